This design comes from an exercise in tuning for small area and a short achievable clock period on the open sky130 flow, not from production work.
RTL that was checked went through simulation tests only; none was proved equivalent to the original.
Runs are listed by start time; runs that overlapped did not see each other's results, and the first one shown may already differ from the original design.
Some runs may be left out. An edit can pass the tests and still lose a function that they never use.
Function not checked in runs 10 to 12: the RTL went through the layout flow alone.
The clock cells of runs 9 to 12 come from the design's own scripts or RTL, not from TritonCTS.
The clock port is modelled as an ideal driver, which makes a skipped or thinned clock tree look cheaper than it is; a real chip needs a root buffer or a tree.
Power is estimated from default activity; no workload was simulated.

File: flow/config.mk
export PLATFORM = sky130hd
export DESIGN_NAME = alu_top
export DESIGN_NICKNAME = alu_top
export VERILOG_FILES = /design/flow/design.v
export SDC_FILE = /design/flow/constraint.sdc
export NUM_CORES = 4
export LEC_CHECK = 0
export CAP_MARGIN = 20
export CORE_MARGIN = 2
export CORE_UTILIZATION = 40
export SLEW_MARGIN = 20
File: flow/constraint.sdc
create_clock -name core_clock -period 26.0 [get_ports {clk_i}]
set_input_delay 5.2000 -clock core_clock [delete_from_list [all_inputs] [get_ports {clk_i}]]
set_output_delay 5.2000 -clock core_clock [all_outputs]
set_load 0.01 [all_outputs]
File: flow/design.v
`timescale 1ns/10ps
module alu_top (
    input  logic        clk_i,
    input  logic [2:0]  ALUControl_i,
    input  logic [63:0] A_i,
    input  logic [63:0] B_i,
    output logic [63:0] result_o,
    output logic        zero_o,
    output logic        overflow_o,
    output logic        carryout_o,
    output logic        negative_o
);
    logic [2:0]  ctrl_q;
    logic [63:0] a_q;
    logic [63:0] b_q;
    logic [63:0] result_d;
    logic        zero_d, overflow_d, carryout_d, negative_d;
    always_ff @(posedge clk_i) begin
        ctrl_q <= ALUControl_i;
        a_q    <= A_i;
        b_q    <= B_i;
    end
    ALU u_alu (
        .result_o     (result_d),
        .zero_o       (zero_d),
        .overflow_o   (overflow_d),
        .carryout_o   (carryout_d),
        .negative_o   (negative_d),
        .ALUControl_i (ctrl_q),
        .A_i          (a_q),
        .B_i          (b_q)
    );
    always_ff @(posedge clk_i) begin
        result_o   <= result_d;
        zero_o     <= zero_d;
        overflow_o <= overflow_d;
        carryout_o <= carryout_d;
        negative_o <= negative_d;
    end
endmodule

`timescale 1ns/10ps
module MUX_2x1 (out_o, in_zero_i, in_one_i, select_i);
    output  logic   out_o;
    input   logic   in_zero_i;
    input   logic   in_one_i;
    input   logic   select_i;
    logic           not_select;
    logic           and_zero;
    logic           and_one;
    not     NOT_SELECT  (not_select, select_i);
    and     AND_ZERO    (and_zero, in_zero_i, not_select);
    and     AND_ONE     (and_one, in_one_i, select_i);
    or      OR_OUT      (out_o, and_zero, and_one);
endmodule
`timescale 1ns/10ps
module MUX_Nx2x1(outputs_o, inputs_i, select_i);
    parameter   INPUT_LENGTH    = 64;
    parameter   INPUT_WIDTH     = 2;
    output  logic [INPUT_LENGTH - 1 : 0]                        outputs_o;
    input   logic [INPUT_WIDTH - 1 : 0] [INPUT_LENGTH - 1 : 0]  inputs_i;
    input   logic                                               select_i;
    genvar i;
    generate
        for (i = 0; i < INPUT_LENGTH; i++)
            MUX_2x1  mux_i   (.out_o(outputs_o[i]), .in_zero_i(inputs_i[0][i]), .in_one_i(inputs_i[1][i]), .select_i(select_i));
    endgenerate
endmodule
`timescale 1ns/10ps
module MUX_Nx4x1(outputs_o, inputs_i, selects_i);
    parameter   INPUT_LENGTH    = 64;
    parameter   INPUT_WIDTH     = 4;
    parameter   SELECT_WIDTH    = $clog2(INPUT_WIDTH);
    output  logic [INPUT_LENGTH - 1 : 0]                        outputs_o;
    input   logic [INPUT_WIDTH - 1 : 0] [INPUT_LENGTH - 1 : 0]  inputs_i;
    input   logic [SELECT_WIDTH - 1 : 0]                        selects_i;
    logic [SELECT_WIDTH - 1 : 0] [INPUT_LENGTH - 1 : 0]         temp;
    MUX_Nx2x1   m1  (.outputs_o(temp[0]), .inputs_i(inputs_i[1:0]), .select_i(selects_i[0]));
    MUX_Nx2x1   m2  (.outputs_o(temp[1]), .inputs_i(inputs_i[3:2]), .select_i(selects_i[0]));
    MUX_Nx2x1   m3  (.outputs_o(outputs_o), .inputs_i(temp), .select_i(selects_i[1]));
endmodule
`timescale 1ns/10ps
module MUX_Nx8x1(outputs_o, inputs_i, selects_i);
    parameter   INPUT_LENGTH    = 64;
    parameter   INPUT_WIDTH     = 8;
    parameter   SELECT_WIDTH    = $clog2(INPUT_WIDTH);
    output  logic [INPUT_LENGTH - 1 : 0]                        outputs_o;
    input   logic [INPUT_WIDTH - 1 : 0] [INPUT_LENGTH - 1 : 0]  inputs_i;
    input   logic [SELECT_WIDTH - 1 : 0]                        selects_i;
    logic [1 : 0] [INPUT_LENGTH - 1 : 0]         temp;
    MUX_Nx4x1   m1  (.outputs_o(temp[0]), .inputs_i(inputs_i[3:0]), .selects_i(selects_i[1:0]));
    MUX_Nx4x1   m2  (.outputs_o(temp[1]), .inputs_i(inputs_i[7:4]), .selects_i(selects_i[1:0]));
    MUX_Nx2x1   m3  (.outputs_o(outputs_o), .inputs_i(temp), .select_i(selects_i[2]));
endmodule
`timescale 1ns/10ps
module Full_Adder(S_o, C_out_o, A_i, B_i, C_in_i);
    output  logic   S_o;
    output  logic   C_out_o;
    input   logic   A_i;
    input   logic   B_i;
    input   logic   C_in_i;
    logic           AB;
    logic           BC_in;
    logic           AC_in;
    and     and_ab      (AB, A_i, B_i);
    and     and_bc      (BC_in, B_i, C_in_i);
    and     and_ac      (AC_in, A_i, C_in_i);
    or      or_c_out    (C_out_o, AB, BC_in, AC_in);
    xor     xor_s       (S_o, A_i, B_i, C_in_i);
endmodule
`timescale 1ns/10ps
module Full_Adder_N(S_o, C_out_o, A_i, B_i, C_in_i);
    parameter   REGISTER_WIDTH              = 64;
    output  logic [REGISTER_WIDTH - 1 : 0]  S_o;
    output  logic [REGISTER_WIDTH - 1 : 0]  C_out_o;
    input   logic [REGISTER_WIDTH - 1 : 0]  A_i;
    input   logic [REGISTER_WIDTH - 1 : 0]  B_i;
    input   logic                           C_in_i;
    Full_Adder  fa_i    (.S_o(S_o[0]), .C_out_o(C_out_o[0]), .A_i(A_i[0]), .B_i(B_i[0]), .C_in_i(C_in_i));
    genvar i;
    generate
        for(i = 1; i < REGISTER_WIDTH; i++) begin
            Full_Adder  fa_i    (.S_o(S_o[i]), .C_out_o(C_out_o[i]), .A_i(A_i[i]), .B_i(B_i[i]), .C_in_i(C_out_o[i-1]));
        end
    endgenerate
endmodule
`timescale 1ns/10ps
module AND_N (out_o, A_i, B_i);
    parameter   REGISTER_LENGTH                 = 64;
    output  logic [REGISTER_LENGTH - 1 : 0]     out_o; 
    input   logic [REGISTER_LENGTH - 1 : 0]     A_i;
    input   logic [REGISTER_LENGTH - 1 : 0]     B_i;
    genvar i;
    generate
        for (i = 0; i < REGISTER_LENGTH; i++) begin
            and     and_i   (out_o[i], A_i[i], B_i[i]);
        end
    endgenerate
endmodule
`timescale 1ns/10ps
module OR_N (out_o, A_i, B_i);
    parameter   REGISTER_LENGTH                 = 64;
    output  logic [REGISTER_LENGTH - 1 : 0]     out_o; 
    input   logic [REGISTER_LENGTH - 1 : 0]     A_i;
    input   logic [REGISTER_LENGTH - 1 : 0]     B_i;
    genvar i;
    generate
        for (i = 0; i < REGISTER_LENGTH; i++) begin
            or  or_i    (out_o[i], A_i[i], B_i[i]);
        end
    endgenerate
endmodule
`timescale 1ns/10ps
module XOR_N (out_o, A_i, B_i);
    parameter   REGISTER_LENGTH                 = 64;
    output  logic [REGISTER_LENGTH - 1 : 0]     out_o; 
    input   logic [REGISTER_LENGTH - 1 : 0]     A_i;
    input   logic [REGISTER_LENGTH - 1 : 0]     B_i;
    genvar i;
    generate
        for (i = 0; i < REGISTER_LENGTH; i++) begin
            xor     xor_i   (out_o[i], A_i[i], B_i[i]);
        end
    endgenerate
endmodule
`timescale 1ns/10ps
module zero_checker (flag_o, in_i);
    parameter   REGISTER_LENGTH     = 64;
    output  logic                               flag_o; 
    input   logic [REGISTER_LENGTH - 1 : 0]     in_i;
    logic [REGISTER_LENGTH : 0]             temp;
    assign temp[0] = 1'b0;
    not     not_one     (flag_o, temp[REGISTER_LENGTH]);
    genvar i;
    generate
        for (i = 0; i < REGISTER_LENGTH; i++) begin
            or  or_i    (temp[i+1], in_i[i], temp[i]);
        end
    endgenerate
endmodule
`timescale 1ns/10ps
module ALU (result_o, zero_o, overflow_o, carryout_o, negative_o, ALUControl_i, A_i, B_i);
    parameter   REGISTER_LENGTH                 = 64;
    parameter   ALU_CONTROL_LENGTH              = 3;
    output  logic [REGISTER_LENGTH - 1 : 0]     result_o;
    output  logic                               zero_o;
    output  logic                               overflow_o;
    output  logic                               carryout_o;
    output  logic                               negative_o;
    input   logic [ALU_CONTROL_LENGTH - 1 : 0]  ALUControl_i;
    input   logic [REGISTER_LENGTH - 1 : 0]     A_i;
    input   logic [REGISTER_LENGTH - 1 : 0]     B_i;
    logic [REGISTER_LENGTH - 1 : 0]             B_not;
    logic [REGISTER_LENGTH - 1 : 0]             cout_add;
    logic [REGISTER_LENGTH - 1 : 0]             cout_sub;
    /*verilator lint_off UNUSEDSIGNAL*/
    logic [REGISTER_LENGTH - 1 : 0]             cout;
    /*verilator lint_on UNUSEDSIGNAL*/
    logic [7 : 0] [REGISTER_LENGTH - 1 : 0]     op_matrix;
    genvar i;
    generate
        for (i = 0; i < REGISTER_LENGTH; i++)
            not     not_b_i     (B_not[i], B_i[i]);
    endgenerate
    Full_Adder_N    add_res     (.S_o(op_matrix[2]), .C_out_o(cout_add), .A_i(A_i), .B_i(B_i), .C_in_i(1'b0));
    Full_Adder_N    sub_res     (.S_o(op_matrix[3]), .C_out_o(cout_sub), .A_i(A_i), .B_i(B_not), .C_in_i(1'b1));
    AND_N           and_res     (.out_o(op_matrix[4]), .A_i(A_i), .B_i(B_i));
    OR_N            or_res      (.out_o(op_matrix[5]), .A_i(A_i), .B_i(B_i));
    XOR_N           xor_res     (.out_o(op_matrix[6]), .A_i(A_i), .B_i(B_i));
    assign op_matrix[0] = B_i;
    assign op_matrix[1] = '0;
    assign op_matrix[7] = '0;
    MUX_Nx8x1       res_mux     (.outputs_o(result_o), .inputs_i(op_matrix), .selects_i(ALUControl_i));
    MUX_Nx2x1       cout_mux    (.outputs_o(cout), .inputs_i({cout_sub, cout_add}), .select_i(ALUControl_i[0]));
    zero_checker    zflag       (.flag_o(zero_o), .in_i(result_o));
    xor             xor_of      (overflow_o, cout[63], cout[62]);
    assign carryout_o = cout[63];
    assign negative_o = result_o[63];
endmodule
File: flow/run.sh
#!/bin/bash
# synth_recipe.tcl (not shown) runs the flow's synth.tcl, then flattens the netlist and writes it again
# the make line also repeats each setting of config.mk as NAME=value (left out here)
make -C /OpenROAD-flow-scripts/flow DESIGN_CONFIG=/design/flow/config.mk WORK_HOME=/design/flow/orfs CLKGATE_MAP_FILE= SYNTH_SCRIPT=/design/flow/synth_recipe.tcl finish
==> out/results.txt, run 1 <==
status - finished clean
Crit path max-delay family - adder cells
area of placed instances - 0.0142 mm^2
vias in the first global route - 8743
ys async rst share - 0%
#FFs+latches synth - 198
worst reg2reg endpoint - zero_o
Core Box Area - 0.0296 mm^2
Routed WL - 31.2 mm
Final period util - 97.3%
Max Slew Vio Count - 0
First DRT Iteration DRCs - 518
die width - 177 um
Reg2Reg Setup Slack - 0.70 ns
clk buf depth - 2
Die Y - 177 um
Placer Congestion - 0.844
# DRC - 0
Req. time, crit path - 26.35 ns
initial antenna violation count - 0
slowest stage delay, CP - 0.46 ns
Setup violations, final - 0
main flop type after synthesis - dfxtp_1
first-pass GRT wire length - 48.5 mm
most used cell, CP - fa_2
Final Hold Viols - 0
unrepaired setup endpoints after global routing - no
dpl hpwl - 23.1 mm
worst setup margin - 0.696 ns
Slowest-stage cell, CP - fa_2
Placement Setup Slack - -1.37 ns
DP Cell Count - 1676
Clk Latency, worst-skew pair - 0.44 ns
count leader, synth - dfxtp_1
port buffer count - 199
crit start category - flop
Mapped Nets - 1527
number of synthesized flops with an enable pin - 0
layout cells sized above 1 - 11.5%
wire per inst - 18.3 um
Synth top area share - 33.0%
Final #Nets - 1692
TritonCTS clock tree - yes
non-filler cells, final - 1708
Hold Crit Class - reg -> reg
Worst EP arrival - 25.66 ns
initial core utilization - 40.6%
synth-to-layout area growth - 25.1%
Clock Skew - 0.0128 ns
final instance area - 0.0150 mm^2
post-CTS setup repair buffer count - 0
clock sink total - 198
MaxCap Viol Count - 0
worst hold start - b_q[55]
via count - 8773
Setup CP Type - reg -> reg
Area contributors post-synth - dfxtp_1, fa_1, ha_1
total gr overflow - 0
Post-Route Setup TNS - 0 ns
area of the die - 0.0314 mm^2
Total Power - 0.823 mW
WP depth - 70
DRT Pass-1 Iters - 5
Core Rows - 63
total CTS buffers - 17
Max VDD drop - 0.0464 mV
Mean Syn Cell Area - 10.5 um^2
FF-to-FF Start - b_q[0]
Antenna Nets Post-Route - 0
largest area contributor in the netlist - dfxtp_1
post-synthesis cell area - 0.0120 mm^2
worst setup path end - zero_o
Fmax achieved - 0.0395 GHz
Cell variety after synth - 30
H-tree level count - 4
GRT Util Overall - 20.4%
Least-Margin Pin Slew - 0.864 ns
pin count of the biggest net entering global routing - 207
YS warnings - 1
min cycle time layout - 25.30 ns
cells on worst reg2reg path - 70
CTS root buf - clkbuf_16
Clk pin slew, worst setup/hold paths - 0.07 ns
worst setup path startpoint - b_q[0]
Synth Instances - 1140
sequential area share after synthesis - 33.0%
maximum fanout along the worst path - 2
CP endpoint kind - flop
Pleak - 6.33 nW
number of diodes - 0
Ports - 200
pwr/cell area - 54.8 mW/mm^2
synth cell count leaders - dfxtp_1, ha_1, inv_1
Buf/Inv on CP - 0
vias per std cell - 5.14
max_slew headroom - 42.4%
==> worst reg2reg max path: cells and delay by family (launching register included) <==
| family | cells | cell delay (ns) |
|---|---|---|
| adders and majority gates | 64 | 23.80 |
| and+or+nand+nor | 4 | 0.85 |
| DFF | 1 | 0.32 |
| AOI/OAI and AO/OA | 2 | 0.26 |
==> power breakdown <==
group	leakage [nW]	switching (mW)	internal [mW]
clock	0.292	0.124	0.152
sequential	1.67	0.0270	0.328
combinational	4.36	0.0932	0.0991
==> metrics by stage <==
| step | hold WS [ns] | utilization [%] |
|---|---|---|
| global route | 0.725 | 50.8 |
| floorplan | 0.586 | - |
| CTS | 0.681 | 50.5 |
| finish | 0.679 | 50.8 |
| global placement | 0.652 | 48.1 |
| detailed placement | 0.667 | 48.1 |
==> registers in the layout (all words and copies together), names as in the netlist <==
signal,count
b_q,64
carryout_o,1
overflow_o,1
result_o,64
a_q,64
zero_o,1
ctrl_q,3
==> cell type report <==
class / count / area, um^2
fill: 2671 / 14500
clock inverter: 12 / 141
sequential: 198 / 3980
tap: 390 / 488
multi-input combinational: 742 / 7310
timing repair buffer: 217 / 2140
clock buffer: 20 / 468
inverter: 129 / 484
==> metal layers <==
| layer | track usage [%] | wire length, um | vias up | share of wire (%) |
|---|---|---|---|---|
| li1 | - | - | 4183 | - |
| met4 | 5.79 | 634 | 0 | 2.0 |
| met1 | 25.9 | 13400 | 4299 | 43 |
| met5 | 0 | 0 | - | 0 |
| met3 | 3.89 | 1570 | 34 | 5.0 |
| met2 | 35.3 | 15600 | 257 | 50 |
==> how the worst min path moves through the flow <==
stage | endpoint | cells past startpoint
after floorplan | result_o[0] | 2
after global placement | result_o[63] | 2
after detailed placement | result_o[24] | 2
after CTS | result_o[55] | 2
after global routing | result_o[44] | 2
final | result_o[55] | 2
==> placed cells by master (no fill, tap or decap), drive strengths merged <==
master	n
clkinvlp	3
a22oi	1
mux2i	1
dfxtp	198
clkinv	3
nor4	17
nand2	121
nor2	62
xnor2	1
nand4	4
clkbuf	20
bufinv	2
ha	129
a21oi	65
nor2b	17
o21ai	8
nand2b	8
a21o	4
fa	126
buf	18
a211o	59
o211ai	56
clkdlybuf4s50	199
a32oi	63
inv	133
==> what timing repair did <==
action                     in CTS  in global routing
setup endpoints to repair       6                  5
hold buffers                    0                  0
resized for setup              39                 34
pin swaps                      11                 16
==> kinds of logic after synthesis <==
group / share of synthesized area [%]
multiplexers: 0.0834
buffers and inverters: 7.91
flip-flops: 33.0
AO/OA/AOI/OAI: 16.1
adder cells (fa/ha/maj): 34.5
AND/OR/NAND/NOR: 8.31
XOR/XNOR: 0.0730
==> inputs of run 2 (changes only) <==
==> flow/design.v (replaced) <==
`timescale 1ns/10ps
module alu_top (
    input  logic        clk_i,
    input  logic [2:0]  ALUControl_i,
    input  logic [63:0] A_i,
    input  logic [63:0] B_i,
    output logic [63:0] result_o,
    output logic        zero_o,
    output logic        overflow_o,
    output logic        carryout_o,
    output logic        negative_o
);
    logic [2:0]  ctrl_q;
    logic [63:0] a_q;
    logic [63:0] b_q;
    logic [63:0] result_d;
    logic        zero_d, overflow_d, carryout_d, negative_d;
    always_ff @(posedge clk_i) begin
        ctrl_q <= ALUControl_i;
        a_q    <= A_i;
        b_q    <= B_i;
    end
    ALU u_alu (
        .result_o     (result_d),
        .zero_o       (zero_d),
        .overflow_o   (overflow_d),
        .carryout_o   (carryout_d),
        .negative_o   (negative_d),
        .ALUControl_i (ctrl_q),
        .A_i          (a_q),
        .B_i          (b_q)
    );
    always_ff @(posedge clk_i) begin
        result_o   <= result_d;
        zero_o     <= zero_d;
        overflow_o <= overflow_d;
        carryout_o <= carryout_d;
        negative_o <= negative_d;
    end
endmodule

`timescale 1ns/10ps
module ALU (result_o, zero_o, overflow_o, carryout_o, negative_o, ALUControl_i, A_i, B_i);
    output  logic [63:0]    result_o;
    output  logic           zero_o;
    output  logic           overflow_o;
    output  logic           carryout_o;
    output  logic           negative_o;
    input   logic [2:0]     ALUControl_i;
    input   logic [63:0]    A_i;
    input   logic [63:0]    B_i;
    logic        sub;
    logic [63:0] p;      
    logic [63:0] pp;     
    logic [64:0] c;      
    logic [63:0] s;      
    assign sub = ALUControl_i[0];
    assign p   = A_i ^ B_i;
    assign pp  = p ^ {64{sub}};
    assign c[0] = sub;
    assign c[1] = pp[0] ? c[0] : A_i[0];
    assign c[2] = pp[1] ? c[1] : A_i[1];
    assign c[3] = pp[2] ? c[2] : A_i[2];
    assign c[4] = pp[3] ? c[3] : A_i[3];
    assign c[5] = pp[4] ? c[4] : A_i[4];
    assign c[6] = pp[5] ? c[5] : A_i[5];
    logic [12:6] gl1, gh1;
    assign gl1[6] = 1'b0;
    assign gh1[6] = 1'b1;
    assign gl1[7] = pp[6] ? gl1[6] : A_i[6];
    assign gh1[7] = pp[6] ? gh1[6] : A_i[6];
    assign gl1[8] = pp[7] ? gl1[7] : A_i[7];
    assign gh1[8] = pp[7] ? gh1[7] : A_i[7];
    assign gl1[9] = pp[8] ? gl1[8] : A_i[8];
    assign gh1[9] = pp[8] ? gh1[8] : A_i[8];
    assign gl1[10] = pp[9] ? gl1[9] : A_i[9];
    assign gh1[10] = pp[9] ? gh1[9] : A_i[9];
    assign gl1[11] = pp[10] ? gl1[10] : A_i[10];
    assign gh1[11] = pp[10] ? gh1[10] : A_i[10];
    assign gl1[12] = pp[11] ? gl1[11] : A_i[11];
    assign gh1[12] = pp[11] ? gh1[11] : A_i[11];
    assign c[7] = c[6] ? gh1[7] : gl1[7];
    assign c[8] = c[6] ? gh1[8] : gl1[8];
    assign c[9] = c[6] ? gh1[9] : gl1[9];
    assign c[10] = c[6] ? gh1[10] : gl1[10];
    assign c[11] = c[6] ? gh1[11] : gl1[11];
    assign c[12] = c[6] ? gh1[12] : gl1[12];
    logic [19:12] gl2, gh2;
    assign gl2[12] = 1'b0;
    assign gh2[12] = 1'b1;
    assign gl2[13] = pp[12] ? gl2[12] : A_i[12];
    assign gh2[13] = pp[12] ? gh2[12] : A_i[12];
    assign gl2[14] = pp[13] ? gl2[13] : A_i[13];
    assign gh2[14] = pp[13] ? gh2[13] : A_i[13];
    assign gl2[15] = pp[14] ? gl2[14] : A_i[14];
    assign gh2[15] = pp[14] ? gh2[14] : A_i[14];
    assign gl2[16] = pp[15] ? gl2[15] : A_i[15];
    assign gh2[16] = pp[15] ? gh2[15] : A_i[15];
    assign gl2[17] = pp[16] ? gl2[16] : A_i[16];
    assign gh2[17] = pp[16] ? gh2[16] : A_i[16];
    assign gl2[18] = pp[17] ? gl2[17] : A_i[17];
    assign gh2[18] = pp[17] ? gh2[17] : A_i[17];
    assign gl2[19] = pp[18] ? gl2[18] : A_i[18];
    assign gh2[19] = pp[18] ? gh2[18] : A_i[18];
    assign c[13] = c[12] ? gh2[13] : gl2[13];
    assign c[14] = c[12] ? gh2[14] : gl2[14];
    assign c[15] = c[12] ? gh2[15] : gl2[15];
    assign c[16] = c[12] ? gh2[16] : gl2[16];
    assign c[17] = c[12] ? gh2[17] : gl2[17];
    assign c[18] = c[12] ? gh2[18] : gl2[18];
    assign c[19] = c[12] ? gh2[19] : gl2[19];
    logic [27:19] gl3, gh3;
    assign gl3[19] = 1'b0;
    assign gh3[19] = 1'b1;
    assign gl3[20] = pp[19] ? gl3[19] : A_i[19];
    assign gh3[20] = pp[19] ? gh3[19] : A_i[19];
    assign gl3[21] = pp[20] ? gl3[20] : A_i[20];
    assign gh3[21] = pp[20] ? gh3[20] : A_i[20];
    assign gl3[22] = pp[21] ? gl3[21] : A_i[21];
    assign gh3[22] = pp[21] ? gh3[21] : A_i[21];
    assign gl3[23] = pp[22] ? gl3[22] : A_i[22];
    assign gh3[23] = pp[22] ? gh3[22] : A_i[22];
    assign gl3[24] = pp[23] ? gl3[23] : A_i[23];
    assign gh3[24] = pp[23] ? gh3[23] : A_i[23];
    assign gl3[25] = pp[24] ? gl3[24] : A_i[24];
    assign gh3[25] = pp[24] ? gh3[24] : A_i[24];
    assign gl3[26] = pp[25] ? gl3[25] : A_i[25];
    assign gh3[26] = pp[25] ? gh3[25] : A_i[25];
    assign gl3[27] = pp[26] ? gl3[26] : A_i[26];
    assign gh3[27] = pp[26] ? gh3[26] : A_i[26];
    assign c[20] = c[19] ? gh3[20] : gl3[20];
    assign c[21] = c[19] ? gh3[21] : gl3[21];
    assign c[22] = c[19] ? gh3[22] : gl3[22];
    assign c[23] = c[19] ? gh3[23] : gl3[23];
    assign c[24] = c[19] ? gh3[24] : gl3[24];
    assign c[25] = c[19] ? gh3[25] : gl3[25];
    assign c[26] = c[19] ? gh3[26] : gl3[26];
    assign c[27] = c[19] ? gh3[27] : gl3[27];
    logic [36:27] gl4, gh4;
    assign gl4[27] = 1'b0;
    assign gh4[27] = 1'b1;
    assign gl4[28] = pp[27] ? gl4[27] : A_i[27];
    assign gh4[28] = pp[27] ? gh4[27] : A_i[27];
    assign gl4[29] = pp[28] ? gl4[28] : A_i[28];
    assign gh4[29] = pp[28] ? gh4[28] : A_i[28];
    assign gl4[30] = pp[29] ? gl4[29] : A_i[29];
    assign gh4[30] = pp[29] ? gh4[29] : A_i[29];
    assign gl4[31] = pp[30] ? gl4[30] : A_i[30];
    assign gh4[31] = pp[30] ? gh4[30] : A_i[30];
    assign gl4[32] = pp[31] ? gl4[31] : A_i[31];
    assign gh4[32] = pp[31] ? gh4[31] : A_i[31];
    assign gl4[33] = pp[32] ? gl4[32] : A_i[32];
    assign gh4[33] = pp[32] ? gh4[32] : A_i[32];
    assign gl4[34] = pp[33] ? gl4[33] : A_i[33];
    assign gh4[34] = pp[33] ? gh4[33] : A_i[33];
    assign gl4[35] = pp[34] ? gl4[34] : A_i[34];
    assign gh4[35] = pp[34] ? gh4[34] : A_i[34];
    assign gl4[36] = pp[35] ? gl4[35] : A_i[35];
    assign gh4[36] = pp[35] ? gh4[35] : A_i[35];
    assign c[28] = c[27] ? gh4[28] : gl4[28];
    assign c[29] = c[27] ? gh4[29] : gl4[29];
    assign c[30] = c[27] ? gh4[30] : gl4[30];
    assign c[31] = c[27] ? gh4[31] : gl4[31];
    assign c[32] = c[27] ? gh4[32] : gl4[32];
    assign c[33] = c[27] ? gh4[33] : gl4[33];
    assign c[34] = c[27] ? gh4[34] : gl4[34];
    assign c[35] = c[27] ? gh4[35] : gl4[35];
    assign c[36] = c[27] ? gh4[36] : gl4[36];
    logic [46:36] gl5, gh5;
    assign gl5[36] = 1'b0;
    assign gh5[36] = 1'b1;
    assign gl5[37] = pp[36] ? gl5[36] : A_i[36];
    assign gh5[37] = pp[36] ? gh5[36] : A_i[36];
    assign gl5[38] = pp[37] ? gl5[37] : A_i[37];
    assign gh5[38] = pp[37] ? gh5[37] : A_i[37];
    assign gl5[39] = pp[38] ? gl5[38] : A_i[38];
    assign gh5[39] = pp[38] ? gh5[38] : A_i[38];
    assign gl5[40] = pp[39] ? gl5[39] : A_i[39];
    assign gh5[40] = pp[39] ? gh5[39] : A_i[39];
    assign gl5[41] = pp[40] ? gl5[40] : A_i[40];
    assign gh5[41] = pp[40] ? gh5[40] : A_i[40];
    assign gl5[42] = pp[41] ? gl5[41] : A_i[41];
    assign gh5[42] = pp[41] ? gh5[41] : A_i[41];
    assign gl5[43] = pp[42] ? gl5[42] : A_i[42];
    assign gh5[43] = pp[42] ? gh5[42] : A_i[42];
    assign gl5[44] = pp[43] ? gl5[43] : A_i[43];
    assign gh5[44] = pp[43] ? gh5[43] : A_i[43];
    assign gl5[45] = pp[44] ? gl5[44] : A_i[44];
    assign gh5[45] = pp[44] ? gh5[44] : A_i[44];
    assign gl5[46] = pp[45] ? gl5[45] : A_i[45];
    assign gh5[46] = pp[45] ? gh5[45] : A_i[45];
    assign c[37] = c[36] ? gh5[37] : gl5[37];
    assign c[38] = c[36] ? gh5[38] : gl5[38];
    assign c[39] = c[36] ? gh5[39] : gl5[39];
    assign c[40] = c[36] ? gh5[40] : gl5[40];
    assign c[41] = c[36] ? gh5[41] : gl5[41];
    assign c[42] = c[36] ? gh5[42] : gl5[42];
    assign c[43] = c[36] ? gh5[43] : gl5[43];
    assign c[44] = c[36] ? gh5[44] : gl5[44];
    assign c[45] = c[36] ? gh5[45] : gl5[45];
    assign c[46] = c[36] ? gh5[46] : gl5[46];
    logic [57:46] gl6, gh6;
    assign gl6[46] = 1'b0;
    assign gh6[46] = 1'b1;
    assign gl6[47] = pp[46] ? gl6[46] : A_i[46];
    assign gh6[47] = pp[46] ? gh6[46] : A_i[46];
    assign gl6[48] = pp[47] ? gl6[47] : A_i[47];
    assign gh6[48] = pp[47] ? gh6[47] : A_i[47];
    assign gl6[49] = pp[48] ? gl6[48] : A_i[48];
    assign gh6[49] = pp[48] ? gh6[48] : A_i[48];
    assign gl6[50] = pp[49] ? gl6[49] : A_i[49];
    assign gh6[50] = pp[49] ? gh6[49] : A_i[49];
    assign gl6[51] = pp[50] ? gl6[50] : A_i[50];
    assign gh6[51] = pp[50] ? gh6[50] : A_i[50];
    assign gl6[52] = pp[51] ? gl6[51] : A_i[51];
    assign gh6[52] = pp[51] ? gh6[51] : A_i[51];
    assign gl6[53] = pp[52] ? gl6[52] : A_i[52];
    assign gh6[53] = pp[52] ? gh6[52] : A_i[52];
    assign gl6[54] = pp[53] ? gl6[53] : A_i[53];
    assign gh6[54] = pp[53] ? gh6[53] : A_i[53];
    assign gl6[55] = pp[54] ? gl6[54] : A_i[54];
    assign gh6[55] = pp[54] ? gh6[54] : A_i[54];
    assign gl6[56] = pp[55] ? gl6[55] : A_i[55];
    assign gh6[56] = pp[55] ? gh6[55] : A_i[55];
    assign gl6[57] = pp[56] ? gl6[56] : A_i[56];
    assign gh6[57] = pp[56] ? gh6[56] : A_i[56];
    assign c[47] = c[46] ? gh6[47] : gl6[47];
    assign c[48] = c[46] ? gh6[48] : gl6[48];
    assign c[49] = c[46] ? gh6[49] : gl6[49];
    assign c[50] = c[46] ? gh6[50] : gl6[50];
    assign c[51] = c[46] ? gh6[51] : gl6[51];
    assign c[52] = c[46] ? gh6[52] : gl6[52];
    assign c[53] = c[46] ? gh6[53] : gl6[53];
    assign c[54] = c[46] ? gh6[54] : gl6[54];
    assign c[55] = c[46] ? gh6[55] : gl6[55];
    assign c[56] = c[46] ? gh6[56] : gl6[56];
    assign c[57] = c[46] ? gh6[57] : gl6[57];
    logic [64:57] gl7, gh7;
    assign gl7[57] = 1'b0;
    assign gh7[57] = 1'b1;
    assign gl7[58] = pp[57] ? gl7[57] : A_i[57];
    assign gh7[58] = pp[57] ? gh7[57] : A_i[57];
    assign gl7[59] = pp[58] ? gl7[58] : A_i[58];
    assign gh7[59] = pp[58] ? gh7[58] : A_i[58];
    assign gl7[60] = pp[59] ? gl7[59] : A_i[59];
    assign gh7[60] = pp[59] ? gh7[59] : A_i[59];
    assign gl7[61] = pp[60] ? gl7[60] : A_i[60];
    assign gh7[61] = pp[60] ? gh7[60] : A_i[60];
    assign gl7[62] = pp[61] ? gl7[61] : A_i[61];
    assign gh7[62] = pp[61] ? gh7[61] : A_i[61];
    assign gl7[63] = pp[62] ? gl7[62] : A_i[62];
    assign gh7[63] = pp[62] ? gh7[62] : A_i[62];
    assign gl7[64] = pp[63] ? gl7[63] : A_i[63];
    assign gh7[64] = pp[63] ? gh7[63] : A_i[63];
    assign c[58] = c[57] ? gh7[58] : gl7[58];
    assign c[59] = c[57] ? gh7[59] : gl7[59];
    assign c[60] = c[57] ? gh7[60] : gl7[60];
    assign c[61] = c[57] ? gh7[61] : gl7[61];
    assign c[62] = c[57] ? gh7[62] : gl7[62];
    assign c[63] = c[57] ? gh7[63] : gl7[63];
    assign c[64] = c[57] ? gh7[64] : gl7[64];
    assign s = pp ^ c[63:0];
    always_comb begin
        case (ALUControl_i)
            3'b000:  result_o = B_i;
            3'b010,
            3'b011:  result_o = s;
            3'b100:  result_o = A_i & B_i;
            3'b101:  result_o = A_i | B_i;
            3'b110:  result_o = p;
            default: result_o = '0;
        endcase
    end
    assign zero_o     = ~|result_o;
    assign negative_o = result_o[63];
    assign carryout_o = c[64];
    assign overflow_o = c[64] ^ c[63];
endmodule
--- a/flow/config.mk
+++ b/flow/config.mk
@@ -5,6 +5,7 @@
 export SDC_FILE = /design/flow/constraint.sdc
 export NUM_CORES = 4
 export LEC_CHECK = 0
+export ABC_AREA = 1
 export CAP_MARGIN = 20
 export CORE_MARGIN = 2
 export CORE_UTILIZATION = 40
==> out/results.txt, run 2 <==
status - finished clean (unchanged)
Final Hold Viols - 0 (unchanged)
main flop type after synthesis - dfxtp_1 (unchanged)
clock sink total - 198 (unchanged)
biggest regs - a_q x64, b_q x64, result_o x64 (unchanged)
Cell variety after synth - 41 (was 30)
most frequent cells in the layout - nand2_1, inv_1, clkdlybuf4s50_1 (was clkdlybuf4s50_1, dfxtp_1, inv_1, ha_1, nand2_1)
layout cells sized above 1 - 4.15% (was 11.5%)
CTS root buf - clkbuf_16 (unchanged)
commonest non-fill, non-tap cell in the layout - nand2_1 (was clkdlybuf4s50_1)
wire per inst - 13.8 um (was 18.3 um)
Mean Syn Cell Area - 7.10 um^2 (was 10.5 um^2)
Crit path max-delay family - buffers and inverters (was adder cells)
crit start category - flop (unchanged)
Slowest-stage cell, CP - clkdlybuf4s50_1 (was fa_2)
Setup violations, final - 0 (unchanged)
Internal Power - 0.601 mW (was 0.579 mW)
Buf/Inv on CP - 1 (was 0)
port buffer count - 199 (unchanged)
via count - 10800 (was 8773)
Max Slew Vio Count - 0 (unchanged)
unrepaired setup endpoints after global routing - no (unchanged)
Hold Crit Class - reg -> reg (unchanged)
Req. time, crit path - 20.80 ns (was 26.35 ns)
total CTS buffers - 17 (unchanged)
Core Rows - 62 (was 63)
number of synthesized flops with an enable pin - 0 (unchanged)
largest area contributor in the netlist - dfxtp_1 (unchanged)
Setup CP Type - reg -> out (was reg -> reg)
area of the die - 0.0309 mm^2 (was 0.0314 mm^2)
initial antenna violation count - 1 (was 0)
final instance area - 0.0146 mm^2 (was 0.0150 mm^2)
YS warnings - 2 (was 1)
count leader, synth - nand2_1 (was dfxtp_1)
vias per std cell - 4.81 (was 5.14)
max_slew headroom - 37.2% (was 42.4%)
ys async rst share - 0% (unchanged)
Final #Nets - 2103 (was 1692)
TritonCTS clock tree - yes (unchanged)
clock share of power - 27.3% (was 33.6%)
Pleak - 7.48 nW (was 6.33 nW)
First DRT Iteration DRCs - 472 (was 518)
Comb pwr share - 35.7% (was 23.4%)
first-pass GRT wire length - 50.4 mm (was 48.5 mm)
maximum fanout along the worst path - 1 (was 2)
die width - 176 um (was 177 um)
total gr overflow - 0 (unchanged)
Fmax achieved - 0.153 GHz (was 0.0395 GHz)
cts hold-fix bufs - 0 (unchanged)
MaxCap Viol Count - 0 (unchanged)
sequential share of power - 37.0% (was 43.1%)
post-CTS setup repair buffer count - 0 (unchanged)
Mapped Nets - 1922 (was 1527)
clk buf depth - 2 (unchanged)
Clk Latency, worst-skew pair - 0.45 ns (was 0.44 ns)
pin count of the biggest net entering global routing - 58 (was 207)
post-synthesis cell area - 0.0118 mm^2 (was 0.0120 mm^2)
Fin Hold WS - 0.548 ns (was 0.679 ns)
Sw Pwr - 0.341 mW (was 0.244 mW)
dpl hpwl - 21.8 mm (was 23.1 mm)
synth-to-layout area growth - 24.1% (was 25.1%)
min cycle time layout - 6.52 ns (was 25.30 ns)
Clk pin slew, worst setup/hold paths - 0.08 ns (was 0.07 ns)
synth cell count leaders - nand2_1, inv_1, dfxtp_1 (was dfxtp_1, ha_1, inv_1)
DP Cell Count - 2208 (was 1676)
Max VDD drop - 0.0617 mV (was 0.0464 mV)
area of placed instances - 0.0141 mm^2 (was 0.0142 mm^2)
Post-Route Setup TNS - 0 ns (unchanged)
slowest stage delay, CP - 0.53 ns (was 0.46 ns)
Synth top area share - 33.6% (was 33.0%)
Least-Margin Pin Slew - 0.939 ns (was 0.864 ns)
Clock Skew - 0.0172 ns (was 0.0128 ns)
CP endpoint kind - primary output (was flop)
Switching Fraction - 36.2% (was 29.7%)
Final period util - 25.1% (was 97.3%)
Ports - 200 (unchanged)
initial core utilization - 40.9% (was 40.6%)
Die Y - 176 um (was 177 um)
H-tree level count - 4 (unchanged)
Antenna Nets Post-Route - 0 (unchanged)
vias in the first global route - 10300 (was 8743)
DRT Pass-1 Iters - 7 (was 5)
Synth Instances - 1662 (was 1140)
Area contributors post-synth - dfxtp_1, nand2_1, ha_1 (was dfxtp_1, fa_1, ha_1)
PostCTS Resize Cnt - 0 (was 39)
Worst EP arrival - 1.32 ns (was 25.66 ns)
GRT Util Overall - 20.5% (was 20.4%)
Placer Congestion - 0.821 (was 0.844)
non-filler cells, final - 2240 (was 1708)
sequential area share after synthesis - 33.6% (was 33.0%)
Routed WL - 31.0 mm (was 31.2 mm)
number of diodes - 0 (unchanged)
# DRC - 0 (unchanged)
pwr/cell area - 64.3 mW/mm^2 (was 54.8 mW/mm^2)
#FFs+latches synth - 198 (unchanged)
worst path cell trace - clkdlybuf4s50_1
Core Box Area - 0.0289 mm^2 (was 0.0296 mm^2)
==> run 2: cell count changes after synthesis, moves of 55 or more <==
cell and delta:
nand3_1 +120, a32oi_1 -63, nand2_1 +414, inv_1 +144, fa_1 -126, a221oi_1 +55, a211o_1 -59
==> run 2: metrics by stage <==
stage | util, % | power, mW | worst slack, ns
after global routing | 50.7 | 1.02 | 19.42
after floorplan | - | 0.583 | 20.31
after CTS | 50.7 | 0.953 | 19.44
final | 50.7 | 0.942 | 19.48
after global placement | 48.8 | 0.684 | 19.97
after detailed placement | 48.8 | 0.691 | 19.94
==> run 2: power groups by stage <==
stage | Clock [mW] | Sequential (mW) | Combinational (mW)
floorplan | 0 | 0.362 | 0.221
global placement | 0 | 0.355 | 0.329
detailed placement | 0 | 0.356 | 0.336
CTS | 0.266 | 0.349 | 0.338
global route | 0.280 | 0.352 | 0.384
finish | 0.257 | 0.349 | 0.336
==> run 2: final timing paths <==
path | slack, ns | start | depth (start not counted) | end
min reg2reg | 0.55 | b_q[58] | 2 | result_o[58]
max reg2reg | 20.27 | ctrl_q[0] | 24 | zero_o
min | 0.55 | b_q[58] | 2 | result_o[58]
max | 19.48 | result_o[54] | 1 | result_o[54]
==> run 2: logic make-up (layout without fill, tap and decap cells) <==
logic type	count (synthesis)	after routing	share of synthesized area (%)
and+or+nand+nor	788	788	27.7
buffers and inverters	320	514	11.0
DFF	198	198	33.6
AOI/OAI and AO/OA	175	175	9.94
adders and majority gates	128	128	13.6
xor gates and xnor gates	53	53	4.16
==> run 2: final cells by class <==
cell class | count | area (um^2)
Inverter | 277 | 1040
Sequential cell | 198 | 3970
Tap cell | 384 | 480
Timing Repair Buffer | 205 | 2040
Multi-Input combinational cell | 1144 | 6560
Clock buffer | 19 | 443
Clock inverter | 13 | 116
Fill cell | 2825 | 14200
==> run 2: routing by layer <==
layer	wire length [um]	share of wire [%]	global-route usage [%]
met5	16	0.052	0
met3	1550	5.0	4.31
met1	14400	47	26.0
met2	14400	46	34.8
met4	557	1.8	6.27
==> inputs of run 3 (changes only) <==
==> flow/design.v (replaced) <==
`timescale 1ns/10ps
module alu_top (
    input  logic        clk_i,
    input  logic [2:0]  ALUControl_i,
    input  logic [63:0] A_i,
    input  logic [63:0] B_i,
    output logic [63:0] result_o,
    output logic        zero_o,
    output logic        overflow_o,
    output logic        carryout_o,
    output logic        negative_o
);
    logic [2:0]  ctrl_q;
    logic [63:0] a_q;
    logic [63:0] b_q;
    logic [63:0] result_d;
    logic        zero_d, overflow_d, carryout_d, negative_d;
    always_ff @(posedge clk_i) begin
        ctrl_q <= ALUControl_i;
        a_q    <= A_i;
        b_q    <= B_i;
    end
    ALU u_alu (
        .result_o     (result_d),
        .zero_o       (zero_d),
        .overflow_o   (overflow_d),
        .carryout_o   (carryout_d),
        .negative_o   (negative_d),
        .ALUControl_i (ctrl_q),
        .A_i          (a_q),
        .B_i          (b_q)
    );
    always_ff @(posedge clk_i) begin
        result_o   <= result_d;
        zero_o     <= zero_d;
        overflow_o <= overflow_d;
        carryout_o <= carryout_d;
        negative_o <= negative_d;
    end
endmodule

`timescale 1ns/10ps
module alu_group #(parameter N = 8, parameter FIRST = 0) (
    input  logic [N-1:0] a_i,
    input  logic [N-1:0] b_i,
    input  logic         sub_i,      
    input  logic         ci_i,       
    input  logic         ts_i,       
    input  logic         tn_i,       
    input  logic         tx_i,       
    input  logic         tb_i,       
    output logic [N-1:0] r_o,
    output logic         g_o,        
    output logic         p_o,        
    output logic         c_last_o    
);
    logic [N-1:0] x, n, pp, s;
    logic [N:0]   gl, pl, c;
    assign x  = a_i ^ b_i;
    assign n  = a_i & b_i;
    assign pp = x ^ {N{sub_i}};
    assign gl[0] = FIRST ? ci_i : 1'b0;
    assign pl[0] = 1'b1;
    genvar i;
    generate
        for (i = 0; i < N; i++) begin : g_bit
            assign gl[i+1] = pp[i] ? gl[i] : a_i[i];
            assign pl[i+1] = pl[i] & pp[i];
            if (FIRST) begin : g_first
                assign c[i] = gl[i];
            end else begin : g_next
                assign c[i] = gl[i] | (pl[i] & ci_i);
            end
        end
    endgenerate
    assign c[N] = 1'b0;
    assign s   = pp ^ c[N-1:0];
    assign r_o = (s & {N{ts_i}}) | (n & {N{tn_i}}) | (x & {N{tx_i}}) | (b_i & {N{tb_i}});
    assign g_o = gl[N];
    assign p_o = pl[N];
    assign c_last_o = c[N-1];
endmodule
module ALU (result_o, zero_o, overflow_o, carryout_o, negative_o, ALUControl_i, A_i, B_i);
    output  logic [63:0]    result_o;
    output  logic           zero_o;
    output  logic           overflow_o;
    output  logic           carryout_o;
    output  logic           negative_o;
    input   logic [2:0]     ALUControl_i;
    input   logic [63:0]    A_i;
    input   logic [63:0]    B_i;
    logic [8:0] gc;        
    logic [7:0] gg, gp, gcl;
    logic ts, tn, tx, tb;
    assign ts = ~ALUControl_i[2] &  ALUControl_i[1];
    assign tb = ~ALUControl_i[2] & ~ALUControl_i[1] & ~ALUControl_i[0];
    assign tn =  ALUControl_i[2] & ~ALUControl_i[1];
    assign tx =  ALUControl_i[2] & (ALUControl_i[1] ^ ALUControl_i[0]);
    assign gc[0] = ALUControl_i[0];
    alu_group #(.N(6), .FIRST(1)) u_g0 (.a_i(A_i[5:0]), .b_i(B_i[5:0]), .sub_i(ALUControl_i[0]), .ci_i(gc[0]),
        .ts_i(ts), .tn_i(tn), .tx_i(tx), .tb_i(tb), .r_o(result_o[5:0]), .g_o(gg[0]), .p_o(gp[0]), .c_last_o(gcl[0]));
    assign gc[1] = gg[0];
    alu_group #(.N(6), .FIRST(0)) u_g1 (.a_i(A_i[11:6]), .b_i(B_i[11:6]), .sub_i(ALUControl_i[0]), .ci_i(gc[1]),
        .ts_i(ts), .tn_i(tn), .tx_i(tx), .tb_i(tb), .r_o(result_o[11:6]), .g_o(gg[1]), .p_o(gp[1]), .c_last_o(gcl[1]));
    assign gc[2] = gg[1] | (gp[1] & gc[1]);
    alu_group #(.N(7), .FIRST(0)) u_g2 (.a_i(A_i[18:12]), .b_i(B_i[18:12]), .sub_i(ALUControl_i[0]), .ci_i(gc[2]),
        .ts_i(ts), .tn_i(tn), .tx_i(tx), .tb_i(tb), .r_o(result_o[18:12]), .g_o(gg[2]), .p_o(gp[2]), .c_last_o(gcl[2]));
    assign gc[3] = gg[2] | (gp[2] & gc[2]);
    alu_group #(.N(8), .FIRST(0)) u_g3 (.a_i(A_i[26:19]), .b_i(B_i[26:19]), .sub_i(ALUControl_i[0]), .ci_i(gc[3]),
        .ts_i(ts), .tn_i(tn), .tx_i(tx), .tb_i(tb), .r_o(result_o[26:19]), .g_o(gg[3]), .p_o(gp[3]), .c_last_o(gcl[3]));
    assign gc[4] = gg[3] | (gp[3] & gc[3]);
    alu_group #(.N(9), .FIRST(0)) u_g4 (.a_i(A_i[35:27]), .b_i(B_i[35:27]), .sub_i(ALUControl_i[0]), .ci_i(gc[4]),
        .ts_i(ts), .tn_i(tn), .tx_i(tx), .tb_i(tb), .r_o(result_o[35:27]), .g_o(gg[4]), .p_o(gp[4]), .c_last_o(gcl[4]));
    assign gc[5] = gg[4] | (gp[4] & gc[4]);
    alu_group #(.N(10), .FIRST(0)) u_g5 (.a_i(A_i[45:36]), .b_i(B_i[45:36]), .sub_i(ALUControl_i[0]), .ci_i(gc[5]),
        .ts_i(ts), .tn_i(tn), .tx_i(tx), .tb_i(tb), .r_o(result_o[45:36]), .g_o(gg[5]), .p_o(gp[5]), .c_last_o(gcl[5]));
    assign gc[6] = gg[5] | (gp[5] & gc[5]);
    alu_group #(.N(11), .FIRST(0)) u_g6 (.a_i(A_i[56:46]), .b_i(B_i[56:46]), .sub_i(ALUControl_i[0]), .ci_i(gc[6]),
        .ts_i(ts), .tn_i(tn), .tx_i(tx), .tb_i(tb), .r_o(result_o[56:46]), .g_o(gg[6]), .p_o(gp[6]), .c_last_o(gcl[6]));
    assign gc[7] = gg[6] | (gp[6] & gc[6]);
    alu_group #(.N(7), .FIRST(0)) u_g7 (.a_i(A_i[63:57]), .b_i(B_i[63:57]), .sub_i(ALUControl_i[0]), .ci_i(gc[7]),
        .ts_i(ts), .tn_i(tn), .tx_i(tx), .tb_i(tb), .r_o(result_o[63:57]), .g_o(gg[7]), .p_o(gp[7]), .c_last_o(gcl[7]));
    assign gc[8] = gg[7] | (gp[7] & gc[7]);
    assign zero_o     = ~|result_o;
    assign negative_o = result_o[63];
    assign carryout_o = gc[8];
    assign overflow_o = gc[8] ^ gcl[7];
endmodule
==> out/results.txt, run 3 <==
Fmax achieved - 0.154 GHz (was 0.153 GHz)
count leader, synth - nand2_1 (unchanged)
number of synthesized flops with an enable pin - 0 (unchanged)
Post-Route Setup TNS - 0 ns (unchanged)
wire per inst - 13.9 um (was 13.8 um)
min cycle time layout - 6.49 ns (was 6.52 ns)
Total Power - 0.856 mW (was 0.942 mW)
Reg2Reg Setup Slack - 20.86 ns (was 20.27 ns)
die width - 161 um (was 176 um)
Clk Latency, worst-skew pair - 0.43 ns (was 0.45 ns)
CP endpoint kind - primary output (unchanged)
layout cells sized above 1 - 8.08% (was 4.15%)
Die Y - 161 um (was 176 um)
Core Rows - 57 (was 62)
sequential share of power - 40.1% (was 37.0%)
pin count of the biggest net entering global routing - 60 (was 58)
Hold Path Stages - 2 (unchanged)
max_slew headroom - 48.9% (was 37.2%)
Core Box Area - 0.0242 mm^2 (was 0.0289 mm^2)
vias in the first global route - 7933 (was 10300)
dpl hpwl - 18.0 mm (was 21.8 mm)
post-synthesis cell area - 0.00983 mm^2 (was 0.0118 mm^2)
Hold Crit Class - reg -> reg (unchanged)
post-CTS setup repair buffer count - 0 (unchanged)
clock sink total - 198 (unchanged)
unrepaired setup endpoints after global routing - no (unchanged)
Placer Congestion - 0.805 (was 0.821)
number of diodes - 0 (unchanged)
total gr overflow - 0 (unchanged)
commonest non-fill, non-tap cell in the layout - nand2_1 (unchanged)
Cell variety after synth - 44 (was 41)
synth-to-layout area growth - 29.0% (was 24.1%)
cts hold-fix bufs - 0 (unchanged)
most frequent cells in the layout - nand2_1, clkdlybuf4s50_1, dfxtp_1 (was nand2_1, inv_1, clkdlybuf4s50_1)
worst reg2reg endpoint - zero_o (unchanged)
Mean Syn Cell Area - 7.73 um^2 (was 7.10 um^2)
Ports - 200 (unchanged)
worst hold start - a_q[63] (was b_q[58])
sequential area share after synthesis - 40.3% (was 33.6%)
Internal Power - 0.598 mW (was 0.601 mW)
Final period util - 25.0% (was 25.1%)
Setup CP Type - reg -> out (unchanged)
GRT Util Overall - 19.5% (was 20.5%)
Mapped Nets - 1467 (was 1922)
FF-to-FF Start - ctrl_q[0] (unchanged)
Pleak - 5.87 nW (was 7.48 nW)
Max VDD drop - 0.0408 mV (was 0.0617 mV)
H-tree level count - 4 (unchanged)
Least-Margin Pin Slew - 0.766 ns (was 0.939 ns)
TritonCTS clock tree - yes (unchanged)
largest area contributor in the netlist - dfxtp_1 (unchanged)
YS warnings - 1 (was 2)
Clock Skew - 0.0114 ns (was 0.0172 ns)
crit start category - flop (unchanged)
worst path cell trace - clkdlybuf4s50_1 (unchanged)
first-pass GRT wire length - 40.0 mm (was 50.4 mm)
Final #Nets - 1655 (was 2103)
port buffer count - 199 (unchanged)
Final Hold Viols - 0 (unchanged)
#FFs+latches synth - 198 (unchanged)
hold worst-path end - carryout_o (was result_o[58])
Worst EP arrival - 1.29 ns (was 1.32 ns)
vias per std cell - 4.73 (was 4.81)
Max Slew Vio Count - 0 (unchanged)
clk buf depth - 2 (unchanged)
MaxCap Viol Count - 0 (unchanged)
biggest regs - a_q x64, b_q x64, result_o x64 (unchanged)
initial core utilization - 40.5% (was 40.9%)
pwr/cell area - 67.6 mW/mm^2 (was 64.3 mW/mm^2)
Crit path max-delay family - buffers and inverters (unchanged)
CTS root buf - clkbuf_16 (unchanged)
Area contributors post-synth - dfxtp_1, nand2_1, ha_1 (unchanged)
DRT Pass-1 Iters - 5 (was 7)
Slowest-stage cell, CP - clkdlybuf4s50_1 (unchanged)
Synth top area share - 40.3% (was 33.6%)
# DRC - 0 (unchanged)
status - finished clean (unchanged)
cells on worst reg2reg path - 31 (was 24)
synth cell count leaders - nand2_1, dfxtp_1, inv_1 (was nand2_1, inv_1, dfxtp_1)
First DRT Iteration DRCs - 430 (was 472)
Comb pwr share - 27.4% (was 35.7%)
Routed WL - 25.0 mm (was 31.0 mm)
PostCTS Resize Cnt - 0 (unchanged)
ys async rst share - 0% (unchanged)
Switching Fraction - 30.1% (was 36.2%)
main flop type after synthesis - dfxtp_1 (unchanged)
slowest stage delay, CP - 0.54 ns (was 0.53 ns)
via count - 8491 (was 10800)
Clk pin slew, worst setup/hold paths - 0.07 ns (was 0.08 ns)
Req. time, crit path - 20.80 ns (about the same)
Antenna Nets Post-Route - 0 (unchanged)
Buf/Inv on CP - 1 (unchanged)
Sw Pwr - 0.258 mW (was 0.341 mW)
Setup violations, final - 0 (unchanged)
area of the die - 0.0258 mm^2 (was 0.0309 mm^2)
maximum fanout along the worst path - 1 (unchanged)
Synth Instances - 1271 (was 1662)
initial antenna violation count - 1 (unchanged)
clock share of power - 32.5% (was 27.3%)
total CTS buffers - 17 (unchanged)
run 3: cell count changes in the layout (fill, tap and decap cells not counted), sizes merged, moves of 9 or more:
cell,delta
nand2,-184
inv,-159
a21oi,+76
ha,-64
a221oi,-55
o22ai,-33
a22o,+31
o21ai,-24
or2,+17
nor2,-9
run 3: area by class of cell:
| class | count | area [um^2] |
|---|---|---|
| clock buffer | 23 | 478 |
| inverter | 124 | 465 |
| clock inverter | 9 | 138 |
| multi-input combinational | 914 | 5190 |
| fill | 2316 | 11600 |
| sequential | 198 | 3970 |
| tap | 324 | 405 |
| timing repair buffer | 204 | 2030 |
run 3: worst max-delay path by stage:
stage,from,cells after the start,to,slack [ns]
6_report,result_o[29],1,result_o[29],19.51
5_1_grt,result_o[18],1,result_o[18],19.45
4_1_cts,result_o[18],1,result_o[18],19.47
3_5_place_dp,result_o[18],1,result_o[18],19.95
3_3_place_gp,result_o[63],1,negative_o,19.97
2_1_floorplan,result_o[63],1,result_o[63],20.31
run 3: power by group through the flow:
stage	clock network (mW)	registers [mW]	logic, mW
after floorplan	0	0.357	0.144
after global placement	0	0.349	0.232
after detailed placement	0	0.350	0.234
after CTS	0.286	0.344	0.236
after global routing	0.300	0.346	0.262
final	0.278	0.343	0.235
run 3: routing by layer:
layer / wire length, um / part of all wire (%) / GRT usage (%) / vias up
met5: 11 / 0.044 / 0 / -
met4: 312 / 1.2 / 5.64 / 2
met3: 1210 / 4.8 / 3.54 / 27
met2: 11400 / 45 / 31.8 / 192
met1: 12100 / 48 / 26.4 / 3779
li1: - / - / - / 4491
run 3: cell families after synthesis:
| family | after synthesis | synth area share, % |
|---|---|---|
| AO/OA/AOI/OAI | 163 | 10.0 |
| AND/OR/NAND/NOR | 623 | 27.9 |
| XOR/XNOR | 64 | 6.54 |
| flip-flops | 198 | 40.3 |
| adder cells (fa/ha/maj) | 64 | 8.15 |
| buffers and inverters | 159 | 7.02 |
run 3: per-stage QoR:
| stage | instance area (um^2) | hold slack, ns | utilization, % | setup slack, ns | std cells |
|---|---|---|---|---|---|
| 5_1_grt | 12700 | 0.537 | 52.3 | 19.45 | 1796 |
| 6_report | 12700 | 0.514 | 52.3 | 19.51 | 1796 |
| 4_1_cts | 12700 | 0.512 | 52.3 | 19.47 | 1796 |
| 3_3_place_gp | 12100 | 0.499 | 49.7 | 19.97 | 1764 |
| 2_1_floorplan | 9830 | 0.467 | - | 20.31 | 1271 |
| 3_5_place_dp | 12100 | 0.495 | 49.7 | 19.95 | 1764 |
==> inputs of run 4 (changes only) <==
==> flow/flow/run.sh (new file) <==
#!/bin/bash
export BUFFER_PORTS_ARGS="-buffer_cell sky130_fd_sc_hd__buf_1"
bash standard.sh > standard.log 2>&1
==> flow/standard.sh (new file) <==
#!/bin/bash
# synth_recipe.tcl (not shown) runs the flow's synth.tcl, then flattens the netlist and writes it again
# the make line also repeats each setting of config.mk as NAME=value (left out here)
make -C /OpenROAD-flow-scripts/flow DESIGN_CONFIG=/design/flow/config.mk WORK_HOME=/design/flow/orfs CLKGATE_MAP_FILE= SYNTH_SCRIPT=/design/flow/synth_recipe.tcl "${@:-finish}"
removed: flow/run.sh
==> out/results.txt, run 4 <==
#FFs+latches synth - 198 (unchanged)
area of placed instances - 0.0108 mm^2 (was 0.0121 mm^2)
post-CTS setup repair buffer count - 0 (unchanged)
post-synthesis cell area - 0.00983 mm^2 (unchanged)
Least-Margin Pin Slew - 0.791 ns (was 0.766 ns)
Hold Path Stages - 2 (unchanged)
via count - 8482 (was 8491)
Area contributors post-synth - dfxtp_1, nand2_1, ha_1 (unchanged)
CP endpoint kind - primary output (unchanged)
Sw Pwr - 0.255 mW (was 0.258 mW)
pin count of the biggest net entering global routing - 60 (unchanged)
initial core utilization - 40.5% (unchanged)
MaxCap Viol Count - 0 (unchanged)
Synth Instances - 1271 (unchanged)
# DRC - 0 (unchanged)
Fmax achieved - 0.164 GHz (was 0.154 GHz)
Pleak - 5.29 nW (was 5.87 nW)
Placer Congestion - 0.848 (was 0.805)
Slowest-stage cell, CP - dfxtp_1 (was clkdlybuf4s50_1)
most frequent cells in the layout - nand2_1, buf_1, dfxtp_1 (was nand2_1, clkdlybuf4s50_1, dfxtp_1)
Max VDD drop - 0.0290 mV (was 0.0408 mV)
WP depth - 1 (unchanged)
sequential area share after synthesis - 40.3% (unchanged)
crit start category - flop (unchanged)
ys async rst share - 0% (unchanged)
Final period util - 23.5% (was 25.0%)
clock sink total - 198 (unchanged)
area of the die - 0.0258 mm^2 (unchanged)
PostCTS Resize Cnt - 0 (unchanged)
sequential share of power - 43.7% (was 40.1%)
largest area contributor in the netlist - dfxtp_1 (unchanged)
min cycle time layout - 6.12 ns (was 6.49 ns)
total CTS buffers - 17 (unchanged)
Comb pwr share - 25.6% (was 27.4%)
final instance area - 0.0113 mm^2 (was 0.0127 mm^2)
CTS root buf - clkbuf_16 (unchanged)
maximum fanout along the worst path - 1 (unchanged)
wire per inst - 13.5 um (was 13.9 um)
cts hold-fix bufs - 0 (unchanged)
Total Power - 0.786 mW (was 0.856 mW)
vias per std cell - 4.73 (about the same)
dpl hpwl - 17.6 mm (was 18.0 mm)
Routed WL - 24.2 mm (was 25.0 mm)
clock share of power - 30.7% (was 32.5%)
Crit path max-delay family - flip-flops (was buffers and inverters)
Die Y - 161 um (unchanged)
commonest non-fill, non-tap cell in the layout - nand2_1 (unchanged)
synth-to-layout area growth - 15.3% (was 29.0%)
Setup CP Type - reg -> out (unchanged)
die width - 161 um (unchanged)
layout cells sized above 1 - 7.89% (was 8.08%)
worst hold start - a_q[63] (unchanged)
clk buf depth - 2 (unchanged)
FF-to-FF Start - ctrl_q[0] (unchanged)
Worst EP arrival - 0.92 ns (was 1.29 ns)
pwr/cell area - 69.4 mW/mm^2 (was 67.6 mW/mm^2)
Ports - 200 (unchanged)
Final #Nets - 1655 (unchanged)
H-tree level count - 4 (unchanged)
worst path cell trace - buf_1 (was clkdlybuf4s50_1)
DRT Pass-1 Iters - 5 (unchanged)
First DRT Iteration DRCs - 370 (was 430)
worst setup path startpoint - result_o[32] (was result_o[29])
Setup violations, final - 0 (unchanged)
total gr overflow - 0 (unchanged)
synth cell count leaders - nand2_1, dfxtp_1, inv_1 (unchanged)
unrepaired setup endpoints after global routing - no (unchanged)
Cell variety after synth - 44 (unchanged)
first-pass GRT wire length - 39.1 mm (was 40.0 mm)
Core Rows - 57 (unchanged)
vias in the first global route - 7807 (was 7933)
Max Slew Vio Count - 0 (unchanged)
Hold Crit Class - reg -> reg (unchanged)
max_slew headroom - 47.3% (was 48.9%)
slowest stage delay, CP - 0.33 ns (was 0.54 ns)
Reg2Reg Setup Slack - 20.92 ns (was 20.86 ns)
Clk Latency, worst-skew pair - 0.43 ns (about the same)
number of synthesized flops with an enable pin - 0 (unchanged)
Buf/Inv on CP - 1 (unchanged)
Post-Route Setup TNS - 0 ns (unchanged)
Switching Fraction - 32.4% (was 30.1%)
Antenna Nets Post-Route - 0 (unchanged)
status - finished clean (unchanged)
TritonCTS clock tree - yes (unchanged)
Clock Skew - 0.0140 ns (was 0.0114 ns)
Mapped Nets - 1467 (unchanged)
Mean Syn Cell Area - 7.73 um^2 (unchanged)
port buffer count - 199 (unchanged)
biggest regs - a_q x64, b_q x64, result_o x64 (unchanged)
Internal Power - 0.531 mW (was 0.598 mW)
number of diodes - 0 (unchanged)
count leader, synth - nand2_1 (unchanged)
GRT Util Overall - 18.9% (was 19.5%)
Req. time, crit path - 20.80 ns (about the same)
Core Box Area - 0.0242 mm^2 (unchanged)
Final Hold Viols - 0 (unchanged)
YS warnings - 1 (unchanged)
cells on worst reg2reg path - 31 (unchanged)
main flop type after synthesis - dfxtp_1 (unchanged)
Clk pin slew, worst setup/hold paths - 0.07 ns (about the same)
initial antenna violation count - 1 (unchanged)
Synth top area share - 40.3% (unchanged)
-- run 4: cell counts after synthesis --
Identical to the previous run, type by type.
-- run 4: kinds of logic after synthesis --
kind of cell             Yosys count  share of synthesized area (%)
AO/OA/AOI/OAI                    163                           10.0
XOR/XNOR                          64                           6.54
adder cells (fa/ha/maj)           64                           8.15
buffers and inverters            159                           7.02
flip-flops                       198                           40.3
AND/OR/NAND/NOR                  623                           27.9
-- run 4: power groups by stage --
stage / Combinational, mW / Sequential, mW / Clock, mW
final: 0.201 / 0.343 / 0.241
after global routing: 0.228 / 0.346 / 0.262
after CTS: 0.202 / 0.344 / 0.248
after detailed placement: 0.201 / 0.350 / 0
after global placement: 0.199 / 0.349 / 0
after floorplan: 0.144 / 0.357 / 0
-- run 4: through the flow --
stage / hold WS, ns / setup WS (ns) / cells / util (%)
after floorplan: 0.467 / 20.31 / 1271 / -
final: 0.510 / 19.88 / 1794 / 46.7
after global placement: 0.514 / 20.35 / 1764 / 44.6
after global routing: 0.525 / 19.83 / 1794 / 46.7
after detailed placement: 0.493 / 20.35 / 1764 / 44.6
after CTS: 0.509 / 19.86 / 1794 / 46.7
-- run 4: tightest hold or removal path: cells and delay by family, from the launching register on --
family,cells,cell delay (ns)
flops,1,0.32
simple gates,2,0.13
-- run 4: routing by layer --
layer / global-route usage, % / routed length, um
met5: 0 / 13
met3: 3.18 / 905
met2: 30.5 / 11000
met4: 4.46 / 279
met1: 26.6 / 12000
-- run 4: final cells by class --
class / count / area, um^2
clock buffers: 23 / 468
clock inverters: 7 / 50.0
multi-input cells: 914 / 5190
inverters: 124 / 465
flip-flops and latches: 198 / 3970
well taps: 324 / 405
repair buffers: 204 / 785
fillers: 2525 / 12900
-- run 4: path summary, 6_finish.rpt --
kind	endpoint
worst max register to register	zero_o
worst max-delay path	result_o[32]
worst min register to register	carryout_o
worst min-delay path	carryout_o
==> inputs of run 5 (changes only) <==
==> flow/flow/run.sh (replaced) <==
#!/bin/bash
# The standard layout with two changes:
#  - synthesis maps with flow/abc_map.script (see flow/abc_override.tcl);
#    everything else in synth_recipe.tcl is kept as is;
#  - the port buffers are the smallest buffer, sky130_fd_sc_hd__buf_1.
set -euo pipefail
here=$(pwd)
export FLOW_FLOW_DIR=$here/flow
{ head -n 1 synth_recipe.tcl; cat flow/abc_override.tcl; tail -n +2 synth_recipe.tcl; } > my_synth.tcl
sed "s#SYNTH_SCRIPT=[^ ]*#SYNTH_SCRIPT=$here/my_synth.tcl#" standard.sh > my_standard.sh
grep -q "SYNTH_SCRIPT=$here/my_synth.tcl" my_standard.sh
export BUFFER_PORTS_ARGS="-buffer_cell sky130_fd_sc_hd__buf_1"
bash my_standard.sh > standard.log 2>&1
==> flow/flow/abc_map.script (new file) <==
&get -n
&st
&dch
&nf -R 1000
&put
topo
stime -c
buffer -c
upsize -c
dnsize -c
==> flow/flow/abc_override.tcl (new file) <==
# Run Yosys's abc with flow/abc_map.script, an area-recovering mapping
# (&nf -R 1000), in place of ORFS's speed script and its 26 ps delay target.
proc abc {args} {
  set new {}
  set skip 0
  foreach a $args {
    if { $skip } { set skip 0; continue }
    if { $a eq "-script" } { lappend new -script $::env(FLOW_FLOW_DIR)/abc_map.script; set skip 1; continue }
    if { $a eq "-D" } { set skip 1; continue }
    lappend new $a
  }
  lappend new -D 4000
  yosys abc {*}$new
}
--- a/flow/config.mk
+++ b/flow/config.mk
@@ -5,7 +5,6 @@
 export SDC_FILE = /design/flow/constraint.sdc
 export NUM_CORES = 4
 export LEC_CHECK = 0
-export ABC_AREA = 1
 export CAP_MARGIN = 20
 export CORE_MARGIN = 2
 export CORE_UTILIZATION = 40
==> out/results.txt, run 5 <==
status - finished clean (unchanged)
Placement Setup Slack - 20.23 ns (was 20.35 ns)
post-synthesis cell area - 0.00849 mm^2 (was 0.00983 mm^2)
initial antenna violation count - 1 (unchanged)
Ports - 200 (unchanged)
Synth top area share - 46.7% (was 40.3%)
PostCTS Resize Cnt - 0 (unchanged)
area of placed instances - 0.00950 mm^2 (was 0.0108 mm^2)
FF-to-FF Start - a_q[1] (was ctrl_q[0])
non-filler cells, final - 1317 (was 1794)
Clock Skew - 0.0101 ns (was 0.0140 ns)
worst path cell trace - buf_1 (unchanged)
synth-to-layout area growth - 18.6% (was 15.3%)
clk buf depth - 2 (unchanged)
Pleak - 4.03 nW (was 5.29 nW)
worst setup path end - zero_o (was result_o[32])
DP Cell Count - 1284 (was 1764)
total CTS buffers - 17 (unchanged)
Mapped Nets - 1035 (was 1467)
worst setup margin - 19.84 ns (was 19.88 ns)
cts hold-fix bufs - 0 (unchanged)
biggest regs - a_q x64, b_q x64, result_o x64 (unchanged)
M1 WL - 9.89 mm (was 12.0 mm)
Final #Nets - 1224 (was 1655)
Buf/Inv on CP - 1 (unchanged)
Clk pin slew, worst setup/hold paths - 0.07 ns (about the same)
Slowest-stage cell, CP - dfxtp_1 (unchanged)
total gr overflow - 0 (unchanged)
Mean Syn Cell Area - 10.1 um^2 (was 7.73 um^2)
vias per std cell - 5.18 (was 4.73)
#FFs+latches synth - 198 (unchanged)
first-pass GRT wire length - 33.4 mm (was 39.1 mm)
most frequent cells in the layout - buf_1, dfxtp_1, nand2_1 (was nand2_1, buf_1, dfxtp_1)
slowest stage delay, CP - 0.32 ns (was 0.33 ns)
Routed WL - 21.5 mm (was 24.2 mm)
Setup violations, final - 0 (unchanged)
clock sink total - 198 (unchanged)
worst reg2reg endpoint - zero_o (unchanged)
CTS root buf - clkbuf_16 (unchanged)
final instance area - 0.0101 mm^2 (was 0.0113 mm^2)
Core Box Area - 0.0209 mm^2 (was 0.0242 mm^2)
TritonCTS clock tree - yes (unchanged)
Max Slew Vio Count - 0 (unchanged)
initial core utilization - 40.6% (was 40.5%)
ys async rst share - 0% (unchanged)
dpl hpwl - 15.3 mm (was 17.6 mm)
layout cells sized above 1 - 5.38% (was 7.89%)
min cycle time layout - 6.16 ns (was 6.12 ns)
# DRC - 0 (unchanged)
Clk Latency, worst-skew pair - 0.44 ns (was 0.43 ns)
Cell variety after synth - 51 (was 44)
number of synthesized flops with an enable pin - 0 (unchanged)
Crit path max-delay family - flip-flops (unchanged)
pin count of the biggest net entering global routing - 46 (was 60)
cells on worst reg2reg path - 24 (was 31)
Fmax achieved - 0.162 GHz (was 0.164 GHz)
synth cell count leaders - dfxtp_1, nand2_1, xnor2_1 (was nand2_1, dfxtp_1, inv_1)
DRT Pass-1 Iters - 6 (was 5)
CP endpoint kind - primary output (unchanged)
Least-Margin Pin Slew - 0.961 ns (was 0.791 ns)
First DRT Iteration DRCs - 484 (was 370)
Die Y - 150 um (was 161 um)
GRT Util Overall - 19.1% (was 18.9%)
H-tree level count - 4 (unchanged)
worst setup path startpoint - zero_o (was result_o[32])
maximum fanout along the worst path - 1 (unchanged)
via count - 6818 (was 8482)
Worst EP arrival - 0.97 ns (was 0.92 ns)
Placer Congestion - 0.831 (was 0.848)
sequential cell area - 0.00397 mm^2 (unchanged)
commonest non-fill, non-tap cell in the layout - buf_1 (was nand2_1)
Synth Instances - 839 (was 1271)
Max VDD drop - 0.0382 mV (was 0.0290 mV)
Setup CP Type - reg -> out (unchanged)
sequential area share after synthesis - 46.7% (was 40.3%)
unrepaired setup endpoints after global routing - no (unchanged)
area of the die - 0.0224 mm^2 (was 0.0258 mm^2)
Req. time, crit path - 20.80 ns (about the same)
max_slew headroom - 36.0% (was 47.3%)
MaxCap Viol Count - 0 (unchanged)
largest area contributor in the netlist - dfxtp_1 (unchanged)
YS warnings - 1 (unchanged)
Antenna Nets Post-Route - 0 (unchanged)
uppermost layer routed - met4 (was met5)
port buffer count - 199 (unchanged)
Reg2Reg Setup Slack - 20.22 ns (was 20.92 ns)
pwr/cell area - 77.5 mW/mm^2 (was 69.4 mW/mm^2)
metal2 WL - 9.65 mm (was 11.0 mm)
main flop type after synthesis - dfxtp_1 (unchanged)
count leader, synth - dfxtp_1 (was nand2_1)
Post-Route Setup TNS - 0 ns (unchanged)
Area contributors post-synth - dfxtp_1, ha_1, xnor2_1 (was dfxtp_1, nand2_1, ha_1)
area occupied by multi-input gates - 0.00437 mm^2 (was 0.00519 mm^2)
crit start category - flop (unchanged)
Fillers - 2035 (was 2525)
die width - 150 um (was 161 um)
Final Hold Viols - 0 (unchanged)
Finished Core Util - 48.2% (was 46.7%)
Hold Crit Class - reg -> reg (unchanged)
metal3 WL - 1.60 mm (was 905 um)
WP depth - 1 (unchanged)
post-CTS setup repair buffer count - 0 (unchanged)
wire per inst - 16.3 um (was 13.5 um)
Final period util - 23.7% (was 23.5%)
Core Rows - 53 (was 57)
vias in the first global route - 6564 (was 7807)
==> run 5: cell count changes in the layout (fill, tap and decap cells not counted), moves of 26 or more <==
| cell | before | now |
|---|---|---|
| inv_1 | 113 | 8 |
| o21ai_0 | 26 | 61 |
| xor2_1 | 5 | 35 |
| a222oi_1 | 0 | 63 |
| a22o_1 | 31 | 0 |
| a21oi_1 | 88 | 30 |
| nand3_1 | 109 | 16 |
| nor2_1 | 82 | 41 |
| nand2_1 | 353 | 106 |
| xnor2_1 | 51 | 77 |
==> run 5: worst min-delay path by stage <==
stage | start | endpoint | slack, ns | cells after the start
final | b_q[4] | result_o[4] | 0.51 | 2
after global routing | b_q[1] | result_o[1] | 0.54 | 2
after CTS | b_q[4] | result_o[4] | 0.52 | 2
after detailed placement | b_q[4] | result_o[4] | 0.50 | 2
after global placement | b_q[1] | result_o[1] | 0.50 | 2
after floorplan | b_q[1] | result_o[1] | 0.47 | 2
==> run 5: through the flow <==
stage	power, mW	hold WS, ns
after floorplan	0.484	0.470
after global placement	0.533	0.503
after detailed placement	0.534	0.498
after CTS	0.788	0.516
after global routing	0.823	0.539
final	0.781	0.511
==> run 5: worst register-to-register path: stages (launching register included) <==
cell and delay (ns):
dfxtp_1 0.33, ha_1 0.33, xnor2_1 0.16, or2_1 0.29
a21o_1 0.19, a21o_1 0.18, a21o_1 0.19, a21oi_2 0.16
a21oi_2 0.11, o41ai_4 0.59, a31oi_4 0.25, o31ai_4 0.53
a31o_4 0.27, nand3_1 0.10, o211ai_2 0.24, nand2_1 0.12
nand2_2 0.17, nand2_1 0.08, nand2_1 0.08, xor2_1 0.13
o21ai_0 0.12, nor4_1 0.49, and4_1 0.32, nand4_1 0.14
nor2b_1 0.14
==> run 5: cell type report <==
| cell class | instances | area share, % |
|---|---|---|
| Clock buffer | 18 | 4.47 |
| Clock inverter | 14 | 1.13 |
| Multi-Input combinational cell | 598 | 43.4 |
| Sequential cell | 198 | 39.4 |
| Tap cell | 275 | 3.42 |
| Inverter | 8 | 0.298 |
| Antenna cell | 1 | 0.0249 |
| Timing Repair Buffer | 205 | 7.87 |
==> run 5: logic make-up (layout without fill, tap and decap cells) <==
family / count (synthesis) / in the layout / synth area share, %
other: 0 / 1 / 0
adders and majority gates: 64 / 64 / 9.44
AOI/OAI and AO/OA: 183 / 183 / 16.1
muxes: 19 / 19 / 2.26
and+or+nand+nor: 220 / 220 / 11.7
buffers and inverters: 43 / 245 / 2.17
xor gates and xnor gates: 112 / 112 / 11.6
DFF: 198 / 198 / 46.7
==> run 5: per-layer routing <==
metal	global-route usage, %	up-vias
met2	31.1	210
met1	24.6	3125
met4	6.32	0
met3	5.06	28
li1	-	3455
met5	0	-
==> run 5: power breakdown <==
part / total (mW) / switching [mW] / internal (mW)
combinational: 0.183 / 0.109 / 0.0732
sequential: 0.345 / 0.0126 / 0.333
clock: 0.253 / 0.122 / 0.131
total: 0.781 / 0.244 / 0.536
==> inputs of run 6 (changes only) <==
--- a/flow/config.mk
+++ b/flow/config.mk
@@ -7,5 +7,5 @@
 export LEC_CHECK = 0
 export CAP_MARGIN = 20
 export CORE_MARGIN = 2
-export CORE_UTILIZATION = 40
+export CORE_UTILIZATION = 70
 export SLEW_MARGIN = 20
==> out/results.txt, run 6 <==
status - finished clean (unchanged)
Reg2Reg Setup Slack - 19.68 ns (was 20.22 ns)
Mean Syn Cell Area - 10.1 um^2 (unchanged)
Buf/Inv on CP - 1 (unchanged)
# DRC - 0 (unchanged)
Hold Path Stages - 2 (unchanged)
port buffer count - 199 (unchanged)
wire per inst - 17.2 um (was 16.3 um)
initial core utilization - 71.2% (was 40.6%)
hold worst-path end - result_o[3] (was result_o[4])
sequential area share after synthesis - 46.7% (unchanged)
Req. time, crit path - 26.36 ns (was 20.80 ns)
YS warnings - 1 (unchanged)
synth-to-layout area growth - 17.0% (was 18.6%)
pwr/cell area - 79.6 mW/mm^2 (was 77.5 mW/mm^2)
Die Y - 114 um (was 150 um)
synth cell count leaders - dfxtp_1, nand2_1, xnor2_1 (unchanged)
ys async rst share - 0% (unchanged)
#FFs+latches synth - 198 (unchanged)
Ports - 200 (unchanged)
Area contributors post-synth - dfxtp_1, ha_1, xnor2_1 (unchanged)
dpl hpwl - 13.8 mm (was 15.3 mm)
Cell variety after synth - 51 (unchanged)
biggest regs - a_q x64, b_q x64, result_o x64 (unchanged)
PostCTS Resize Cnt - 0 (unchanged)
Setup CP Type - reg -> reg (was reg -> out)
Setup violations, final - 0 (unchanged)
FF-to-FF Start - ctrl_q[0] (was a_q[1])
DRT Pass-1 Iters - 9 (was 6)
layout cells sized above 1 - 5.10% (was 5.38%)
sequential cell area - 0.00397 mm^2 (unchanged)
main flop type after synthesis - dfxtp_1 (unchanged)
TritonCTS clock tree - yes (unchanged)
Crit path max-delay family - compound AO/OA/AOI/OAI gates (was flip-flops)
Max Slew Vio Count - 0 (unchanged)
Final Hold Viols - 0 (unchanged)
GRT Util Overall - 31.7% (was 19.1%)
initial antenna violation count - 0 (was 1)
slowest stage delay, CP - 0.70 ns (was 0.32 ns)
unrepaired setup endpoints after global routing - no (unchanged)
vias per std cell - 6.05 (was 5.18)
area of the die - 0.0130 mm^2 (was 0.0224 mm^2)
CP endpoint kind - flop (was primary output)
Final #Nets - 1223 (was 1224)
Finished Core Util - 83.4% (was 48.2%)
number of synthesized flops with an enable pin - 0 (unchanged)
non-filler cells, final - 1189 (was 1317)
CTS root buf - clkbuf_16 (unchanged)
worst hold start - b_q[3] (was b_q[4])
max_slew headroom - 42.7% (was 36.0%)
Routed WL - 20.5 mm (was 21.5 mm)
count leader, synth - dfxtp_1 (unchanged)
Core Box Area - 0.0119 mm^2 (was 0.0209 mm^2)
cts hold-fix bufs - 0 (unchanged)
total CTS buffers - 17 (unchanged)
Antenna Nets Post-Route - 0 (unchanged)
area of placed instances - 0.00933 mm^2 (was 0.00950 mm^2)
post-synthesis cell area - 0.00849 mm^2 (unchanged)
maximum fanout along the worst path - 46 (was 1)
worst reg2reg endpoint - zero_o (unchanged)
clk buf depth - 2 (unchanged)
Post-Route Setup TNS - 0 ns (unchanged)
Mapped Nets - 1035 (unchanged)
clock sink total - 198 (unchanged)
H-tree level count - 4 (unchanged)
Clk pin slew, worst setup/hold paths - 0.07 ns (about the same)
vias in the first global route - 6859 (was 6564)
cells on worst reg2reg path - 24 (unchanged)
via count - 7192 (was 6818)
final instance area - 0.00993 mm^2 (was 0.0101 mm^2)
Hold Crit Class - reg -> reg (unchanged)
Core Rows - 40 (was 53)
DP Cell Count - 1155 (was 1284)
first-pass GRT wire length - 32.5 mm (was 33.4 mm)
Least-Margin Pin Slew - 0.859 ns (was 0.961 ns)
worst setup margin - 19.68 ns (was 19.84 ns)
Placement Setup Slack - 19.84 ns (was 20.23 ns)
pin count of the biggest net entering global routing - 60 (was 46)
die width - 114 um (was 150 um)
Synth Instances - 839 (unchanged)
Placer Congestion - 0.848 (was 0.831)
min cycle time layout - 6.32 ns (was 6.16 ns)
crit start category - flop (unchanged)
Final period util - 24.3% (was 23.7%)
Clk Latency, worst-skew pair - 0.44 ns (about the same)
Fmax achieved - 0.158 GHz (was 0.162 GHz)
Synth top area share - 46.7% (unchanged)
First DRT Iteration DRCs - 931 (was 484)
Fillers - 751 (was 2035)
area occupied by multi-input gates - 0.00437 mm^2 (about the same)
Pleak - 4.05 nW (was 4.03 nW)
Slowest-stage cell, CP - buf_4 (was dfxtp_1)
largest area contributor in the netlist - dfxtp_1 (unchanged)
worst setup path startpoint - ctrl_q[0] (was zero_o)
total gr overflow - 0 (unchanged)
Worst EP arrival - 6.68 ns (was 0.97 ns)
post-CTS setup repair buffer count - 0 (unchanged)
worst path cell trace - buf_4, xnor2_1, or2_1, a21o_1, a21o_1, a21o_1, a21oi_2, a21oi_2, o41ai_4, a31oi_4, o31ai_4, a31o_4, nand3_1, o211ai_2, nand2_1, nand2_2, nand2_1, nand2_1, xor2_1, o21ai_0, nor4_1, and4_1, nand4_1, nor2b_1 (was buf_1)
MaxCap Viol Count - 0 (unchanged)
Max VDD drop - 0.0643 mV (was 0.0382 mV)
commonest non-fill, non-tap cell in the layout - buf_1 (unchanged)
most frequent cells in the layout - buf_1, dfxtp_1, nand2_1 (unchanged)
Clock Skew - 0.00798 ns (was 0.0101 ns)
-- run 6: cell count changes in the layout (fill, tap and decap cells not counted) --
| cell | previous run | this run |
|---|---|---|
| inv_8 | 1 | 0 |
| nor3_2 | 1 | 0 |
| inv_6 | 6 | 2 |
| bufinv_16 | 0 | 2 |
| buf_4 | 6 | 5 |
| clkinv_4 | 2 | 3 |
| clkinv_2 | 2 | 4 |
| clkbuf_1 | 0 | 2 |
| clkbuf_8 | 0 | 2 |
| nor3_4 | 0 | 1 |
| clkinvlp_4 | 3 | 0 |
| clkbuf_16 | 18 | 17 |
| diode_2 | 1 | 2 |
-- run 6: final cells by class --
class                   count  share of cell area, %
flip-flops and latches    198                   40.0
repair buffers            204                   7.90
clock buffers              21                   4.64
well taps                 147                   1.85
clock inverters            11                   1.25
multi-input cells         598                   44.0
inverters                   8                  0.302
diodes                      2                 0.0504
-- run 6: power by group --
group / total, mW / internal (mW) / switching (mW)
Combinational: 0.185 / 0.0735 / 0.112
Sequential: 0.346 / 0.333 / 0.0129
Clock: 0.259 / 0.147 / 0.112
Total: 0.790 / 0.553 / 0.237
-- run 6: tightest hold or removal path: stages (launching register included) --
cell and delay, ns:
dfxtp_1 0.33, a222oi_1 0.07, nand2_1 0.08
-- run 6: worst max-delay path by stage --
stage                    to  slack (ns)  cells past startpoint
6_report             zero_o       19.68                     24
4_1_cts              zero_o       19.73                     25
2_1_floorplan  result_o[63]       20.31                      1
3_5_place_dp         zero_o       19.84                     25
3_3_place_gp         zero_o       19.96                     24
5_1_grt              zero_o       19.23                     25
-- run 6: routing by layer --
layer | GRT usage, % | vias to the layer above | part of all wire [%]
li1 | - | 3459 | -
met1 | 38.1 | 3329 | 41
met3 | 8.52 | 46 | 8.3
met2 | 53.7 | 358 | 49
met5 | 0 | - | 0
met4 | 13.2 | 0 | 2.5
-- run 6: cell families after synthesis --
| kind of cell | count (synthesis) | share of synthesized area [%] |
|---|---|---|
| AND/OR/NAND/NOR | 220 | 11.7 |
| flip-flops | 198 | 46.7 |
| AO/OA/AOI/OAI | 183 | 16.1 |
| XOR/XNOR | 112 | 11.6 |
| adder cells (fa/ha/maj) | 64 | 9.44 |
| buffers and inverters | 43 | 2.17 |
| multiplexers | 19 | 2.26 |
-- run 6: stage by stage --
step	hold WS, ns	total power [mW]
after detailed placement	0.501	0.531
after CTS	0.515	0.788
after global placement	0.497	0.527
after floorplan	0.470	0.484
after global routing	0.548	0.827
final	0.514	0.790
==> inputs of run 7 (changes only) <==
--- a/flow/flow/run.sh
+++ b/flow/flow/run.sh
@@ -10,4 +10,6 @@
 sed "s#SYNTH_SCRIPT=[^ ]*#SYNTH_SCRIPT=$here/my_synth.tcl#" standard.sh > my_standard.sh
 grep -q "SYNTH_SCRIPT=$here/my_synth.tcl" my_standard.sh
 export BUFFER_PORTS_ARGS="-buffer_cell sky130_fd_sc_hd__buf_1"
+# repair_timing: aim for setup slack of 19.9 ns (a 6.1 ns period) on every path it can fix
+export SETUP_SLACK_MARGIN=19.9
 bash my_standard.sh > standard.log 2>&1
--- a/flow/config.mk
+++ b/flow/config.mk
@@ -7,5 +7,5 @@
 export LEC_CHECK = 0
 export CAP_MARGIN = 20
 export CORE_MARGIN = 2
-export CORE_UTILIZATION = 70
+export CORE_UTILIZATION = 40
 export SLEW_MARGIN = 20
==> out/results.txt, run 7 <==
synth-to-layout area growth - 21.6% (was 17.0%)
Mapped Nets - 1035 (unchanged)
Hold Crit Class - reg -> reg (unchanged)
post-synthesis cell area - 0.00849 mm^2 (unchanged)
Finished Core Util - 49.4% (was 83.4%)
Internal Power - 0.549 mW (was 0.553 mW)
unrepaired setup endpoints after global routing - yes (was no)
slowest stage delay, CP - 0.33 ns (was 0.70 ns)
TritonCTS clock tree - yes (unchanged)
status - finished clean (unchanged)
worst setup margin - 19.92 ns (was 19.68 ns)
Final Hold Viols - 0 (unchanged)
H-tree level count - 4 (unchanged)
GRT Util Overall - 19.1% (was 31.7%)
area of placed instances - 0.00950 mm^2 (was 0.00933 mm^2)
metal3 WL - 1.56 mm (was 1.70 mm)
die width - 150 um (was 114 um)
Crit path max-delay family - flip-flops (was compound AO/OA/AOI/OAI gates)
DP Cell Count - 1284 (was 1155)
#FFs+latches synth - 198 (unchanged)
Core Rows - 53 (was 40)
Clk Latency, worst-skew pair - 0.44 ns (about the same)
total CTS buffers - 17 (unchanged)
CTS root buf - clkbuf_16 (unchanged)
vias in the first global route - 6576 (was 6859)
Setup CP Type - reg -> out (was reg -> reg)
first-pass GRT wire length - 33.4 mm (was 32.5 mm)
layout cells sized above 1 - 14.2% (was 5.10%)
final instance area - 0.0103 mm^2 (was 0.00993 mm^2)
pin count of the biggest net entering global routing - 46 (was 60)
Ports - 200 (unchanged)
First DRT Iteration DRCs - 466 (was 931)
clock share of power - 31.9% (was 32.8%)
Max Slew Vio Count - 0 (unchanged)
Placement Setup Slack - 20.23 ns (was 19.84 ns)
CP endpoint kind - primary output (was flop)
cts hold-fix bufs - 0 (unchanged)
crit start category - flop (unchanged)
Worst EP arrival - 0.88 ns (was 6.68 ns)
count leader, synth - dfxtp_1 (unchanged)
MaxCap Viol Count - 0 (unchanged)
# DRC - 0 (unchanged)
clk buf depth - 2 (unchanged)
clock sink total - 198 (unchanged)
maximum fanout along the worst path - 1 (was 46)
biggest regs - a_q x64, b_q x64, result_o x64 (unchanged)
Pleak - 4.30 nW (was 4.05 nW)
Fmax achieved - 0.164 GHz (was 0.158 GHz)
Core Box Area - 0.0209 mm^2 (was 0.0119 mm^2)
Synth top area share - 46.7% (unchanged)
Least-Margin Pin Slew - 0.958 ns (was 0.859 ns)
Final #Nets - 1225 (was 1223)
Area contributors post-synth - dfxtp_1, ha_1, xnor2_1 (unchanged)
commonest non-fill, non-tap cell in the layout - dfxtp_1 (was buf_1)
ys async rst share - 0% (unchanged)
via count - 6838 (was 7192)
Cell variety after synth - 51 (unchanged)
Comb pwr share - 24.4% (was 23.4%)
Clk pin slew, worst setup/hold paths - 0.08 ns (was 0.07 ns)
Fin Hold WS - 0.511 ns (was 0.514 ns)
Routed WL - 21.6 mm (was 20.5 mm)
Post-Route Setup TNS - 0 ns (unchanged)
sequential share of power - 43.7% (was 43.8%)
area of the die - 0.0224 mm^2 (was 0.0130 mm^2)
Sw Pwr - 0.246 mW (was 0.237 mW)
uppermost layer routed - met4 (unchanged)
Buf/Inv on CP - 1 (unchanged)
max_slew headroom - 36.1% (was 42.7%)
M1 WL - 9.90 mm (was 8.30 mm)
Switching Fraction - 30.9% (was 29.9%)
Clock Skew - 0.0102 ns (was 0.00798 ns)
Setup violations, final - 0 (unchanged)
total gr overflow - 0 (unchanged)
wire per inst - 16.4 um (was 17.2 um)
vias per std cell - 5.19 (was 6.05)
Die Y - 150 um (was 114 um)
number of synthesized flops with an enable pin - 0 (unchanged)
metal2 WL - 9.77 mm (was 9.97 mm)
sequential area share after synthesis - 46.7% (unchanged)
main flop type after synthesis - dfxtp_1 (unchanged)
most frequent cells in the layout - dfxtp_1, buf_1, nand2_1 (was buf_1, dfxtp_1, nand2_1)
largest area contributor in the netlist - dfxtp_1 (unchanged)
initial antenna violation count - 1 (was 0)
min cycle time layout - 6.08 ns (was 6.32 ns)
Fillers - 1998 (was 751)
Final period util - 23.4% (was 24.3%)
worst path cell trace - buf_6 (was buf_4, xnor2_1, or2_1, a21o_1, a21o_1, a21o_1, a21oi_2, a21oi_2, o41ai_4, a31oi_4, o31ai_4, a31o_4, nand3_1, o211ai_2, nand2_1, nand2_2, nand2_1, nand2_1, xor2_1, o21ai_0, nor4_1, and4_1, nand4_1, nor2b_1)
synth cell count leaders - dfxtp_1, nand2_1, xnor2_1 (unchanged)
Max VDD drop - 0.0382 mV (was 0.0643 mV)
initial core utilization - 40.6% (was 71.2%)
YS warnings - 1 (unchanged)
non-filler cells, final - 1318 (was 1189)
Antenna Nets Post-Route - 0 (unchanged)
Slowest-stage cell, CP - dfxtp_2 (was buf_4)
pwr/cell area - 77.0 mW/mm^2 (was 79.6 mW/mm^2)
dpl hpwl - 15.3 mm (was 13.8 mm)
DRT Pass-1 Iters - 8 (was 9)
Req. time, crit path - 20.80 ns (was 26.36 ns)
Total Power - 0.794 mW (was 0.790 mW)
Placer Congestion - 0.831 (was 0.848)
Synth Instances - 839 (unchanged)
Mean Syn Cell Area - 10.1 um^2 (unchanged)
port buffer count - 199 (unchanged)
==> run 7: changes by cell type in the layout (fill, tap and decap cells not counted), moves of 2 or more <==
cell	delta
inv_6	+4
buf_2	+44
buf_1	-68
dfxtp_1	-23
bufinv_16	-2
clkbuf_8	-2
clkinv_2	-2
clkbuf_1	-2
clkinvlp_4	+3
dfxtp_2	+23
clkbuf_2	+5
buf_6	+19
==> run 7: worst paths after layout <==
path                              startpoint      endpoint  slack [ns]  cells past startpoint
worst min-delay path                  b_q[4]   result_o[4]        0.51                      2
worst min register to register        b_q[4]   result_o[4]        0.51                      2
worst max-delay path            result_o[18]  result_o[18]       19.92                      1
worst max register to register        a_q[1]        zero_o       20.44                     24
==> run 7: cell families (layout without fill, tap and decap cells) <==
logic type,count (synthesis),count (layout),synth area share [%]
simple gates,220,220,11.7
compound gates,183,183,16.1
fa+ha+maj,64,64,9.44
xor+xnor,112,112,11.6
other cells,0,1,0
flops,198,198,46.7
mux,19,19,2.26
buf+inv,43,246,2.17
==> run 7: layer usage <==
metal,global-route usage (%),vias to the layer above
met3,5.03,30
met1,24.6,3142
met2,31.2,209
met5,0,-
met4,6.32,0
li1,-,3457
==> run 7: layout make-up <==
cell class | instances | area (um^2) | share of cell area [%]
Tap cell | 275 | 344 | 3.34
Antenna cell | 1 | 2.50 | 0.0243
Clock inverter | 14 | 114 | 1.10
Inverter | 8 | 30.0 | 0.291
Multi-Input combinational cell | 598 | 4370 | 42.3
Sequential cell | 198 | 4000 | 38.7
Timing Repair Buffer | 206 | 1010 | 9.80
Clock buffer | 18 | 450 | 4.37
==> run 7: repair_timing <==
action,4_1_cts,5_1_grt
pin swaps,0,1
gates cloned,0,0
setup endpoints to repair,57,40
buffers inserted,0,1
resized for setup,60,60
==> run 7: worst min-delay path: cells and delay by family (launching register included) <==
family | cells | cell delay (ns)
AND/OR/NAND/NOR | 1 | 0.08
flip-flops | 1 | 0.33
AO/OA/AOI/OAI | 1 | 0.06
==> run 7: power groups by stage <==
stage,sequential [mW],clock [mW],combinational [mW]
finish,0.347,0.253,0.194
global route,0.350,0.270,0.216
CTS,0.345,0.259,0.188
detailed placement,0.352,0,0.182
global placement,0.352,0,0.181
floorplan,0.359,0,0.125
==> inputs of run 8 (changes only) <==
--- a/flow/config.mk
+++ b/flow/config.mk
@@ -7,5 +7,5 @@
 export LEC_CHECK = 0
 export CAP_MARGIN = 20
 export CORE_MARGIN = 2
-export CORE_UTILIZATION = 40
+export CORE_UTILIZATION = 60
 export SLEW_MARGIN = 20
==> out/results.txt, run 8 <==
GRT Util Overall - 28.2% (was 19.1%)
clock sink total - 198 (unchanged)
Hold Path Stages - 2 (unchanged)
most frequent cells in the layout - dfxtp_1, buf_1, nand2_1 (unchanged)
Final Hold Viols - 0 (unchanged)
total CTS buffers - 17 (unchanged)
YS warnings - 1 (unchanged)
DRT Pass-1 Iters - 8 (unchanged)
port buffer count - 199 (unchanged)
unrepaired setup endpoints after global routing - yes (unchanged)
count leader, synth - dfxtp_1 (unchanged)
Synth Instances - 839 (unchanged)
Cell variety after synth - 51 (unchanged)
first-pass GRT wire length - 33.1 mm (was 33.4 mm)
crit start category - flop (unchanged)
sequential cell area - 0.00400 mm^2 (about the same)
synth-to-layout area growth - 19.8% (was 21.6%)
slowest stage delay, CP - 0.32 ns (was 0.33 ns)
Post-Route Setup TNS - 0 ns (unchanged)
commonest non-fill, non-tap cell in the layout - dfxtp_1 (unchanged)
Worst EP arrival - 0.89 ns (was 0.88 ns)
max_slew headroom - 42.8% (was 36.1%)
Setup violations, final - 0 (unchanged)
CTS root buf - clkbuf_16 (unchanged)
final instance area - 0.0102 mm^2 (was 0.0103 mm^2)
Max Slew Vio Count - 0 (unchanged)
Buf/Inv on CP - 1 (unchanged)
WP depth - 1 (unchanged)
CP endpoint kind - primary output (unchanged)
Area contributors post-synth - dfxtp_1, ha_1, xnor2_1 (unchanged)
cells on worst reg2reg path - 25 (was 24)
pwr/cell area - 78.2 mW/mm^2 (was 77.0 mW/mm^2)
Fin Hold WS - 0.513 ns (was 0.511 ns)
Setup CP Type - reg -> out (unchanged)
Mean Syn Cell Area - 10.1 um^2 (unchanged)
biggest regs - a_q x64, b_q x64, result_o x64 (unchanged)
Slowest-stage cell, CP - dfxtp_1 (was dfxtp_2)
layout cells sized above 1 - 14.2% (about the same)
MaxCap Viol Count - 0 (unchanged)
pin count of the biggest net entering global routing - 65 (was 46)
Pleak - 4.29 nW (was 4.30 nW)
Clk pin slew, worst setup/hold paths - 0.07 ns (was 0.08 ns)
largest area contributor in the netlist - dfxtp_1 (unchanged)
wire per inst - 17.6 um (was 16.4 um)
area of the die - 0.0151 mm^2 (was 0.0224 mm^2)
sequential area share after synthesis - 46.7% (unchanged)
Placement Setup Slack - 19.65 ns (was 20.23 ns)
Placer Congestion - 0.855 (was 0.831)
ys async rst share - 0% (unchanged)
Ports - 200 (unchanged)
number of synthesized flops with an enable pin - 0 (unchanged)
maximum fanout along the worst path - 1 (unchanged)
total gr overflow - 0 (unchanged)
Fillers - 1043 (was 1998)
initial antenna violation count - 0 (was 1)
H-tree level count - 4 (unchanged)
area of placed instances - 0.00938 mm^2 (was 0.00950 mm^2)
area occupied by multi-input gates - 0.00437 mm^2 (unchanged)
worst setup margin - 19.91 ns (was 19.92 ns)
Synth top area share - 46.7% (unchanged)
Antenna Nets Post-Route - 0 (unchanged)
via count - 7194 (was 6838)
# DRC - 0 (unchanged)
#FFs+latches synth - 198 (unchanged)
Routed WL - 21.6 mm (about the same)
Hold Crit Class - reg -> reg (unchanged)
Least-Margin Pin Slew - 0.859 ns (was 0.958 ns)
Fmax achieved - 0.164 GHz (about the same)
die width - 123 um (was 150 um)
post-synthesis cell area - 0.00849 mm^2 (unchanged)
vias in the first global route - 7202 (was 6576)
Req. time, crit path - 20.80 ns (about the same)
TritonCTS clock tree - yes (unchanged)
status - finished clean (unchanged)
synth cell count leaders - dfxtp_1, nand2_1, xnor2_1 (unchanged)
worst path cell trace - clkbuf_2 (was buf_6)
initial core utilization - 61.4% (was 40.6%)
Core Box Area - 0.0138 mm^2 (was 0.0209 mm^2)
number of diodes - 0 (was 1)
Crit path max-delay family - flip-flops (unchanged)
Mapped Nets - 1035 (unchanged)
min cycle time layout - 6.09 ns (was 6.08 ns)
clk buf depth - 2 (unchanged)
Final #Nets - 1228 (was 1225)
Die Y - 123 um (was 150 um)
main flop type after synthesis - dfxtp_1 (unchanged)
Final period util - 23.4% (about the same)
First DRT Iteration DRCs - 595 (was 466)
Max VDD drop - 0.0564 mV (was 0.0382 mV)
Clk Latency, worst-skew pair - 0.43 ns (was 0.44 ns)
Core Rows - 43 (was 53)
dpl hpwl - 14.8 mm (was 15.3 mm)
vias per std cell - 5.88 (was 5.19)
Clock Skew - 0.0100 ns (was 0.0102 ns)
[run 8: cell types whose count changed in the layout (fill, tap and decap cells not counted), moves of 2 or more]
cell / before / now
buf_2: 44 / 37
bufinv_16: 0 / 2
buf_4: 6 / 8
buf_6: 19 / 8
clkinvlp_4: 3 / 5
inv_6: 6 / 1
clkbuf_1: 0 / 3
clkbuf_2: 5 / 23
[run 8: through the flow]
stage,std cells,power [mW],utilization (%)
6_report,1224,0.795,73.5
5_1_grt,1224,0.833,73.5
4_1_cts,1220,0.788,72.4
3_5_place_dp,1189,0.534,67.8
3_3_place_gp,1189,0.528,67.8
2_1_floorplan,839,0.484,-
[run 8: kinds of logic after synthesis]
family                   count (synthesis)  share of synthesized area (%)
AO/OA/AOI/OAI                          183                           16.1
XOR/XNOR                               112                           11.6
adder cells (fa/ha/maj)                 64                           9.44
buffers and inverters                   43                           2.17
flip-flops                             198                           46.7
multiplexers                            19                           2.26
AND/OR/NAND/NOR                        220                           11.7
[run 8: layout make-up]
| type | instances | share of cell area [%] |
|---|---|---|
| clock buffers | 20 | 4.30 |
| inverters | 8 | 0.295 |
| multi-input cells | 598 | 43.0 |
| flip-flops and latches | 198 | 39.3 |
| repair buffers | 209 | 9.62 |
| well taps | 180 | 2.22 |
| clock inverters | 11 | 1.27 |
[run 8: final timing paths]
path           startpoint      endpoint  slack [ns]
max          result_o[20]  result_o[20]       19.91
min               b_q[23]  result_o[23]        0.51
max reg2reg     ctrl_q[0]        zero_o       20.33
min reg2reg       b_q[23]  result_o[23]        0.51
[run 8: layer usage]
layer	track usage (%)	wire (um)	vias to the layer above	share of wire [%]
met4	12.4	656	0	3.0
met5	0	0	-	0
met1	30.8	8430	3416	39
met2	51.4	10900	280	51
li1	-	-	3450	-
met3	6.87	1570	48	7.3
[run 8: report_power, final]
| group | total (mW) | internal, mW | switching (mW) |
|---|---|---|---|
| Sequential | 0.348 | 0.334 | 0.0142 |
| Clock | 0.252 | 0.141 | 0.111 |
| Combinational | 0.194 | 0.0824 | 0.112 |
| Total | 0.795 | 0.558 | 0.237 |
[run 8: worst register-to-register path: stages (launching register included)]
cell and delay (ns):
dfxtp_4 0.54, buf_12 0.35, mux2i_1 0.20, or2_1 0.27
a21o_1 0.19, a21o_1 0.19, a21o_1 0.19, a21oi_2 0.16
a21oi_2 0.10, o41ai_4 0.32, buf_4 0.21, a31oi_4 0.15
o31ai_4 0.46, a31o_4 0.26, nand3_1 0.09, o211ai_2 0.24
nand2_1 0.14, nand2_2 0.16, nand2_1 0.09, nand2_1 0.08
xor2_1 0.15, o21ai_0 0.11, nor4_1 0.45, and4_1 0.27
nand4_1 0.09, nor2b_1 0.14
[run 8: repair_timing]
action | CTS | global route
pin swaps | 0 | 1
setup endpoints to repair | 40 | 51
buffers inserted | 0 | 4
hold buffers | 0 | 0
resized for setup | 46 | 64
==> inputs of run 9 (changes only) <==
==> flow/flow/run.sh (replaced) <==
#!/bin/bash
# The standard layout with these changes:
#  - synthesis maps with flow/abc_map.script (see flow/abc_override.tcl);
#    everything else in synth_recipe.tcl is kept as is;
#  - the port buffers are the smallest buffer, sky130_fd_sc_hd__buf_1;
#  - repair_timing aims at a setup slack of 19.8 ns;
#  - the clock tree is built by flow/pre_cts.tcl (two balanced levels of
#    clkbuf_16, see flow/manual_cts.tcl) instead of TritonCTS.
set -euo pipefail
here=$(pwd)
export FLOW_FLOW_DIR=$here/flow
{ head -n 1 synth_recipe.tcl; cat flow/abc_override.tcl; tail -n +2 synth_recipe.tcl; } > my_synth.tcl
sed "s#SYNTH_SCRIPT=[^ ]*#SYNTH_SCRIPT=$here/my_synth.tcl#" standard.sh > my_standard.sh
grep -q "SYNTH_SCRIPT=$here/my_synth.tcl" my_standard.sh
export BUFFER_PORTS_ARGS="-buffer_cell sky130_fd_sc_hd__buf_1"
# repair_timing: aim for a setup slack of 19.8 ns (a 6.2 ns period), below what the
# output paths reach, so that it only speeds up paths inside the design
export SETUP_SLACK_MARGIN=19.8
export PRE_CTS_TCL=$here/flow/pre_cts.tcl
bash my_standard.sh > standard.log 2>&1
==> flow/flow/manual_cts.tcl (new file) <==
proc mc_kmeans { pts k } {
  set n [llength $pts]
  set xs [lsort -real [lmap p $pts {lindex $p 0}]]
  set ys [lsort -real [lmap p $pts {lindex $p 1}]]
  set x0 [lindex $xs 0]; set x1 [lindex $xs end]; set y0 [lindex $ys 0]; set y1 [lindex $ys end]
  set nx [expr {int(ceil(sqrt($k)))}]; set ny [expr {int(ceil(double($k) / $nx))}]
  set cent {}
  for {set c 0} {$c < $k} {incr c} {
    set i [expr {$c % $nx}]; set j [expr {$c / $nx}]
    lappend cent [list [expr {$x0 + ($i + 0.5) * ($x1 - $x0) / $nx}] [expr {$y0 + ($j + 0.5) * ($y1 - $y0) / $ny}]]
  }
  set cap [expr {int(ceil(1.15 * $n / $k))}]
  for {set iter 0} {$iter < 40} {incr iter} {
    set cnt [lrepeat $k 0]
    set asg {}
    foreach p $pts {
      set order {}
      for {set c 0} {$c < $k} {incr c} {
        set q [lindex $cent $c]
        lappend order [list $c [expr {abs([lindex $p 0] - [lindex $q 0]) + abs([lindex $p 1] - [lindex $q 1])}]]
      }
      set best -1
      foreach o [lsort -real -index 1 $order] {
        set c [lindex $o 0]
        if { [lindex $cnt $c] < $cap } { set best $c; break }
      }
      lset cnt $best [expr {[lindex $cnt $best] + 1}]
      lappend asg $best
    }
    set newc {}
    for {set c 0} {$c < $k} {incr c} {
      set sx 0; set sy 0; set m 0
      foreach p $pts a $asg { if { $a == $c } { set sx [expr {$sx + [lindex $p 0]}]; set sy [expr {$sy + [lindex $p 1]}]; incr m } }
      if { $m > 0 } { lappend newc [list [expr {$sx / $m}] [expr {$sy / $m}]] } else { lappend newc [lindex $cent $c] }
    }
    set cent $newc
  }
  return [list $asg $cent]
}
proc mc_make_buf { block master name in_net centre } {
  set inst [odb::dbInst_create $block $master $name]
  set net [odb::dbNet_create $block "${name}_net"]
  $net setSigType CLOCK
  $inst setLocation [expr {int([lindex $centre 0])}] [expr {int([lindex $centre 1])}]
  $inst setPlacementStatus PLACED
  foreach it [$inst getITerms] {
    set mt [$it getMTerm]
    if { [$mt getSigType] eq "POWER" || [$mt getSigType] eq "GROUND" } { continue }
    if { [$mt getIoType] eq "INPUT" } { $it connect $in_net } else { $it connect $net }
  }
  return $net
}
proc manual_clock_tree2 { clk_name n1 m1 n2 m2 } {
  set block [ord::get_db_block]
  set clk_net [$block findNet $clk_name]
  set sinks {}
  foreach it [$clk_net getITerms] { if { [$it isInputSignal] } { lappend sinks $it } }
  set pts {}
  foreach it $sinks {
    set bb [[$it getInst] getBBox]
    lappend pts [list [expr {([$bb xMin] + [$bb xMax]) / 2.0}] [expr {([$bb yMin] + [$bb yMax]) / 2.0}]]
  }
  lassign [mc_kmeans $pts $n2] asg2 cent2
  lassign [mc_kmeans $cent2 $n1] asg1 cent1
  set l1nets {}
  for {set c 0} {$c < $n1} {incr c} {
    lappend l1nets [mc_make_buf $block [[ord::get_db] findMaster $m1] "clkbuf_l1_$c" $clk_net [lindex $cent1 $c]]
  }
  for {set c 0} {$c < $n2} {incr c} {
    set net [mc_make_buf $block [[ord::get_db] findMaster $m2] "clkbuf_l2_$c" [lindex $l1nets [lindex $asg1 $c]] [lindex $cent2 $c]]
    set cnt 0
    foreach it $sinks a $asg2 { if { $a == $c } { $it disconnect; $it connect $net; incr cnt } }
    puts "clkbuf_l2_$c: $cnt sinks, driven by clkbuf_l1_[lindex $asg1 $c]"
  }
}
==> flow/flow/pre_cts.tcl (new file) <==
# Sourced by ORFS's cts.tcl before it builds the clock tree (PRE_CTS_TCL).
# Replaces TritonCTS with a two-level tree of clkbuf_16 cells: the clock port
# drives 4 buffers, which drive 8 leaf buffers, each of which drives about 25
# flip-flops that sit close together.  The tree is balanced; it is shallower
# and smaller than TritonCTS's H-tree, which adds a root buffer and dummy loads.
source $::env(FLOW_FLOW_DIR)/manual_cts.tcl
rename clock_tree_synthesis tritoncts_clock_tree_synthesis
proc clock_tree_synthesis { args } {
  manual_clock_tree2 clk_i 4 sky130_fd_sc_hd__clkbuf_16 8 sky130_fd_sc_hd__clkbuf_16
}
--- a/flow/config.mk
+++ b/flow/config.mk
@@ -7,5 +7,5 @@
 export LEC_CHECK = 0
 export CAP_MARGIN = 20
 export CORE_MARGIN = 2
-export CORE_UTILIZATION = 60
+export CORE_UTILIZATION = 40
 export SLEW_MARGIN = 20
==> out/results.txt, run 9 <==
CP endpoint kind - primary output (unchanged)
worst setup path end - zero_o (was result_o[20])
die width - 150 um (was 123 um)
min cycle time layout - 6.00 ns (was 6.09 ns)
Die Y - 150 um (was 123 um)
Crit path max-delay family - flip-flops (unchanged)
Final #Nets - 1220 (was 1228)
wire per inst - 16.5 um (was 17.6 um)
initial core utilization - 40.6% (was 61.4%)
first-pass GRT wire length - 32.9 mm (was 33.1 mm)
Worst EP arrival - 0.80 ns (was 0.89 ns)
# DRC - 0 (unchanged)
Core Box Area - 0.0209 mm^2 (was 0.0138 mm^2)
pin count of the biggest net entering global routing - 46 (was 65)
MaxCap Viol Count - 0 (unchanged)
dpl hpwl - 15.3 mm (was 14.8 mm)
count leader, synth - dfxtp_1 (unchanged)
total gr overflow - 0 (unchanged)
cts hold-fix bufs - 0 (unchanged)
main flop type after synthesis - dfxtp_1 (unchanged)
DRT Pass-1 Iters - 8 (unchanged)
status - finished clean (unchanged)
maximum fanout along the worst path - 1 (unchanged)
Routed WL - 21.4 mm (was 21.6 mm)
Fmax achieved - 0.167 GHz (was 0.164 GHz)
Least-Margin Pin Slew - 0.970 ns (was 0.859 ns)
sequential area share after synthesis - 46.7% (unchanged)
Clock Skew - 0.0376 ns (was 0.0100 ns)
Buf/Inv on CP - 1 (unchanged)
Slowest-stage cell, CP - dfxtp_1 (unchanged)
vias per std cell - 5.19 (was 5.88)
worst path cell trace - buf_1 (was clkbuf_2)
#FFs+latches synth - 198 (unchanged)
layout cells sized above 1 - 3.62% (was 14.2%)
worst setup path startpoint - zero_o (was result_o[20])
Mapped Nets - 1035 (unchanged)
Final Hold Viols - 0 (unchanged)
First DRT Iteration DRCs - 432 (was 595)
Max VDD drop - 0.0493 mV (was 0.0564 mV)
number of synthesized flops with an enable pin - 0 (unchanged)
port buffer count - 199 (unchanged)
unrepaired setup endpoints after global routing - no (was yes)
GRT Util Overall - 18.0% (was 28.2%)
metal3 WL - 1.77 mm (was 1.57 mm)
Placer Congestion - 0.831 (was 0.855)
Req. time, crit path - 20.80 ns (about the same)
Post-Route Setup TNS - 0 ns (unchanged)
metal2 WL - 9.47 mm (was 10.9 mm)
Cell variety after synth - 51 (unchanged)
synth cell count leaders - dfxtp_1, nand2_1, xnor2_1 (unchanged)
Synth top area share - 46.7% (unchanged)
Setup violations, final - 0 (unchanged)
Antenna Nets Post-Route - 0 (unchanged)
Mean Syn Cell Area - 10.1 um^2 (unchanged)
Max Slew Vio Count - 0 (unchanged)
Fillers - 2067 (was 1043)
Hold Crit Class - reg -> reg (unchanged)
FF-to-FF Start - a_q[1] (was ctrl_q[0])
crit start category - flop (unchanged)
area of the die - 0.0224 mm^2 (was 0.0151 mm^2)
slowest stage delay, CP - 0.32 ns (about the same)
vias in the first global route - 6453 (was 7202)
largest area contributor in the netlist - dfxtp_1 (unchanged)
non-filler cells, final - 1299 (was 1224)
Pleak - 3.92 nW (was 4.29 nW)
final instance area - 0.00982 mm^2 (was 0.0102 mm^2)
synth-to-layout area growth - 15.7% (was 19.8%)
Clk pin slew, worst setup/hold paths - 0.11 ns (was 0.07 ns)
Reg2Reg Setup Slack - 20.47 ns (was 20.33 ns)
Finished Core Util - 47.0% (was 73.5%)
most frequent cells in the layout - buf_1, dfxtp_1, nand2_1 (was dfxtp_1, buf_1, nand2_1)
initial antenna violation count - 1 (was 0)
pwr/cell area - 71.3 mW/mm^2 (was 78.2 mW/mm^2)
max_slew headroom - 35.3% (was 42.8%)
biggest regs - a_q x64, b_q x64, result_o x64 (unchanged)
commonest non-fill, non-tap cell in the layout - buf_1 (was dfxtp_1)
DP Cell Count - 1284 (was 1189)
area of placed instances - 0.00950 mm^2 (was 0.00938 mm^2)
Fin Hold WS - 0.519 ns (was 0.513 ns)
WP depth - 1 (unchanged)
cells on worst reg2reg path - 24 (was 25)
Clk Latency, worst-skew pair - 0.31 ns (was 0.43 ns)
Area contributors post-synth - dfxtp_1, ha_1, xnor2_1 (unchanged)
Ports - 200 (unchanged)
via count - 6737 (was 7194)
ys async rst share - 0% (unchanged)
YS warnings - 1 (unchanged)
M1 WL - 9.78 mm (was 8.43 mm)
Core Rows - 53 (was 43)
Synth Instances - 839 (unchanged)
post-synthesis cell area - 0.00849 mm^2 (unchanged)
Final period util - 23.1% (was 23.4%)
uppermost layer routed - met4 (unchanged)
worst reg2reg endpoint - zero_o (unchanged)
Setup CP Type - reg -> out (unchanged)
run 9: area by class of cell:
| type | instances | area [um^2] | area share (%) |
|---|---|---|---|
| multi-input cells | 598 | 4370 | 44.5 |
| flip-flops and latches | 198 | 3970 | 40.4 |
| repair buffers | 206 | 803 | 8.18 |
| well taps | 275 | 344 | 3.50 |
| plain buffers | 12 | 300 | 3.06 |
| inverters | 8 | 30.0 | 0.306 |
| diodes | 2 | 5.00 | 0.0510 |
run 9: repair_timing:
action,in CTS,in global routing
resized for setup,0,1
buffers inserted,0,1
endpoints found under the setup margin,0,1
run 9: metal layers:
| metal | vias to the layer above | global-route usage [%] |
|---|---|---|
| met3 | 27 | 3.38 |
| met2 | 221 | 30.7 |
| li1 | 3428 | - |
| met1 | 3061 | 24.2 |
| met4 | 0 | 3.16 |
| met5 | - | 0 |
run 9: report_power, final:
| part | leakage (nW) | switching (mW) | total (mW) | internal [mW] |
|---|---|---|---|---|
| logic | 2.10 | 0.109 | 0.183 | 0.0737 |
| clock network | 0.148 | 0.0881 | 0.171 | 0.0831 |
| registers | 1.67 | 0.0127 | 0.345 | 0.333 |
| total | 3.92 | 0.210 | 0.700 | 0.489 |
run 9: worst min-delay path by stage:
stage | slack (ns) | to | from | cells past startpoint
6_report | 0.52 | result_o[11] | b_q[11] | 2
5_1_grt | 0.55 | result_o[1] | b_q[1] | 2
4_1_cts | 0.50 | result_o[4] | b_q[4] | 2
3_5_place_dp | 0.50 | result_o[4] | b_q[4] | 2
3_3_place_gp | 0.50 | result_o[1] | b_q[1] | 2
2_1_floorplan | 0.47 | result_o[1] | b_q[1] | 2
run 9: cells by family after synthesis:
kind of cell / count (synthesis) / share of synthesized area, %
and+or+nand+nor: 220 / 11.7
DFF: 198 / 46.7
AOI/OAI and AO/OA: 183 / 16.1
xor gates and xnor gates: 112 / 11.6
adders and majority gates: 64 / 9.44
buffers and inverters: 43 / 2.17
muxes: 19 / 2.26
run 9: per-stage QoR:
stage          setup WS, ns  total power [mW]
2_1_floorplan         20.31             0.484
3_3_place_gp          20.31             0.533
4_1_cts               20.22             0.672
6_report              20.00             0.700
3_5_place_dp          20.23             0.534
5_1_grt               19.83             0.739
==> inputs of run 10 (changes only) <==
--- a/flow/design.v
+++ b/flow/design.v
@@ -89,40 +89,31 @@
     input   logic [2:0]     ALUControl_i;
     input   logic [63:0]    A_i;
     input   logic [63:0]    B_i;
-    logic [8:0] gc;        
-    logic [7:0] gg, gp, gcl;
+    logic [5:0] gc;        
+    logic [4:0] gg, gp, gcl;
     logic ts, tn, tx, tb;
     assign ts = ~ALUControl_i[2] &  ALUControl_i[1];
     assign tb = ~ALUControl_i[2] & ~ALUControl_i[1] & ~ALUControl_i[0];
     assign tn =  ALUControl_i[2] & ~ALUControl_i[1];
     assign tx =  ALUControl_i[2] & (ALUControl_i[1] ^ ALUControl_i[0]);
     assign gc[0] = ALUControl_i[0];
-    alu_group #(.N(6), .FIRST(1)) u_g0 (.a_i(A_i[5:0]), .b_i(B_i[5:0]), .sub_i(ALUControl_i[0]), .ci_i(gc[0]),
-        .ts_i(ts), .tn_i(tn), .tx_i(tx), .tb_i(tb), .r_o(result_o[5:0]), .g_o(gg[0]), .p_o(gp[0]), .c_last_o(gcl[0]));
+    alu_group #(.N(12), .FIRST(1)) u_g0 (.a_i(A_i[11:0]), .b_i(B_i[11:0]), .sub_i(ALUControl_i[0]), .ci_i(gc[0]),
+        .ts_i(ts), .tn_i(tn), .tx_i(tx), .tb_i(tb), .r_o(result_o[11:0]), .g_o(gg[0]), .p_o(gp[0]), .c_last_o(gcl[0]));
     assign gc[1] = gg[0];
-    alu_group #(.N(6), .FIRST(0)) u_g1 (.a_i(A_i[11:6]), .b_i(B_i[11:6]), .sub_i(ALUControl_i[0]), .ci_i(gc[1]),
-        .ts_i(ts), .tn_i(tn), .tx_i(tx), .tb_i(tb), .r_o(result_o[11:6]), .g_o(gg[1]), .p_o(gp[1]), .c_last_o(gcl[1]));
+    alu_group #(.N(13), .FIRST(0)) u_g1 (.a_i(A_i[24:12]), .b_i(B_i[24:12]), .sub_i(ALUControl_i[0]), .ci_i(gc[1]),
+        .ts_i(ts), .tn_i(tn), .tx_i(tx), .tb_i(tb), .r_o(result_o[24:12]), .g_o(gg[1]), .p_o(gp[1]), .c_last_o(gcl[1]));
     assign gc[2] = gg[1] | (gp[1] & gc[1]);
-    alu_group #(.N(7), .FIRST(0)) u_g2 (.a_i(A_i[18:12]), .b_i(B_i[18:12]), .sub_i(ALUControl_i[0]), .ci_i(gc[2]),
-        .ts_i(ts), .tn_i(tn), .tx_i(tx), .tb_i(tb), .r_o(result_o[18:12]), .g_o(gg[2]), .p_o(gp[2]), .c_last_o(gcl[2]));
+    alu_group #(.N(13), .FIRST(0)) u_g2 (.a_i(A_i[37:25]), .b_i(B_i[37:25]), .sub_i(ALUControl_i[0]), .ci_i(gc[2]),
+        .ts_i(ts), .tn_i(tn), .tx_i(tx), .tb_i(tb), .r_o(result_o[37:25]), .g_o(gg[2]), .p_o(gp[2]), .c_last_o(gcl[2]));
     assign gc[3] = gg[2] | (gp[2] & gc[2]);
-    alu_group #(.N(8), .FIRST(0)) u_g3 (.a_i(A_i[26:19]), .b_i(B_i[26:19]), .sub_i(ALUControl_i[0]), .ci_i(gc[3]),
-        .ts_i(ts), .tn_i(tn), .tx_i(tx), .tb_i(tb), .r_o(result_o[26:19]), .g_o(gg[3]), .p_o(gp[3]), .c_last_o(gcl[3]));
+    alu_group #(.N(13), .FIRST(0)) u_g3 (.a_i(A_i[50:38]), .b_i(B_i[50:38]), .sub_i(ALUControl_i[0]), .ci_i(gc[3]),
+        .ts_i(ts), .tn_i(tn), .tx_i(tx), .tb_i(tb), .r_o(result_o[50:38]), .g_o(gg[3]), .p_o(gp[3]), .c_last_o(gcl[3]));
     assign gc[4] = gg[3] | (gp[3] & gc[3]);
-    alu_group #(.N(9), .FIRST(0)) u_g4 (.a_i(A_i[35:27]), .b_i(B_i[35:27]), .sub_i(ALUControl_i[0]), .ci_i(gc[4]),
-        .ts_i(ts), .tn_i(tn), .tx_i(tx), .tb_i(tb), .r_o(result_o[35:27]), .g_o(gg[4]), .p_o(gp[4]), .c_last_o(gcl[4]));
+    alu_group #(.N(13), .FIRST(0)) u_g4 (.a_i(A_i[63:51]), .b_i(B_i[63:51]), .sub_i(ALUControl_i[0]), .ci_i(gc[4]),
+        .ts_i(ts), .tn_i(tn), .tx_i(tx), .tb_i(tb), .r_o(result_o[63:51]), .g_o(gg[4]), .p_o(gp[4]), .c_last_o(gcl[4]));
     assign gc[5] = gg[4] | (gp[4] & gc[4]);
-    alu_group #(.N(10), .FIRST(0)) u_g5 (.a_i(A_i[45:36]), .b_i(B_i[45:36]), .sub_i(ALUControl_i[0]), .ci_i(gc[5]),
-        .ts_i(ts), .tn_i(tn), .tx_i(tx), .tb_i(tb), .r_o(result_o[45:36]), .g_o(gg[5]), .p_o(gp[5]), .c_last_o(gcl[5]));
-    assign gc[6] = gg[5] | (gp[5] & gc[5]);
-    alu_group #(.N(11), .FIRST(0)) u_g6 (.a_i(A_i[56:46]), .b_i(B_i[56:46]), .sub_i(ALUControl_i[0]), .ci_i(gc[6]),
-        .ts_i(ts), .tn_i(tn), .tx_i(tx), .tb_i(tb), .r_o(result_o[56:46]), .g_o(gg[6]), .p_o(gp[6]), .c_last_o(gcl[6]));
-    assign gc[7] = gg[6] | (gp[6] & gc[6]);
-    alu_group #(.N(7), .FIRST(0)) u_g7 (.a_i(A_i[63:57]), .b_i(B_i[63:57]), .sub_i(ALUControl_i[0]), .ci_i(gc[7]),
-        .ts_i(ts), .tn_i(tn), .tx_i(tx), .tb_i(tb), .r_o(result_o[63:57]), .g_o(gg[7]), .p_o(gp[7]), .c_last_o(gcl[7]));
-    assign gc[8] = gg[7] | (gp[7] & gc[7]);
     assign zero_o     = ~|result_o;
     assign negative_o = result_o[63];
-    assign carryout_o = gc[8];
-    assign overflow_o = gc[8] ^ gcl[7];
+    assign carryout_o = gc[5];
+    assign overflow_o = gc[5] ^ gcl[4];
 endmodule
==> flow/flow/abc_map.script (replaced) <==
&get -n
&st
&dch
&nf -R 1000 -F 8 -A 4 -C 32
&put
topo
stime -c
buffer -c
upsize -c
dnsize -c
--- a/flow/flow/abc_override.tcl
+++ b/flow/flow/abc_override.tcl
@@ -1,5 +1,5 @@
 # Run Yosys's abc with flow/abc_map.script, an area-recovering mapping
-# (&nf -R 1000), in place of ORFS's speed script and its 26 ps delay target.
+# (&nf -R 1000 -F 8 -A 4 -C 32), in place of ORFS's speed script and its 26 ps delay target.
 proc abc {args} {
   set new {}
   set skip 0
==> out/results.txt, run 10 <==
status - finished clean (unchanged)
number of diodes - 0 (was 2)
vias in the first global route - 6340 (was 6453)
sequential area share after synthesis - 47.6% (was 46.7%)
dpl hpwl - 15.1 mm (was 15.3 mm)
Clock Skew - 0.0290 ns (was 0.0376 ns)
sequential cell area - 0.00397 mm^2 (unchanged)
synth cell count leaders - dfxtp_1, o21ai_0, nand2_1, xnor2_1, ha_1 (was dfxtp_1, nand2_1, xnor2_1)
WP depth - 1 (unchanged)
# DRC - 0 (unchanged)
Fillers - 1984 (was 2067)
Clk pin slew, worst setup/hold paths - 0.10 ns (was 0.11 ns)
Least-Margin Pin Slew - 0.720 ns (was 0.970 ns)
Final period util - 23.4% (was 23.1%)
cts hold-fix bufs - 0 (unchanged)
Antenna Nets Post-Route - 0 (unchanged)
unrepaired setup endpoints after global routing - no (unchanged)
Post-Route Setup TNS - 0 ns (unchanged)
pin count of the biggest net entering global routing - 51 (was 46)
Req. time, crit path - 20.80 ns (about the same)
Internal Power - 0.487 mW (was 0.489 mW)
min cycle time layout - 6.08 ns (was 6.00 ns)
Comb pwr share - 25.6% (was 26.2%)
crit start category - flop (unchanged)
Slowest-stage cell, CP - dfxtp_1 (unchanged)
MaxCap Viol Count - 0 (unchanged)
clock share of power - 24.3% (was 24.5%)
Placer Congestion - 0.815 (was 0.831)
ys async rst share - 0% (unchanged)
layout cells sized above 1 - 3.53% (was 3.62%)
first-pass GRT wire length - 32.4 mm (was 32.9 mm)
Mapped Nets - 1005 (was 1035)
biggest regs - a_q x64, b_q x64, result_o x64 (unchanged)
Buf/Inv on CP - 1 (unchanged)
initial antenna violation count - 0 (was 1)
via count - 6678 (was 6737)
commonest non-fill, non-tap cell in the layout - buf_1 (unchanged)
Setup CP Type - reg -> out (unchanged)
Area contributors post-synth - dfxtp_1, ha_1, a222oi_1 (was dfxtp_1, ha_1, xnor2_1)
post-synthesis cell area - 0.00833 mm^2 (was 0.00849 mm^2)
Core Rows - 52 (was 53)
Ports - 200 (unchanged)
DRT Pass-1 Iters - 9 (was 8)
GRT Util Overall - 17.9% (was 18.0%)
wire per inst - 16.7 um (was 16.5 um)
Setup violations, final - 0 (unchanged)
Max Slew Vio Count - 0 (unchanged)
number of synthesized flops with an enable pin - 0 (unchanged)
Synth top area share - 47.6% (was 46.7%)
Crit path max-delay family - flip-flops (unchanged)
Worst EP arrival - 0.88 ns (was 0.80 ns)
Final #Nets - 1189 (was 1220)
Switching Fraction - 29.7% (was 30.0%)
First DRT Iteration DRCs - 545 (was 432)
YS warnings - 1 (unchanged)
Core Box Area - 0.0204 mm^2 (was 0.0209 mm^2)
Final Hold Viols - 0 (unchanged)
port buffer count - 199 (unchanged)
area occupied by multi-input gates - 0.00419 mm^2 (was 0.00437 mm^2)
Pleak - 3.80 nW (was 3.92 nW)
max_slew headroom - 51.9% (was 35.3%)
Synth Instances - 809 (was 839)
Total Power - 0.693 mW (was 0.700 mW)
slowest stage delay, CP - 0.38 ns (was 0.32 ns)
pwr/cell area - 71.6 mW/mm^2 (was 71.3 mW/mm^2)
Hold Crit Class - reg -> reg (unchanged)
Sw Pwr - 0.205 mW (was 0.210 mW)
Max VDD drop - 0.0580 mV (was 0.0493 mV)
#FFs+latches synth - 198 (unchanged)
initial core utilization - 40.9% (was 40.6%)
Hold Path Stages - 2 (unchanged)
Routed WL - 21.1 mm (was 21.4 mm)
Clk Latency, worst-skew pair - 0.30 ns (was 0.31 ns)
synth-to-layout area growth - 16.1% (was 15.7%)
total gr overflow - 0 (unchanged)
CP endpoint kind - primary output (unchanged)
cells on worst reg2reg path - 26 (was 24)
vias per std cell - 5.30 (was 5.19)
worst path cell trace - buf_1 (unchanged)
maximum fanout along the worst path - 1 (unchanged)
sequential share of power - 50.1% (was 49.4%)
die width - 148 um (was 150 um)
most frequent cells in the layout - buf_1, dfxtp_1, o21ai_0 (was buf_1, dfxtp_1, nand2_1)
Die Y - 148 um (was 150 um)
count leader, synth - dfxtp_1 (unchanged)
Cell variety after synth - 48 (was 51)
Fmax achieved - 0.164 GHz (was 0.167 GHz)
main flop type after synthesis - dfxtp_1 (unchanged)
Reg2Reg Setup Slack - 20.32 ns (was 20.47 ns)
area of the die - 0.0220 mm^2 (was 0.0224 mm^2)
largest area contributor in the netlist - dfxtp_1 (unchanged)
Mean Syn Cell Area - 10.3 um^2 (was 10.1 um^2)
==> run 10: path summary, 6_finish.rpt <==
path                 end  startpoint
max               zero_o      zero_o
min          result_o[4]      b_q[4]
min reg2reg  result_o[4]      b_q[4]
max reg2reg       zero_o      a_q[1]
==> run 10: power by group through the flow <==
stage / logic, mW / registers (mW) / clock network [mW]
after floorplan: 0.119 / 0.359 / 0
after global placement: 0.173 / 0.354 / 0
after detailed placement: 0.174 / 0.354 / 0
after CTS: 0.176 / 0.355 / 0.136
after global routing: 0.198 / 0.350 / 0.185
final: 0.177 / 0.347 / 0.169
==> run 10: area by class of cell <==
class / count / share of cell area (%)
sequential: 198 / 41.0
buffer: 12 / 3.10
timing repair buffer: 207 / 8.68
multi-input combinational: 565 / 43.4
tap: 270 / 3.49
inverter: 9 / 0.349
==> run 10: logic make-up (layout without fill, tap and decap cells) <==
| kind of cell | Yosys count | in the layout | synth area share, % |
|---|---|---|---|
| flip-flops | 198 | 198 | 47.6 |
| XOR/XNOR | 112 | 112 | 11.9 |
| AO/OA/AOI/OAI | 199 | 199 | 16.8 |
| buffers and inverters | 46 | 228 | 2.42 |
| adder cells (fa/ha/maj) | 64 | 64 | 9.62 |
| AND/OR/NAND/NOR | 176 | 176 | 9.95 |
| multiplexers | 14 | 14 | 1.76 |
==> run 10: what timing repair did <==
| item | in CTS | in global routing |
|---|---|---|
| setup endpoints to repair | 1 | 1 |
| setup buffers | 0 | 1 |
| resized for setup | 1 | 5 |
==> run 10: layer usage <==
layer	vias to the layer above	part of all wire (%)	track usage, %
met5	-	0	0
met4	0	1.3	2.43
met3	22	6.7	2.42
met2	224	45	30.2
met1	3086	47	25.0
li1	3346	-	-
==> run 10: metrics by stage <==
stage          hold slack, ns  cell area, um^2  cells  setup slack (ns)  utilization (%)
6_report                0.511             9670   1261             19.92             47.5
3_3_place_gp            0.496             9320   1248             19.96             45.8
4_1_cts                 0.502             9620   1260             19.95             47.2
5_1_grt                 0.541             9670   1261             19.82             47.5
3_5_place_dp            0.502             9320   1248             19.74             45.8
2_1_floorplan           0.470             8330    809             20.31                -
==> inputs of run 11 (changes only) <==
--- a/flow/design.v
+++ b/flow/design.v
@@ -89,31 +89,28 @@
     input   logic [2:0]     ALUControl_i;
     input   logic [63:0]    A_i;
     input   logic [63:0]    B_i;
-    logic [5:0] gc;        
-    logic [4:0] gg, gp, gcl;
+    logic [4:0] gc;        
+    logic [3:0] gg, gp, gcl;
     logic ts, tn, tx, tb;
     assign ts = ~ALUControl_i[2] &  ALUControl_i[1];
     assign tb = ~ALUControl_i[2] & ~ALUControl_i[1] & ~ALUControl_i[0];
     assign tn =  ALUControl_i[2] & ~ALUControl_i[1];
     assign tx =  ALUControl_i[2] & (ALUControl_i[1] ^ ALUControl_i[0]);
     assign gc[0] = ALUControl_i[0];
-    alu_group #(.N(12), .FIRST(1)) u_g0 (.a_i(A_i[11:0]), .b_i(B_i[11:0]), .sub_i(ALUControl_i[0]), .ci_i(gc[0]),
-        .ts_i(ts), .tn_i(tn), .tx_i(tx), .tb_i(tb), .r_o(result_o[11:0]), .g_o(gg[0]), .p_o(gp[0]), .c_last_o(gcl[0]));
+    alu_group #(.N(16), .FIRST(1)) u_g0 (.a_i(A_i[15:0]), .b_i(B_i[15:0]), .sub_i(ALUControl_i[0]), .ci_i(gc[0]),
+        .ts_i(ts), .tn_i(tn), .tx_i(tx), .tb_i(tb), .r_o(result_o[15:0]), .g_o(gg[0]), .p_o(gp[0]), .c_last_o(gcl[0]));
     assign gc[1] = gg[0];
-    alu_group #(.N(13), .FIRST(0)) u_g1 (.a_i(A_i[24:12]), .b_i(B_i[24:12]), .sub_i(ALUControl_i[0]), .ci_i(gc[1]),
-        .ts_i(ts), .tn_i(tn), .tx_i(tx), .tb_i(tb), .r_o(result_o[24:12]), .g_o(gg[1]), .p_o(gp[1]), .c_last_o(gcl[1]));
+    alu_group #(.N(16), .FIRST(0)) u_g1 (.a_i(A_i[31:16]), .b_i(B_i[31:16]), .sub_i(ALUControl_i[0]), .ci_i(gc[1]),
+        .ts_i(ts), .tn_i(tn), .tx_i(tx), .tb_i(tb), .r_o(result_o[31:16]), .g_o(gg[1]), .p_o(gp[1]), .c_last_o(gcl[1]));
     assign gc[2] = gg[1] | (gp[1] & gc[1]);
-    alu_group #(.N(13), .FIRST(0)) u_g2 (.a_i(A_i[37:25]), .b_i(B_i[37:25]), .sub_i(ALUControl_i[0]), .ci_i(gc[2]),
-        .ts_i(ts), .tn_i(tn), .tx_i(tx), .tb_i(tb), .r_o(result_o[37:25]), .g_o(gg[2]), .p_o(gp[2]), .c_last_o(gcl[2]));
+    alu_group #(.N(16), .FIRST(0)) u_g2 (.a_i(A_i[47:32]), .b_i(B_i[47:32]), .sub_i(ALUControl_i[0]), .ci_i(gc[2]),
+        .ts_i(ts), .tn_i(tn), .tx_i(tx), .tb_i(tb), .r_o(result_o[47:32]), .g_o(gg[2]), .p_o(gp[2]), .c_last_o(gcl[2]));
     assign gc[3] = gg[2] | (gp[2] & gc[2]);
-    alu_group #(.N(13), .FIRST(0)) u_g3 (.a_i(A_i[50:38]), .b_i(B_i[50:38]), .sub_i(ALUControl_i[0]), .ci_i(gc[3]),
-        .ts_i(ts), .tn_i(tn), .tx_i(tx), .tb_i(tb), .r_o(result_o[50:38]), .g_o(gg[3]), .p_o(gp[3]), .c_last_o(gcl[3]));
+    alu_group #(.N(16), .FIRST(0)) u_g3 (.a_i(A_i[63:48]), .b_i(B_i[63:48]), .sub_i(ALUControl_i[0]), .ci_i(gc[3]),
+        .ts_i(ts), .tn_i(tn), .tx_i(tx), .tb_i(tb), .r_o(result_o[63:48]), .g_o(gg[3]), .p_o(gp[3]), .c_last_o(gcl[3]));
     assign gc[4] = gg[3] | (gp[3] & gc[3]);
-    alu_group #(.N(13), .FIRST(0)) u_g4 (.a_i(A_i[63:51]), .b_i(B_i[63:51]), .sub_i(ALUControl_i[0]), .ci_i(gc[4]),
-        .ts_i(ts), .tn_i(tn), .tx_i(tx), .tb_i(tb), .r_o(result_o[63:51]), .g_o(gg[4]), .p_o(gp[4]), .c_last_o(gcl[4]));
-    assign gc[5] = gg[4] | (gp[4] & gc[4]);
     assign zero_o     = ~|result_o;
     assign negative_o = result_o[63];
-    assign carryout_o = gc[5];
-    assign overflow_o = gc[5] ^ gcl[4];
+    assign carryout_o = gc[4];
+    assign overflow_o = gc[4] ^ gcl[3];
 endmodule
==> out/results.txt, run 11 <==
Placer Congestion - 0.805 (was 0.815)
largest area contributor in the netlist - dfxtp_1 (unchanged)
crit start category - flop (unchanged)
Routed WL - 20.8 mm (was 21.1 mm)
biggest regs - a_q x64, b_q x64, result_o x64 (unchanged)
MaxCap Viol Count - 0 (unchanged)
initial antenna violation count - 0 (unchanged)
Core Rows - 52 (unchanged)
Buf/Inv on CP - 1 (unchanged)
Clk pin slew, worst setup/hold paths - 0.08 ns (was 0.10 ns)
CP endpoint kind - primary output (unchanged)
Post-Route Setup TNS - 0 ns (unchanged)
Req. time, crit path - 20.80 ns (about the same)
Antenna Nets Post-Route - 0 (unchanged)
area of placed instances - 0.00929 mm^2 (was 0.00932 mm^2)
dpl hpwl - 14.6 mm (was 15.1 mm)
Hold Crit Class - reg -> reg (unchanged)
Area contributors post-synth - dfxtp_1, ha_1, a222oi_1 (unchanged)
First DRT Iteration DRCs - 454 (was 545)
Pleak - 3.84 nW (was 3.80 nW)
port buffer count - 199 (unchanged)
Ports - 200 (unchanged)
worst setup margin - 19.96 ns (was 19.92 ns)
post-synthesis cell area - 0.00829 mm^2 (was 0.00833 mm^2)
# DRC - 0 (unchanged)
vias in the first global route - 6515 (was 6340)
Setup violations, final - 0 (unchanged)
Placement Setup Slack - 19.33 ns (was 19.74 ns)
Mapped Nets - 995 (was 1005)
pin count of the biggest net entering global routing - 54 (was 51)
total gr overflow - 0 (unchanged)
number of diodes - 0 (unchanged)
Die Y - 148 um (about the same)
worst path cell trace - buf_1 (unchanged)
pwr/cell area - 71.0 mW/mm^2 (was 71.6 mW/mm^2)
Least-Margin Pin Slew - 0.652 ns (was 0.720 ns)
Synth top area share - 47.8% (was 47.6%)
Max Slew Vio Count - 0 (unchanged)
count leader, synth - dfxtp_1 (unchanged)
layout cells sized above 1 - 6.22% (was 3.53%)
max_slew headroom - 56.5% (was 51.9%)
area of the die - 0.0219 mm^2 (was 0.0220 mm^2)
Worst EP arrival - 0.84 ns (was 0.88 ns)
min cycle time layout - 6.04 ns (was 6.08 ns)
Clock Skew - 0.0728 ns (was 0.0290 ns)
die width - 148 um (about the same)
initial core utilization - 40.9% (about the same)
YS warnings - 1 (unchanged)
Core Box Area - 0.0203 mm^2 (was 0.0204 mm^2)
status - finished clean (unchanged)
sequential area share after synthesis - 47.8% (was 47.6%)
synth cell count leaders - dfxtp_1, o21ai_0, ha_1, xnor2_1, a222oi_1 (was dfxtp_1, o21ai_0, nand2_1, xnor2_1, ha_1)
final instance area - 0.00982 mm^2 (was 0.00967 mm^2)
unrepaired setup endpoints after global routing - no (unchanged)
Mean Syn Cell Area - 10.4 um^2 (was 10.3 um^2)
Cell variety after synth - 44 (was 48)
Final period util - 23.2% (was 23.4%)
synth-to-layout area growth - 18.4% (was 16.1%)
via count - 6686 (was 6678)
wire per inst - 16.4 um (was 16.7 um)
Slowest-stage cell, CP - dfxtp_1 (unchanged)
Final Hold Viols - 0 (unchanged)
main flop type after synthesis - dfxtp_1 (unchanged)
Synth Instances - 799 (was 809)
maximum fanout along the worst path - 1 (unchanged)
Final #Nets - 1195 (was 1189)
Clk Latency, worst-skew pair - 0.32 ns (was 0.30 ns)
most frequent cells in the layout - buf_1, dfxtp_1, o21ai_0 (unchanged)
ys async rst share - 0% (unchanged)
Crit path max-delay family - flip-flops (unchanged)
number of synthesized flops with an enable pin - 0 (unchanged)
Max VDD drop - 0.0438 mV (was 0.0580 mV)
#FFs+latches synth - 198 (unchanged)
DRT Pass-1 Iters - 8 (was 9)
slowest stage delay, CP - 0.31 ns (was 0.38 ns)
GRT Util Overall - 17.8% (was 17.9%)
first-pass GRT wire length - 32.1 mm (was 32.4 mm)
vias per std cell - 5.28 (was 5.30)
commonest non-fill, non-tap cell in the layout - buf_1 (unchanged)
Fmax achieved - 0.166 GHz (was 0.164 GHz)
Setup CP Type - reg -> out (unchanged)
[run 11: worst register-to-register path, delay by kind of cell (launching register included)]
family                     cells  cell delay, ns
DFF                            1            0.33
adders and majority gates      1            0.32
buffers and inverters          2            0.41
xor gates and xnor gates       2            0.34
and+or+nand+nor                4            1.01
AOI/OAI and AO/OA             19            3.33
[run 11: final cells by class]
class / instances / area (um^2)
multi-input cells: 557 / 4210
fillers: 1990 / 10500
inverters: 8 / 30.0
repair buffers: 222 / 973
plain buffers: 12 / 300
well taps: 270 / 338
flip-flops and latches: 198 / 3970
[run 11: cells by family (layout without fill, tap and decap cells)]
group                    Yosys count  in the layout  synth area share, %
multiplexers                       9              9                 1.09
adder cells (fa/ha/maj)           64             64                 9.66
buffers and inverters             44            242                 2.32
flip-flops                       198            198                 47.8
XOR/XNOR                         113            113                 12.0
AO/OA/AOI/OAI                    208            208                 18.0
AND/OR/NAND/NOR                  163            163                 9.16
[run 11: per-stage QoR]
stage,utilization [%],power (mW),hold slack [ns],std cells
after floorplan,-,0.477,0.438,799
after global placement,45.8,0.524,0.466,1239
after detailed placement,45.8,0.525,0.459,1239
after CTS,47.5,0.665,0.465,1255
after global routing,48.4,0.739,0.514,1267
final,48.4,0.697,0.479,1267
[run 11: worst paths after layout]
path,slack (ns),cells past startpoint,start,end
max,19.96,1,result_o[28],result_o[28]
max reg2reg,20.20,28,a_q[1],zero_o
min reg2reg,0.48,2,b_q[4],result_o[4]
min,0.48,2,b_q[4],result_o[4]
[run 11: timing repair]
action,CTS,global route
gates cloned,0,1
setup buffers,4,11
gates resized for setup,1,18
pin swaps,0,9
hold buffers,0,0
endpoints found under the setup margin,1,1
[run 11: report_power, final]
part	leakage, nW	internal, mW	switching [mW]
combinational	2.03	0.0741	0.107
sequential	1.67	0.333	0.0131
clock	0.148	0.0827	0.0862
[run 11: layer usage]
metal / routed length [um] / global-route usage [%]
met1: 9130 / 23.9
met2: 9550 / 30.8
met4: 450 / 3.81
met3: 1630 / 2.44
met5: 0 / 0
==> inputs of run 12 (changes only) <==
==> flow/design.v: back to that of run 10 <==
--- a/flow/config.mk
+++ b/flow/config.mk
@@ -7,5 +7,5 @@
 export LEC_CHECK = 0
 export CAP_MARGIN = 20
 export CORE_MARGIN = 2
-export CORE_UTILIZATION = 40
+export CORE_UTILIZATION = 55
 export SLEW_MARGIN = 20
==> out/results.txt, run 12 <==
status - finished clean (unchanged)
Synth Instances - 809 (was 799)
Final Hold Viols - 0 (unchanged)
Cell variety after synth - 48 (was 44)
dpl hpwl - 14.6 mm (about the same)
commonest non-fill, non-tap cell in the layout - buf_1 (unchanged)
# DRC - 0 (unchanged)
Fillers - 1216 (was 1990)
pwr/cell area - 72.4 mW/mm^2 (was 71.0 mW/mm^2)
non-filler cells, final - 1176 (was 1267)
sequential area share after synthesis - 47.6% (was 47.8%)
Slowest-stage cell, CP - dfxtp_1 (unchanged)
First DRT Iteration DRCs - 705 (was 454)
Antenna Nets Post-Route - 0 (unchanged)
DP Cell Count - 1160 (was 1239)
Pleak - 3.81 nW (was 3.84 nW)
area of the die - 0.0161 mm^2 (was 0.0219 mm^2)
area occupied by multi-input gates - 0.00419 mm^2 (was 0.00421 mm^2)
slowest stage delay, CP - 0.39 ns (was 0.31 ns)
Crit path max-delay family - flip-flops (unchanged)
Die Y - 127 um (was 148 um)
Final #Nets - 1190 (was 1195)
CP endpoint kind - primary output (unchanged)
Ports - 200 (unchanged)
Setup CP Type - reg -> out (unchanged)
unrepaired setup endpoints after global routing - no (unchanged)
initial core utilization - 56.9% (was 40.9%)
Area contributors post-synth - dfxtp_1, ha_1, a222oi_1 (unchanged)
Fmax achieved - 0.165 GHz (was 0.166 GHz)
crit start category - flop (unchanged)
MaxCap Viol Count - 0 (unchanged)
final instance area - 0.00959 mm^2 (was 0.00982 mm^2)
largest area contributor in the netlist - dfxtp_1 (unchanged)
Routed WL - 20.7 mm (was 20.8 mm)
DRT Pass-1 Iters - 9 (was 8)
Post-Route Setup TNS - 0 ns (unchanged)
area of placed instances - 0.00920 mm^2 (was 0.00929 mm^2)
synth cell count leaders - dfxtp_1, o21ai_0, nand2_1, xnor2_1, ha_1 (was dfxtp_1, o21ai_0, ha_1, xnor2_1, a222oi_1)
total gr overflow - 0 (unchanged)
vias per std cell - 5.85 (was 5.28)
most frequent cells in the layout - buf_1, dfxtp_1, o21ai_0 (unchanged)
wire per inst - 17.6 um (was 16.4 um)
YS warnings - 1 (unchanged)
sequential cell area - 0.00397 mm^2 (unchanged)
layout cells sized above 1 - 3.63% (was 6.22%)
initial antenna violation count - 0 (unchanged)
GRT Util Overall - 24.3% (was 17.8%)
maximum fanout along the worst path - 1 (unchanged)
Clk pin slew, worst setup/hold paths - 0.10 ns (was 0.08 ns)
Hold Crit Class - reg -> reg (unchanged)
Synth top area share - 47.6% (was 47.8%)
Max Slew Vio Count - 0 (unchanged)
pin count of the biggest net entering global routing - 60 (was 54)
via count - 6880 (was 6686)
port buffer count - 199 (unchanged)
vias in the first global route - 6724 (was 6515)
min cycle time layout - 6.07 ns (was 6.04 ns)
number of diodes - 0 (unchanged)
Clock Skew - 0.0470 ns (was 0.0728 ns)
Max VDD drop - 0.0462 mV (was 0.0438 mV)
Setup violations, final - 0 (unchanged)
#FFs+latches synth - 198 (unchanged)
Core Box Area - 0.0146 mm^2 (was 0.0203 mm^2)
Least-Margin Pin Slew - 0.988 ns (was 0.652 ns)
Req. time, crit path - 20.80 ns (about the same)
synth-to-layout area growth - 15.1% (was 18.4%)
biggest regs - a_q x64, b_q x64, result_o x64 (unchanged)
Mapped Nets - 1005 (was 995)
worst path cell trace - buf_1 (unchanged)
count leader, synth - dfxtp_1 (unchanged)
Placer Congestion - 0.886 (was 0.805)
Mean Syn Cell Area - 10.3 um^2 (was 10.4 um^2)
number of synthesized flops with an enable pin - 0 (unchanged)
main flop type after synthesis - dfxtp_1 (unchanged)
Core Rows - 44 (was 52)
Clk Latency, worst-skew pair - 0.31 ns (was 0.32 ns)
max_slew headroom - 34.1% (was 56.5%)
post-synthesis cell area - 0.00833 mm^2 (was 0.00829 mm^2)
ys async rst share - 0% (unchanged)
first-pass GRT wire length - 32.7 mm (was 32.1 mm)
Worst EP arrival - 0.87 ns (was 0.84 ns)
Final period util - 23.4% (was 23.2%)
die width - 127 um (was 148 um)
Buf/Inv on CP - 1 (unchanged)
==> run 12: cell types whose count changed after synthesis, moves of 5 or more <==
cell     delta
nand3_1     -9
a21oi_1     +8
nand2_1     +8
o21ai_1     -7
and3_1      +5
or3_1       -5
==> run 12: layout make-up <==
| type | count | share of cell area [%] |
|---|---|---|
| inverters | 9 | 0.352 |
| flip-flops and latches | 198 | 41.4 |
| repair buffers | 208 | 9.02 |
| well taps | 184 | 2.40 |
| multi-input cells | 565 | 43.7 |
| plain buffers | 12 | 3.13 |
==> run 12: through the flow <==
step	power [mW]	utilization [%]	setup WS [ns]	hold slack, ns
3_5_place_dp	0.527	62.8	19.76	0.506
3_3_place_gp	0.523	62.8	20.00	0.506
6_report	0.694	65.5	19.93	0.523
5_1_grt	0.731	65.5	19.83	0.554
2_1_floorplan	0.478	-	20.31	0.470
4_1_cts	0.665	64.9	20.04	0.507
==> run 12: final timing paths <==
kind | start | to | slack [ns] | depth (start not counted)
hold reg to reg | b_q[22] | result_o[22] | 0.52 | 2
hold / removal | b_q[22] | result_o[22] | 0.52 | 2
setup reg to reg | a_q[1] | zero_o | 20.25 | 25
setup / recovery | zero_o | zero_o | 19.93 | 1
==> run 12: logic make-up after synthesis <==
family                     synth area share [%]
buffers and inverters                      2.42
adders and majority gates                  9.62
AOI/OAI and AO/OA                          16.8
and+or+nand+nor                            9.95
xor gates and xnor gates                   11.9
DFF                                        47.6
muxes                                      1.76
==> run 12: report_power, final <==
part / switching (mW) / leakage, nW / internal (mW) / total (mW)
clock network: 0.0843 / 0.148 / 0.0828 / 0.167
registers: 0.0138 / 1.67 / 0.333 / 0.347
logic: 0.107 / 1.99 / 0.0730 / 0.180
total: 0.205 / 3.81 / 0.489 / 0.694
==> run 12: repair_timing <==
action                     4_1_cts  5_1_grt
hold buffers                     0        0
setup endpoints to repair        1        1
pin swaps                        0        1
resized for setup                1        6
gates cloned                     0        1
buffers inserted                 0        3
==> run 12: per-layer routing <==
metal / GRT usage (%) / up-vias / routed length (um) / part of all wire (%)
li1: - / 3364 / - / -
met1: 32.3 / 3212 / 8960 / 43
met2: 42.5 / 264 / 10000 / 48
met3: 2.51 / 40 / 1260 / 6.1
met4: 6.33 / 0 / 507 / 2.4
met5: 0 / - / 0 / 0

-- static timing again, ports no longer ideal --
The results above use ideal ports. As a check the final layouts listed here were re-extracted and re-timed, cells and wires unchanged. Step 1 assumes that a clkbuf_16 drives the clock port and a buf_2 every other input. Step 2, shift: input delay + t, output delay - t, t = (earliest + latest rising clock arrival at the registers) / 2. This alone moves slack from input paths to output paths. Slacks: ideal / step 1 / step 2; pairs: ideal / step 1.
| run | shift t [ns] | setup WS [ns] | clock arrival spread, ns | slew at the worst register clock pin (ns) | pins driven straight from the clock port |
|---|---|---|---|---|---|
| run 1 | 0.480 | 0.696 / 0.696 / 0.696 | 0.013 / 0.013 | 0.07 / 0.07 | 1 |
| run 2 | 0.494 | 19.481 / 19.432 / 19.926 | 0.018 / 0.017 | 0.08 / 0.08 | 1 |
| run 3 | 0.474 | 19.505 / 19.459 / 19.933 | 0.012 / 0.012 | 0.07 / 0.07 | 1 |
| run 4 | 0.469 | 19.884 / 19.840 / 20.309 | 0.014 / 0.014 | 0.07 / 0.07 | 1 |
| run 5 | 0.481 | 19.835 / 19.788 / 20.216 | 0.011 / 0.010 | 0.08 / 0.08 | 1 |
| run 6 | 0.475 | 19.679 / 19.679 / 19.679 | 0.009 / 0.009 | 0.07 / 0.07 | 1 |
| run 7 | 0.480 | 19.919 / 19.873 / 20.354 | 0.011 / 0.011 | 0.08 / 0.08 | 1 |
| run 8 | 0.469 | 19.913 / 19.868 / 20.333 | 0.010 / 0.010 | 0.07 / 0.07 | 1 |
| run 9 | 0.390 | 20.004 / 19.904 / 20.294 | 0.039 / 0.038 | 0.11 / 0.11 | 4 |
| run 10 | 0.387 | 19.921 / 19.823 / 20.209 | 0.029 / 0.029 | 0.10 / 0.10 | 4 |
| run 11 | 0.382 | 19.962 / 19.865 / 20.203 | 0.073 / 0.073 | 0.11 / 0.11 | 4 |
| run 12 | 0.380 | 19.925 / 19.832 / 20.212 | 0.047 / 0.047 | 0.10 / 0.10 | 4 |
After both steps every run listed still meets setup and hold.
